What follows belongs to an exercise in optimizing a design on an open flow for small area; a production flow would make more cautious choices.
Only simulation tests tie the RTL to the original design; equivalence was not proved.
The runs stand in the order in which they began. Some may have run side by side, so a run need not build on the results above it, and the first need not be the original design.
Not every run is shown, and edits may drop behaviour that the tests do not exercise.
Power and IR drop assume default switching activity. The clock port is modelled as an ideal driver; clocking choices that lean on that would not hold on a real chip.

[config.mk]
export PLATFORM = sky130hd
export DESIGN_NAME = uvc_app
export DESIGN_NICKNAME = uvc_app
export VERILOG_FILES = /design/flow/design.v
export SDC_FILE = /design/flow/constraint.sdc
export NUM_CORES = 4
export LEC_CHECK = 0
export CAP_MARGIN = 20
export CORE_MARGIN = 2
export CORE_UTILIZATION = 40
export SLEW_MARGIN = 20
[constraint.sdc]
create_clock -name core_clock -period 12.5 [get_ports {clk}]
set_input_delay 2.5000 -clock core_clock [delete_from_list [all_inputs] [get_ports {clk}]]
set_output_delay 2.5000 -clock core_clock [all_outputs]
set_load 0.01 [all_outputs]
[design.v]
module frame
(
    input              CLK_I     ,        
    input              RST_I     ,        
    input              FIFO_AFULL_I,     
    input              FIFO_EMPTY_I,     
    input              SOF_I     ,       
    output [7:0]       DATA_O    ,       
    output             DVAL_O            
);
localparam HERADER_LEN = 12;
localparam WIDTH  = 480 ; 
localparam HEIGHT = 320; 
localparam PAYLOAD_SIZE = ((3) * (1024));
localparam FRAME_SIZE = WIDTH * HEIGHT * 2;
reg sof_d0;
reg sof_d1;
wire sof_rise;
always @(posedge CLK_I or posedge RST_I) begin
    if (RST_I) begin
        sof_d0 <= 1'b0;
        sof_d1 <= 1'b0;
    end
    else begin
        sof_d0 <= SOF_I;
        sof_d1 <= sof_d0;
    end
end
assign sof_rise = (sof_d0)&(~sof_d1);
reg [10:0] sofCounts;
reg [10:0] sofCounts_reg;
reg [3:0] sof_1ms;
always @(posedge CLK_I or posedge RST_I) begin
    if (RST_I) begin
        sofCounts <= 11'd0;
        sof_1ms <= 4'd0;
    end
    else begin
        if (sof_rise) begin
            if (sof_1ms >= 4'd7) begin
                sof_1ms <= 4'd0;
            end
            else begin
                sof_1ms <= sof_1ms + 4'd1;
            end
        end
        if ((sof_rise)&&(sof_1ms == 3'd7)) begin
            sofCounts <= sofCounts + 'd1;
        end
    end
end
reg [31:0] pts;
reg [31:0] pts_reg;
always @(posedge CLK_I or posedge RST_I) begin
    if (RST_I) begin
        pts <= 32'd0;
    end
    else begin
        pts <= pts + 32'd1;
    end
end
reg [7:0] frame;
reg [15:0] byte_cnt;
reg [11:0] color_cnt;
reg [31:0] expectPixels;
reg frame_valid;
reg [7:0] dout;
reg       dval;
reg [15:0] sof_cnt;
assign DATA_O = dout;
assign DVAL_O = dval;
reg [7:0] moving_pixel;
always @(posedge CLK_I or posedge RST_I) begin
    if (RST_I) begin
        frame_valid <= 1'b0;
        dout <= 8'd0;
        dval <= 1'd0;
        byte_cnt <= 16'd0;
        color_cnt <= 12'd0;
        expectPixels <= 32'd0;
        frame <= 8'h0C;
        pts_reg <= 32'd0;
        sofCounts_reg <= 11'd0;
        moving_pixel <= 8'd0;
    end
    else begin
        if (frame_valid) begin
            if(FIFO_AFULL_I == 1'b0) begin
                dval <= 1'b1;
                if (byte_cnt >= PAYLOAD_SIZE - 1'b1) begin
                    byte_cnt <= 16'd0;
                end
                else begin
                    byte_cnt <= byte_cnt + 16'd1;
                end
                case (byte_cnt)
                    16'd0 : dout <= HERADER_LEN;
                    16'd1 : 
                        if (expectPixels >= FRAME_SIZE - PAYLOAD_SIZE - 12 - 1'b1) begin
                            dout <= frame|8'h02;
                        end
                        else begin
                            dout <= frame;
                        end
                    16'd2 : dout <= pts_reg[7:0];      
                    16'd3 : dout <= pts_reg[15:8];     
                    16'd4 : dout <= pts_reg[23:16];    
                    16'd5 : dout <= pts_reg[31:24];    
                    16'd6 : dout <= pts_reg[7:0];      
                    16'd7 : dout <= pts_reg[15:8];     
                    16'd8 : dout <= pts_reg[23:16];    
                    16'd9 : dout <= pts_reg[31:24];    
                    16'd10 : dout <= sofCounts[7:0];             
                    16'd11 : dout <= {5'd0,sofCounts[10:8]};     
                    default : begin
                        if (color_cnt >= 12'd480 - 1) begin
                            color_cnt <= 12'd0;
                        end
                        else begin
                            color_cnt <= color_cnt + 4'd1;
                        end
                        if (expectPixels >= FRAME_SIZE - 1'b1) begin
                            frame_valid <= 1'b0;
                            expectPixels <= 32'd0;
                            frame <= {frame[7:1],frame[0]^1'b1};
                        end
                        else begin
                            expectPixels <= expectPixels + 1'b1;
                        end
                        if (color_cnt < 12'd80 - moving_pixel) begin  
                            case (byte_cnt[1:0])
                                2'd0 : dout <= 8'h20;
                                2'd1 : dout <= 8'h60;
                                2'd2 : dout <= 8'h20;
                                2'd3 : dout <= 8'hDC;
                            endcase
                        end
                        else if (color_cnt < 12'd160 - moving_pixel) begin  
                            case (byte_cnt[1:0])
                                2'd0 : dout <= 8'h00; 
                                2'd1 : dout <= 8'h00; 
                                2'd2 : dout <= 8'h00; 
                                2'd3 : dout <= 8'h00; 
                            endcase
                        end
                        else if (color_cnt < 12'd240 - moving_pixel) begin  
                            case (byte_cnt[1:0])
                                2'd0 : dout <= 8'h10; 
                                2'd1 : dout <= 8'hD0; 
                                2'd2 : dout <= 8'h10; 
                                2'd3 : dout <= 8'h70; 
                            endcase
                        end
                        else if (color_cnt < 12'd320 - moving_pixel) begin  
                            case (byte_cnt[1:0])
                                2'd0 : dout <= 8'h20; 
                                2'd1 : dout <= 8'h60; 
                                2'd2 : dout <= 8'h20; 
                                2'd3 : dout <= 8'hDC; 
                            endcase
                        end
                        else if (color_cnt < 12'd400 - moving_pixel) begin  
                            case (byte_cnt[1:0])
                                2'd0 : dout <= 8'h00; 
                                2'd1 : dout <= 8'h00; 
                                2'd2 : dout <= 8'h00; 
                                2'd3 : dout <= 8'h00; 
                            endcase
                        end
                        else if (color_cnt < 12'd480 - moving_pixel) begin  
                            case (byte_cnt[1:0])
                                2'd0 : dout <= 8'h10; 
                                2'd1 : dout <= 8'hD0; 
                                2'd2 : dout <= 8'h10; 
                                2'd3 : dout <= 8'h70; 
                            endcase
                        end
                        else begin
                            case (byte_cnt[1:0])
                                2'd0 : dout <= 8'h20;
                                2'd1 : dout <= 8'h60;
                                2'd2 : dout <= 8'h20;
                                2'd3 : dout <= 8'hDC;
                            endcase
                        end
                    end
                endcase
            end
            else begin
                dval <= 1'b0;
            end
        end
        else if ((sof_cnt == 16'd0)&&(sof_rise)) begin
            if (FIFO_EMPTY_I) begin
                if (color_cnt >= 480) begin
                    color_cnt <= 12'd4;
                end
                else if (color_cnt >= 476) begin
                    color_cnt <= 12'd0;
                end
                else begin
                    color_cnt <= color_cnt + 12'd4;
                end
                frame_valid <= 1'b1;
                pts_reg <= pts;
                sofCounts_reg <= sofCounts;
            end
            byte_cnt <= 16'd0;
            expectPixels <= 32'd0;
            dout <= 8'd0;
            dval <= 1'd0;
        end
        else begin
            byte_cnt <= 16'd0;
            expectPixels <= 32'd0;
            dout <= 8'd0;
            dval <= 1'd0;
        end
    end
end
always @(posedge CLK_I or posedge RST_I) begin
    if (RST_I) begin
        sof_cnt <= 16'd0;
    end
    else begin
        if (sof_rise) begin
            if (sof_cnt >= 103) begin
                sof_cnt <= 16'd0;
            end
            else begin
                sof_cnt <= sof_cnt + 16'd1;
            end
        end
    end
end
endmodule
module usb_desc #(
        parameter VENDORID = 16'h0403, 
        parameter PRODUCTID = 16'h6010, 
        parameter VERSIONBCD = 16'h0100, 
        parameter VENDORSTR = "Gowinsemi",
        parameter VENDORSTR_LEN = 9, 
        parameter PRODUCTSTR = "Gowin USB Video",
        parameter PRODUCTSTR_LEN = 15, 
        parameter SERIALSTR = "Blank string",
        parameter SERIALSTR_LEN = 0,
        parameter HSSUPPORT = 0,
        parameter SELFPOWERED = 0
)
(
        input        CLK                  ,
        input        RESET                ,
        input  [9:0] i_descrom_raddr        ,
        output [7:0] o_descrom_rdat         ,
        output [9:0] o_desc_dev_addr        ,
        output [7:0] o_desc_dev_len         ,
        output [9:0] o_desc_qual_addr       ,
        output [7:0] o_desc_qual_len        ,
        output [9:0] o_desc_fscfg_addr      ,
        output [7:0] o_desc_fscfg_len       ,
        output [9:0] o_desc_hscfg_addr      ,
        output [7:0] o_desc_hscfg_len       ,
        output [9:0] o_desc_oscfg_addr      ,
        output [9:0] o_desc_strlang_addr    ,
        output [9:0] o_desc_strvendor_addr  ,
        output [7:0] o_desc_strvendor_len   ,
        output [9:0] o_desc_strproduct_addr ,
        output [7:0] o_desc_strproduct_len  ,
        output [9:0] o_desc_strserial_addr  ,
        output [7:0] o_desc_strserial_len   ,
        output       o_descrom_have_strings
);
    localparam  DESC_DEV_ADDR         = 0;
    localparam  DESC_DEV_LEN          = 18;
    localparam  DESC_QUAL_ADDR        = 20;
    localparam  DESC_QUAL_LEN         = 10;
    localparam  DESC_FSCFG_ADDR       = 32;
    localparam  DESC_FSCFG_LEN        = 174;
    localparam  DESC_HSCFG_ADDR       = DESC_FSCFG_ADDR;
    localparam  DESC_HSCFG_LEN        = DESC_FSCFG_LEN;
    localparam  DESC_OSCFG_ADDR       = DESC_HSCFG_ADDR + DESC_HSCFG_LEN;
    localparam  DESC_OSCFG_LEN        = 13;
    localparam  DESC_STRLANG_ADDR     = DESC_OSCFG_ADDR + DESC_OSCFG_LEN;
    localparam  DESC_STRVENDOR_ADDR   = DESC_STRLANG_ADDR + 4;
    localparam  DESC_STRVENDOR_LEN    = 2 + 2*VENDORSTR_LEN;
    localparam  DESC_STRPRODUCT_ADDR  = DESC_STRVENDOR_ADDR + DESC_STRVENDOR_LEN;
    localparam  DESC_STRPRODUCT_LEN   = 2 + 2*PRODUCTSTR_LEN;
    localparam  DESC_STRSERIAL_ADDR   = DESC_STRPRODUCT_ADDR + DESC_STRPRODUCT_LEN;
    localparam  DESC_STRSERIAL_LEN    = 2 + 2*SERIALSTR_LEN;
    localparam  DESC_END_ADDR         = DESC_STRSERIAL_ADDR + DESC_STRSERIAL_LEN;
    assign  o_desc_dev_addr        = DESC_DEV_ADDR        ;
    assign  o_desc_dev_len         = DESC_DEV_LEN         ;
    assign  o_desc_qual_addr       = DESC_QUAL_ADDR       ;
    assign  o_desc_qual_len        = DESC_QUAL_LEN        ;
    assign  o_desc_fscfg_addr      = DESC_FSCFG_ADDR      ;
    assign  o_desc_fscfg_len       = DESC_FSCFG_LEN       ;
    assign  o_desc_hscfg_addr      = DESC_HSCFG_ADDR      ;
    assign  o_desc_hscfg_len       = DESC_HSCFG_LEN       ;
    assign  o_desc_oscfg_addr      = DESC_OSCFG_ADDR      ;
    assign  o_desc_strlang_addr    = DESC_STRLANG_ADDR    ;
    assign  o_desc_strvendor_addr  = DESC_STRVENDOR_ADDR  ;
    assign  o_desc_strvendor_len   = DESC_STRVENDOR_LEN   ;
    assign  o_desc_strproduct_addr = DESC_STRPRODUCT_ADDR ;
    assign  o_desc_strproduct_len  = DESC_STRPRODUCT_LEN  ;
    assign  o_desc_strserial_addr  = DESC_STRSERIAL_ADDR  ;
    assign  o_desc_strserial_len   = DESC_STRSERIAL_LEN   ;
    localparam descrom_have_strings = (VENDORSTR_LEN > 0 || PRODUCTSTR_LEN > 0 || SERIALSTR_LEN > 0);
    localparam descrom_len = (HSSUPPORT || descrom_have_strings)?((descrom_have_strings)? DESC_END_ADDR : DESC_OSCFG_ADDR + DESC_OSCFG_LEN) : DESC_FSCFG_ADDR + DESC_FSCFG_LEN;
    assign o_descrom_have_strings = descrom_have_strings;
    localparam [31:0] C_ADDITIONAL_PACKET = (2);
    localparam [31:0] C_FRAME_INTERVAL = (10000000/78);
    localparam [31:0] C_HEIGHT = 320;
    localparam [31:0] C_MAX_BIT_RATE = ((480 * 320 * 16 / 8) * 78 * 8);
    localparam [31:0] C_MAX_FRAME_SIZE = (480 * 320 * 16 / 8);
    localparam [31:0] C_MIN_BIT_RATE = ((480 * 320 * 16 / 8) * 1 * 8);
    localparam [31:0] C_PACKET_SIZE = (1024);
    localparam [31:0] C_WIDTH = 480;
    reg [7:0] descrom [0 : descrom_len-1];
    integer i;
    integer z;
    always @(posedge CLK or posedge RESET)
      if(RESET) begin
        descrom[0]  <= 8'h12; 
        descrom[1]  <= 8'h01  ; 
        descrom[2]  <= (HSSUPPORT)? 8'h00 :8'h10; 
        descrom[3]  <= (HSSUPPORT)? 8'h02 :8'h01;
        descrom[4]  <= 8'hEF; 
        descrom[5]  <= 8'h02; 
        descrom[6]  <= 8'h01; 
        descrom[7]  <= 8'h40; 
        descrom[8]  <= VENDORID[7 : 0]; 
        descrom[9]  <= VENDORID[15 :8];
        descrom[10] <= PRODUCTID[7 :0]; 
        descrom[11] <= PRODUCTID[15 :8];
        descrom[12] <= VERSIONBCD[7 : 0]; 
        descrom[13] <= VERSIONBCD[15 : 8];
        descrom[14] <= (VENDORSTR_LEN > 0)?  8'h01: 8'h00; 
        descrom[15] <= (PRODUCTSTR_LEN > 0)? 8'h02: 8'h00; 
        descrom[16] <= (SERIALSTR_LEN > 0)?  8'h03: 8'h00; 
        descrom[17] <= 8'h01;                   
        descrom[18] <= 8'h00;
        descrom[19] <= 8'h00;
        descrom[DESC_QUAL_ADDR + 0] <= 8'h0a; 
        descrom[DESC_QUAL_ADDR + 1] <= 8'h06; 
        descrom[DESC_QUAL_ADDR + 2] <= 8'h00;
        descrom[DESC_QUAL_ADDR + 3] <= 8'h02; 
        descrom[DESC_QUAL_ADDR + 4] <= 8'h01; 
        descrom[DESC_QUAL_ADDR + 5] <= 8'h00; 
        descrom[DESC_QUAL_ADDR + 6] <= 8'h00; 
        descrom[DESC_QUAL_ADDR + 7] <= 8'h40; 
        descrom[DESC_QUAL_ADDR + 8] <= 8'h00; 
        descrom[DESC_QUAL_ADDR + 9] <= 8'h00; 
        descrom[DESC_QUAL_ADDR + 10] <= 8'h00;
        descrom[DESC_QUAL_ADDR + 11] <= 8'h00;
        descrom[DESC_FSCFG_ADDR + 0] <= 8'h09; 
        descrom[DESC_FSCFG_ADDR + 1] <= 8'h02  ; 
        descrom[DESC_FSCFG_ADDR + 2] <= DESC_FSCFG_LEN[7:0]; 
        descrom[DESC_FSCFG_ADDR + 3] <= DESC_FSCFG_LEN[15:8]; 
        descrom[DESC_FSCFG_ADDR + 4] <= 8'h02; 
        descrom[DESC_FSCFG_ADDR + 5] <= 8'h01; 
        descrom[DESC_FSCFG_ADDR + 6] <= 8'h00; 
        descrom[DESC_FSCFG_ADDR + 7] <= (SELFPOWERED)? 8'hc0 : 8'h80;  
        descrom[DESC_FSCFG_ADDR + 8] <= 8'hFA; 
        descrom[DESC_FSCFG_ADDR + 9 + 0]  <= 8'h08; 
        descrom[DESC_FSCFG_ADDR + 9 + 1] <= 8'h0B  ; 
        descrom[DESC_FSCFG_ADDR + 9 + 2] <= 8'h00; 
        descrom[DESC_FSCFG_ADDR + 9 + 3] <= 8'h02; 
        descrom[DESC_FSCFG_ADDR + 9 + 4] <= 8'h0E; 
        descrom[DESC_FSCFG_ADDR + 9 + 5] <= 8'h03; 
        descrom[DESC_FSCFG_ADDR + 9 + 6] <= 8'h00; 
        descrom[DESC_FSCFG_ADDR + 9 + 7] <= 8'h02; 
        descrom[DESC_FSCFG_ADDR + 17 + 0] <= 8'h09; 
        descrom[DESC_FSCFG_ADDR + 17 + 1] <= 8'h04  ; 
        descrom[DESC_FSCFG_ADDR + 17 + 2] <= 8'h00; 
        descrom[DESC_FSCFG_ADDR + 17 + 3] <= 8'h00; 
        descrom[DESC_FSCFG_ADDR + 17 + 4] <= 8'h01; 
        descrom[DESC_FSCFG_ADDR + 17 + 5] <= 8'h0E; 
        descrom[DESC_FSCFG_ADDR + 17 + 6] <= 8'h01; 
        descrom[DESC_FSCFG_ADDR + 17 + 7] <= 8'h00; 
        descrom[DESC_FSCFG_ADDR + 17 + 8] <= 8'h02; 
        descrom[DESC_FSCFG_ADDR + 26 + 0] <= 8'h0D; 
        descrom[DESC_FSCFG_ADDR + 26 + 1] <= 8'h24; 
        descrom[DESC_FSCFG_ADDR + 26 + 2] <= 8'h01; 
        descrom[DESC_FSCFG_ADDR + 26 + 3] <= 8'h10; 
        descrom[DESC_FSCFG_ADDR + 26 + 4] <= 8'h01; 
        descrom[DESC_FSCFG_ADDR + 26 + 5] <= 8'h28; 
        descrom[DESC_FSCFG_ADDR + 26 + 6] <= 8'h00; 
        descrom[DESC_FSCFG_ADDR + 26 + 7] <=  8'h00; 
        descrom[DESC_FSCFG_ADDR + 26 + 8] <=  8'h87; 
        descrom[DESC_FSCFG_ADDR + 26 + 9] <=  8'h93; 
        descrom[DESC_FSCFG_ADDR + 26 + 10] <= 8'h03; 
        descrom[DESC_FSCFG_ADDR + 26 + 11] <= 8'h01; 
        descrom[DESC_FSCFG_ADDR + 26 + 12] <= 8'h01; 
        descrom[DESC_FSCFG_ADDR + 39 + 0] <= 8'h12; 
        descrom[DESC_FSCFG_ADDR + 39 + 1] <= 8'h24; 
        descrom[DESC_FSCFG_ADDR + 39 + 2] <= 8'h02; 
        descrom[DESC_FSCFG_ADDR + 39 + 3] <= 8'h01; 
        descrom[DESC_FSCFG_ADDR + 39 + 4] <= 8'h01; 
        descrom[DESC_FSCFG_ADDR + 39 + 5] <= 8'h02; 
        descrom[DESC_FSCFG_ADDR + 39 + 6] <= 8'h00; 
        descrom[DESC_FSCFG_ADDR + 39 + 7] <= 8'h00; 
        descrom[DESC_FSCFG_ADDR + 39 + 8] <= 8'h00; 
        descrom[DESC_FSCFG_ADDR + 39 + 9] <= 8'h00; 
        descrom[DESC_FSCFG_ADDR + 39 + 10] <= 8'h00; 
        descrom[DESC_FSCFG_ADDR + 39 + 11] <= 8'h00; 
        descrom[DESC_FSCFG_ADDR + 39 + 12] <= 8'h00; 
        descrom[DESC_FSCFG_ADDR + 39 + 13] <= 8'h00; 
        descrom[DESC_FSCFG_ADDR + 39 + 14] <= 8'h03; 
        descrom[DESC_FSCFG_ADDR + 39 + 15] <= 8'h00; 
        descrom[DESC_FSCFG_ADDR + 39 + 16] <= 8'h00; 
        descrom[DESC_FSCFG_ADDR + 39 + 17] <= 8'h00; 
        descrom[DESC_FSCFG_ADDR + 57 + 0] <= 8'h09; 
        descrom[DESC_FSCFG_ADDR + 57 + 1] <= 8'h24; 
        descrom[DESC_FSCFG_ADDR + 57 + 2] <= 8'h03; 
        descrom[DESC_FSCFG_ADDR + 57 + 3] <= 8'h02; 
        descrom[DESC_FSCFG_ADDR + 57 + 4] <= 8'h01; 
        descrom[DESC_FSCFG_ADDR + 57 + 5] <= 8'h01; 
        descrom[DESC_FSCFG_ADDR + 57 + 6] <= 8'h00; 
        descrom[DESC_FSCFG_ADDR + 57 + 7] <= 8'h01; 
        descrom[DESC_FSCFG_ADDR + 57 + 8] <= 8'h00; 
        descrom[DESC_FSCFG_ADDR + 66 + 0] <= 8'h07; 
        descrom[DESC_FSCFG_ADDR + 66 + 1] <= 8'h05  ; 
        descrom[DESC_FSCFG_ADDR + 66 + 2] <= (8'h01   | 8'h80); 
        descrom[DESC_FSCFG_ADDR + 66 + 3] <= 8'h03; 
        descrom[DESC_FSCFG_ADDR + 66 + 4] <= 8'h40; 
        descrom[DESC_FSCFG_ADDR + 66 + 5] <= 8'h00; 
        descrom[DESC_FSCFG_ADDR + 66 + 6] <= 8'h09; 
        descrom[DESC_FSCFG_ADDR + 73 + 0] <= 8'h05; 
        descrom[DESC_FSCFG_ADDR + 73 + 1] <= 8'h25; 
        descrom[DESC_FSCFG_ADDR + 73 + 2] <= 8'h03; 
        descrom[DESC_FSCFG_ADDR + 73 + 3] <= 8'h40; 
        descrom[DESC_FSCFG_ADDR + 73 + 4] <= 8'h00; 
        descrom[DESC_FSCFG_ADDR + 78 + 0] <= 8'h09; 
        descrom[DESC_FSCFG_ADDR + 78 + 1] <= 8'h04  ; 
        descrom[DESC_FSCFG_ADDR + 78 + 2] <= 8'h01; 
        descrom[DESC_FSCFG_ADDR + 78 + 3] <= 8'h00; 
        descrom[DESC_FSCFG_ADDR + 78 + 4] <= 8'h00; 
        descrom[DESC_FSCFG_ADDR + 78 + 5] <= 8'h0E; 
        descrom[DESC_FSCFG_ADDR + 78 + 6] <= 8'h02; 
        descrom[DESC_FSCFG_ADDR + 78 + 7] <= 8'h00; 
        descrom[DESC_FSCFG_ADDR + 78 + 8] <= 8'h00; 
        descrom[DESC_FSCFG_ADDR + 87 + 0] <= 8'h0E; 
        descrom[DESC_FSCFG_ADDR + 87 + 1] <= 8'h24; 
        descrom[DESC_FSCFG_ADDR + 87 + 2] <= 8'h01; 
        descrom[DESC_FSCFG_ADDR + 87 + 3] <= 8'h01; 
        descrom[DESC_FSCFG_ADDR + 87 + 4] <= 8'h47; 
        descrom[DESC_FSCFG_ADDR + 87 + 5] <= 8'h00; 
        descrom[DESC_FSCFG_ADDR + 87 + 6] <= (8'h02   | 8'h80); 
        descrom[DESC_FSCFG_ADDR + 87 + 7] <= 8'h00; 
        descrom[DESC_FSCFG_ADDR + 87 + 8] <= 8'h02; 
        descrom[DESC_FSCFG_ADDR + 87 + 9] <= 8'h01; 
        descrom[DESC_FSCFG_ADDR + 87 + 10] <= 8'h00; 
        descrom[DESC_FSCFG_ADDR + 87 + 11] <= 8'h00; 
        descrom[DESC_FSCFG_ADDR + 87 + 12] <= 8'h01; 
        descrom[DESC_FSCFG_ADDR + 87 + 13] <= 8'h00; 
        descrom[DESC_FSCFG_ADDR + 101 + 0] <= 8'h1B; 
        descrom[DESC_FSCFG_ADDR + 101 + 1] <= 8'h24; 
        descrom[DESC_FSCFG_ADDR + 101 + 2] <= 8'h04; 
        descrom[DESC_FSCFG_ADDR + 101 + 3] <= 8'h01; 
        descrom[DESC_FSCFG_ADDR + 101 + 4] <= 8'h01; 
        descrom[DESC_FSCFG_ADDR + 101 + 5 ] <= 8'h59; 
        descrom[DESC_FSCFG_ADDR + 101 + 6 ] <= 8'h55; 
        descrom[DESC_FSCFG_ADDR + 101 + 7 ] <= 8'h59; 
        descrom[DESC_FSCFG_ADDR + 101 + 8 ] <= 8'h32; 
        descrom[DESC_FSCFG_ADDR + 101 + 9 ] <= 8'h00; 
        descrom[DESC_FSCFG_ADDR + 101 + 10] <= 8'h00; 
        descrom[DESC_FSCFG_ADDR + 101 + 11] <= 8'h10; 
        descrom[DESC_FSCFG_ADDR + 101 + 12] <= 8'h00; 
        descrom[DESC_FSCFG_ADDR + 101 + 13] <= 8'h80; 
        descrom[DESC_FSCFG_ADDR + 101 + 14] <= 8'h00; 
        descrom[DESC_FSCFG_ADDR + 101 + 15] <= 8'h00; 
        descrom[DESC_FSCFG_ADDR + 101 + 16] <= 8'hAA; 
        descrom[DESC_FSCFG_ADDR + 101 + 17] <= 8'h00; 
        descrom[DESC_FSCFG_ADDR + 101 + 18] <= 8'h38; 
        descrom[DESC_FSCFG_ADDR + 101 + 19] <= 8'h9B; 
        descrom[DESC_FSCFG_ADDR + 101 + 20] <= 8'h71; 
        descrom[DESC_FSCFG_ADDR + 101 + 21] <= 16; 
        descrom[DESC_FSCFG_ADDR + 101 + 22] <= 8'h01; 
        descrom[DESC_FSCFG_ADDR + 101 + 23] <= 8'h00; 
        descrom[DESC_FSCFG_ADDR + 101 + 24] <= 8'h00; 
        descrom[DESC_FSCFG_ADDR + 101 + 25] <= 8'h00; 
        descrom[DESC_FSCFG_ADDR + 101 + 26] <= 8'h00; 
        descrom[DESC_FSCFG_ADDR + 128 + 0 ] <= 8'h1E; 
        descrom[DESC_FSCFG_ADDR + 128 + 1 ] <= 8'h24; 
        descrom[DESC_FSCFG_ADDR + 128 + 2 ] <= 8'h05; 
        descrom[DESC_FSCFG_ADDR + 128 + 3 ] <= 8'h01; 
        descrom[DESC_FSCFG_ADDR + 128 + 4 ] <= 8'h01; 
        descrom[DESC_FSCFG_ADDR + 128 + 5 ] <= C_WIDTH[7:0]; 
        descrom[DESC_FSCFG_ADDR + 128 + 6 ] <= C_WIDTH[15:8]; 
        descrom[DESC_FSCFG_ADDR + 128 + 7 ] <= C_HEIGHT[7:0]; 
        descrom[DESC_FSCFG_ADDR + 128 + 8 ] <= C_HEIGHT[15:8]; 
        descrom[DESC_FSCFG_ADDR + 128 + 9 ] <= C_MIN_BIT_RATE[7:0]; 
        descrom[DESC_FSCFG_ADDR + 128 + 10] <= C_MIN_BIT_RATE[15:8]; 
        descrom[DESC_FSCFG_ADDR + 128 + 11] <= C_MIN_BIT_RATE[23:16]; 
        descrom[DESC_FSCFG_ADDR + 128 + 12] <= C_MIN_BIT_RATE[31:24]; 
        descrom[DESC_FSCFG_ADDR + 128 + 13] <= C_MAX_BIT_RATE[7:0]; 
        descrom[DESC_FSCFG_ADDR + 128 + 14] <= C_MAX_BIT_RATE[15:8]; 
        descrom[DESC_FSCFG_ADDR + 128 + 15] <= C_MAX_BIT_RATE[23:16]; 
        descrom[DESC_FSCFG_ADDR + 128 + 16] <= C_MAX_BIT_RATE[31:24]; 
        descrom[DESC_FSCFG_ADDR + 128 + 17] <= C_MAX_FRAME_SIZE[7:0]; 
        descrom[DESC_FSCFG_ADDR + 128 + 18] <= C_MAX_FRAME_SIZE[15:8]; 
        descrom[DESC_FSCFG_ADDR + 128 + 19] <= C_MAX_FRAME_SIZE[23:16]; 
        descrom[DESC_FSCFG_ADDR + 128 + 20] <= C_MAX_FRAME_SIZE[31:24]; 
        descrom[DESC_FSCFG_ADDR + 128 + 21] <= C_FRAME_INTERVAL[7:0]; 
        descrom[DESC_FSCFG_ADDR + 128 + 22] <= C_FRAME_INTERVAL[15:8]; 
        descrom[DESC_FSCFG_ADDR + 128 + 23] <= C_FRAME_INTERVAL[23:16]; 
        descrom[DESC_FSCFG_ADDR + 128 + 24] <= C_FRAME_INTERVAL[31:24]; 
        descrom[DESC_FSCFG_ADDR + 128 + 25] <= 8'h01; 
        descrom[DESC_FSCFG_ADDR + 128 + 26] <= C_FRAME_INTERVAL[7:0]; 
        descrom[DESC_FSCFG_ADDR + 128 + 27] <= C_FRAME_INTERVAL[15:8]; 
        descrom[DESC_FSCFG_ADDR + 128 + 28] <= C_FRAME_INTERVAL[23:16]; 
        descrom[DESC_FSCFG_ADDR + 128 + 29] <= C_FRAME_INTERVAL[31:24]; 
        descrom[DESC_FSCFG_ADDR + 158 + 0] <= 8'h09; 
        descrom[DESC_FSCFG_ADDR + 158 + 1] <= 8'h04  ; 
        descrom[DESC_FSCFG_ADDR + 158 + 2] <= 8'h01; 
        descrom[DESC_FSCFG_ADDR + 158 + 3] <= 8'h01; 
        descrom[DESC_FSCFG_ADDR + 158 + 4] <= 8'h01; 
        descrom[DESC_FSCFG_ADDR + 158 + 5] <= 8'h0E; 
        descrom[DESC_FSCFG_ADDR + 158 + 6] <= 8'h02; 
        descrom[DESC_FSCFG_ADDR + 158 + 7] <= 8'h00; 
        descrom[DESC_FSCFG_ADDR + 158 + 8] <= 8'h00; 
        descrom[DESC_FSCFG_ADDR + 167 + 0] <= 8'h07; 
        descrom[DESC_FSCFG_ADDR + 167 + 1] <= 8'h05  ; 
        descrom[DESC_FSCFG_ADDR + 167 + 2] <= (8'h02   | 8'h80); 
        descrom[DESC_FSCFG_ADDR + 167 + 3] <= 8'h05; 
        descrom[DESC_FSCFG_ADDR + 167 + 4] <= C_PACKET_SIZE[7:0]; 
        descrom[DESC_FSCFG_ADDR + 167 + 5] <= {3'd0,C_ADDITIONAL_PACKET[1:0],C_PACKET_SIZE[10:8]}; 
        descrom[DESC_FSCFG_ADDR + 167 + 6] <= 8'h01; 
        descrom[DESC_OSCFG_ADDR + 0]  <= 8'h07;
        descrom[DESC_OSCFG_ADDR + 1]  <= 8'h00; 
        descrom[DESC_OSCFG_ADDR + 2]  <= 8'h00;
        descrom[DESC_OSCFG_ADDR + 3]  <= 8'h00; 
        descrom[DESC_OSCFG_ADDR + 4]  <= 8'h00; 
        descrom[DESC_OSCFG_ADDR + 5]  <= 8'h00; 
        descrom[DESC_OSCFG_ADDR + 6]  <= 8'h00; 
        descrom[DESC_OSCFG_ADDR + 7]  <= 8'h00; 
        descrom[DESC_OSCFG_ADDR + 8]  <= 8'h00; 
        descrom[DESC_OSCFG_ADDR + 9]  <= 8'h00; 
        descrom[DESC_OSCFG_ADDR + 10] <= 8'h00;
        descrom[DESC_OSCFG_ADDR + 11] <= 8'h00; 
        descrom[DESC_OSCFG_ADDR + 12] <= 8'h00; 
        if(descrom_len > DESC_STRLANG_ADDR)begin
            descrom[DESC_STRLANG_ADDR + 0] <= 8'h04;                 
            descrom[DESC_STRLANG_ADDR + 1] <= 8'h03;                 
            descrom[DESC_STRLANG_ADDR + 2] <= 8'h09;
            descrom[DESC_STRLANG_ADDR + 3] <= 8'h04;          
            descrom[DESC_STRVENDOR_ADDR + 0] <= 2 + 2*VENDORSTR_LEN;
            descrom[DESC_STRVENDOR_ADDR + 1] <= 8'h03;
            for(i = 0; i < VENDORSTR_LEN; i = i + 1) begin
                for(z = 0; z < 8; z = z + 1) begin
                    descrom[DESC_STRVENDOR_ADDR+ 2*i + 2][z] <= VENDORSTR[(VENDORSTR_LEN - 1 -i)*8+z];
                end
                descrom[DESC_STRVENDOR_ADDR+ 2*i + 3] <= 8'h00;
            end
            descrom[DESC_STRPRODUCT_ADDR + 0] <= 2 + 2*PRODUCTSTR_LEN;
            descrom[DESC_STRPRODUCT_ADDR + 1] <= 8'h03;
            for(i = 0; i < PRODUCTSTR_LEN; i = i + 1) begin
                for(z = 0; z < 8; z = z + 1) begin
                    descrom[DESC_STRPRODUCT_ADDR + 2*i + 2][z] <= PRODUCTSTR[(PRODUCTSTR_LEN - 1 - i)*8+z];
                end
                descrom[DESC_STRPRODUCT_ADDR + 2*i + 3] <= 8'h00;
            end
            descrom[DESC_STRSERIAL_ADDR + 0] <= 2 + 2*SERIALSTR_LEN;
            descrom[DESC_STRSERIAL_ADDR + 1] <= 8'h03;
            for(i = 0; i < SERIALSTR_LEN; i = i + 1) begin
                for(z = 0; z < 8; z = z + 1) begin
                    descrom[DESC_STRSERIAL_ADDR + 2*i + 2][z] <= SERIALSTR[(SERIALSTR_LEN - 1 - i)*8+z];
                end
                descrom[DESC_STRSERIAL_ADDR + 2*i + 3] <= 8'h00;
            end
        end
      end
    assign o_descrom_rdat = descrom[i_descrom_raddr];
endmodule
module uvc_app(
    input         clk,
    input         rst,               
    input         usb_sof_i,
    input         usb_txact_i,
    input         usb_txpop_i,
    input  [7:0]  usb_rxdat_i,
    input         usb_rxval_i,
    input         usb_rxact_i,
    input         usb_setup_i,
    input  [3:0]  usb_endpt_i,
    input  [7:0]  inf_alter_i,
    input  [7:0]  inf_sel_i,
    input         inf_set_i,
    input  [9:0]  descrom_raddr_i,
    input         phy_txvalid_i,
    input  [7:0]  fifo_rdat_i,
    input  [11:0] fifo_wnum_i,
    input         fifo_aempty_i,
    input         fifo_afull_i,
    input         fifo_empty_i,
    output [7:0]  usb_txdat_o,
    output        usb_txval_o,
    output [11:0] usb_txdat_len_o,
    output        usb_txcork_o,
    output [3:0]  usb_txiso_pid_o,
    output [7:0]  inf_alter_o,
    output [7:0]  descrom_rdat_o,
    output [9:0]  desc_dev_addr_o,
    output [7:0]  desc_dev_len_o,
    output [9:0]  desc_qual_addr_o,
    output [7:0]  desc_qual_len_o,
    output [9:0]  desc_fscfg_addr_o,
    output [7:0]  desc_fscfg_len_o,
    output [9:0]  desc_hscfg_addr_o,
    output [7:0]  desc_hscfg_len_o,
    output [9:0]  desc_oscfg_addr_o,
    output [9:0]  desc_strlang_addr_o,
    output [9:0]  desc_strvendor_addr_o,
    output [7:0]  desc_strvendor_len_o,
    output [9:0]  desc_strproduct_addr_o,
    output [7:0]  desc_strproduct_len_o,
    output [9:0]  desc_strserial_addr_o,
    output [7:0]  desc_strserial_len_o,
    output        desc_have_strings_o,
    output [7:0]  fifo_wdat_o,
    output        fifo_wren_o,
    output        fifo_rden_o,
    output        LED,
    output [5:0]  GPIO
);
wire        PHY_CLKOUT = clk;
wire        RESET_IN   = rst;
wire        PHY_TXVALID = phy_txvalid_i;
wire [7:0]  usb_txdat;
wire        usb_txval;
reg  [11:0] txdat_len;
reg         usb_txcork;
wire        usb_txpop    = usb_txpop_i;
wire        usb_txact    = usb_txact_i;
wire [7:0]  usb_rxdat    = usb_rxdat_i;
wire        usb_rxact    = usb_rxact_i;
wire        usb_rxval    = usb_rxval_i;
wire [3:0]  endpt_sel    = usb_endpt_i;
wire        setup_active = usb_setup_i;
wire        usb_sof      = usb_sof_i;
wire [7:0]  fifo_rdat    = fifo_rdat_i;
wire [11:0] fifo_wnum    = fifo_wnum_i;
wire        fifo_afull   = fifo_afull_i;
wire        fifo_aempty  = fifo_aempty_i;
wire        fifo_empty   = fifo_empty_i;
wire [7:0]  frame_data;
wire        frame_dval;
reg  [7:0]  endpt0_dat;
reg         endpt0_send;
reg  [3:0]  iso_pid_data;
reg  [7:0]  interface0_alter;
reg  [7:0]  interface1_alter;
wire [7:0]  interface_alter_i;
wire [7:0]  interface_alter_o = inf_alter_i;
wire [7:0]  interface_sel     = inf_sel_i;
wire        interface_update  = inf_set_i;
assign usb_txdat_o     = usb_txdat;
assign usb_txval_o     = usb_txval;
assign usb_txdat_len_o = txdat_len;
assign usb_txcork_o    = usb_txcork;
assign usb_txiso_pid_o = iso_pid_data;
assign inf_alter_o     = interface_alter_i;
assign fifo_wdat_o     = frame_data;
assign fifo_wren_o     = frame_dval;
assign fifo_rden_o     = usb_txact&usb_txpop&(endpt_sel==4'd2);
reg [31:0] led_cnt;
assign LED = (led_cnt >= 10000);
always@(posedge PHY_CLKOUT, posedge RESET_IN) begin
    if (RESET_IN) begin
        led_cnt <= 31'd0;
    end
    else if (led_cnt >= 16'd60000000) begin
        led_cnt <= 31'd0;
    end
    else begin
        led_cnt <= led_cnt + 1'd1;
    end
end
reg [7:0] dect;
always@(posedge PHY_CLKOUT, posedge RESET_IN) begin
    if (RESET_IN) begin
         dect <= 'd0;
    end
    else begin
        if (PHY_TXVALID) begin
            dect <= 'd0;
        end
        else begin
            dect <= dect + 1'd1;
        end
    end
end
assign usb_txdat = (endpt_sel == 4'd0) ? endpt0_dat[7:0] : fifo_rdat[7:0];
assign usb_txval = (endpt_sel == 4'd0) ? endpt0_send : 1'b0;
frame u_frame
(
     .CLK_I       (PHY_CLKOUT)
    ,.RST_I       (RESET_IN  )
    ,.FIFO_AFULL_I(fifo_afull)
    ,.FIFO_EMPTY_I(fifo_empty)
    ,.SOF_I       (usb_sof   )
    ,.DATA_O      (frame_data)
    ,.DVAL_O      (frame_dval)
);
reg txact_d0;
reg txact_d1;
wire txact_rise;
wire txact_fall;
assign txact_rise = txact_d0&(~txact_d1);
assign txact_fall = txact_d1&(~txact_d0);
always@(posedge PHY_CLKOUT, posedge RESET_IN) begin
    if (RESET_IN) begin
        txact_d0 <= 1'b0;
        txact_d1 <= 1'b0;
    end
    else begin
        txact_d0 <= usb_txact;
        txact_d1 <= txact_d0;
    end
end
reg sof_d0;
reg sof_d1;
wire sof_rise;
assign sof_rise = sof_d0&(~sof_d1);
always@(posedge PHY_CLKOUT, posedge RESET_IN) begin
    if (RESET_IN) begin
        sof_d0 <= 1'b0;
        sof_d1 <= 1'b0;
    end
    else begin
        sof_d0 <= usb_sof;
        sof_d1 <= sof_d0;
    end
end
reg [15:0] sof_dly_cnt;
wire tx_dual_flag;
assign GPIO[0] = dect>=150;
assign GPIO[1] = usb_txact&usb_txpop&(endpt_sel==4'd2);
assign GPIO[2] = frame_dval;
assign GPIO[3] = usb_txact;
assign GPIO[4] = tx_dual_flag;
assign GPIO[5] = (sof_dly_cnt>=8000);
always@(posedge PHY_CLKOUT, posedge RESET_IN) begin
    if (RESET_IN) begin
        sof_dly_cnt <= 16'd0;
    end
    else begin
        if (sof_rise) begin
            sof_dly_cnt <= 16'd0;
        end
        else  begin
            sof_dly_cnt <= sof_dly_cnt + 16'd1;
        end
    end
end
reg [15:0] tx_width_cnt;
always@(posedge PHY_CLKOUT, posedge RESET_IN) begin
    if (RESET_IN) begin
        tx_width_cnt <= 16'd0;
    end
    else begin
        if (txact_fall&&(endpt_sel==4'd2)) begin
            tx_width_cnt <= 16'd0;
        end
        else if (usb_txact&&(endpt_sel==4'd2)) begin
            tx_width_cnt <= 16'd0;
        end
        else begin
            if (iso_pid_data == 4'b1011) begin
                tx_width_cnt <= tx_width_cnt + 16'd1;
            end
        end
    end
end
assign tx_dual_flag = (tx_width_cnt>350)&fifo_afull;
always@(posedge PHY_CLKOUT, posedge RESET_IN) begin
    if (RESET_IN) begin
        txdat_len <= 12'd34;
        usb_txcork <= 1'b0;
    end
    else if (usb_txact) begin
        if (endpt_sel == 0) begin
            txdat_len <= 12'd0;  
        end
        else begin
            txdat_len <= txdat_len;
        end
    end
    else begin
        if (endpt_sel == 0) begin
            txdat_len <= 12'd34;  
            usb_txcork <= 1'b0;
        end
        else if (endpt_sel == 4'd2) begin
            if (fifo_afull) begin
                txdat_len <= 12'd1024;
                usb_txcork <= 1'b0;
            end
            else begin
                if (frame_dval) begin
                    usb_txcork <= 1'b1;
                    txdat_len <= 12'd0;
                end
                else if (fifo_empty) begin
                    usb_txcork <= 1'b1;
                    txdat_len <= 12'd0;
                end
                else if (fifo_aempty) begin
                    usb_txcork <= 1'b0;
                    txdat_len <= fifo_wnum;
                end
                else begin
                    usb_txcork <= 1'b0;
                    txdat_len <= 12'd1024; 
                end
            end
        end
        else begin
            txdat_len <= 12'd0;
            usb_txcork <= 1'b1;
        end
    end
end
always @(posedge PHY_CLKOUT) begin
    if(RESET_IN) begin
        iso_pid_data <= 4'b0111; 
    end
    else begin
        if (usb_sof) begin
            if (fifo_afull) begin
                iso_pid_data <= 4'b0111; 
            end
            else if (fifo_aempty) begin
                iso_pid_data <= 4'b0011; 
            end
            else begin
                iso_pid_data <= 4'b1011; 
            end
        end
        else if (txact_fall&&(endpt_sel==4'd2)) begin
            iso_pid_data <= (iso_pid_data == 4'b0111) ? 4'b1011 : ((iso_pid_data == 4'b1011) ? 4'b0011 : iso_pid_data); 
        end
    end
end
assign interface_alter_i = (interface_sel == 0) ?  interface0_alter :
                           (interface_sel == 1) ?  interface1_alter : 8'd0;
always@(posedge PHY_CLKOUT, posedge RESET_IN   ) begin
    if (RESET_IN) begin
        interface0_alter <= 'd0;
        interface1_alter <= 'd0;
    end
    else begin
        if (interface_update) begin
            if (interface_sel == 0) begin
                interface0_alter <= interface_alter_o;
            end
            else if (interface_sel == 1) begin
                interface1_alter <= interface_alter_o;
            end
        end
    end
end
usb_desc
#(
         .VENDORID    (16'h33AA)
        ,.PRODUCTID   (16'h0200)
        ,.VERSIONBCD  (16'h0200)
        ,.HSSUPPORT   (1)
        ,.SELFPOWERED (0)
)
u_usb_desc (
         .CLK                    (PHY_CLKOUT            )
        ,.RESET                  (RESET_IN              )
        ,.i_descrom_raddr        (descrom_raddr_i       )
        ,.o_descrom_rdat         (descrom_rdat_o        )
        ,.o_desc_dev_addr        (desc_dev_addr_o       )
        ,.o_desc_dev_len         (desc_dev_len_o        )
        ,.o_desc_qual_addr       (desc_qual_addr_o      )
        ,.o_desc_qual_len        (desc_qual_len_o       )
        ,.o_desc_fscfg_addr      (desc_fscfg_addr_o     )
        ,.o_desc_fscfg_len       (desc_fscfg_len_o      )
        ,.o_desc_hscfg_addr      (desc_hscfg_addr_o     )
        ,.o_desc_hscfg_len       (desc_hscfg_len_o      )
        ,.o_desc_oscfg_addr      (desc_oscfg_addr_o     )
        ,.o_desc_strlang_addr    (desc_strlang_addr_o   )
        ,.o_desc_strvendor_addr  (desc_strvendor_addr_o )
        ,.o_desc_strvendor_len   (desc_strvendor_len_o  )
        ,.o_desc_strproduct_addr (desc_strproduct_addr_o)
        ,.o_desc_strproduct_len  (desc_strproduct_len_o )
        ,.o_desc_strserial_addr  (desc_strserial_addr_o )
        ,.o_desc_strserial_len   (desc_strserial_len_o  )
        ,.o_descrom_have_strings (desc_have_strings_o   )
);
reg  [15:0] bmHint                  ;
reg  [ 7:0] bFormatIndex            ;
reg  [ 7:0] bFrameIndex             ;
reg  [31:0] dwFrameInterval         ;
reg  [15:0] wKeyFrameRate           ;
reg  [15:0] wPFrameRate             ;
reg  [15:0] wCompQuality            ;
reg  [15:0] wCompWindowSize         ;
reg  [15:0] wDelay                  ;
reg  [31:0] dwMaxVideoFrameSize     ;
reg  [31:0] dwMaxPayloadTransferSize;
reg  [31:0] dwClockFrequency        ;
reg  [ 7:0] bmFramingInfo           ;
reg  [ 7:0] bPreferedVersion        ;
reg  [ 7:0] bMinVersion             ;
reg  [ 7:0] bMaxVersion             ;
reg  [ 7:0] bmRequestType;
reg  [ 7:0] bRequest     ;
reg  [15:0] wValue       ;
reg  [15:0] wIndex       ;
reg  [15:0] wLength      ;
reg  [ 7:0] sub_stage    ;
reg  [ 7:0] stage        ;
always @(posedge PHY_CLKOUT,posedge RESET_IN) begin
    if (RESET_IN) begin
        stage <= 8'd0;
        sub_stage <= 8'd0;
        endpt0_send <= 1'd0;
        endpt0_dat  <= 8'd0;
        bmRequestType <= 8'd0;
        bRequest      <= 8'd0;
        wValue        <= 16'd0;
        wIndex        <= 16'd0;
        wLength       <= 16'd0;
        bmHint                   <= 0;
        bFormatIndex             <= 8'h01;
        bFrameIndex              <= 8'h01;
        dwFrameInterval          <= 333333; 
        wKeyFrameRate            <= 0;
        wPFrameRate              <= 0;
        wCompQuality             <= 0;
        wCompWindowSize          <= 0;
        wDelay                   <= 0;
        dwMaxVideoFrameSize      <= (480 * 320 * 16 / 8);
        dwMaxPayloadTransferSize <= 32'd1024; 
        dwClockFrequency         <= 60000000;
        bmFramingInfo            <= 0;
        bPreferedVersion         <= 0;
        bMinVersion              <= 0;
        bMaxVersion              <= 0;
    end
    else begin
        if (setup_active) begin
            if (usb_rxval) begin
                case (stage)
                    8'd0 : begin
                        bmRequestType <= usb_rxdat;
                        stage <= stage + 8'd1;
                        sub_stage <= 8'd0;
                        endpt0_send <= 1'd0;
                    end
                    8'd1 : begin
                        bRequest <= usb_rxdat;
                        stage <= stage + 8'd1;
                    end
                    8'd2 : begin
                        wValue[7:0] <= usb_rxdat;
                        stage <= stage + 8'd1;
                    end
                    8'd3 : begin
                        wValue[15:8] <= usb_rxdat;
                        stage <= stage + 8'd1;
                    end
                    8'd4 : begin
                        stage <= stage + 8'd1;
                        wIndex[7:0] <= usb_rxdat;
                    end
                    8'd5 : begin
                        stage <= stage + 8'd1;
                        wIndex[15:8] <= usb_rxdat;
                    end
                    8'd6 : begin
                        if ((bRequest == 8'h81)||(bRequest == 8'h87)) begin
                            if (wIndex[7:0] == 8'h01) begin  
                                if (wValue[15:8] == 8'h01) begin
                                    endpt0_send <= 1'd1;
                                end
                            end
                        end
                        wLength[7:0] <= usb_rxdat;
                        stage <= stage + 8'd1;
                    end
                    8'd7 : begin
                        wLength[15:8] <= usb_rxdat;
                        stage <= stage + 8'd1;
                        sub_stage <= 8'd0;
                    end
                    8'd8 : begin
                        ;
                    end
                endcase
            end
        end
        else if (bRequest == 8'h01) begin
            stage <= 8'd0;
            if (wIndex[7:0] == 8'h01) begin
                if (wValue[15:8] == 8'h01) begin
                    if ((usb_rxact)&&(endpt_sel == 4'd0)) begin
                        if (usb_rxval) begin
                            sub_stage <= sub_stage + 8'd1;
                            case (sub_stage)
                                8'd0 :
                                    bmHint[7:0] <= usb_rxdat;
                                8'd1 :
                                    bmHint[15:8] <= usb_rxdat;
                                8'd2 :
                                    bFormatIndex[7:0] <= usb_rxdat;
                                8'd3 :
                                    bFrameIndex[7:0] <= usb_rxdat;
                                8'd4 :
                                    dwFrameInterval[7:0]  <= usb_rxdat;
                                8'd5 :
                                    dwFrameInterval[15:8] <= usb_rxdat;
                                8'd6 :
                                    dwFrameInterval[23:16] <= usb_rxdat;
                                8'd7 :
                                    dwFrameInterval[31:24] <= usb_rxdat;
                                8'd8 :
                                    wKeyFrameRate[7:0] <= usb_rxdat;
                                8'd9 :
                                    wKeyFrameRate[15:8] <= usb_rxdat;
                                8'd10 :
                                    wPFrameRate[7:0] <= usb_rxdat;
                                8'd11 :
                                    wPFrameRate[15:8]<= usb_rxdat;
                                8'd12 :
                                    wCompQuality[7:0] <= usb_rxdat;
                                8'd13 :
                                    wCompQuality[15:8] <= usb_rxdat;
                                8'd14 :
                                    wCompWindowSize[7:0] <= usb_rxdat;
                                8'd15 :
                                    wCompWindowSize[15:8] <= usb_rxdat;
                                8'd16 :
                                    wDelay[7:0] <= usb_rxdat;
                                8'd17 :
                                    wDelay[15:8] <= usb_rxdat;
                                8'd18 :
                                    dwMaxVideoFrameSize[7:0]  <= usb_rxdat;
                                8'd19 :
                                    dwMaxVideoFrameSize[15:8] <= usb_rxdat;
                                8'd20 :
                                    dwMaxVideoFrameSize[23:16] <= usb_rxdat;
                                8'd21 :
                                    dwMaxVideoFrameSize[31:24] <= usb_rxdat;
                                8'd22 :
                                    ; 
                                8'd23 :
                                    ; 
                                8'd24 :
                                    ; 
                                8'd25 :
                                    ; 
                                8'd26 :
                                    dwClockFrequency[7:0]  <= usb_rxdat;
                                8'd27 :
                                    dwClockFrequency[15:8] <= usb_rxdat;
                                8'd28 :
                                    dwClockFrequency[23:16] <= usb_rxdat;
                                8'd29 :
                                    dwClockFrequency[31:24] <= usb_rxdat;
                                8'd30 :
                                    bmFramingInfo[7:0] <= usb_rxdat;
                                8'd31 :
                                    bPreferedVersion[7:0] <= usb_rxdat;
                                8'd32 :
                                    bMinVersion[7:0] <= usb_rxdat;
                                8'd33 :
                                    bMaxVersion[7:0] <= usb_rxdat;
                                default : ;
                            endcase
                        end
                    end
                    else begin
                        sub_stage <= 8'd0;
                    end
                end
            end
        end
        else if ((bRequest == 8'h81)||(bRequest == 8'h87)) begin
            stage <= 8'd0;
            if (wIndex[7:0] == 8'h01) begin
                if (wValue[15:8] == 8'h01) begin
                    if ((usb_txact)&&(endpt_sel == 4'd0)) begin
                        if (endpt0_send == 1'b1) begin
                            if (usb_txpop) begin
                                sub_stage <= sub_stage + 8'd1;
                                if (sub_stage == 12'd33) begin
                                    endpt0_send <= 1'd0;
                                end
                                case (sub_stage)
                                    8'd0 :
                                        endpt0_dat <= bmHint[15:8];
                                    8'd1 :
                                        endpt0_dat <= bFormatIndex[7:0];
                                    8'd2 :
                                        endpt0_dat <= bFrameIndex[7:0];
                                    8'd3 :
                                        endpt0_dat <= dwFrameInterval[7:0];
                                    8'd4 :
                                        endpt0_dat <= dwFrameInterval[15:8];
                                    8'd5 :
                                        endpt0_dat <= dwFrameInterval[23:16];
                                    8'd6 :
                                        endpt0_dat <= dwFrameInterval[31:24];
                                    8'd7 :
                                        endpt0_dat <= wKeyFrameRate[7:0];
                                    8'd8 :
                                        endpt0_dat <= wKeyFrameRate[15:8];
                                    8'd9 :
                                        endpt0_dat <= wPFrameRate[7:0];
                                    8'd10 :
                                        endpt0_dat <= wPFrameRate[15:8];
                                    8'd11 :
                                        endpt0_dat <= wCompQuality[7:0];
                                    8'd12 :
                                        endpt0_dat <= wCompQuality[15:8];
                                    8'd13 :
                                        endpt0_dat <= wCompWindowSize[7:0];
                                    8'd14 :
                                        endpt0_dat <= wCompWindowSize[15:8];
                                    8'd15 :
                                        endpt0_dat <= wDelay[7:0];
                                    8'd16 :
                                        endpt0_dat <= wDelay[15:8];
                                    8'd17 :
                                        endpt0_dat <= dwMaxVideoFrameSize[7:0];
                                    8'd18 :
                                        endpt0_dat <= dwMaxVideoFrameSize[15:8];
                                    8'd19 :
                                        endpt0_dat <= dwMaxVideoFrameSize[23:16];
                                    8'd20 :
                                        endpt0_dat <= dwMaxVideoFrameSize[31:24];
                                    8'd21 :
                                        endpt0_dat <= dwMaxPayloadTransferSize[7:0];
                                    8'd22 :
                                        endpt0_dat <= dwMaxPayloadTransferSize[15:8];
                                    8'd23 :
                                        endpt0_dat <= dwMaxPayloadTransferSize[23:16];
                                    8'd24 :
                                        endpt0_dat <= dwMaxPayloadTransferSize[31:24];
                                    8'd25 :
                                        endpt0_dat <= dwClockFrequency[7:0];
                                    8'd26 :
                                        endpt0_dat <= dwClockFrequency[15:8];
                                    8'd27 :
                                        endpt0_dat <= dwClockFrequency[23:16];
                                    8'd28 :
                                        endpt0_dat <= dwClockFrequency[31:24];
                                    8'd29 :
                                        endpt0_dat <= bmFramingInfo[7:0];
                                    8'd30 :
                                        endpt0_dat <= bPreferedVersion[7:0];
                                    8'd31 :
                                        endpt0_dat <= bMinVersion[7:0];
                                    8'd32 :
                                        endpt0_dat <=  bMaxVersion[7:0];
                                    default : ;
                                endcase
                            end
                            else if (sub_stage == 8'd0) begin
                                endpt0_dat <= bmHint[7:0];
                            end
                        end
                    end
                    else begin
                        sub_stage <= 8'd0;
                    end
                end
            end
        end
        else begin
             stage <= 8'd0;
             sub_stage <= 8'd0;
        end
    end
end
endmodule
[run.sh]
#!/bin/bash
# synth_recipe.tcl (not shown) runs the flow's synth.tcl, then flattens the netlist and writes it again
# the make line also repeats each setting of config.mk as NAME=value (left out here)
make -C /OpenROAD-flow-scripts/flow DESIGN_CONFIG=/design/flow/config.mk WORK_HOME=/design/flow/orfs CLKGATE_MAP_FILE= SYNTH_SCRIPT=/design/flow/synth_recipe.tcl finish
==> flow_metrics.env, run 1 <==
export IMPL_initial_core_util=0.404
export IMPL_gp_congestion=0.942
export IMPL_ff2ff_path_depth=9
export IMPL_grt_util_met1=0.311
export IMPL_grt_pass1_wl_um=139000
export IMPL_setup_viol_count_final=0
export IMPL_portBuffers=126
export IMPL_grt_pass1_vias=23679
export IMPL_r2r_start="sub_stage[2]$_DFFE_PP0P_"
export IMPL_cts_tree="done"
export IMPL_detailed_place_hpwl_um=61100
export IMPL_synth_cell_types=99
export IMPL_syn_inst=2936
export IMPL_synth_seq_cells=562
export IMPL_slew_headroom=0.230
export IMPL_status="finished clean"
export IMPL_placed_cell_area_um2=31800
export IMPL_drt_iter0_drc=2196
export IMPL_ys_flop_type="dfrtp_1"
export IMPL_h_tree_depth=3
export IMPL_syn_area_um2=30200
export IMPL_rsz0062_at_grt="false"
export IMPL_slew_viol_final=0
export IMPL_fillCellCount=6911
export IMPL_core_area_um2=74600
export IMPL_max_slew_worst_pin_slew_ps=1150
export IMPL_end_kind="output port"
export IMPL_clock_latency_ps=610
export IMPL_final_cell_mix="534 x dfrtp_1, 329 x mux2_2, 239 x nor2_1"
export IMPL_post_cts_buffers=0
export IMPL_grt_use_met3=0.0366
export IMPL_avgSynthCellArea_um2=10.3
export IMPL_arrival_ps=7050
export IMPL_fin_crit_sh=0.764
export IMPL_cts_resized=0
export IMPL_ir_drop_uv=87.7
export IMPL_clk_pin_slew_ps=60
export IMPL_wl_um=89900
export IMPL_pin_count=277
export IMPL_crit_end="descrom_rdat_o[2]"
export IMPL_cts_root_buf="clkbuf_16"
export IMPL_final_area_um2=34000
export IMPL_reg2reg_slack_ps=8410
export IMPL_hold_path_class="reg -> reg"
export IMPL_cts_hold_buf=0
export IMPL_synth_edf_count=0
export IMPL_syn_to_final_growth_pct=12.7
export IMPL_clock_sinks=562
export IMPL_rows=100
export IMPL_wl_per_cell_um=22.3
export IMPL_crit_path_start="descrom_raddr_i[3]"
export IMPL_fmax_mhz=105
export IMPL_top_usage_layer="met2"
export IMPL_yosysSeqAreaShare=0.467
export IMPL_grt_ovfl_total=0
export IMPL_r2r_end="endpt0_dat[3]$_DFFE_PP0P_"
export IMPL_die_h_um=279
export IMPL_drive_above_1_share=0.181
export IMPL_grt_use_total=0.229
export IMPL_crit_type="in -> out"
export IMPL_detail_route_antenna_nets=0
export IMPL_hold_viol=0
export IMPL_viasPerCell=5.86
export IMPL_required_ps=10000
export IMPL_largest_reg_flops=64
export IMPL_grt_antenna_before_repair=2
export IMPL_firstDrtPassIters=6
export IMPL_route_vias_total=23651
export IMPL_numCtsBuffers=66
export IMPL_crit_fanout=19
export IMPL_p_per_area_nw_per_um2=131
export IMPL_fin_nets=3121
export IMPL_period_minus_slack_ps=9550
export IMPL_final_common_cell="dfrtp_1"
export IMPL_drc=0
export IMPL_synthArstFlopShare=0.996
export IMPL_fin_tns_setup_ps=0
export IMPL_die_area_um2=77600
export IMPL_grt_max_degree=164
export IMPL_ctsLongestPathBuffers=3
export IMPL_maxCapViolations=0
export IMPL_antennaDiodeCount=0
export IMPL_fin_skew_ps=32.0
export IMPL_use_met2=0.364
export IMPL_cp_start_kind="input port"
export IMPL_p_leak_nw=15.1
export IMPL_yosysWarningCount=5
export IMPL_die_x_um=279
[logic make-up (layout without fill, tap and decap cells)]
family	Yosys count	count (layout)	synth area share
compound gates	541	541	0.122
xor+xnor	95	95	0.0276
fa+ha+maj	31	31	0.0129
buf+inv	370	340	0.0693
flops	562	562	0.467
mux	359	359	0.133
other cells	2	165	0.000249
simple gates	976	976	0.168
[final cells by class]
type / instances / area, um2 / area share
flip-flops and latches: 562 / 14100 / 0.415
multi-input cells: 2167 / 14600 / 0.431
clock buffers: 104 / 1990 / 0.0584
clock inverters: 14 / 213 / 0.00626
well taps: 969 / 1210 / 0.0357
inverters: 43 / 165 / 0.00486
repair buffers: 179 / 1680 / 0.0493
[report_power, final]
| group | total (mW) | leakage (nW) | switching [mW] | internal [mW] |
|---|---|---|---|---|
| Clock | 1.94 | 1.07 | 0.776 | 1.16 |
| Combinational | 0.520 | 6.42 | 0.323 | 0.197 |
| Sequential | 2.00 | 7.59 | 0.0958 | 1.91 |
| Total | 4.46 | 15.1 | 1.19 | 3.27 |
[synth_stat cells (all sizes together), types with 10 or more instances]
master	n	area [um2]
dfrtp	534	13400
mux2	329	3700
nor2	241	910
nand2	197	757
buf	193	1420
clkbuf	134	513
o21ai	118	591
nand3	116	591
a21oi	92	460
nor3	75	450
and3	56	350
a22oi	55	418
xnor2	51	447
nand4	50	313
xor2	44	385
inv	42	158
nor2b	40	250
and2	37	236
nor4	37	231
a31oi	36	231
o22ai	32	200
ha	31	388
mux2i	30	300
a22o	27	236
o31ai	27	203
dfstp	26	683
nand2b	26	165
or3	19	119
a32oi	15	131
a221oi	13	114
a211oi	10	75.1
a222oi	10	100
nor4b	10	87.6
o211ai	10	75.1
[critical path, cell delays in order]
cell	delay, ps
clkdlybuf4s50_1	1080
nor2_1	300
buf_4	260
nand2_1	320
nor4_1	120
a31oi_2	350
nand2_1	150
or4_1	550
or4_1	420
or4b_1	490
clkdlybuf4s50_1	500
[worst min-delay path by stage]
| stage | slack, ps | start | to | cells after the start |
|---|---|---|---|---|
| CTS | 380 | txact_d0$_DFF_PP0_ | txact_d1$_DFF_PP0_ | 0 |
| floorplan | 350 | txact_d0$_DFF_PP0_ | txact_d1$_DFF_PP0_ | 0 |
| detailed placement | 360 | txact_d0$_DFF_PP0_ | txact_d1$_DFF_PP0_ | 0 |
| global route | 390 | txact_d0$_DFF_PP0_ | txact_d1$_DFF_PP0_ | 0 |
| finish | 380 | txact_d0$_DFF_PP0_ | txact_d1$_DFF_PP0_ | 0 |
| global placement | 350 | txact_d0$_DFF_PP0_ | txact_d1$_DFF_PP0_ | 0 |
[per-layer routing]
layer / wire, um / up-vias / part of all wire
met2: 41500 / 972 / 0.46
met4: 3480 / 2 / 0.039
met1: 38600 / 11907 / 0.43
met5: 16 / - / 0.00018
met3: 6330 / 242 / 0.070
li1: - / 10528 / -
[through the flow]
stage / total power [mW] / hold slack, ps / instances / util / worst slack (ps)
floorplan: 2.40 / 345 / 3099 / - / 2400
global placement: 2.53 / 352 / 3920 / 0.426 / 2920
detailed placement: 2.55 / 361 / 3920 / 0.426 / 3020
CTS: 4.51 / 381 / 4038 / 0.456 / 3010
global route: 4.66 / 393 / 4038 / 0.456 / 2850
finish: 4.46 / 375 / 4038 / 0.456 / 2950
==> inputs of run 2 (changes only) <==
==> design.v (replaced) <==
module frame
(
    input             CLK_I,
    input             RST_I,
    input             FIFO_AFULL_I,
    input             FIFO_EMPTY_I,
    input             SOF_RISE_I,
    output reg [7:0]  DATA_O,
    output reg        DVAL_O
);
reg [13:0] sofc;
always @(posedge CLK_I or posedge RST_I) begin
    if (RST_I)
        sofc <= 14'd0;
    else if (SOF_RISE_I)
        sofc <= sofc + 14'd1;
end
reg [6:0] sof_cnt;
wire sof_cnt_wrap = sof_cnt[6] & sof_cnt[5] & sof_cnt[2] & sof_cnt[1] & sof_cnt[0];  
always @(posedge CLK_I or posedge RST_I) begin
    if (RST_I)
        sof_cnt <= 7'd0;
    else if (SOF_RISE_I)
        sof_cnt <= sof_cnt_wrap ? 7'd0 : sof_cnt + 7'd1;
end
reg [31:0] pts;
always @(posedge CLK_I or posedge RST_I) begin
    if (RST_I)
        pts <= 32'd0;
    else
        pts <= pts + 32'd1;
end
reg        fv;
reg [11:0] byte_cnt;
reg [6:0]  pay_cnt;
reg [7:0]  pos;
reg        fid;
reg [31:0] pts_reg;
wire start    = ~fv & SOF_RISE_I & (sof_cnt == 7'd0) & FIFO_EMPTY_I;
wire wr       = fv & ~FIFO_AFULL_I;
wire hdr      = (byte_cnt[11:4] == 8'd0) & ~(byte_cnt[3] & byte_cnt[2]);
wire pay_end  = byte_cnt[11] & (&byte_cnt[9:0]);                       
wire last_pay = pay_cnt[6] & pay_cnt[5] & pay_cnt[2];                   
wire frm_end  = last_pay & byte_cnt[10] & byte_cnt[7] & byte_cnt[5] &
                byte_cnt[4] & byte_cnt[3] & byte_cnt[1] & byte_cnt[0];  
wire pix      = wr & ~hdr;
always @(posedge CLK_I) begin
    if (start)
        pts_reg <= pts;
end
always @(posedge CLK_I or posedge RST_I) begin
    if (RST_I) begin
        fv       <= 1'b0;
        byte_cnt <= 12'd0;
        pay_cnt  <= 7'd0;
        fid      <= 1'b0;
    end
    else begin
        if (fv) begin
            if (wr) begin
                byte_cnt <= pay_end ? 12'd0 : byte_cnt + 12'd1;
                if (pay_end)
                    pay_cnt <= pay_cnt + 7'd1;
                if (frm_end) begin
                    fv  <= 1'b0;
                    fid <= ~fid;
                end
            end
        end
        else begin
            byte_cnt <= 12'd0;
            pay_cnt  <= 7'd0;
            if (start)
                fv <= 1'b1;
        end
    end
end
always @(posedge CLK_I or posedge RST_I) begin
    if (RST_I)
        pos <= 8'd0;
    else if (start)
        pos <= (pos >= 8'd236) ? pos - 8'd236 : pos + 8'd4;
    else if (pix)
        pos <= (pos == 8'd239) ? 8'd0 : pos + 8'd1;
end
reg [7:0] pixel;
always @(*) begin
    if (pos < 8'd80) begin           
        case (byte_cnt[1:0])
            2'd0: pixel = 8'h20;
            2'd1: pixel = 8'h60;
            2'd2: pixel = 8'h20;
            default: pixel = 8'hDC;
        endcase
    end
    else if (pos < 8'd160)           
        pixel = 8'h00;
    else begin                       
        case (byte_cnt[1:0])
            2'd0: pixel = 8'h10;
            2'd1: pixel = 8'hD0;
            2'd2: pixel = 8'h10;
            default: pixel = 8'h70;
        endcase
    end
end
reg [7:0] hbyte;
always @(*) begin
    case (byte_cnt[3:0])
        4'd0:  hbyte = 8'd12;
        4'd1:  hbyte = {6'b000011, last_pay, fid};
        4'd2:  hbyte = pts_reg[7:0];
        4'd3:  hbyte = pts_reg[15:8];
        4'd4:  hbyte = pts_reg[23:16];
        4'd5:  hbyte = pts_reg[31:24];
        4'd6:  hbyte = pts_reg[7:0];
        4'd7:  hbyte = pts_reg[15:8];
        4'd8:  hbyte = pts_reg[23:16];
        4'd9:  hbyte = pts_reg[31:24];
        4'd10: hbyte = sofc[10:3];
        default: hbyte = {5'd0, sofc[13:11]};
    endcase
end
always @(posedge CLK_I or posedge RST_I) begin
    if (RST_I) begin
        DATA_O <= 8'd0;
        DVAL_O <= 1'b0;
    end
    else begin
        DVAL_O <= wr;
        if (~fv)
            DATA_O <= 8'd0;
        else if (wr)
            DATA_O <= hdr ? hbyte : pixel;
    end
end
endmodule
module usb_desc (
    input      [9:0] i_descrom_raddr,
    output reg [7:0] o_descrom_rdat
);
always @(*) begin
    case (i_descrom_raddr[8:0])
        9'd0: o_descrom_rdat = 8'h12;
        9'd1: o_descrom_rdat = 8'h01;
        9'd2: o_descrom_rdat = 8'h00;
        9'd3: o_descrom_rdat = 8'h02;
        9'd4: o_descrom_rdat = 8'hef;
        9'd5: o_descrom_rdat = 8'h02;
        9'd6: o_descrom_rdat = 8'h01;
        9'd7: o_descrom_rdat = 8'h40;
        9'd8: o_descrom_rdat = 8'haa;
        9'd9: o_descrom_rdat = 8'h33;
        9'd10: o_descrom_rdat = 8'h00;
        9'd11: o_descrom_rdat = 8'h02;
        9'd12: o_descrom_rdat = 8'h00;
        9'd13: o_descrom_rdat = 8'h02;
        9'd14: o_descrom_rdat = 8'h01;
        9'd15: o_descrom_rdat = 8'h02;
        9'd16: o_descrom_rdat = 8'h00;
        9'd17: o_descrom_rdat = 8'h01;
        9'd18: o_descrom_rdat = 8'h00;
        9'd19: o_descrom_rdat = 8'h00;
        9'd20: o_descrom_rdat = 8'h0a;
        9'd21: o_descrom_rdat = 8'h06;
        9'd22: o_descrom_rdat = 8'h00;
        9'd23: o_descrom_rdat = 8'h02;
        9'd24: o_descrom_rdat = 8'h01;
        9'd25: o_descrom_rdat = 8'h00;
        9'd26: o_descrom_rdat = 8'h00;
        9'd27: o_descrom_rdat = 8'h40;
        9'd28: o_descrom_rdat = 8'h00;
        9'd29: o_descrom_rdat = 8'h00;
        9'd30: o_descrom_rdat = 8'h00;
        9'd31: o_descrom_rdat = 8'h00;
        9'd32: o_descrom_rdat = 8'h09;
        9'd33: o_descrom_rdat = 8'h02;
        9'd34: o_descrom_rdat = 8'hae;
        9'd35: o_descrom_rdat = 8'h00;
        9'd36: o_descrom_rdat = 8'h02;
        9'd37: o_descrom_rdat = 8'h01;
        9'd38: o_descrom_rdat = 8'h00;
        9'd39: o_descrom_rdat = 8'h80;
        9'd40: o_descrom_rdat = 8'hfa;
        9'd41: o_descrom_rdat = 8'h08;
        9'd42: o_descrom_rdat = 8'h0b;
        9'd43: o_descrom_rdat = 8'h00;
        9'd44: o_descrom_rdat = 8'h02;
        9'd45: o_descrom_rdat = 8'h0e;
        9'd46: o_descrom_rdat = 8'h03;
        9'd47: o_descrom_rdat = 8'h00;
        9'd48: o_descrom_rdat = 8'h02;
        9'd49: o_descrom_rdat = 8'h09;
        9'd50: o_descrom_rdat = 8'h04;
        9'd51: o_descrom_rdat = 8'h00;
        9'd52: o_descrom_rdat = 8'h00;
        9'd53: o_descrom_rdat = 8'h01;
        9'd54: o_descrom_rdat = 8'h0e;
        9'd55: o_descrom_rdat = 8'h01;
        9'd56: o_descrom_rdat = 8'h00;
        9'd57: o_descrom_rdat = 8'h02;
        9'd58: o_descrom_rdat = 8'h0d;
        9'd59: o_descrom_rdat = 8'h24;
        9'd60: o_descrom_rdat = 8'h01;
        9'd61: o_descrom_rdat = 8'h10;
        9'd62: o_descrom_rdat = 8'h01;
        9'd63: o_descrom_rdat = 8'h28;
        9'd64: o_descrom_rdat = 8'h00;
        9'd65: o_descrom_rdat = 8'h00;
        9'd66: o_descrom_rdat = 8'h87;
        9'd67: o_descrom_rdat = 8'h93;
        9'd68: o_descrom_rdat = 8'h03;
        9'd69: o_descrom_rdat = 8'h01;
        9'd70: o_descrom_rdat = 8'h01;
        9'd71: o_descrom_rdat = 8'h12;
        9'd72: o_descrom_rdat = 8'h24;
        9'd73: o_descrom_rdat = 8'h02;
        9'd74: o_descrom_rdat = 8'h01;
        9'd75: o_descrom_rdat = 8'h01;
        9'd76: o_descrom_rdat = 8'h02;
        9'd77: o_descrom_rdat = 8'h00;
        9'd78: o_descrom_rdat = 8'h00;
        9'd79: o_descrom_rdat = 8'h00;
        9'd80: o_descrom_rdat = 8'h00;
        9'd81: o_descrom_rdat = 8'h00;
        9'd82: o_descrom_rdat = 8'h00;
        9'd83: o_descrom_rdat = 8'h00;
        9'd84: o_descrom_rdat = 8'h00;
        9'd85: o_descrom_rdat = 8'h03;
        9'd86: o_descrom_rdat = 8'h00;
        9'd87: o_descrom_rdat = 8'h00;
        9'd88: o_descrom_rdat = 8'h00;
        9'd89: o_descrom_rdat = 8'h09;
        9'd90: o_descrom_rdat = 8'h24;
        9'd91: o_descrom_rdat = 8'h03;
        9'd92: o_descrom_rdat = 8'h02;
        9'd93: o_descrom_rdat = 8'h01;
        9'd94: o_descrom_rdat = 8'h01;
        9'd95: o_descrom_rdat = 8'h00;
        9'd96: o_descrom_rdat = 8'h01;
        9'd97: o_descrom_rdat = 8'h00;
        9'd98: o_descrom_rdat = 8'h07;
        9'd99: o_descrom_rdat = 8'h05;
        9'd100: o_descrom_rdat = 8'h81;
        9'd101: o_descrom_rdat = 8'h03;
        9'd102: o_descrom_rdat = 8'h40;
        9'd103: o_descrom_rdat = 8'h00;
        9'd104: o_descrom_rdat = 8'h09;
        9'd105: o_descrom_rdat = 8'h05;
        9'd106: o_descrom_rdat = 8'h25;
        9'd107: o_descrom_rdat = 8'h03;
        9'd108: o_descrom_rdat = 8'h40;
        9'd109: o_descrom_rdat = 8'h00;
        9'd110: o_descrom_rdat = 8'h09;
        9'd111: o_descrom_rdat = 8'h04;
        9'd112: o_descrom_rdat = 8'h01;
        9'd113: o_descrom_rdat = 8'h00;
        9'd114: o_descrom_rdat = 8'h00;
        9'd115: o_descrom_rdat = 8'h0e;
        9'd116: o_descrom_rdat = 8'h02;
        9'd117: o_descrom_rdat = 8'h00;
        9'd118: o_descrom_rdat = 8'h00;
        9'd119: o_descrom_rdat = 8'h0e;
        9'd120: o_descrom_rdat = 8'h24;
        9'd121: o_descrom_rdat = 8'h01;
        9'd122: o_descrom_rdat = 8'h01;
        9'd123: o_descrom_rdat = 8'h47;
        9'd124: o_descrom_rdat = 8'h00;
        9'd125: o_descrom_rdat = 8'h82;
        9'd126: o_descrom_rdat = 8'h00;
        9'd127: o_descrom_rdat = 8'h02;
        9'd128: o_descrom_rdat = 8'h01;
        9'd129: o_descrom_rdat = 8'h00;
        9'd130: o_descrom_rdat = 8'h00;
        9'd131: o_descrom_rdat = 8'h01;
        9'd132: o_descrom_rdat = 8'h00;
        9'd133: o_descrom_rdat = 8'h1b;
        9'd134: o_descrom_rdat = 8'h24;
        9'd135: o_descrom_rdat = 8'h04;
        9'd136: o_descrom_rdat = 8'h01;
        9'd137: o_descrom_rdat = 8'h01;
        9'd138: o_descrom_rdat = 8'h59;
        9'd139: o_descrom_rdat = 8'h55;
        9'd140: o_descrom_rdat = 8'h59;
        9'd141: o_descrom_rdat = 8'h32;
        9'd142: o_descrom_rdat = 8'h00;
        9'd143: o_descrom_rdat = 8'h00;
        9'd144: o_descrom_rdat = 8'h10;
        9'd145: o_descrom_rdat = 8'h00;
        9'd146: o_descrom_rdat = 8'h80;
        9'd147: o_descrom_rdat = 8'h00;
        9'd148: o_descrom_rdat = 8'h00;
        9'd149: o_descrom_rdat = 8'haa;
        9'd150: o_descrom_rdat = 8'h00;
        9'd151: o_descrom_rdat = 8'h38;
        9'd152: o_descrom_rdat = 8'h9b;
        9'd153: o_descrom_rdat = 8'h71;
        9'd154: o_descrom_rdat = 8'h10;
        9'd155: o_descrom_rdat = 8'h01;
        9'd156: o_descrom_rdat = 8'h00;
        9'd157: o_descrom_rdat = 8'h00;
        9'd158: o_descrom_rdat = 8'h00;
        9'd159: o_descrom_rdat = 8'h00;
        9'd160: o_descrom_rdat = 8'h1e;
        9'd161: o_descrom_rdat = 8'h24;
        9'd162: o_descrom_rdat = 8'h05;
        9'd163: o_descrom_rdat = 8'h01;
        9'd164: o_descrom_rdat = 8'h01;
        9'd165: o_descrom_rdat = 8'he0;
        9'd166: o_descrom_rdat = 8'h01;
        9'd167: o_descrom_rdat = 8'h40;
        9'd168: o_descrom_rdat = 8'h01;
        9'd169: o_descrom_rdat = 8'h00;
        9'd170: o_descrom_rdat = 8'h80;
        9'd171: o_descrom_rdat = 8'h25;
        9'd172: o_descrom_rdat = 8'h00;
        9'd173: o_descrom_rdat = 8'h00;
        9'd174: o_descrom_rdat = 8'h00;
        9'd175: o_descrom_rdat = 8'h6d;
        9'd176: o_descrom_rdat = 8'h0b;
        9'd177: o_descrom_rdat = 8'h00;
        9'd178: o_descrom_rdat = 8'hb0;
        9'd179: o_descrom_rdat = 8'h04;
        9'd180: o_descrom_rdat = 8'h00;
        9'd181: o_descrom_rdat = 8'hcd;
        9'd182: o_descrom_rdat = 8'hf4;
        9'd183: o_descrom_rdat = 8'h01;
        9'd184: o_descrom_rdat = 8'h00;
        9'd185: o_descrom_rdat = 8'h01;
        9'd186: o_descrom_rdat = 8'hcd;
        9'd187: o_descrom_rdat = 8'hf4;
        9'd188: o_descrom_rdat = 8'h01;
        9'd189: o_descrom_rdat = 8'h00;
        9'd190: o_descrom_rdat = 8'h09;
        9'd191: o_descrom_rdat = 8'h04;
        9'd192: o_descrom_rdat = 8'h01;
        9'd193: o_descrom_rdat = 8'h01;
        9'd194: o_descrom_rdat = 8'h01;
        9'd195: o_descrom_rdat = 8'h0e;
        9'd196: o_descrom_rdat = 8'h02;
        9'd197: o_descrom_rdat = 8'h00;
        9'd198: o_descrom_rdat = 8'h00;
        9'd199: o_descrom_rdat = 8'h07;
        9'd200: o_descrom_rdat = 8'h05;
        9'd201: o_descrom_rdat = 8'h82;
        9'd202: o_descrom_rdat = 8'h05;
        9'd203: o_descrom_rdat = 8'h00;
        9'd204: o_descrom_rdat = 8'h14;
        9'd205: o_descrom_rdat = 8'h01;
        9'd206: o_descrom_rdat = 8'h07;
        9'd207: o_descrom_rdat = 8'h00;
        9'd208: o_descrom_rdat = 8'h00;
        9'd209: o_descrom_rdat = 8'h00;
        9'd210: o_descrom_rdat = 8'h00;
        9'd211: o_descrom_rdat = 8'h00;
        9'd212: o_descrom_rdat = 8'h00;
        9'd213: o_descrom_rdat = 8'h00;
        9'd214: o_descrom_rdat = 8'h00;
        9'd215: o_descrom_rdat = 8'h00;
        9'd216: o_descrom_rdat = 8'h00;
        9'd217: o_descrom_rdat = 8'h00;
        9'd218: o_descrom_rdat = 8'h00;
        9'd219: o_descrom_rdat = 8'h04;
        9'd220: o_descrom_rdat = 8'h03;
        9'd221: o_descrom_rdat = 8'h09;
        9'd222: o_descrom_rdat = 8'h04;
        9'd223: o_descrom_rdat = 8'h14;
        9'd224: o_descrom_rdat = 8'h03;
        9'd225: o_descrom_rdat = 8'h47;
        9'd226: o_descrom_rdat = 8'h00;
        9'd227: o_descrom_rdat = 8'h6f;
        9'd228: o_descrom_rdat = 8'h00;
        9'd229: o_descrom_rdat = 8'h77;
        9'd230: o_descrom_rdat = 8'h00;
        9'd231: o_descrom_rdat = 8'h69;
        9'd232: o_descrom_rdat = 8'h00;
        9'd233: o_descrom_rdat = 8'h6e;
        9'd234: o_descrom_rdat = 8'h00;
        9'd235: o_descrom_rdat = 8'h73;
        9'd236: o_descrom_rdat = 8'h00;
        9'd237: o_descrom_rdat = 8'h65;
        9'd238: o_descrom_rdat = 8'h00;
        9'd239: o_descrom_rdat = 8'h6d;
        9'd240: o_descrom_rdat = 8'h00;
        9'd241: o_descrom_rdat = 8'h69;
        9'd242: o_descrom_rdat = 8'h00;
        9'd243: o_descrom_rdat = 8'h20;
        9'd244: o_descrom_rdat = 8'h03;
        9'd245: o_descrom_rdat = 8'h47;
        9'd246: o_descrom_rdat = 8'h00;
        9'd247: o_descrom_rdat = 8'h6f;
        9'd248: o_descrom_rdat = 8'h00;
        9'd249: o_descrom_rdat = 8'h77;
        9'd250: o_descrom_rdat = 8'h00;
        9'd251: o_descrom_rdat = 8'h69;
        9'd252: o_descrom_rdat = 8'h00;
        9'd253: o_descrom_rdat = 8'h6e;
        9'd254: o_descrom_rdat = 8'h00;
        9'd255: o_descrom_rdat = 8'h20;
        9'd256: o_descrom_rdat = 8'h00;
        9'd257: o_descrom_rdat = 8'h55;
        9'd258: o_descrom_rdat = 8'h00;
        9'd259: o_descrom_rdat = 8'h53;
        9'd260: o_descrom_rdat = 8'h00;
        9'd261: o_descrom_rdat = 8'h42;
        9'd262: o_descrom_rdat = 8'h00;
        9'd263: o_descrom_rdat = 8'h20;
        9'd264: o_descrom_rdat = 8'h00;
        9'd265: o_descrom_rdat = 8'h56;
        9'd266: o_descrom_rdat = 8'h00;
        9'd267: o_descrom_rdat = 8'h69;
        9'd268: o_descrom_rdat = 8'h00;
        9'd269: o_descrom_rdat = 8'h64;
        9'd270: o_descrom_rdat = 8'h00;
        9'd271: o_descrom_rdat = 8'h65;
        9'd272: o_descrom_rdat = 8'h00;
        9'd273: o_descrom_rdat = 8'h6f;
        9'd274: o_descrom_rdat = 8'h00;
        9'd275: o_descrom_rdat = 8'h02;
        9'd276: o_descrom_rdat = 8'h03;
        default: o_descrom_rdat = 8'h00;
    endcase
end
endmodule
module uvc_app(
    input         clk,
    input         rst,               
    input         usb_sof_i,
    input         usb_txact_i,
    input         usb_txpop_i,
    input  [7:0]  usb_rxdat_i,
    input         usb_rxval_i,
    input         usb_rxact_i,
    input         usb_setup_i,
    input  [3:0]  usb_endpt_i,
    input  [7:0]  inf_alter_i,
    input  [7:0]  inf_sel_i,
    input         inf_set_i,
    input  [9:0]  descrom_raddr_i,
    input         phy_txvalid_i,
    input  [7:0]  fifo_rdat_i,
    input  [11:0] fifo_wnum_i,
    input         fifo_aempty_i,
    input         fifo_afull_i,
    input         fifo_empty_i,
    output [7:0]  usb_txdat_o,
    output        usb_txval_o,
    output [11:0] usb_txdat_len_o,
    output        usb_txcork_o,
    output [3:0]  usb_txiso_pid_o,
    output [7:0]  inf_alter_o,
    output [7:0]  descrom_rdat_o,
    output [9:0]  desc_dev_addr_o,
    output [7:0]  desc_dev_len_o,
    output [9:0]  desc_qual_addr_o,
    output [7:0]  desc_qual_len_o,
    output [9:0]  desc_fscfg_addr_o,
    output [7:0]  desc_fscfg_len_o,
    output [9:0]  desc_hscfg_addr_o,
    output [7:0]  desc_hscfg_len_o,
    output [9:0]  desc_oscfg_addr_o,
    output [9:0]  desc_strlang_addr_o,
    output [9:0]  desc_strvendor_addr_o,
    output [7:0]  desc_strvendor_len_o,
    output [9:0]  desc_strproduct_addr_o,
    output [7:0]  desc_strproduct_len_o,
    output [9:0]  desc_strserial_addr_o,
    output [7:0]  desc_strserial_len_o,
    output        desc_have_strings_o,
    output [7:0]  fifo_wdat_o,
    output        fifo_wren_o,
    output        fifo_rden_o,
    output        LED,
    output [5:0]  GPIO
);
reg txact_d0, txact_d1;
reg sof_d0, sof_d1;
always @(posedge clk, posedge rst) begin
    if (rst) begin
        txact_d0 <= 1'b0;
        txact_d1 <= 1'b0;
        sof_d0   <= 1'b0;
        sof_d1   <= 1'b0;
    end
    else begin
        txact_d0 <= usb_txact_i;
        txact_d1 <= txact_d0;
        sof_d0   <= usb_sof_i;
        sof_d1   <= sof_d0;
    end
end
wire txact_fall = txact_d1 & ~txact_d0;
wire sof_rise   = sof_d0 & ~sof_d1;
wire ep0 = (usb_endpt_i == 4'd0);
wire ep2 = (usb_endpt_i == 4'd2);
reg [15:0] led_cnt;
assign LED = (led_cnt >= 16'd10000);
always @(posedge clk, posedge rst) begin
    if (rst)
        led_cnt <= 16'd0;
    else if (led_cnt[15] & led_cnt[10] & led_cnt[9] & led_cnt[8])  
        led_cnt <= 16'd0;
    else
        led_cnt <= led_cnt + 16'd1;
end
reg [7:0] dect;
always @(posedge clk, posedge rst) begin
    if (rst)
        dect <= 8'd0;
    else if (phy_txvalid_i)
        dect <= 8'd0;
    else
        dect <= dect + 8'd1;
end
reg [15:0] sof_dly_cnt;
always @(posedge clk, posedge rst) begin
    if (rst)
        sof_dly_cnt <= 16'd0;
    else if (sof_rise)
        sof_dly_cnt <= 16'd0;
    else
        sof_dly_cnt <= sof_dly_cnt + 16'd1;
end
reg [1:0] pid_hi;
always @(posedge clk) begin
    if (rst)
        pid_hi <= 2'b01;
    else if (usb_sof_i)
        pid_hi <= fifo_afull_i ? 2'b01 : fifo_aempty_i ? 2'b00 : 2'b10;
    else if (txact_fall & ep2)
        pid_hi <= {pid_hi[0], 1'b0};
end
assign usb_txiso_pid_o = {pid_hi, 2'b11};
reg [15:0] tx_width_cnt;
always @(posedge clk, posedge rst) begin
    if (rst)
        tx_width_cnt <= 16'd0;
    else if ((txact_fall | usb_txact_i) & ep2)
        tx_width_cnt <= 16'd0;
    else if (pid_hi[1])
        tx_width_cnt <= tx_width_cnt + 16'd1;
end
wire frame_dval;
assign GPIO[0] = (dect >= 8'd150);
assign GPIO[1] = fifo_rden_o;
assign GPIO[2] = frame_dval;
assign GPIO[3] = usb_txact_i;
assign GPIO[4] = (tx_width_cnt > 16'd350) & fifo_afull_i;
assign GPIO[5] = (sof_dly_cnt >= 16'd8000);
assign fifo_rden_o = usb_txact_i & usb_txpop_i & ep2;
assign fifo_wren_o = frame_dval;
frame u_frame (
    .CLK_I       (clk),
    .RST_I       (rst),
    .FIFO_AFULL_I(fifo_afull_i),
    .FIFO_EMPTY_I(fifo_empty_i),
    .SOF_RISE_I  (sof_rise),
    .DATA_O      (fifo_wdat_o),
    .DVAL_O      (frame_dval)
);
reg [11:0] txdat_len;
reg        usb_txcork;
assign usb_txdat_len_o = txdat_len;
assign usb_txcork_o    = usb_txcork;
always @(posedge clk, posedge rst) begin
    if (rst) begin
        txdat_len  <= 12'd34;
        usb_txcork <= 1'b0;
    end
    else if (usb_txact_i) begin
        if (ep0)
            txdat_len <= 12'd0;
    end
    else if (ep0) begin
        txdat_len  <= 12'd34;
        usb_txcork <= 1'b0;
    end
    else if (ep2) begin
        if (fifo_afull_i) begin
            txdat_len  <= 12'd1024;
            usb_txcork <= 1'b0;
        end
        else if (frame_dval | fifo_empty_i) begin
            txdat_len  <= 12'd0;
            usb_txcork <= 1'b1;
        end
        else if (fifo_aempty_i) begin
            txdat_len  <= fifo_wnum_i;
            usb_txcork <= 1'b0;
        end
        else begin
            txdat_len  <= 12'd1024;
            usb_txcork <= 1'b0;
        end
    end
    else begin
        txdat_len  <= 12'd0;
        usb_txcork <= 1'b1;
    end
end
reg [7:0] interface0_alter;
reg [7:0] interface1_alter;
wire inf0 = (inf_sel_i == 8'd0);
wire inf1 = (inf_sel_i == 8'd1);
assign inf_alter_o = inf0 ? interface0_alter : inf1 ? interface1_alter : 8'd0;
always @(posedge clk, posedge rst) begin
    if (rst) begin
        interface0_alter <= 8'd0;
        interface1_alter <= 8'd0;
    end
    else if (inf_set_i) begin
        if (inf0)
            interface0_alter <= inf_alter_i;
        else if (inf1)
            interface1_alter <= inf_alter_i;
    end
end
usb_desc u_usb_desc (
    .i_descrom_raddr (descrom_raddr_i),
    .o_descrom_rdat  (descrom_rdat_o)
);
assign desc_dev_addr_o        = 10'd0;
assign desc_dev_len_o         = 8'd18;
assign desc_qual_addr_o       = 10'd20;
assign desc_qual_len_o        = 8'd10;
assign desc_fscfg_addr_o      = 10'd32;
assign desc_fscfg_len_o       = 8'd174;
assign desc_hscfg_addr_o      = 10'd32;
assign desc_hscfg_len_o       = 8'd174;
assign desc_oscfg_addr_o      = 10'd206;
assign desc_strlang_addr_o    = 10'd219;
assign desc_strvendor_addr_o  = 10'd223;
assign desc_strvendor_len_o   = 8'd20;
assign desc_strproduct_addr_o = 10'd243;
assign desc_strproduct_len_o  = 8'd32;
assign desc_strserial_addr_o  = 10'd275;
assign desc_strserial_len_o   = 8'd2;
assign desc_have_strings_o    = 1'b1;
reg        rq_set, rq_get, v_ok, i_ok;
reg [3:0]  stage;
reg [7:0]  sub_stage;
reg        endpt0_send;
reg [7:0]  endpt0_dat;
wire       match = v_ok & i_ok;
assign usb_txdat_o = ep0 ? endpt0_dat : fifo_rdat_i;
assign usb_txval_o = ep0 & endpt0_send;
localparam [271:0] PROBE_RST = 272'h0000000003938700000004000004b000000000000000000000000005161501010000;
wire [271:0] probe;
wire probe_we = ~usb_setup_i & rq_set & match & usb_rxact_i & ep0 & usb_rxval_i;
genvar k;
generate
    for (k = 0; k < 34; k = k + 1) begin : g_probe
        if (k >= 22 && k <= 25) begin : g_const
            assign probe[8*k +: 8] = PROBE_RST[8*k +: 8];
        end
        else begin : g_reg
            reg [7:0] r;
            always @(posedge clk, posedge rst) begin
                if (rst)
                    r <= PROBE_RST[8*k +: 8];
                else if (probe_we && sub_stage == k)
                    r <= usb_rxdat_i;
            end
            assign probe[8*k +: 8] = r;
        end
    end
endgenerate
reg [7:0] probe_next;
integer j;
always @(*) begin
    probe_next = endpt0_dat;
    for (j = 0; j < 33; j = j + 1)
        if (sub_stage == j)
            probe_next = probe[8*(j+1) +: 8];
end
always @(posedge clk, posedge rst) begin
    if (rst) begin
        stage       <= 4'd0;
        sub_stage   <= 8'd0;
        endpt0_send <= 1'b0;
        endpt0_dat  <= 8'd0;
        rq_set      <= 1'b0;
        rq_get      <= 1'b0;
        v_ok        <= 1'b0;
        i_ok        <= 1'b0;
    end
    else if (usb_setup_i) begin
        if (usb_rxval_i) begin
            if (stage != 4'd8)
                stage <= stage + 4'd1;
            case (stage)
                4'd0: begin
                    sub_stage   <= 8'd0;
                    endpt0_send <= 1'b0;
                end
                4'd1: begin
                    rq_set <= (usb_rxdat_i == 8'h01);
                    rq_get <= (usb_rxdat_i == 8'h81) | (usb_rxdat_i == 8'h87);
                end
                4'd3: v_ok <= (usb_rxdat_i == 8'h01);
                4'd4: i_ok <= (usb_rxdat_i == 8'h01);
                4'd6: if (rq_get & match) endpt0_send <= 1'b1;
                4'd7: sub_stage <= 8'd0;
                default: ;
            endcase
        end
    end
    else begin
        stage <= 4'd0;
        if (rq_set) begin
            if (match) begin
                if (usb_rxact_i & ep0) begin
                    if (usb_rxval_i)
                        sub_stage <= sub_stage + 8'd1;
                end
                else
                    sub_stage <= 8'd0;
            end
        end
        else if (rq_get) begin
            if (match) begin
                if (usb_txact_i & ep0) begin
                    if (endpt0_send) begin
                        if (usb_txpop_i) begin
                            sub_stage <= sub_stage + 8'd1;
                            if (sub_stage == 8'd33)
                                endpt0_send <= 1'b0;
                            endpt0_dat <= probe_next;
                        end
                        else if (sub_stage == 8'd0)
                            endpt0_dat <= probe[7:0];
                    end
                end
                else
                    sub_stage <= 8'd0;
            end
        end
        else
            sub_stage <= 8'd0;
    end
end
endmodule
--- a/config.mk
+++ b/config.mk
@@ -5,6 +5,7 @@
 export SDC_FILE = /design/flow/constraint.sdc
 export NUM_CORES = 4
 export LEC_CHECK = 0
+export ABC_AREA = 1
 export CAP_MARGIN = 20
 export CORE_MARGIN = 2
 export CORE_UTILIZATION = 40
==> run 2 against run 1 <==
Still clean on timing, DRC and antenna. Global-route usage fell by 2.6 points. Via count is 8.3% lower. Maximum frequency up 8.3%. First-iteration DRC count is 26% lower. Clock skew is essentially flat. Cell count increased by 8.0%. Cell area is 13% lower. Die area decreased by 13%. Flip-flop and latch count is 83 lower. Largest cell class is now flip-flops and latches. Largest power group unchanged. Highest routed layer unchanged.
==> flow_metrics.env, run 2 <==
export IMPL_grt_antenna_before_repair=3
export IMPL_core_area_um2=64600
export IMPL_synth_most_common_cell="nand2_1"
export IMPL_slew_viol_final=0
export IMPL_crit_fanout=9
export IMPL_yosysTopAreaCell="dfrtp_1"
export IMPL_antennaDiodeCount=0
export IMPL_rsz0062_at_grt="false"
export IMPL_grt_use_total=0.203
export IMPL_portBuffers=126
export IMPL_final_cells=4363
export IMPL_required_ps=10000
export IMPL_cts_resized=0
export IMPL_synth_area_leaders="dfrtp_1 40%, nand2_1 12%, o21ai_0 7.6%, inv_1 5.1%, buf_4 4.4%"
export IMPL_die_x_um=260
export IMPL_route_vias_total=21696
export IMPL_initial_core_util=0.406
export IMPL_firstDrtPassIters=8
export IMPL_r2r_start="sub_stage[5]$_DFFE_PP0P_"
export IMPL_dpl_cell_count=4261
export IMPL_clock_latency_ps=610
export IMPL_syn_area_um2=26200
export IMPL_detail_route_antenna_nets=0
export IMPL_slew_headroom=0.258
export IMPL_period_minus_slack_ps=8820
export IMPL_setup_ws_ps=3680
export IMPL_viasPerCell=4.97
export IMPL_pin_count=277
export IMPL_fin_tns_setup_ps=0
export IMPL_synth_mux_area_frac=0.00115
export IMPL_wl_per_cell_um=15.7
export IMPL_hold_viol=0
export IMPL_maxCapViolations=0
export IMPL_clk_pin_slew_ps=60
export IMPL_synth_top_area_frac=0.400
export IMPL_largest_reg_flops=240
export IMPL_die_h_um=260
export IMPL_grt_pass1_wl_um=112000
export IMPL_ir_drop_uv=106
export IMPL_detailed_place_hpwl_um=47400
export IMPL_crit_type="in -> out"
export IMPL_ff2ff_path_depth=37
export IMPL_final_cell_mix="843 x nand2_1, 419 x dfrtp_1, 399 x o21ai_0"
export IMPL_grt_max_degree=76
export IMPL_p_per_area_nw_per_um2=129
export IMPL_status="finished clean"
export IMPL_post_cts_buffers=0
export IMPL_synthXorXnorAreaFrac=0.0201
export IMPL_cts_root_buf="clkbuf_16"
export IMPL_setup_viol_count_final=0
export IMPL_yosysWarningCount=3
export IMPL_cts_hold_buf=0
export IMPL_worstHoldStart="sof_d0$_DFF_PP0_"
export IMPL_die_area_um2=67600
export IMPL_fin_crit_sh=0.706
export IMPL_grt_pass1_vias=20886
export IMPL_r2r_end="endpt0_dat[6]$_DFFE_PP0P_"
export IMPL_fin_skew_ps=32.2
export IMPL_cp_start_kind="input port"
export IMPL_synth_common_cells="843 x nand2_1, 419 x dfrtp_1, 399 x o21ai_0, 354 x inv_1, 303 x nor2_1"
export IMPL_synthArstFlopShare=0.929
export IMPL_synthAdderAreaFrac=0.0186
export IMPL_synth_top_family_by_area="simple AND/OR/NAND/NOR gates"
export IMPL_synth_compound_area_frac=0.147
export IMPL_fillCellCount=6556
export IMPL_ctsLongestPathBuffers=3
export IMPL_drt_iter0_drc=1615
export IMPL_p_leak_nw=13.8
export IMPL_hold_path_class="reg -> reg"
export IMPL_yosysSeqAreaShare=0.464
export IMPL_fin_nets=3573
export IMPL_rows=93
export IMPL_end_kind="output port"
export IMPL_syn_to_final_growth_pct=13.0
export IMPL_final_common_cell="nand2_1"
export IMPL_yosys_area_share_simple=0.232
export IMPL_synth_seq_cells=479
export IMPL_numCtsBuffers=54
export IMPL_ys_flop_type="dfrtp_1"
export IMPL_place_ws_ps=3830
export IMPL_reg2reg_slack_ps=8720
export IMPL_hold_path_end="sof_d1$_DFF_PP0_"
export IMPL_wl_um=68700
export IMPL_avgSynthCellArea_um2=7.78
export IMPL_clock_sinks=479
export IMPL_synth_cell_types=70
export IMPL_max_slew_worst_pin_slew_ps=1110
export IMPL_drive_above_1_share=0.0639
export IMPL_drc=0
export IMPL_gp_congestion=0.946
export IMPL_syn_inst=3366
export IMPL_arrival_ps=6320
export IMPL_fmax_mhz=113
export IMPL_cts_tree="done"
export IMPL_synth_edf_count=32
export IMPL_hold_depth=0
export IMPL_h_tree_depth=2
export IMPL_grt_ovfl_total=0
-- run 2: critical path, cell delays in order --
cell and delay, ps:
clkdlybuf4s50_1 620, inv_1 300, ha_1 360, inv_1 100
nor2_1 590, inv_1 300, nand3_1 160, nand2_1 70
o311ai_0 80, o21ai_0 140, o21ai_0 390, a32o_1 180
clkdlybuf4s50_1 540
-- run 2: how the worst max path moves through the flow --
stage,to,cells after the start,slack [ps],start
6_report,descrom_rdat_o[0],13,3680,descrom_raddr_i[1]
5_1_grt,descrom_rdat_o[3],18,3580,descrom_raddr_i[3]
4_1_cts,descrom_rdat_o[3],18,3850,descrom_raddr_i[3]
3_5_place_dp,descrom_rdat_o[0],13,3830,descrom_raddr_i[1]
3_3_place_gp,descrom_rdat_o[0],13,3720,descrom_raddr_i[1]
2_1_floorplan,pid_hi[0]$_SDFFE_PP1P_,2,2860,rst
-- run 2: layer usage --
| metal | track usage | share of wire | vias to the layer above |
|---|---|---|---|
| li1 | - | - | 10865 |
| met1 | 0.291 | 0.47 | 10182 |
| met3 | 0.0267 | 0.050 | 123 |
| met5 | 0 | 0.00060 | - |
| met4 | 0.0603 | 0.025 | 6 |
| met2 | 0.318 | 0.45 | 520 |
-- run 2: cells by family after synthesis --
group                      Yosys count
and+or+nand+nor                   1449
AOI/OAI and AO/OA                  690
buffers and inverters              644
DFF                                479
xor gates and xnor gates            60
adders and majority gates           39
muxes                                3
other                                2
-- run 2: stage by stage --
step | hold WS (ps) | total power [mW] | utilization | cell area (um2)
final | 352 | 3.82 | 0.459 | 29600
after global routing | 374 | 4.00 | 0.459 | 29600
after CTS | 356 | 3.87 | 0.458 | 29600
after detailed placement | 365 | 2.20 | 0.429 | 27700
after global placement | 359 | 2.20 | 0.429 | 27700
after floorplan | 354 | 2.06 | - | 26800
-- run 2: final cells by class --
| type | count | area (um2) | share of cell area |
|---|---|---|---|
| repair buffers | 160 | 1530 | 0.0518 |
| multi-input cells | 2390 | 11600 | 0.390 |
| flip-flops and latches | 479 | 12200 | 0.411 |
| well taps | 855 | 1070 | 0.0361 |
| clock inverters | 16 | 213 | 0.00718 |
| clock buffers | 85 | 1650 | 0.0556 |
| inverters | 378 | 1420 | 0.0480 |
-- run 2: power by group --
| group | switching, mW | leakage (nW) | internal [mW] | total (mW) |
|---|---|---|---|---|
| Clock | 0.660 | 0.919 | 0.988 | 1.65 |
| Combinational | 0.322 | 6.55 | 0.166 | 0.488 |
| Sequential | 0.0578 | 6.36 | 1.63 | 1.69 |
==> inputs of run 3 (changes only) <==
--- a/config.mk
+++ b/config.mk
@@ -9,4 +9,7 @@
 export CAP_MARGIN = 20
 export CORE_MARGIN = 2
 export CORE_UTILIZATION = 40
+export CTS_BUF_LIST = sky130_fd_sc_hd__clkbuf_16
+export CTS_CLUSTER_DIAMETER = 100
+export CTS_CLUSTER_SIZE = 32
 export SLEW_MARGIN = 20
==> run 3 against run 2 <==
Still clean. Register-to-register slack worse by 70 ps. Count of clock-buffer cells in the layout is 59 lower. Core utilization is 1.5 points lower. Global-route usage is 0.39 points lower. Die area stayed put. Cell count is 1.3% lower. Wire length is 1.6% lower. Via count is 1.2% lower. Clock skew is 11 ps higher. Power is 16% lower. Critical path type unchanged. Largest cell class unchanged.
==> flow_metrics.env, run 3 <==
export IMPL_post_cts_buffers=0
export IMPL_path_cells="clkdlybuf4s50_1 > inv_1 > ha_1 > inv_1 > nor2_1 > inv_1 > nand3_1 > nand2_1 > o311ai_0 > o21ai_0 > o21ai_0 > a32o_1 > clkdlybuf4s50_1"
export IMPL_grt_antenna_before_repair=3
export IMPL_route_vias_total=21438
export IMPL_drt_iter0_drc=1805
export IMPL_core_area_um2=64600
export IMPL_arrival_ps=6340
export IMPL_cp_slowest_cell="clkdlybuf4s50_1"
export IMPL_use_met2=0.318
export IMPL_hold_viol=0
export IMPL_die_x_um=260
export IMPL_rows=93
export IMPL_cts_tree="done"
export IMPL_fin_crit_sh=0.707
export IMPL_synth_most_common_cell="nand2_1"
export IMPL_drc=0
export IMPL_detailed_place_hpwl_um=47400
export IMPL_synth_common_cells="843 x nand2_1, 419 x dfrtp_1, 399 x o21ai_0, 354 x inv_1, 303 x nor2_1"
export IMPL_crit_family="buffers and inverters"
export IMPL_syn_inst=3366
export IMPL_viasPerCell=4.98
export IMPL_cp_buffers_inverters=5
export IMPL_cts_root_buf="clkbuf_16"
export IMPL_grt_pass1_vias=20450
export IMPL_setup_ws_ps=3660
export IMPL_clock_latency_ps=610
export IMPL_cts_hold_buf=0
export IMPL_numCtsBuffers=24
export IMPL_clock_sinks=479
export IMPL_place_ws_ps=3830
export IMPL_end_kind="output port"
export IMPL_wl_um=67600
export IMPL_yosysWarningCount=3
export IMPL_synth_top_area_frac=0.400
export IMPL_grt_max_degree=76
export IMPL_placed_cell_area_um2=27700
export IMPL_ir_drop_uv=75.2
export IMPL_rsz0062_at_grt="false"
export IMPL_fin_nets=3543
export IMPL_final_area_um2=28700
export IMPL_initial_core_util=0.406
export IMPL_synthArstFlopShare=0.929
export IMPL_avgSynthCellArea_um2=7.78
export IMPL_status="finished clean"
export IMPL_synth_area_leaders="dfrtp_1 40%, nand2_1 12%, o21ai_0 7.6%, inv_1 5.1%, buf_4 4.4%"
export IMPL_grt_use_total=0.199
export IMPL_yosysTopAreaCell="dfrtp_1"
export IMPL_die_area_um2=67600
export IMPL_p_per_area_nw_per_um2=111
export IMPL_setup_viol_count_final=0
export IMPL_detail_route_antenna_nets=0
export IMPL_grt_ovfl_total=0
export IMPL_worstHoldStart="txact_d0$_DFF_PP0_"
export IMPL_final_cell_mix="843 x nand2_1, 419 x dfrtp_1, 399 x o21ai_0"
export IMPL_grt_pass1_wl_um=110000
export IMPL_required_ps=10000
export IMPL_die_h_um=260
export IMPL_ctsLongestPathBuffers=3
export IMPL_synth_seq_cells=479
export IMPL_crit_fanout=9
export IMPL_fin_skew_ps=42.8
export IMPL_period_minus_slack_ps=8840
export IMPL_crit_type="in -> out"
export IMPL_hold_path_class="reg -> reg"
export IMPL_syn_area_um2=26200
export IMPL_grt_util_met1=0.290
export IMPL_post_route_util=0.444
export IMPL_r2r_end="endpt0_dat[4]$_DFFE_PP0P_"
export IMPL_h_tree_depth=1
export IMPL_p_leak_nw=13.3
export IMPL_fmax_mhz=113
export IMPL_crit_end="descrom_rdat_o[0]"
export IMPL_r2r_start="sub_stage[0]$_DFFE_PP0P_"
export IMPL_drive_above_1_share=0.0516
export IMPL_cp_depth=13
export IMPL_ff2ff_path_depth=15
export IMPL_cts_resized=0
export IMPL_portBuffers=126
export IMPL_fin_tns_setup_ps=0
export IMPL_power_mw=3.19
export IMPL_pin_count=277
export IMPL_synth_cell_types=70
export IMPL_yosysSeqAreaShare=0.464
export IMPL_antennaDiodeCount=0
export IMPL_maxCapViolations=0
export IMPL_slew_headroom=0.256
export IMPL_cp_start_kind="input port"
export IMPL_crit_path_start="descrom_raddr_i[1]"
export IMPL_crit_top_cell="inv_1"
export IMPL_wl_per_cell_um=15.7
export IMPL_largest_reg_flops=240
export IMPL_firstDrtPassIters=6
export IMPL_clk_pin_slew_ps=110
export IMPL_slew_viol_final=0
export IMPL_final_common_cell="nand2_1"
export IMPL_synth_edf_count=32
export IMPL_grt_use_met3=0.0215
export IMPL_max_slew_worst_pin_slew_ps=1110
export IMPL_ys_flop_type="dfrtp_1"
export IMPL_top_usage_layer="met2"
export IMPL_gp_congestion=0.946
export IMPL_critPathMaxStageDelay_ps=620
export IMPL_reg2reg_slack_ps=8650
export IMPL_syn_to_final_growth_pct=9.42
[run 3: metrics by stage]
| stage | instances | hold slack (ps) |
|---|---|---|
| floorplan | 3513 | 354 |
| global placement | 4260 | 359 |
| detailed placement | 4261 | 365 |
| CTS | 4305 | 392 |
| global route | 4306 | 409 |
| finish | 4306 | 389 |
[run 3: logic make-up (layout without fill, tap and decap cells)]
group	count (synthesis)	in the layout	share of synthesized area
compound gates	690	690	0.147
xor+xnor	60	60	0.0201
fa+ha+maj	39	39	0.0186
buf+inv	644	582	0.116
flops	479	479	0.464
mux	3	3	0.00115
other cells	2	149	0.000287
simple gates	1449	1449	0.232
[run 3: layer usage]
| metal | wire, um | share of wire |
|---|---|---|
| met3 | 3450 | 0.051 |
| met5 | 37 | 0.00055 |
| met4 | 1350 | 0.020 |
| met1 | 32200 | 0.48 |
| met2 | 30600 | 0.45 |
[run 3: how the worst min path moves through the flow]
stage                                     to  slack, ps  depth (start not counted)
after floorplan             sof_d1$_DFF_PP0_        350                          0
after CTS                 txact_d1$_DFF_PP0_        390                          0
after global placement      sof_d1$_DFF_PP0_        360                          0
after global routing      txact_d1$_DFF_PP0_        410                          0
after detailed placement  txact_d1$_DFF_PP0_        360                          0
final                     txact_d1$_DFF_PP0_        390                          0
[run 3: worst reg2reg max path: cells and delay by family (launching register included)]
kind | cells | cell delay, ps
flops | 1 | 430
buf+inv | 4 | 630
fa+ha+maj | 1 | 170
simple gates | 9 | 2410
compound gates | 1 | 150
[run 3: final cells by class]
class,count,area [um2]
clock buffer,26,651
clock inverter,18,263
fill,6648,35900
inverter,378,1420
multi-input combinational,2390,11600
sequential,479,12200
tap,855,1070
timing repair buffer,160,1530
[run 3: where the power goes]
part	leakage, nW	internal [mW]	switching, mW
clock network	0.446	0.437	0.586
registers	6.36	1.62	0.0579
logic	6.55	0.166	0.322
total	13.3	2.23	0.966
==> inputs of run 4 (changes only) <==
--- a/design.v
+++ b/design.v
@@ -636,17 +636,50 @@
 assign desc_strserial_addr_o  = 10'd275;
 assign desc_strserial_len_o   = 8'd2;
 assign desc_have_strings_o    = 1'b1;
+wire       endpt0_send;
+wire [7:0] endpt0_dat;
+uvc_probe u_probe (
+    .clk         (clk),
+    .rst         (rst),
+    .setup_i     (usb_setup_i),
+    .rxdat_i     (usb_rxdat_i),
+    .rxval_i     (usb_rxval_i),
+    .rxact_i     (usb_rxact_i),
+    .txact_i     (usb_txact_i),
+    .txpop_i     (usb_txpop_i),
+    .ep0_i       (ep0),
+    .send_o      (endpt0_send),
+    .dat_o       (endpt0_dat)
+);
+assign usb_txdat_o = ep0 ? endpt0_dat : fifo_rdat_i;
+assign usb_txval_o = ep0 & endpt0_send;
+endmodule
+module uvc_probe (
+    input            clk,
+    input            rst,
+    input            setup_i,
+    input      [7:0] rxdat_i,
+    input            rxval_i,
+    input            rxact_i,
+    input            txact_i,
+    input            txpop_i,
+    input            ep0_i,
+    output           send_o,
+    output     [7:0] dat_o
+);
 reg        rq_set, rq_get, v_ok, i_ok;
 reg [3:0]  stage;
 reg [7:0]  sub_stage;
 reg        endpt0_send;
+assign send_o = endpt0_send;
 reg [7:0]  endpt0_dat;
+assign dat_o = endpt0_dat;
 wire       match = v_ok & i_ok;
-assign usb_txdat_o = ep0 ? endpt0_dat : fifo_rdat_i;
-assign usb_txval_o = ep0 & endpt0_send;
 localparam [271:0] PROBE_RST = 272'h0000000003938700000004000004b000000000000000000000000005161501010000;
 wire [271:0] probe;
-wire probe_we = ~usb_setup_i & rq_set & match & usb_rxact_i & ep0 & usb_rxval_i;
+wire probe_we = ~setup_i & rq_set & match & rxact_i & ep0_i & rxval_i;
+wire [7:0] rxd_z = rxdat_i & {8{~rst}};
+wire [7:0] rxd_o = rxdat_i | {8{rst}};
 genvar k;
 generate
     for (k = 0; k < 34; k = k + 1) begin : g_probe
@@ -655,24 +688,29 @@
         end
         else begin : g_reg
             reg [7:0] r;
-            always @(posedge clk, posedge rst) begin
-                if (rst)
-                    r <= PROBE_RST[8*k +: 8];
-                else if (probe_we && sub_stage == k)
-                    r <= usb_rxdat_i;
+            wire en = rst | (probe_we & dec[k]);
+            always @(posedge clk) begin
+                if (en)
+                    r <= (rxd_z & ~PROBE_RST[8*k +: 8]) | (rxd_o & PROBE_RST[8*k +: 8]);
             end
             assign probe[8*k +: 8] = r;
         end
     end
 endgenerate
+wire [33:0] dec;
+generate
+    for (k = 0; k < 34; k = k + 1) begin : g_dec
+        assign dec[k] = (sub_stage == k);
+    end
+endgenerate
 reg [7:0] probe_next;
 integer j;
 always @(*) begin
-    probe_next = endpt0_dat;
+    probe_next = 8'd0;
     for (j = 0; j < 33; j = j + 1)
-        if (sub_stage == j)
-            probe_next = probe[8*(j+1) +: 8];
+        probe_next = probe_next | ({8{dec[j]}} & probe[8*(j+1) +: 8]);
 end
+wire rd_ok = |dec[32:0];
 always @(posedge clk, posedge rst) begin
     if (rst) begin
         stage       <= 4'd0;
@@ -684,8 +722,8 @@
         v_ok        <= 1'b0;
         i_ok        <= 1'b0;
     end
-    else if (usb_setup_i) begin
-        if (usb_rxval_i) begin
+    else if (setup_i) begin
+        if (rxval_i) begin
             if (stage != 4'd8)
                 stage <= stage + 4'd1;
             case (stage)
@@ -694,11 +732,11 @@
                     endpt0_send <= 1'b0;
                 end
                 4'd1: begin
-                    rq_set <= (usb_rxdat_i == 8'h01);
-                    rq_get <= (usb_rxdat_i == 8'h81) | (usb_rxdat_i == 8'h87);
+                    rq_set <= (rxdat_i == 8'h01);
+                    rq_get <= (rxdat_i == 8'h81) | (rxdat_i == 8'h87);
                 end
-                4'd3: v_ok <= (usb_rxdat_i == 8'h01);
-                4'd4: i_ok <= (usb_rxdat_i == 8'h01);
+                4'd3: v_ok <= (rxdat_i == 8'h01);
+                4'd4: i_ok <= (rxdat_i == 8'h01);
                 4'd6: if (rq_get & match) endpt0_send <= 1'b1;
                 4'd7: sub_stage <= 8'd0;
                 default: ;
@@ -709,8 +747,8 @@
         stage <= 4'd0;
         if (rq_set) begin
             if (match) begin
-                if (usb_rxact_i & ep0) begin
-                    if (usb_rxval_i)
+                if (rxact_i & ep0_i) begin
+                    if (rxval_i)
                         sub_stage <= sub_stage + 8'd1;
                 end
                 else
@@ -719,15 +757,16 @@
         end
         else if (rq_get) begin
             if (match) begin
-                if (usb_txact_i & ep0) begin
+                if (txact_i & ep0_i) begin
                     if (endpt0_send) begin
-                        if (usb_txpop_i) begin
+                        if (txpop_i) begin
                             sub_stage <= sub_stage + 8'd1;
-                            if (sub_stage == 8'd33)
+                            if (dec[33])
                                 endpt0_send <= 1'b0;
-                            endpt0_dat <= probe_next;
+                            if (rd_ok)
+                                endpt0_dat <= probe_next;
                         end
-                        else if (sub_stage == 8'd0)
+                        else if (dec[0])
                             endpt0_dat <= probe[7:0];
                     end
                 end
==> flow/run.sh (new file) <==
#!/bin/bash
# Standard ORFS layout (standard.sh, standard synthesis unchanged) with
# two changes: ports are buffered with buf_1 instead of the resizer's default
# pick, and the clock tree uses clkbuf_16 leaf clusters without dummy loads.
# make's output goes to flow_make.log; ORFS keeps each step's log under orfs/logs.
set -euo pipefail
bash standard.sh \
  "BUFFER_PORTS_ARGS=-buffer_cell sky130_fd_sc_hd__buf_1" \
  "CTS_ARGS=-sink_clustering_enable -repair_clock_nets -dont_use_dummy_load -buf_list sky130_fd_sc_hd__clkbuf_16 -sink_clustering_size 32 -sink_clustering_max_diameter 100" \
  finish > flow_make.log 2>&1
==> standard.sh (new file) <==
#!/bin/bash
# synth_recipe.tcl (not shown) runs the flow's synth.tcl, then flattens the netlist and writes it again
# the make line also repeats each setting of config.mk as NAME=value (left out here)
make -C /OpenROAD-flow-scripts/flow DESIGN_CONFIG=/design/flow/config.mk WORK_HOME=/design/flow/orfs CLKGATE_MAP_FILE= SYNTH_SCRIPT=/design/flow/synth_recipe.tcl "${@:-finish}"
--- a/config.mk
+++ b/config.mk
@@ -9,7 +9,4 @@
 export CAP_MARGIN = 20
 export CORE_MARGIN = 2
 export CORE_UTILIZATION = 40
-export CTS_BUF_LIST = sky130_fd_sc_hd__clkbuf_16
-export CTS_CLUSTER_DIAMETER = 100
-export CTS_CLUSTER_SIZE = 32
 export SLEW_MARGIN = 20
removed: run.sh
==> run 4 against run 3 <==
Still clean. Die area fell by 4.9%. Core utilization fell by 1.6 points. Power fell by 1.8%. Flip-flop and latch count did not move. Hold slack improved by 2.0 ps. Largest cell class unchanged.
==> flow_metrics.env, run 4 <==
export IMPL_rsz0062_at_grt="false"
export IMPL_r2r_start="u_probe.sub_stage[1]$_DFFE_PP0P_"
export IMPL_drive_above_1_share=0.0486
export IMPL_drc=0
export IMPL_detailed_place_hpwl_um=48700
export IMPL_die_x_um=253
export IMPL_grt_antenna_before_repair=0
export IMPL_period_minus_slack_ps=7840
export IMPL_cts_resized=0
export IMPL_viasPerCell=5.17
export IMPL_initial_core_util=0.404
export IMPL_fmax_mhz=127
export IMPL_status="finished clean"
export IMPL_largest_reg_flops=240
export IMPL_final_cell_mix="732 x nand2_1, 286 x nor2_1, 272 x edfxtp_1"
export IMPL_die_h_um=253
export IMPL_p_per_area_nw_per_um2=119
export IMPL_clock_latency_ps=560
export IMPL_crit_fanout=34
export IMPL_placed_cell_area_um2=25800
export IMPL_cts_root_buf="clkbuf_16"
export IMPL_cts_hold_buf=0
export IMPL_maxCapViolations=0
export IMPL_reg2reg_slack_ps=9560
export IMPL_ctsLongestPathBuffers=3
export IMPL_dpl_cell_count=3735
export IMPL_synth_seq_cells=479
export IMPL_ys_flop_type="edfxtp_1"
export IMPL_rows=91
export IMPL_fin_hold_ws_ps=391
export IMPL_syn_to_final_growth_pct=5.87
export IMPL_fin_nets=3033
export IMPL_antennaDiodeCount=0
export IMPL_hold_path_end="txact_d1$_DFF_PP0_"
export IMPL_crit_type="in -> out"
export IMPL_syn_inst=2806
export IMPL_h_tree_depth=1
export IMPL_gp_congestion=0.913
export IMPL_wl_per_cell_um=18.3
export IMPL_grt_use_total=0.209
export IMPL_max_slew_worst_pin_slew_ps=1140
export IMPL_fin_skew_ps=49.6
export IMPL_clock_sinks=479
export IMPL_hold_path_class="reg -> reg"
export IMPL_synthArstFlopShare=0.428
export IMPL_final_area_um2=26300
export IMPL_wl_um=68800
export IMPL_pin_count=277
export IMPL_setup_viol_count_final=0
export IMPL_grt_pass1_wl_um=104000
export IMPL_syn_area_um2=24900
export IMPL_drt_iter0_drc=1852
export IMPL_r2r_end="u_probe.g_probe[9].g_reg.r[3]$_DFFE_PP_"
export IMPL_route_vias_total=19424
export IMPL_grt_max_degree=113
export IMPL_hold_viol=0
export IMPL_cp_start_kind="input port"
export IMPL_fin_tns_setup_ps=0
export IMPL_yosysWarningCount=4
export IMPL_slew_viol_final=0
export IMPL_fin_crit_sh=0.628
export IMPL_numCtsBuffers=20
export IMPL_avgSynthCellArea_um2=8.87
export IMPL_synth_area_leaders="edfxtp_1 33%, dfrtp_1 20%, nand2_1 11%, buf_4 4.9%, nand3_1 4.8%"
export IMPL_clk_pin_slew_ps=110
export IMPL_ff2ff_path_depth=6
export IMPL_grt_pass1_vias=18193
export IMPL_portBuffers=126
export IMPL_yosysTopAreaCell="edfxtp_1"
export IMPL_final_cells=3758
export IMPL_arrival_ps=5340
export IMPL_die_area_um2=64200
export IMPL_synth_most_common_cell="nand2_1"
export IMPL_p_leak_nw=11.6
export IMPL_detail_route_antenna_nets=0
export IMPL_yosysSeqAreaShare=0.536
export IMPL_grt_ovfl_total=0
export IMPL_end_kind="output port"
export IMPL_firstDrtPassIters=8
export IMPL_core_area_um2=61600
export IMPL_synth_edf_count=272
export IMPL_hold_depth=0
export IMPL_post_cts_buffers=0
export IMPL_final_common_cell="nand2_1"
export IMPL_synth_common_cells="732 x nand2_1, 293 x nor2_1, 272 x edfxtp_1, 251 x inv_1, 237 x nand3_1"
export IMPL_cts_tree="done"
export IMPL_ir_drop_uv=88.0
export IMPL_worstHoldStart="txact_d0$_DFF_PP0_"
export IMPL_synth_top_area_frac=0.328
export IMPL_required_ps=10000
export IMPL_synth_cell_types=67
export IMPL_slew_headroom=0.233
run 4: changes by cell type after synthesis, moves of 71 or more:
| cell | change |
|---|---|
| o21ai_0 | -261 |
| inv_1 | -103 |
| clkbuf_1 | -71 |
| dfrtp_1 | -216 |
| nand2_1 | -111 |
| edfxtp_1 | +240 |
| nand3_1 | +117 |
run 4: cell families (layout without fill, tap and decap cells):
group | Yosys count | count (layout) | share of synthesized area
adder cells (fa/ha/maj) | 39 | 39 | 0.0196
buffers and inverters | 479 | 447 | 0.0986
XOR/XNOR | 66 | 66 | 0.0232
AO/OA/AOI/OAI | 310 | 310 | 0.0731
AND/OR/NAND/NOR | 1431 | 1431 | 0.249
flip-flops | 479 | 479 | 0.536
other | 2 | 149 | 0.000302
run 4: through the flow:
| step | worst slack, ps | util | power, mW |
|---|---|---|---|
| 4_1_cts | 4750 | 0.427 | 3.16 |
| 3_3_place_gp | 4670 | 0.419 | 2.39 |
| 6_report | 4660 | 0.428 | 3.14 |
| 5_1_grt | 4430 | 0.428 | 3.30 |
| 2_1_floorplan | 908 | - | 2.28 |
| 3_5_place_dp | 4740 | 0.419 | 2.41 |
run 4: routing by layer:
metal / GRT usage / share of wire / up-vias
met2: 0.332 / 0.45 / 842
met4: 0.0529 / 0.022 / 0
met3: 0.0203 / 0.077 / 78
met1: 0.307 / 0.45 / 9284
li1: - / - / 9220
met5: 0 / 0 / -
run 4: power breakdown:
group	internal (mW)	total [mW]	switching, mW
combinational	0.144	0.487	0.343
sequential	1.81	1.89	0.0817
clock	0.290	0.761	0.471
total	2.24	3.14	0.896
run 4: cell type report:
| class | count | area [um2] |
|---|---|---|
| inverters | 266 | 1010 |
| well taps | 837 | 1050 |
| flip-flops and latches | 479 | 13300 |
| repair buffers | 161 | 738 |
| multi-input cells | 1995 | 9710 |
| clock buffers | 20 | 500 |
| fillers | 5986 | 35300 |
run 4: worst max-delay path by stage:
| stage | startpoint | endpoint | slack, ps | depth (start not counted) |
|---|---|---|---|---|
| after floorplan | rst | u_probe.g_probe[1].g_reg.r[0]$_DFFE_PP_ | 910 | 5 |
| after global placement | descrom_raddr_i[3] | descrom_rdat_o[5] | 4670 | 10 |
| after detailed placement | descrom_raddr_i[3] | descrom_rdat_o[5] | 4740 | 10 |
| after CTS | descrom_raddr_i[3] | descrom_rdat_o[5] | 4750 | 10 |
| after global routing | descrom_raddr_i[3] | descrom_rdat_o[3] | 4430 | 11 |
| final | descrom_raddr_i[3] | descrom_rdat_o[3] | 4660 | 11 |
run 4: worst max-delay path, stage by stage:
cell	delay [ps]
clkbuf_2	580
inv_1	600
nor2_2	570
nand2_1	170
inv_1	100
o21ai_0	70
and2_1	180
a31oi_1	250
nand2_1	100
nand2_1	70
buf_1	160
==> inputs of run 5 (changes only) <==
==> run.sh (new file) <==
#!/bin/bash
# synth_recipe.tcl (not shown) runs the flow's synth.tcl, then flattens the netlist and writes it again
# the make line also repeats each setting of config.mk as NAME=value (left out here)
make -C /OpenROAD-flow-scripts/flow DESIGN_CONFIG=/design/flow/config.mk WORK_HOME=/design/flow/orfs CLKGATE_MAP_FILE= SYNTH_SCRIPT=/design/flow/synth_recipe.tcl finish
--- a/config.mk
+++ b/config.mk
@@ -9,4 +9,7 @@
 export CAP_MARGIN = 20
 export CORE_MARGIN = 2
 export CORE_UTILIZATION = 40
+export CTS_BUF_LIST = sky130_fd_sc_hd__clkbuf_16
+export CTS_CLUSTER_DIAMETER = 100
+export CTS_CLUSTER_SIZE = 32
 export SLEW_MARGIN = 20
removed: flow/run.sh
removed: standard.sh
==> run 5 against run 4 <==
Sequential power about the same. Critical endpoint is now descrom_rdat_o[5]. Setup slack got worse by 730 ps. Hold slack gained 4.2 ps. Non-clock buffer count is 3 lower. Wire length is 0.40% lower. Sequential share of layout area shrank 1.8 points. Still clean on timing, DRC and antenna. Register-to-register slack worse by 140 ps. Clock power rose by 12%. Critical path depth did not move.
==> flow_metrics.env, run 5 <==
export IMPL_clock_sinks=479
export IMPL_power_mw=3.27
export IMPL_portBuffers=126
export IMPL_cts_resized=0
export IMPL_numCtsBuffers=21
export IMPL_synth_edf_count=272
export IMPL_fin_tns_setup_ps=0
export IMPL_slew_viol_final=0
export IMPL_wl_met1_um=31300
export IMPL_die_x_um=253
export IMPL_syn_to_final_growth_pct=9.71
export IMPL_syn_area_um2=24900
export IMPL_post_cts_buffers=0
export IMPL_fin_skew_ps=34.9
export IMPL_ys_flop_type="edfxtp_1"
export IMPL_drt_iter0_drc=2075
export IMPL_h_tree_depth=1
export IMPL_r2r_start="u_probe.sub_stage[7]$_DFFE_PP0P_"
export IMPL_final_cell_mix="732 x nand2_1, 286 x nor2_1, 272 x edfxtp_1"
export IMPL_slew_headroom=0.215
export IMPL_drc=0
export IMPL_final_common_cell="nand2_1"
export IMPL_switchingPower_mw=0.947
export IMPL_initial_core_util=0.404
export IMPL_pwr_share_seq=0.579
export IMPL_synth_area_leaders="edfxtp_1 33%, dfrtp_1 20%, nand2_1 11%, buf_4 4.9%, nand3_1 4.8%"
export IMPL_status="finished clean"
export IMPL_fin_nets=3031
export IMPL_die_area_um2=64200
export IMPL_cts_tree="done"
export IMPL_cp_start_kind="input port"
export IMPL_crit_family="buffers and inverters"
export IMPL_period_minus_slack_ps=8570
export IMPL_grt_max_degree=100
export IMPL_netSwitchingFraction=0.290
export IMPL_required_ps=10000
export IMPL_hold_viol=0
export IMPL_fmax_mhz=117
export IMPL_cp_buffers_inverters=4
export IMPL_max_slew_worst_pin_slew_ps=1170
export IMPL_pwr_share_clk=0.261
export IMPL_wl_met2_um=30900
export IMPL_pin_count=277
export IMPL_synth_top_area_frac=0.328
export IMPL_p_per_area_nw_per_um2=120
export IMPL_gp_congestion=0.931
export IMPL_die_h_um=253
export IMPL_grt_use_total=0.211
export IMPL_path_cells="clkdlybuf4s50_1 > inv_1 > nand2_1 > nor2_1 > inv_1 > nand3_1 > nand3_1 > o2111ai_1 > nand2_1 > o21ai_0 > clkdlybuf4s50_1"
export IMPL_cts_hold_buf=0
export IMPL_route_vias_total=19320
export IMPL_critPathMaxStageDelay_ps=860
export IMPL_detailed_place_hpwl_um=48500
export IMPL_firstDrtPassIters=5
export IMPL_core_area_um2=61600
export IMPL_wl_per_cell_um=18.2
export IMPL_clk_pin_slew_ps=120
export IMPL_cp_slowest_cell="clkdlybuf4s50_1"
export IMPL_avgSynthCellArea_um2=8.87
export IMPL_viasPerCell=5.12
export IMPL_synthArstFlopShare=0.428
export IMPL_drive_above_1_share=0.0494
export IMPL_ir_drop_uv=97.7
export IMPL_clock_latency_ps=560
export IMPL_fin_crit_sh=0.686
export IMPL_crit_type="in -> out"
export IMPL_yosysTopAreaCell="edfxtp_1"
export IMPL_ctsLongestPathBuffers=3
export IMPL_synth_cell_types=67
export IMPL_p_int_mw=2.32
export IMPL_rsz0062_at_grt="false"
export IMPL_top_layer="met4"
export IMPL_maxCapViolations=0
export IMPL_yosysWarningCount=4
export IMPL_synth_seq_cells=479
export IMPL_cts_root_buf="clkbuf_16"
export IMPL_setup_viol_count_final=0
export IMPL_detail_route_antenna_nets=0
export IMPL_crit_path_start="descrom_raddr_i[2]"
export IMPL_wl_met3_um=4930
export IMPL_wl_um=68500
export IMPL_grt_antenna_before_repair=1
export IMPL_largest_reg_flops=240
export IMPL_arrival_ps=6070
export IMPL_power_frac_comb=0.160
export IMPL_grt_ovfl_total=0
export IMPL_grt_pass1_wl_um=106000
export IMPL_syn_inst=2806
export IMPL_yosysSeqAreaShare=0.536
export IMPL_grt_pass1_vias=17961
export IMPL_hold_path_class="reg -> reg"
export IMPL_synth_common_cells="732 x nand2_1, 293 x nor2_1, 272 x edfxtp_1, 251 x inv_1, 237 x nand3_1"
export IMPL_worstHoldStart="sof_d0$_DFF_PP0_"
export IMPL_crit_fanout=22
export IMPL_rows=91
export IMPL_p_leak_nw=12.0
export IMPL_synth_most_common_cell="nand2_1"
export IMPL_end_kind="output port"
## run 5: layout make-up
type	count	area [um2]
flip-flops and latches	479	13300
clock inverters	16	155
inverters	266	1010
clock buffers	21	526
repair buffers	158	1500
well taps	837	1050
diodes	1	2.50
fillers	5945	34300
multi-input cells	1995	9720
## run 5: power groups by stage
stage / registers, mW / clock network (mW) / logic (mW)
global route: 1.91 / 0.928 / 0.592
global placement: 1.92 / 0 / 0.508
floorplan: 1.91 / 0 / 0.367
CTS: 1.89 / 0.879 / 0.522
detailed placement: 1.92 / 0 / 0.519
finish: 1.89 / 0.851 / 0.523
## run 5: worst paths after layout
kind / slack (ps) / cells past startpoint / end
max reg2reg: 9420 / 5 / u_probe.g_probe[15].g_reg.r[6]$_DFFE_PP_
min: 390 / 0 / sof_d1$_DFF_PP0_
max in group asynchronous: 8100 / 3 / u_probe.stage[2]$_DFFE_PP0P_
max: 3930 / 11 / descrom_rdat_o[5]
min reg2reg: 390 / 0 / sof_d1$_DFF_PP0_
min in group asynchronous: 2920 / 2 / u_frame.pts[6]$_DFF_PP0_
## run 5: layer usage
layer  vias to the layer above  track usage
met5                         -            0
met4                         0       0.0499
met3                        69       0.0207
met2                       768        0.328
met1                      9247        0.316
li1                       9236            -
## run 5: metrics by stage
| stage | setup slack, ps | cells | utilization | cell area (um2) | hold WS [ps] |
|---|---|---|---|---|---|
| after CTS | 4010 | 3771 | 0.443 | 27300 | 399 |
| after floorplan | 908 | 2953 | - | 25400 | 354 |
| after global placement | 3970 | 3734 | 0.431 | 26600 | 361 |
| after global routing | 3800 | 3773 | 0.443 | 27300 | 410 |
| after detailed placement | 3990 | 3734 | 0.432 | 26600 | 366 |
| final | 3930 | 3773 | 0.443 | 27300 | 395 |
## run 5: cell families after synthesis
family / count (synthesis) / synth area share
adders and majority gates: 39 / 0.0196
buffers and inverters: 479 / 0.0986
other: 2 / 0.000302
AOI/OAI and AO/OA: 310 / 0.0731
xor gates and xnor gates: 66 / 0.0232
DFF: 479 / 0.536
and+or+nand+nor: 1431 / 0.249
==> inputs of run 6 (changes only) <==
--- a/design.v
+++ b/design.v
@@ -50,29 +50,27 @@
 end
 always @(posedge CLK_I or posedge RST_I) begin
     if (RST_I) begin
-        fv       <= 1'b0;
+        fv  <= 1'b0;
+        fid <= 1'b0;
+    end
+    else if (fv) begin
+        if (wr & frm_end) begin
+            fv  <= 1'b0;
+            fid <= ~fid;
+        end
+    end
+    else if (start)
+        fv <= 1'b1;
+end
+always @(posedge CLK_I) begin
+    if (~fv) begin
         byte_cnt <= 12'd0;
         pay_cnt  <= 7'd0;
-        fid      <= 1'b0;
     end
-    else begin
-        if (fv) begin
-            if (wr) begin
-                byte_cnt <= pay_end ? 12'd0 : byte_cnt + 12'd1;
-                if (pay_end)
-                    pay_cnt <= pay_cnt + 7'd1;
-                if (frm_end) begin
-                    fv  <= 1'b0;
-                    fid <= ~fid;
-                end
-            end
-        end
-        else begin
-            byte_cnt <= 12'd0;
-            pay_cnt  <= 7'd0;
-            if (start)
-                fv <= 1'b1;
-        end
+    else if (wr) begin
+        byte_cnt <= pay_end ? 12'd0 : byte_cnt + 12'd1;
+        if (pay_end)
+            pay_cnt <= pay_cnt + 7'd1;
     end
 end
 always @(posedge CLK_I or posedge RST_I) begin
@@ -136,291 +134,501 @@
 end
 endmodule
 module usb_desc (
-    input      [9:0] i_descrom_raddr,
-    output reg [7:0] o_descrom_rdat
+    input  [9:0] i_descrom_raddr,
+    output [7:0] o_descrom_rdat
 );
-always @(*) begin
-    case (i_descrom_raddr[8:0])
-        9'd0: o_descrom_rdat = 8'h12;
-        9'd1: o_descrom_rdat = 8'h01;
-        9'd2: o_descrom_rdat = 8'h00;
-        9'd3: o_descrom_rdat = 8'h02;
-        9'd4: o_descrom_rdat = 8'hef;
-        9'd5: o_descrom_rdat = 8'h02;
-        9'd6: o_descrom_rdat = 8'h01;
-        9'd7: o_descrom_rdat = 8'h40;
-        9'd8: o_descrom_rdat = 8'haa;
-        9'd9: o_descrom_rdat = 8'h33;
-        9'd10: o_descrom_rdat = 8'h00;
-        9'd11: o_descrom_rdat = 8'h02;
-        9'd12: o_descrom_rdat = 8'h00;
-        9'd13: o_descrom_rdat = 8'h02;
-        9'd14: o_descrom_rdat = 8'h01;
-        9'd15: o_descrom_rdat = 8'h02;
-        9'd16: o_descrom_rdat = 8'h00;
-        9'd17: o_descrom_rdat = 8'h01;
-        9'd18: o_descrom_rdat = 8'h00;
-        9'd19: o_descrom_rdat = 8'h00;
-        9'd20: o_descrom_rdat = 8'h0a;
-        9'd21: o_descrom_rdat = 8'h06;
-        9'd22: o_descrom_rdat = 8'h00;
-        9'd23: o_descrom_rdat = 8'h02;
-        9'd24: o_descrom_rdat = 8'h01;
-        9'd25: o_descrom_rdat = 8'h00;
-        9'd26: o_descrom_rdat = 8'h00;
-        9'd27: o_descrom_rdat = 8'h40;
-        9'd28: o_descrom_rdat = 8'h00;
-        9'd29: o_descrom_rdat = 8'h00;
-        9'd30: o_descrom_rdat = 8'h00;
-        9'd31: o_descrom_rdat = 8'h00;
-        9'd32: o_descrom_rdat = 8'h09;
-        9'd33: o_descrom_rdat = 8'h02;
-        9'd34: o_descrom_rdat = 8'hae;
-        9'd35: o_descrom_rdat = 8'h00;
-        9'd36: o_descrom_rdat = 8'h02;
-        9'd37: o_descrom_rdat = 8'h01;
-        9'd38: o_descrom_rdat = 8'h00;
-        9'd39: o_descrom_rdat = 8'h80;
-        9'd40: o_descrom_rdat = 8'hfa;
-        9'd41: o_descrom_rdat = 8'h08;
-        9'd42: o_descrom_rdat = 8'h0b;
-        9'd43: o_descrom_rdat = 8'h00;
-        9'd44: o_descrom_rdat = 8'h02;
-        9'd45: o_descrom_rdat = 8'h0e;
-        9'd46: o_descrom_rdat = 8'h03;
-        9'd47: o_descrom_rdat = 8'h00;
-        9'd48: o_descrom_rdat = 8'h02;
-        9'd49: o_descrom_rdat = 8'h09;
-        9'd50: o_descrom_rdat = 8'h04;
-        9'd51: o_descrom_rdat = 8'h00;
-        9'd52: o_descrom_rdat = 8'h00;
-        9'd53: o_descrom_rdat = 8'h01;
-        9'd54: o_descrom_rdat = 8'h0e;
-        9'd55: o_descrom_rdat = 8'h01;
-        9'd56: o_descrom_rdat = 8'h00;
-        9'd57: o_descrom_rdat = 8'h02;
-        9'd58: o_descrom_rdat = 8'h0d;
-        9'd59: o_descrom_rdat = 8'h24;
-        9'd60: o_descrom_rdat = 8'h01;
-        9'd61: o_descrom_rdat = 8'h10;
-        9'd62: o_descrom_rdat = 8'h01;
-        9'd63: o_descrom_rdat = 8'h28;
-        9'd64: o_descrom_rdat = 8'h00;
-        9'd65: o_descrom_rdat = 8'h00;
-        9'd66: o_descrom_rdat = 8'h87;
-        9'd67: o_descrom_rdat = 8'h93;
-        9'd68: o_descrom_rdat = 8'h03;
-        9'd69: o_descrom_rdat = 8'h01;
-        9'd70: o_descrom_rdat = 8'h01;
-        9'd71: o_descrom_rdat = 8'h12;
-        9'd72: o_descrom_rdat = 8'h24;
-        9'd73: o_descrom_rdat = 8'h02;
-        9'd74: o_descrom_rdat = 8'h01;
-        9'd75: o_descrom_rdat = 8'h01;
-        9'd76: o_descrom_rdat = 8'h02;
-        9'd77: o_descrom_rdat = 8'h00;
-        9'd78: o_descrom_rdat = 8'h00;
-        9'd79: o_descrom_rdat = 8'h00;
-        9'd80: o_descrom_rdat = 8'h00;
-        9'd81: o_descrom_rdat = 8'h00;
-        9'd82: o_descrom_rdat = 8'h00;
-        9'd83: o_descrom_rdat = 8'h00;
-        9'd84: o_descrom_rdat = 8'h00;
-        9'd85: o_descrom_rdat = 8'h03;
-        9'd86: o_descrom_rdat = 8'h00;
-        9'd87: o_descrom_rdat = 8'h00;
-        9'd88: o_descrom_rdat = 8'h00;
-        9'd89: o_descrom_rdat = 8'h09;
-        9'd90: o_descrom_rdat = 8'h24;
-        9'd91: o_descrom_rdat = 8'h03;
-        9'd92: o_descrom_rdat = 8'h02;
-        9'd93: o_descrom_rdat = 8'h01;
-        9'd94: o_descrom_rdat = 8'h01;
-        9'd95: o_descrom_rdat = 8'h00;
-        9'd96: o_descrom_rdat = 8'h01;
-        9'd97: o_descrom_rdat = 8'h00;
-        9'd98: o_descrom_rdat = 8'h07;
-        9'd99: o_descrom_rdat = 8'h05;
-        9'd100: o_descrom_rdat = 8'h81;
-        9'd101: o_descrom_rdat = 8'h03;
-        9'd102: o_descrom_rdat = 8'h40;
-        9'd103: o_descrom_rdat = 8'h00;
-        9'd104: o_descrom_rdat = 8'h09;
-        9'd105: o_descrom_rdat = 8'h05;
-        9'd106: o_descrom_rdat = 8'h25;
-        9'd107: o_descrom_rdat = 8'h03;
-        9'd108: o_descrom_rdat = 8'h40;
-        9'd109: o_descrom_rdat = 8'h00;
-        9'd110: o_descrom_rdat = 8'h09;
-        9'd111: o_descrom_rdat = 8'h04;
-        9'd112: o_descrom_rdat = 8'h01;
-        9'd113: o_descrom_rdat = 8'h00;
-        9'd114: o_descrom_rdat = 8'h00;
-        9'd115: o_descrom_rdat = 8'h0e;
-        9'd116: o_descrom_rdat = 8'h02;
-        9'd117: o_descrom_rdat = 8'h00;
-        9'd118: o_descrom_rdat = 8'h00;
-        9'd119: o_descrom_rdat = 8'h0e;
-        9'd120: o_descrom_rdat = 8'h24;
-        9'd121: o_descrom_rdat = 8'h01;
-        9'd122: o_descrom_rdat = 8'h01;
-        9'd123: o_descrom_rdat = 8'h47;
-        9'd124: o_descrom_rdat = 8'h00;
-        9'd125: o_descrom_rdat = 8'h82;
-        9'd126: o_descrom_rdat = 8'h00;
-        9'd127: o_descrom_rdat = 8'h02;
-        9'd128: o_descrom_rdat = 8'h01;
-        9'd129: o_descrom_rdat = 8'h00;
-        9'd130: o_descrom_rdat = 8'h00;
-        9'd131: o_descrom_rdat = 8'h01;
-        9'd132: o_descrom_rdat = 8'h00;
-        9'd133: o_descrom_rdat = 8'h1b;
-        9'd134: o_descrom_rdat = 8'h24;
-        9'd135: o_descrom_rdat = 8'h04;
-        9'd136: o_descrom_rdat = 8'h01;
-        9'd137: o_descrom_rdat = 8'h01;
-        9'd138: o_descrom_rdat = 8'h59;
-        9'd139: o_descrom_rdat = 8'h55;
-        9'd140: o_descrom_rdat = 8'h59;
-        9'd141: o_descrom_rdat = 8'h32;
-        9'd142: o_descrom_rdat = 8'h00;
-        9'd143: o_descrom_rdat = 8'h00;
-        9'd144: o_descrom_rdat = 8'h10;
-        9'd145: o_descrom_rdat = 8'h00;
-        9'd146: o_descrom_rdat = 8'h80;
-        9'd147: o_descrom_rdat = 8'h00;
-        9'd148: o_descrom_rdat = 8'h00;
-        9'd149: o_descrom_rdat = 8'haa;
-        9'd150: o_descrom_rdat = 8'h00;
-        9'd151: o_descrom_rdat = 8'h38;
-        9'd152: o_descrom_rdat = 8'h9b;
-        9'd153: o_descrom_rdat = 8'h71;
-        9'd154: o_descrom_rdat = 8'h10;
-        9'd155: o_descrom_rdat = 8'h01;
-        9'd156: o_descrom_rdat = 8'h00;
-        9'd157: o_descrom_rdat = 8'h00;
-        9'd158: o_descrom_rdat = 8'h00;
-        9'd159: o_descrom_rdat = 8'h00;
-        9'd160: o_descrom_rdat = 8'h1e;
-        9'd161: o_descrom_rdat = 8'h24;
-        9'd162: o_descrom_rdat = 8'h05;
-        9'd163: o_descrom_rdat = 8'h01;
-        9'd164: o_descrom_rdat = 8'h01;
-        9'd165: o_descrom_rdat = 8'he0;
-        9'd166: o_descrom_rdat = 8'h01;
-        9'd167: o_descrom_rdat = 8'h40;
-        9'd168: o_descrom_rdat = 8'h01;
-        9'd169: o_descrom_rdat = 8'h00;
-        9'd170: o_descrom_rdat = 8'h80;
-        9'd171: o_descrom_rdat = 8'h25;
-        9'd172: o_descrom_rdat = 8'h00;
-        9'd173: o_descrom_rdat = 8'h00;
-        9'd174: o_descrom_rdat = 8'h00;
-        9'd175: o_descrom_rdat = 8'h6d;
-        9'd176: o_descrom_rdat = 8'h0b;
-        9'd177: o_descrom_rdat = 8'h00;
-        9'd178: o_descrom_rdat = 8'hb0;
-        9'd179: o_descrom_rdat = 8'h04;
-        9'd180: o_descrom_rdat = 8'h00;
-        9'd181: o_descrom_rdat = 8'hcd;
-        9'd182: o_descrom_rdat = 8'hf4;
-        9'd183: o_descrom_rdat = 8'h01;
-        9'd184: o_descrom_rdat = 8'h00;
-        9'd185: o_descrom_rdat = 8'h01;
-        9'd186: o_descrom_rdat = 8'hcd;
-        9'd187: o_descrom_rdat = 8'hf4;
-        9'd188: o_descrom_rdat = 8'h01;
-        9'd189: o_descrom_rdat = 8'h00;
-        9'd190: o_descrom_rdat = 8'h09;
-        9'd191: o_descrom_rdat = 8'h04;
-        9'd192: o_descrom_rdat = 8'h01;
-        9'd193: o_descrom_rdat = 8'h01;
-        9'd194: o_descrom_rdat = 8'h01;
-        9'd195: o_descrom_rdat = 8'h0e;
-        9'd196: o_descrom_rdat = 8'h02;
-        9'd197: o_descrom_rdat = 8'h00;
-        9'd198: o_descrom_rdat = 8'h00;
-        9'd199: o_descrom_rdat = 8'h07;
-        9'd200: o_descrom_rdat = 8'h05;
-        9'd201: o_descrom_rdat = 8'h82;
-        9'd202: o_descrom_rdat = 8'h05;
-        9'd203: o_descrom_rdat = 8'h00;
-        9'd204: o_descrom_rdat = 8'h14;
-        9'd205: o_descrom_rdat = 8'h01;
-        9'd206: o_descrom_rdat = 8'h07;
-        9'd207: o_descrom_rdat = 8'h00;
-        9'd208: o_descrom_rdat = 8'h00;
-        9'd209: o_descrom_rdat = 8'h00;
-        9'd210: o_descrom_rdat = 8'h00;
-        9'd211: o_descrom_rdat = 8'h00;
-        9'd212: o_descrom_rdat = 8'h00;
-        9'd213: o_descrom_rdat = 8'h00;
-        9'd214: o_descrom_rdat = 8'h00;
-        9'd215: o_descrom_rdat = 8'h00;
-        9'd216: o_descrom_rdat = 8'h00;
-        9'd217: o_descrom_rdat = 8'h00;
-        9'd218: o_descrom_rdat = 8'h00;
-        9'd219: o_descrom_rdat = 8'h04;
-        9'd220: o_descrom_rdat = 8'h03;
-        9'd221: o_descrom_rdat = 8'h09;
-        9'd222: o_descrom_rdat = 8'h04;
-        9'd223: o_descrom_rdat = 8'h14;
-        9'd224: o_descrom_rdat = 8'h03;
-        9'd225: o_descrom_rdat = 8'h47;
-        9'd226: o_descrom_rdat = 8'h00;
-        9'd227: o_descrom_rdat = 8'h6f;
-        9'd228: o_descrom_rdat = 8'h00;
-        9'd229: o_descrom_rdat = 8'h77;
-        9'd230: o_descrom_rdat = 8'h00;
-        9'd231: o_descrom_rdat = 8'h69;
-        9'd232: o_descrom_rdat = 8'h00;
-        9'd233: o_descrom_rdat = 8'h6e;
-        9'd234: o_descrom_rdat = 8'h00;
-        9'd235: o_descrom_rdat = 8'h73;
-        9'd236: o_descrom_rdat = 8'h00;
-        9'd237: o_descrom_rdat = 8'h65;
-        9'd238: o_descrom_rdat = 8'h00;
-        9'd239: o_descrom_rdat = 8'h6d;
-        9'd240: o_descrom_rdat = 8'h00;
-        9'd241: o_descrom_rdat = 8'h69;
-        9'd242: o_descrom_rdat = 8'h00;
-        9'd243: o_descrom_rdat = 8'h20;
-        9'd244: o_descrom_rdat = 8'h03;
-        9'd245: o_descrom_rdat = 8'h47;
-        9'd246: o_descrom_rdat = 8'h00;
-        9'd247: o_descrom_rdat = 8'h6f;
-        9'd248: o_descrom_rdat = 8'h00;
-        9'd249: o_descrom_rdat = 8'h77;
-        9'd250: o_descrom_rdat = 8'h00;
-        9'd251: o_descrom_rdat = 8'h69;
-        9'd252: o_descrom_rdat = 8'h00;
-        9'd253: o_descrom_rdat = 8'h6e;
-        9'd254: o_descrom_rdat = 8'h00;
-        9'd255: o_descrom_rdat = 8'h20;
-        9'd256: o_descrom_rdat = 8'h00;
-        9'd257: o_descrom_rdat = 8'h55;
-        9'd258: o_descrom_rdat = 8'h00;
-        9'd259: o_descrom_rdat = 8'h53;
-        9'd260: o_descrom_rdat = 8'h00;
-        9'd261: o_descrom_rdat = 8'h42;
-        9'd262: o_descrom_rdat = 8'h00;
-        9'd263: o_descrom_rdat = 8'h20;
-        9'd264: o_descrom_rdat = 8'h00;
-        9'd265: o_descrom_rdat = 8'h56;
-        9'd266: o_descrom_rdat = 8'h00;
-        9'd267: o_descrom_rdat = 8'h69;
-        9'd268: o_descrom_rdat = 8'h00;
-        9'd269: o_descrom_rdat = 8'h64;
-        9'd270: o_descrom_rdat = 8'h00;
-        9'd271: o_descrom_rdat = 8'h65;
-        9'd272: o_descrom_rdat = 8'h00;
-        9'd273: o_descrom_rdat = 8'h6f;
-        9'd274: o_descrom_rdat = 8'h00;
-        9'd275: o_descrom_rdat = 8'h02;
-        9'd276: o_descrom_rdat = 8'h03;
-        default: o_descrom_rdat = 8'h00;
-    endcase
-end
+  wire x0 = i_descrom_raddr[8];
+  wire x1 = i_descrom_raddr[7];
+  wire x2 = i_descrom_raddr[6];
+  wire x3 = i_descrom_raddr[5];
+  wire x4 = i_descrom_raddr[4];
+  wire x5 = i_descrom_raddr[3];
+  wire x6 = i_descrom_raddr[2];
+  wire x7 = i_descrom_raddr[1];
+  wire x8 = i_descrom_raddr[0];
+  wire z0, z1, z2, z3, z4, z5, z6, z7;
+  assign o_descrom_rdat = {z0, z1, z2, z3, z4, z5, z6, z7};
+  wire new_n18, new_n19, new_n20, new_n21, new_n22, new_n23, new_n24,
+    new_n25, new_n26, new_n27, new_n28, new_n29, new_n30, new_n31, new_n32,
+    new_n33, new_n34, new_n35, new_n36, new_n37, new_n38, new_n39, new_n40,
+    new_n41, new_n42, new_n43, new_n44, new_n45, new_n46, new_n47, new_n48,
+    new_n49, new_n50, new_n51, new_n52, new_n53, new_n54, new_n55, new_n56,
+    new_n57, new_n58, new_n59, new_n60, new_n61, new_n62, new_n63, new_n64,
+    new_n65, new_n66, new_n67, new_n68, new_n69, new_n70, new_n71, new_n72,
+    new_n73, new_n74, new_n75, new_n76, new_n77, new_n78, new_n79, new_n80,
+    new_n81, new_n82, new_n83, new_n84, new_n85, new_n86, new_n87, new_n88,
+    new_n89, new_n90, new_n91, new_n92, new_n93, new_n94, new_n95, new_n96,
+    new_n97, new_n98, new_n99, new_n100, new_n101, new_n102, new_n103,
+    new_n104, new_n105, new_n106, new_n107, new_n108, new_n109, new_n110,
+    new_n111, new_n112, new_n113, new_n114, new_n115, new_n116, new_n117,
+    new_n118, new_n119, new_n120, new_n121, new_n122, new_n123, new_n124,
+    new_n125, new_n126, new_n127, new_n128, new_n130, new_n131, new_n132,
+    new_n133, new_n134, new_n135, new_n136, new_n137, new_n138, new_n139,
+    new_n140, new_n141, new_n142, new_n143, new_n144, new_n145, new_n146,
+    new_n147, new_n148, new_n149, new_n150, new_n151, new_n152, new_n153,
+    new_n154, new_n155, new_n156, new_n157, new_n158, new_n159, new_n160,
+    new_n161, new_n162, new_n163, new_n164, new_n165, new_n166, new_n167,
+    new_n168, new_n169, new_n170, new_n171, new_n172, new_n173, new_n174,
+    new_n175, new_n176, new_n177, new_n178, new_n179, new_n180, new_n181,
+    new_n182, new_n183, new_n184, new_n185, new_n186, new_n187, new_n188,
+    new_n189, new_n190, new_n191, new_n192, new_n193, new_n194, new_n195,
+    new_n196, new_n197, new_n198, new_n199, new_n200, new_n202, new_n203,
+    new_n204, new_n205, new_n206, new_n207, new_n208, new_n209, new_n210,
+    new_n211, new_n212, new_n213, new_n214, new_n215, new_n216, new_n217,
+    new_n218, new_n219, new_n220, new_n221, new_n222, new_n223, new_n224,
+    new_n225, new_n226, new_n227, new_n228, new_n229, new_n230, new_n231,
+    new_n232, new_n233, new_n234, new_n235, new_n236, new_n237, new_n238,
+    new_n240, new_n241, new_n242, new_n243, new_n244, new_n245, new_n246,
+    new_n247, new_n248, new_n249, new_n250, new_n251, new_n252, new_n253,
+    new_n254, new_n255, new_n256, new_n257, new_n258, new_n259, new_n260,
+    new_n261, new_n262, new_n263, new_n264, new_n265, new_n266, new_n267,
+    new_n269, new_n270, new_n271, new_n272, new_n273, new_n274, new_n275,
+    new_n276, new_n277, new_n278, new_n279, new_n280, new_n281, new_n282,
+    new_n283, new_n284, new_n285, new_n286, new_n287, new_n288, new_n289,
+    new_n290, new_n291, new_n292, new_n293, new_n294, new_n295, new_n296,
+    new_n297, new_n298, new_n299, new_n301, new_n302, new_n303, new_n304,
+    new_n305, new_n306, new_n307, new_n308, new_n309, new_n310, new_n311,
+    new_n312, new_n313, new_n314, new_n315, new_n316, new_n317, new_n318,
+    new_n319, new_n320, new_n321, new_n323, new_n324, new_n325, new_n326,
+    new_n327, new_n328, new_n329, new_n330, new_n331, new_n332, new_n333,
+    new_n334, new_n335, new_n336, new_n337, new_n338, new_n339, new_n340,
+    new_n341, new_n342, new_n343, new_n344, new_n345, new_n346, new_n347,
+    new_n348, new_n349, new_n350, new_n351, new_n352, new_n353, new_n354,
+    new_n355, new_n356, new_n357, new_n358, new_n359, new_n360, new_n361,
+    new_n362, new_n363, new_n364, new_n365, new_n366, new_n367, new_n368,
+    new_n369, new_n370, new_n371, new_n372, new_n373, new_n374, new_n375,
+    new_n376, new_n377, new_n379, new_n380, new_n381, new_n382, new_n383,
+    new_n384, new_n385, new_n386, new_n387, new_n388, new_n389, new_n390,
+    new_n391, new_n392, new_n393, new_n394, new_n395, new_n396, new_n397,
+    new_n398, new_n399, new_n400, new_n401, new_n402, new_n403, new_n404,
+    new_n405, new_n406, new_n407, new_n408, new_n409, new_n410, new_n411,
+    new_n412, new_n413, new_n414, new_n415, new_n416, new_n417, new_n418,
+    new_n419, new_n420, new_n421, new_n422, new_n423, new_n424, new_n425,
+    new_n426, new_n427, new_n428, new_n429, new_n430, new_n431, new_n432,
+    new_n433, new_n434, new_n435, new_n436, new_n437, new_n438, new_n439;
+  assign new_n18 = ~x3 & ~x6;
+  assign new_n19 = ~x6 & x7;
+  assign new_n20 = ~x4 & ~x7;
+  assign new_n21 = x4 & x7;
+  assign new_n22 = ~new_n20 & ~new_n21;
+  assign new_n23 = x5 & ~new_n22;
+  assign new_n24 = ~new_n19 & new_n23;
+  assign new_n25 = new_n18 & new_n24;
+  assign new_n26 = ~x5 & ~x6;
+  assign new_n27 = x4 & new_n26;
+  assign new_n28 = x1 & x3;
+  assign new_n29 = ~new_n27 & new_n28;
+  assign new_n30 = x5 & x6;
+  assign new_n31 = x4 & ~new_n30;
+  assign new_n32 = ~new_n26 & ~new_n31;
+  assign new_n33 = ~x5 & ~new_n32;
+  assign new_n34 = x7 & ~new_n33;
+  assign new_n35 = new_n29 & ~new_n34;
+  assign new_n36 = ~x4 & ~x5;
+  assign new_n37 = x4 & x5;
+  assign new_n38 = ~new_n36 & ~new_n37;
+  assign new_n39 = x1 & ~x3;
+  assign new_n40 = x7 & new_n39;
+  assign new_n41 = ~new_n38 & new_n40;
+  assign new_n42 = ~x1 & x3;
+  assign new_n43 = x7 & new_n42;
+  assign new_n44 = ~new_n32 & new_n43;
+  assign new_n45 = ~new_n41 & ~new_n44;
+  assign new_n46 = ~new_n35 & new_n45;
+  assign new_n47 = ~x1 & ~x3;
+  assign new_n48 = ~x5 & ~x7;
+  assign new_n49 = x6 & new_n48;
+  assign new_n50 = new_n47 & new_n49;
+  assign new_n51 = x6 & ~x7;
+  assign new_n52 = ~new_n19 & ~new_n51;
+  assign new_n53 = x5 & new_n39;
+  assign new_n54 = ~new_n52 & new_n53;
+  assign new_n55 = ~x1 & x5;
+  assign new_n56 = ~x6 & ~x7;
+  assign new_n57 = x3 & new_n56;
+  assign new_n58 = new_n55 & new_n57;
+  assign new_n59 = ~new_n54 & ~new_n58;
+  assign new_n60 = ~new_n50 & new_n59;
+  assign new_n61 = ~x2 & ~new_n60;
+  assign new_n62 = new_n46 & ~new_n61;
+  assign new_n63 = ~x1 & ~x4;
+  assign new_n64 = x6 & x7;
+  assign new_n65 = ~new_n63 & ~new_n64;
+  assign new_n66 = ~x4 & ~new_n65;
+  assign new_n67 = ~new_n62 & new_n66;
+  assign new_n68 = x1 & new_n21;
+  assign new_n69 = x5 & x7;
+  assign new_n70 = ~x3 & ~x5;
+  assign new_n71 = ~new_n69 & ~new_n70;
+  assign new_n72 = new_n68 & new_n71;
+  assign new_n73 = ~x2 & ~new_n72;
+  assign new_n74 = ~new_n67 & new_n73;
+  assign new_n75 = ~new_n25 & new_n74;
+  assign new_n76 = ~x1 & ~x8;
+  assign new_n77 = ~x2 & new_n76;
+  assign new_n78 = ~new_n75 & new_n77;
+  assign new_n79 = new_n18 & ~new_n55;
+  assign new_n80 = x8 & new_n20;
+  assign new_n81 = ~new_n63 & ~new_n80;
+  assign new_n82 = ~new_n48 & ~new_n69;
+  assign new_n83 = ~new_n81 & new_n82;
+  assign new_n84 = x2 & new_n83;
+  assign new_n85 = ~x7 & ~x8;
+  assign new_n86 = ~x2 & x5;
+  assign new_n87 = new_n85 & new_n86;
+  assign new_n88 = ~new_n38 & new_n87;
+  assign new_n89 = ~new_n84 & ~new_n88;
+  assign new_n90 = new_n79 & ~new_n89;
+  assign new_n91 = x1 & ~x2;
+  assign new_n92 = x8 & new_n49;
+  assign new_n93 = ~x6 & ~x8;
+  assign new_n94 = ~new_n31 & ~new_n93;
+  assign new_n95 = x6 & x8;
+  assign new_n96 = new_n82 & new_n95;
+  assign new_n97 = x7 & ~new_n26;
+  assign new_n98 = ~new_n96 & new_n97;
+  assign new_n99 = ~new_n94 & new_n98;
+  assign new_n100 = ~new_n92 & ~new_n99;
+  assign new_n101 = new_n91 & ~new_n100;
+  assign new_n102 = ~x4 & ~x6;
+  assign new_n103 = x4 & x6;
+  assign new_n104 = ~new_n102 & ~new_n103;
+  assign new_n105 = new_n48 & ~new_n104;
+  assign new_n106 = new_n101 & new_n105;
+  assign new_n107 = ~new_n90 & ~new_n106;
+  assign new_n108 = ~new_n78 & new_n107;
+  assign new_n109 = x4 & x8;
+  assign new_n110 = new_n91 & ~new_n109;
+  assign new_n111 = new_n21 & new_n26;
+  assign new_n112 = new_n110 & new_n111;
+  assign new_n113 = ~x5 & x6;
+  assign new_n114 = ~x2 & x8;
+  assign new_n115 = new_n113 & new_n114;
+  assign new_n116 = new_n83 & new_n115;
+  assign new_n117 = ~x2 & ~new_n56;
+  assign new_n118 = ~x1 & ~new_n117;
+  assign new_n119 = ~x4 & ~x8;
+  assign new_n120 = ~new_n109 & ~new_n119;
+  assign new_n121 = ~new_n38 & new_n51;
+  assign new_n122 = ~new_n120 & new_n121;
+  assign new_n123 = new_n118 & new_n122;
+  assign new_n124 = ~new_n116 & ~new_n123;
+  assign new_n125 = ~new_n101 & new_n124;
+  assign new_n126 = x3 & ~new_n125;
+  assign new_n127 = ~new_n112 & ~new_n126;
+  assign new_n128 = new_n108 & new_n127;
+  assign z0 = ~x0 & ~new_n128;
+  assign new_n130 = new_n61 & new_n119;
+  assign new_n131 = ~new_n26 & ~new_n30;
+  assign new_n132 = new_n44 & new_n131;
+  assign new_n133 = x5 & new_n21;
+  assign new_n134 = ~x7 & new_n26;
+  assign new_n135 = ~new_n133 & ~new_n134;
+  assign new_n136 = new_n28 & ~new_n135;
+  assign new_n137 = ~new_n50 & ~new_n136;
+  assign new_n138 = ~new_n132 & new_n137;
+  assign new_n139 = ~x8 & ~new_n138;
+  assign new_n140 = new_n108 & ~new_n139;
+  assign new_n141 = ~x4 & new_n140;
+  assign new_n142 = new_n47 & ~new_n141;
+  assign new_n143 = ~new_n47 & new_n141;
+  assign new_n144 = ~x5 & ~new_n95;
+  assign new_n145 = ~new_n93 & new_n144;
+  assign new_n146 = x3 & x4;
+  assign new_n147 = ~x2 & new_n56;
+  assign new_n148 = ~new_n146 & new_n147;
+  assign new_n149 = ~new_n145 & new_n148;
+  assign new_n150 = ~new_n143 & new_n149;
+  assign new_n151 = ~new_n142 & new_n150;
+  assign new_n152 = ~x2 & ~new_n64;
+  assign new_n153 = x3 & ~new_n152;
+  assign new_n154 = x7 & new_n18;
+  assign new_n155 = new_n86 & new_n154;
+  assign new_n156 = ~new_n153 & ~new_n155;
+  assign new_n157 = ~new_n151 & new_n156;
+  assign new_n158 = x6 & ~new_n89;
+  assign new_n159 = ~x8 & ~new_n158;
+  assign new_n160 = ~new_n91 & new_n131;
+  assign new_n161 = new_n21 & ~new_n160;
+  assign new_n162 = ~x1 & x8;
+  assign new_n163 = ~new_n133 & new_n162;
+  assign new_n164 = ~new_n161 & ~new_n163;
+  assign new_n165 = ~new_n159 & new_n164;
+  assign new_n166 = ~new_n157 & new_n165;
+  assign new_n167 = ~x4 & x7;
+  assign new_n168 = x3 & ~new_n167;
+  assign new_n169 = new_n101 & new_n168;
+  assign new_n170 = ~x3 & new_n116;
+  assign new_n171 = ~new_n169 & ~new_n170;
+  assign new_n172 = ~new_n166 & new_n171;
+  assign new_n173 = ~new_n130 & new_n172;
+  assign new_n174 = ~x0 & ~new_n173;
+  assign new_n175 = x2 & x8;
+  assign new_n176 = ~new_n166 & ~new_n175;
+  assign new_n177 = ~new_n62 & ~new_n105;
+  assign new_n178 = x8 & ~new_n177;
+  assign new_n179 = new_n176 & ~new_n178;
+  assign new_n180 = x3 & x5;
+  assign new_n181 = ~x1 & ~new_n20;
+  assign new_n182 = ~x2 & ~new_n181;
+  assign new_n183 = ~x2 & x6;
+  assign new_n184 = ~x4 & ~new_n183;
+  assign new_n185 = new_n52 & new_n184;
+  assign new_n186 = ~new_n182 & ~new_n185;
+  assign new_n187 = new_n180 & ~new_n186;
+  assign new_n188 = new_n62 & ~new_n187;
+  assign new_n189 = ~new_n179 & ~new_n188;
+  assign new_n190 = ~x1 & ~x2;
+  assign new_n191 = new_n37 & new_n190;
+  assign new_n192 = ~x8 & ~new_n43;
+  assign new_n193 = ~new_n191 & ~new_n192;
+  assign new_n194 = ~x2 & new_n47;
+  assign new_n195 = ~new_n119 & new_n194;
+  assign new_n196 = x0 & ~new_n21;
+  assign new_n197 = new_n195 & new_n196;
+  assign new_n198 = new_n193 & new_n197;
+  assign new_n199 = new_n172 & new_n198;
+  assign new_n200 = ~new_n189 & new_n199;
+  assign z1 = new_n174 | new_n200;
+  assign new_n202 = ~new_n102 & ~new_n113;
+  assign new_n203 = ~new_n97 & ~new_n202;
+  assign new_n204 = new_n198 & ~new_n203;
+  assign new_n205 = ~new_n82 & ~new_n103;
+  assign new_n206 = new_n29 & new_n205;
+  assign new_n207 = new_n37 & new_n43;
+  assign new_n208 = ~new_n36 & new_n39;
+  assign new_n209 = ~new_n20 & ~new_n113;
+  assign new_n210 = new_n208 & ~new_n209;
+  assign new_n211 = ~new_n207 & ~new_n210;
+  assign new_n212 = ~new_n206 & new_n211;
+  assign new_n213 = x8 & new_n212;
+  assign new_n214 = ~new_n151 & new_n213;
+  assign new_n215 = ~x8 & new_n75;
+  assign new_n216 = new_n43 & new_n102;
+  assign new_n217 = new_n18 & ~new_n167;
+  assign new_n218 = ~new_n39 & ~new_n217;
+  assign new_n219 = x1 & ~x6;
+  assign new_n220 = x7 & ~new_n219;
+  assign new_n221 = x4 & ~new_n220;
+  assign new_n222 = ~new_n218 & ~new_n221;
+  assign new_n223 = new_n57 & new_n181;
+  assign new_n224 = ~new_n222 & ~new_n223;
+  assign new_n225 = x5 & ~new_n224;
+  assign new_n226 = ~new_n216 & ~new_n225;
+  assign new_n227 = new_n131 & ~new_n226;
+  assign new_n228 = x2 & ~new_n227;
+  assign new_n229 = x1 & new_n227;
+  assign new_n230 = ~new_n228 & ~new_n229;
+  assign new_n231 = ~new_n215 & new_n230;
+  assign new_n232 = ~new_n214 & new_n231;
+  assign new_n233 = x3 & x8;
+  assign new_n234 = x1 & x2;
+  assign new_n235 = new_n233 & new_n234;
+  assign new_n236 = ~new_n105 & new_n235;
+  assign new_n237 = ~new_n232 & ~new_n236;
+  assign new_n238 = ~x0 & ~new_n237;
+  assign z2 = new_n204 | new_n238;
+  assign new_n240 = new_n189 & ~new_n226;
+  assign new_n241 = ~new_n232 & ~new_n240;
+  assign new_n242 = new_n68 & ~new_n241;
+  assign new_n243 = x7 & new_n36;
+  assign new_n244 = new_n47 & new_n243;
+  assign new_n245 = x1 & new_n180;
+  assign new_n246 = ~new_n206 & ~new_n245;
+  assign new_n247 = ~new_n23 & new_n131;
+  assign new_n248 = ~new_n246 & new_n247;
+  assign new_n249 = ~new_n244 & ~new_n248;
+  assign new_n250 = new_n175 & ~new_n249;
+  assign new_n251 = new_n39 & new_n183;
+  assign new_n252 = new_n80 & new_n251;
+  assign new_n253 = ~new_n250 & ~new_n252;
+  assign new_n254 = ~new_n242 & new_n253;
+  assign new_n255 = new_n110 & new_n154;
+  assign new_n256 = ~x2 & new_n42;
+  assign new_n257 = new_n109 & new_n256;
+  assign new_n258 = new_n39 & new_n119;
+  assign new_n259 = ~new_n257 & ~new_n258;
+  assign new_n260 = new_n51 & ~new_n259;
+  assign new_n261 = ~new_n255 & ~new_n260;
+  assign new_n262 = x5 & ~new_n261;
+  assign new_n263 = ~new_n151 & ~new_n262;
+  assign new_n264 = new_n254 & new_n263;
+  assign new_n265 = ~x0 & ~new_n264;
+  assign new_n266 = ~x6 & new_n198;
+  assign new_n267 = ~z2 & new_n266;
+  assign z3 = new_n265 | new_n267;
+  assign new_n269 = x3 & x6;
+  assign new_n270 = ~new_n18 & ~new_n269;
+  assign new_n271 = new_n167 & ~new_n270;
+  assign new_n272 = ~x7 & new_n27;
+  assign new_n273 = ~new_n271 & ~new_n272;
+  assign new_n274 = z2 & ~new_n273;
+  assign new_n275 = x4 & new_n71;
+  assign new_n276 = ~new_n208 & ~new_n275;
+  assign new_n277 = new_n219 & ~new_n276;
+  assign new_n278 = ~new_n219 & ~new_n275;
+  assign new_n279 = ~new_n21 & ~new_n82;
+  assign new_n280 = ~new_n18 & new_n55;
+  assign new_n281 = x8 & ~new_n280;
+  assign new_n282 = ~new_n279 & new_n281;
+  assign new_n283 = ~new_n278 & new_n282;
+  assign new_n284 = ~new_n277 & new_n283;
+  assign new_n285 = new_n76 & new_n187;
+  assign new_n286 = x2 & ~new_n285;
+  assign new_n287 = ~new_n284 & new_n286;
+  assign new_n288 = new_n70 & ~new_n254;
+  assign new_n289 = x8 & ~new_n272;
+  assign new_n290 = ~new_n24 & new_n289;
+  assign new_n291 = ~x8 & ~new_n102;
+  assign new_n292 = new_n42 & ~new_n291;
+  assign new_n293 = ~new_n290 & new_n292;
+  assign new_n294 = ~x2 & ~new_n293;
+  assign new_n295 = new_n140 & new_n294;
+  assign new_n296 = ~new_n288 & new_n295;
+  assign new_n297 = ~new_n287 & ~new_n296;
+  assign new_n298 = ~new_n130 & ~new_n297;
+  assign new_n299 = ~x0 & ~new_n298;
+  assign z4 = new_n274 | new_n299;
+  assign new_n301 = ~new_n39 & ~new_n219;
+  assign new_n302 = ~x2 & new_n301;
+  assign new_n303 = ~new_n90 & ~new_n302;
+  assign new_n304 = new_n226 & new_n303;
+  assign new_n305 = ~new_n74 & new_n304;
+  assign new_n306 = ~new_n119 & new_n212;
+  assign new_n307 = ~new_n138 & ~new_n306;
+  assign new_n308 = ~x3 & ~x8;
+  assign new_n309 = ~new_n48 & ~new_n308;
+  assign new_n310 = ~x8 & new_n309;
+  assign new_n311 = new_n33 & new_n310;
+  assign new_n312 = ~x2 & ~new_n311;
+  assign new_n313 = ~new_n307 & new_n312;
+  assign new_n314 = ~new_n305 & ~new_n313;
+  assign new_n315 = new_n176 & new_n314;
+  assign new_n316 = new_n305 & new_n313;
+  assign new_n317 = ~new_n315 & ~new_n316;
+  assign new_n318 = ~new_n189 & new_n317;
+  assign new_n319 = ~x0 & ~new_n318;
+  assign new_n320 = ~new_n19 & ~new_n113;
+  assign new_n321 = new_n198 & new_n320;
+  assign z5 = new_n319 | new_n321;
+  assign new_n323 = new_n75 & ~new_n145;
+  assign new_n324 = new_n195 & ~new_n323;
+  assign new_n325 = x0 & ~new_n324;
+  assign new_n326 = x4 & ~new_n301;
+  assign new_n327 = ~x4 & new_n301;
+  assign new_n328 = ~new_n326 & ~new_n327;
+  assign new_n329 = new_n189 & new_n328;
+  assign new_n330 = x3 & ~new_n120;
+  assign new_n331 = ~x3 & ~new_n119;
+  assign new_n332 = ~x5 & ~new_n331;
+  assign new_n333 = ~new_n330 & new_n332;
+  assign new_n334 = new_n37 & new_n308;
+  assign new_n335 = x5 & x8;
+  assign new_n336 = new_n47 & ~new_n335;
+  assign new_n337 = ~new_n120 & new_n336;
+  assign new_n338 = ~new_n334 & ~new_n337;
+  assign new_n339 = ~new_n333 & new_n338;
+  assign new_n340 = new_n51 & ~new_n339;
+  assign new_n341 = ~new_n26 & ~new_n53;
+  assign new_n342 = new_n119 & new_n220;
+  assign new_n343 = ~new_n341 & new_n342;
+  assign new_n344 = ~new_n340 & ~new_n343;
+  assign new_n345 = ~new_n329 & new_n344;
+  assign new_n346 = ~new_n75 & ~new_n345;
+  assign new_n347 = x2 & x4;
+  assign new_n348 = ~new_n180 & ~new_n233;
+  assign new_n349 = ~new_n347 & new_n348;
+  assign new_n350 = ~new_n140 & new_n349;
+  assign new_n351 = x7 & x8;
+  assign new_n352 = ~new_n85 & ~new_n351;
+  assign new_n353 = new_n270 & new_n352;
+  assign new_n354 = ~new_n270 & ~new_n352;
+  assign new_n355 = ~new_n38 & ~new_n354;
+  assign new_n356 = ~new_n353 & new_n355;
+  assign new_n357 = ~x3 & new_n113;
+  assign new_n358 = ~x0 & x4;
+  assign new_n359 = ~new_n57 & new_n358;
+  assign new_n360 = ~new_n357 & new_n359;
+  assign new_n361 = ~new_n51 & new_n233;
+  assign new_n362 = ~new_n308 & ~new_n361;
+  assign new_n363 = ~x7 & ~new_n38;
+  assign new_n364 = ~new_n362 & ~new_n363;
+  assign new_n365 = new_n190 & ~new_n364;
+  assign new_n366 = ~new_n360 & new_n365;
+  assign new_n367 = ~new_n356 & new_n366;
+  assign new_n368 = new_n18 & ~new_n22;
+  assign new_n369 = x3 & ~new_n104;
+  assign new_n370 = ~new_n20 & new_n369;
+  assign new_n371 = ~new_n368 & ~new_n370;
+  assign new_n372 = new_n55 & new_n175;
+  assign new_n373 = ~new_n371 & new_n372;
+  assign new_n374 = ~new_n367 & ~new_n373;
+  assign new_n375 = new_n253 & new_n374;
+  assign new_n376 = ~new_n350 & new_n375;
+  assign new_n377 = ~new_n346 & new_n376;
+  assign z6 = ~new_n325 & ~new_n377;
+  assign new_n379 = ~new_n69 & ~new_n145;
+  assign new_n380 = new_n197 & ~new_n379;
+  assign new_n381 = ~x8 & ~new_n71;
+  assign new_n382 = new_n117 & new_n381;
+  assign new_n383 = new_n79 & new_n86;
+  assign new_n384 = ~new_n46 & new_n335;
+  assign new_n385 = ~x1 & ~new_n49;
+  assign new_n386 = ~new_n114 & ~new_n385;
+  assign new_n387 = ~new_n180 & ~new_n357;
+  assign new_n388 = ~new_n351 & ~new_n387;
+  assign new_n389 = ~new_n19 & ~new_n245;
+  assign new_n390 = ~new_n388 & new_n389;
+  assign new_n391 = ~new_n386 & new_n390;
+  assign new_n392 = ~x6 & ~new_n309;
+  assign new_n393 = ~new_n233 & new_n234;
+  assign new_n394 = ~new_n96 & new_n393;
+  assign new_n395 = ~new_n392 & new_n394;
+  assign new_n396 = new_n51 & new_n180;
+  assign new_n397 = ~x4 & ~new_n190;
+  assign new_n398 = ~new_n396 & new_n397;
+  assign new_n399 = ~new_n395 & new_n398;
+  assign new_n400 = ~new_n391 & new_n399;
+  assign new_n401 = ~new_n384 & new_n400;
+  assign new_n402 = ~new_n151 & new_n401;
+  assign new_n403 = ~new_n383 & ~new_n402;
+  assign new_n404 = ~new_n382 & ~new_n403;
+  assign new_n405 = ~new_n183 & new_n226;
+  assign new_n406 = ~new_n63 & ~new_n184;
+  assign new_n407 = new_n381 & ~new_n406;
+  assign new_n408 = ~new_n405 & new_n407;
+  assign new_n409 = new_n193 & ~new_n369;
+  assign new_n410 = ~new_n117 & new_n180;
+  assign new_n411 = ~new_n118 & ~new_n410;
+  assign new_n412 = ~new_n26 & new_n65;
+  assign new_n413 = x2 & ~new_n412;
+  assign new_n414 = ~new_n411 & ~new_n413;
+  assign new_n415 = new_n409 & new_n414;
+  assign new_n416 = new_n147 & new_n181;
+  assign new_n417 = x3 & ~new_n416;
+  assign new_n418 = ~new_n64 & ~new_n86;
+  assign new_n419 = new_n118 & ~new_n418;
+  assign new_n420 = x5 & new_n51;
+  assign new_n421 = new_n234 & new_n420;
+  assign new_n422 = ~new_n419 & ~new_n421;
+  assign new_n423 = ~new_n417 & new_n422;
+  assign new_n424 = ~x8 & ~new_n113;
+  assign new_n425 = ~new_n115 & ~new_n234;
+  assign new_n426 = ~new_n424 & new_n425;
+  assign new_n427 = ~new_n111 & ~new_n410;
+  assign new_n428 = ~x1 & new_n48;
+  assign new_n429 = ~x4 & ~new_n428;
+  assign new_n430 = ~x8 & ~new_n51;
+  assign new_n431 = new_n234 & new_n430;
+  assign new_n432 = ~new_n429 & ~new_n431;
+  assign new_n433 = new_n427 & new_n432;
+  assign new_n434 = ~new_n426 & new_n433;
+  assign new_n435 = ~new_n423 & new_n434;
+  assign new_n436 = ~new_n415 & ~new_n435;
+  assign new_n437 = ~new_n408 & new_n436;
+  assign new_n438 = ~new_n404 & new_n437;
+  assign new_n439 = ~x0 & ~new_n438;
+  assign z7 = new_n380 | new_n439;
 endmodule
 module uvc_app(
     input         clk,
==> flow/run.sh (new file) <==
#!/bin/bash
# Standard ORFS layout (standard.sh, standard synthesis unchanged) with
# two changes: ports are buffered with buf_1 instead of the resizer's default
# pick, and the clock tree uses clkbuf_16 leaf clusters without dummy loads.
# make's output goes to flow_make.log; ORFS keeps each step's log under orfs/logs.
set -euo pipefail
bash standard.sh \
  "BUFFER_PORTS_ARGS=-buffer_cell sky130_fd_sc_hd__buf_1" \
  "CTS_ARGS=-sink_clustering_enable -repair_clock_nets -dont_use_dummy_load -buf_list sky130_fd_sc_hd__clkbuf_16 -sink_clustering_size 32 -sink_clustering_max_diameter 100" \
  finish > flow_make.log 2>&1
==> standard.sh (new file) <==
#!/bin/bash
# synth_recipe.tcl (not shown) runs the flow's synth.tcl, then flattens the netlist and writes it again
# the make line also repeats each setting of config.mk as NAME=value (left out here)
make -C /OpenROAD-flow-scripts/flow DESIGN_CONFIG=/design/flow/config.mk WORK_HOME=/design/flow/orfs CLKGATE_MAP_FILE= SYNTH_SCRIPT=/design/flow/synth_recipe.tcl "${@:-finish}"
--- a/config.mk
+++ b/config.mk
@@ -9,7 +9,4 @@
 export CAP_MARGIN = 20
 export CORE_MARGIN = 2
 export CORE_UTILIZATION = 40
-export CTS_BUF_LIST = sky130_fd_sc_hd__clkbuf_16
-export CTS_CLUSTER_DIAMETER = 100
-export CTS_CLUSTER_SIZE = 32
 export SLEW_MARGIN = 20
removed: run.sh
==> run 6 against run 5 <==
Via count down 10%. Power decreased by 5.2%. Non-clock buffer count rose by 12. Maximum frequency rose by 0.20%. Combinational power decreased by 15%. Synthesized area shrank 4.9%. Critical path type unchanged. Largest power group unchanged.
==> flow_metrics.env, run 6 <==
export IMPL_status="finished clean"
export IMPL_fin_nets=2679
export IMPL_path_cells="buf_1 > inv_2 > ha_1 > nand2_1 > inv_1 > nand2_1 > nand3_1 > nand2_1 > nand3_2 > nand2_2 > nand3_2 > a21oi_2 > nand4_1 > nand3_1 > nand2_1 > o211ai_1 > o31ai_1 > nand2_1 > o221ai_1 > o22ai_1 > buf_1"
export IMPL_pin_count=277
export IMPL_cp_slowest_cell="buf_1"
export IMPL_crit_fanout=14
export IMPL_reg2reg_slack_ps=8930
export IMPL_crit_top_cell="nand2_1"
export IMPL_hold_path_class="reg -> reg"
export IMPL_die_x_um=247
export IMPL_setup_viol_count_final=0
export IMPL_synth_common_cells="372 x nand2_1, 284 x inv_1, 272 x edfxtp_1, 214 x nor2_1, 184 x dfrtp_1"
export IMPL_required_ps=10000
export IMPL_fin_tns_setup_ps=0
export IMPL_numCtsBuffers=21
export IMPL_synthAdderAreaFrac=0.0264
export IMPL_power_mw=3.10
export IMPL_yosysSeqAreaShare=0.560
export IMPL_h_tree_depth=1
export IMPL_cp_buffers_inverters=4
export IMPL_slew_headroom=0.271
export IMPL_cts_hold_buf=0
export IMPL_dpl_cell_count=3308
export IMPL_fmax_mhz=117
export IMPL_p_per_area_nw_per_um2=123
export IMPL_synth_top_family_by_area="simple AND/OR/NAND/NOR gates"
export IMPL_clk_pin_slew_ps=70
export IMPL_grt_use_total=0.190
export IMPL_wl_um=59500
export IMPL_fin_skew_ps=40.1
export IMPL_gp_congestion=0.891
export IMPL_syn_inst=2419
export IMPL_wl_per_cell_um=17.9
export IMPL_synth_top_area_frac=0.345
export IMPL_drive_above_1_share=0.0556
export IMPL_setup_ws_ps=3940
export IMPL_syn_area_um2=23700
export IMPL_cts_root_buf="clkbuf_16"
export IMPL_cp_start_kind="input port"
export IMPL_die_area_um2=61100
export IMPL_detailed_place_hpwl_um=42800
export IMPL_avgSynthCellArea_um2=9.78
export IMPL_synth_compound_area_frac=0.113
export IMPL_synth_edf_count=272
export IMPL_drc=0
export IMPL_yosys_area_share_simple=0.172
export IMPL_p_leak_nw=10.3
export IMPL_syn_to_final_growth_pct=6.37
export IMPL_route_vias_total=17382
export IMPL_rsz0062_at_grt="false"
export IMPL_clock_sinks=479
export IMPL_grt_antenna_before_repair=1
export IMPL_max_slew_worst_pin_slew_ps=1070
export IMPL_portBuffers=126
export IMPL_largest_reg_flops=240
export IMPL_core_area_um2=58800
export IMPL_cts_tree="done"
export IMPL_ctsLongestPathBuffers=3
export IMPL_yosysWarningCount=3
export IMPL_critPathMaxStageDelay_ps=570
export IMPL_grt_ovfl_total=0
export IMPL_synth_cell_types=64
export IMPL_firstDrtPassIters=7
export IMPL_synthArstFlopShare=0.388
export IMPL_die_h_um=247
export IMPL_synth_most_common_cell="nand2_1"
export IMPL_slew_viol_final=0
export IMPL_final_cells=3330
export IMPL_synth_area_leaders="edfxtp_1 35%, dfrtp_1 19%, nand2_1 5.9%, buf_4 5.3%, inv_1 4.5%"
export IMPL_synth_seq_cells=479
export IMPL_drt_iter0_drc=1637
export IMPL_final_common_cell="nand2_1"
export IMPL_place_ws_ps=4050
export IMPL_rows=89
export IMPL_initial_core_util=0.402
export IMPL_detail_route_antenna_nets=0
export IMPL_yosysTopAreaCell="edfxtp_1"
export IMPL_hold_viol=0
export IMPL_synthXorXnorAreaFrac=0.0204
export IMPL_maxCapViolations=0
export IMPL_post_cts_buffers=0
export IMPL_grt_pass1_wl_um=91300
export IMPL_viasPerCell=5.22
export IMPL_ir_drop_uv=84.9
export IMPL_clock_latency_ps=580
export IMPL_ys_flop_type="edfxtp_1"
export IMPL_fin_crit_sh=0.685
export IMPL_arrival_ps=6060
export IMPL_synth_mux_area_frac=0
export IMPL_grt_pass1_vias=16486
export IMPL_grt_max_degree=96
export IMPL_final_cell_mix="371 x nand2_1, 283 x inv_1, 272 x edfxtp_1"
export IMPL_period_minus_slack_ps=8560
export IMPL_end_kind="output port"
export IMPL_crit_family="simple AND/OR/NAND/NOR gates"
export IMPL_cts_resized=0
export IMPL_crit_type="in -> out"
==> run 6: cell count changes in the layout (fill, tap and decap cells not counted), sizes merged, moves of 19 or more <==
cell           change
a221oi            +28
o21ai             +21
dfxtp             +19
buf              +138
nor2              -95
clkdlybuf4s50    -126
nand2            -358
nand3            -108
dfrtp             -19
nor4              +20
inv               +31
==> run 6: where the power goes <==
group	total [mW]	internal [mW]	switching, mW
clock	0.765	0.303	0.462
combinational	0.445	0.138	0.307
sequential	1.89	1.80	0.0831
==> run 6: cell type report <==
class | count | area, um2
tap | 773 | 967
sequential | 479 | 13200
inverter | 310 | 1170
clock buffer | 21 | 526
timing repair buffer | 170 | 803
fill | 5657 | 33600
multi-input combinational | 1576 | 8450
antenna | 1 | 2.50
==> run 6: cells by family (layout without fill, tap and decap cells) <==
group | after synthesis | in the layout
compound gates | 421 | 421
xor+xnor | 55 | 55
fa+ha+maj | 50 | 50
buf+inv | 511 | 501
flops | 479 | 479
other cells | 2 | 150
simple gates | 901 | 901
==> run 6: worst register-to-register path: cells and delay by family, from the launching register on <==
kind                       cells  cell delay (ps)
AOI/OAI and AO/OA              4             1610
adders and majority gates      1              200
buffers and inverters          3              400
DFF                            1              440
and+or+nand+nor                5              810
==> run 6: routing by layer <==
| layer | vias to the layer above | GRT usage | routed length [um] |
|---|---|---|---|
| met5 | - | 0 | 0 |
| met4 | 0 | 0.0569 | 1590 |
| met1 | 8454 | 0.260 | 26500 |
| li1 | 8277 | - | - |
| met3 | 99 | 0.0246 | 3490 |
| met2 | 552 | 0.316 | 28000 |
==> run 6: path summary, 6_finish.rpt <==
| check | cells past startpoint | endpoint | from |
|---|---|---|---|
| worst max-delay path | 21 | descrom_rdat_o[4] | descrom_raddr_i[1] |
| worst min-delay path | 0 | txact_d1$_DFF_PP0_ | txact_d0$_DFF_PP0_ |
| worst max register to register | 13 | u_probe.endpt0_dat[7]$_DFFE_PP0P_ | u_probe.sub_stage[0]$_DFFE_PP0P_ |
| worst min register to register | 0 | txact_d1$_DFF_PP0_ | txact_d0$_DFF_PP0_ |
| max in group asynchronous | 4 | u_frame.sofc[12]$_DFFE_PP0P_ | rst |
| min in group asynchronous | 2 | u_probe.rq_get$_DFFE_PP0P_ | rst |
==> run 6: stage by stage <==
step                       util  hold WS (ps)  instance area, um2
final                     0.428           380               25200
after global routing      0.428           405               25200
after CTS                 0.428           382               25200
after detailed placement  0.419           364               24600
after global placement    0.419           358               24600
after floorplan               -           354               24200
==> inputs of run 7 (changes only) <==
--- a/flow/run.sh
+++ b/flow/run.sh
@@ -6,5 +6,5 @@
 set -euo pipefail
 bash standard.sh \
   "BUFFER_PORTS_ARGS=-buffer_cell sky130_fd_sc_hd__buf_1" \
-  "CTS_ARGS=-sink_clustering_enable -repair_clock_nets -dont_use_dummy_load -buf_list sky130_fd_sc_hd__clkbuf_16 -sink_clustering_size 32 -sink_clustering_max_diameter 100" \
+  "CTS_ARGS=-sink_clustering_enable -repair_clock_nets -dont_use_dummy_load -buf_list sky130_fd_sc_hd__clkbuf_16 -sink_clustering_size 45 -sink_clustering_max_diameter 60" \
   finish > flow_make.log 2>&1
--- a/config.mk
+++ b/config.mk
@@ -8,5 +8,5 @@
 export ABC_AREA = 1
 export CAP_MARGIN = 20
 export CORE_MARGIN = 2
-export CORE_UTILIZATION = 40
+export CORE_UTILIZATION = 65
 export SLEW_MARGIN = 20
==> run 7 against run 6 <==
Clock skew up 32 ps. Cell area down 0.34%. Clock power up 28%. Sequential share of layout area up 0.18 points. Synthesized cell count unchanged. Hold slack better by 6.7 ps. Register-to-register slack worse by 30 ps. Maximum frequency down 0.86%. Count of clock-buffer cells in the layout up 13. Core utilization up 27 points. Non-clock buffer count down 2. Largest cell class unchanged.
==> flow_metrics.env, run 7 <==
export IMPL_status="finished clean"
export IMPL_hold_path_class="reg -> reg"
export IMPL_viasPerCell=5.89
export IMPL_post_route_util=0.702
export IMPL_crit_top_cell="nand2_1"
export IMPL_detailed_place_hpwl_um=40000
export IMPL_synthArstFlopShare=0.388
export IMPL_grt_use_total=0.300
export IMPL_p_per_area_nw_per_um2=132
export IMPL_clock_latency_ps=560
export IMPL_p_leak_nw=10.5
export IMPL_gp_congestion=0.955
export IMPL_fin_skew_ps=71.8
export IMPL_ir_drop_uv=138
export IMPL_drc=0
export IMPL_grt_ovfl_total=0
export IMPL_required_ps=10000
export IMPL_ys_flop_type="edfxtp_1"
export IMPL_drive_above_1_share=0.0580
export IMPL_slew_headroom=0.178
export IMPL_cts_hold_buf=0
export IMPL_synth_edf_count=272
export IMPL_synth_common_cells="372 x nand2_1, 284 x inv_1, 272 x edfxtp_1, 214 x nor2_1, 184 x dfrtp_1"
export IMPL_crit_family="simple AND/OR/NAND/NOR gates"
export IMPL_syn_inst=2419
export IMPL_hold_viol=0
export IMPL_crit_type="in -> out"
export IMPL_post_cts_buffers=0
export IMPL_pin_count=277
export IMPL_final_common_cell="nand2_1"
export IMPL_initial_core_util=0.662
export IMPL_synth_seq_cells=479
export IMPL_power_mw=3.31
export IMPL_cts_resized=0
export IMPL_critPathMaxStageDelay_ps=600
export IMPL_h_tree_depth=2
export IMPL_clock_sinks=479
export IMPL_die_h_um=195
export IMPL_wl_um=56900
export IMPL_dpl_cell_count=2993
export IMPL_grt_pass1_vias=16944
export IMPL_detail_route_antenna_nets=0
export IMPL_numCtsBuffers=34
export IMPL_fin_crit_sh=0.690
export IMPL_die_x_um=195
export IMPL_route_vias_total=17833
export IMPL_grt_pass1_wl_um=90100
export IMPL_rows=69
export IMPL_rsz0062_at_grt="false"
export IMPL_fmax_mhz=116
export IMPL_synth_most_common_cell="nand2_1"
export IMPL_cp_buffers_inverters=4
export IMPL_period_minus_slack_ps=8630
export IMPL_portBuffers=126
export IMPL_crit_fanout=14
export IMPL_fin_nets=2690
export IMPL_cp_start_kind="input port"
export IMPL_avgSynthCellArea_um2=9.78
export IMPL_ctsLongestPathBuffers=3
export IMPL_end_kind="output port"
export IMPL_yosysTopAreaCell="edfxtp_1"
export IMPL_drt_iter0_drc=1738
export IMPL_fin_tns_setup_ps=0
export IMPL_syn_area_um2=23700
export IMPL_maxCapViolations=0
export IMPL_grt_max_degree=89
export IMPL_grt_antenna_before_repair=0
export IMPL_firstDrtPassIters=6
export IMPL_fin_hold_ws_ps=386
export IMPL_synth_area_leaders="edfxtp_1 35%, dfrtp_1 19%, nand2_1 5.9%, buf_4 5.3%, inv_1 4.5%"
export IMPL_core_area_um2=35700
export IMPL_clk_pin_slew_ps=90
export IMPL_arrival_ps=6130
export IMPL_yosysWarningCount=3
export IMPL_yosysSeqAreaShare=0.560
export IMPL_syn_to_final_growth_pct=6.00
export IMPL_setup_viol_count_final=0
export IMPL_die_area_um2=37900
export IMPL_final_cell_mix="372 x nand2_1, 283 x inv_1, 272 x edfxtp_1"
export IMPL_largest_reg_flops=240
export IMPL_cp_slowest_cell="buf_1"
export IMPL_wl_per_cell_um=18.8
export IMPL_cts_root_buf="clkbuf_16"
export IMPL_synth_top_area_frac=0.345
export IMPL_antennaDiodeCount=0
export IMPL_cts_tree="done"
export IMPL_synth_cell_types=64
export IMPL_slew_viol_final=0
export IMPL_max_slew_worst_pin_slew_ps=1200
export IMPL_final_cells=3028
run 7: report_power, final:
part           internal, mW  switching, mW
Clock                 0.482          0.494
Sequential             1.80         0.0840
Combinational         0.138          0.305
run 7: cells by family after synthesis:
logic type / Yosys count / share of synthesized area
buf+inv: 511 / 0.108
xor+xnor: 55 / 0.0204
fa+ha+maj: 50 / 0.0264
flops: 479 / 0.560
other cells: 2 / 0.000317
compound gates: 421 / 0.113
simple gates: 901 / 0.172
run 7: worst paths after layout:
check                      slack, ps                              from                           endpoint  cells after the start
min in group asynchronous       2420                               rst   u_probe.sub_stage[2]$_DFFE_PP0P_                      2
max                             3870                descrom_raddr_i[1]                  descrom_rdat_o[3]                     28
min                              390                txact_d0$_DFF_PP0_                 txact_d1$_DFF_PP0_                      0
max reg2reg                     8900  u_probe.sub_stage[6]$_DFFE_PP0P_  u_probe.endpt0_dat[5]$_DFFE_PP0P_                     13
max in group asynchronous       8710                               rst          sof_dly_cnt[13]$_DFF_PP0_                      3
min reg2reg                      390                txact_d0$_DFF_PP0_                 txact_d1$_DFF_PP0_                      0
run 7: layer usage:
layer / part of all wire / vias to the layer above / global-route usage
met5: 0 / - / 0
li1: - / 8302 / -
met4: 0.040 / 0 / 0.126
met1: 0.41 / 8534 / 0.407
met2: 0.48 / 851 / 0.492
met3: 0.074 / 146 / 0.0401
run 7: layout make-up:
class	instances	area (um2)
tap	461	577
multi-input combinational	1576	8440
inverter	310	1170
fill	2680	10700
timing repair buffer	168	796
sequential	479	13200
clock buffer	34	851
run 7: worst reg2reg max path, delay by kind of cell (launching register included):
kind / cells / cell delay [ps]
simple gates: 8 / 2150
compound gates: 2 / 290
buf+inv: 3 / 720
flops: 1 / 410
run 7: per-stage QoR:
| stage | cell area (um2) | setup slack (ps) |
|---|---|---|
| after global routing | 25100 | 3580 |
| after detailed placement | 24200 | 4030 |
| after global placement | 24200 | 3980 |
| after floorplan | 24200 | 1620 |
| final | 25100 | 3870 |
| after CTS | 25100 | 4010 |
==> inputs of run 8 (changes only) <==
--- a/design.v
+++ b/design.v
@@ -9,31 +9,38 @@
     output reg        DVAL_O
 );
 reg [13:0] sofc;
+wire [13:0] sofc_inc;
+rinc #(14) u_sofc_inc (.q(sofc), .cin(SOF_RISE_I), .s(sofc_inc));
 always @(posedge CLK_I or posedge RST_I) begin
     if (RST_I)
         sofc <= 14'd0;
-    else if (SOF_RISE_I)
-        sofc <= sofc + 14'd1;
+    else
+        sofc <= sofc_inc;
 end
 reg [6:0] sof_cnt;
 wire sof_cnt_wrap = sof_cnt[6] & sof_cnt[5] & sof_cnt[2] & sof_cnt[1] & sof_cnt[0];  
+wire [6:0] sof_cnt_inc;
+rinc #(7) u_sof_cnt_inc (.q(sof_cnt), .cin(SOF_RISE_I), .s(sof_cnt_inc));
+wire sof_cnt_clr = SOF_RISE_I & sof_cnt_wrap;
 always @(posedge CLK_I or posedge RST_I) begin
     if (RST_I)
         sof_cnt <= 7'd0;
-    else if (SOF_RISE_I)
-        sof_cnt <= sof_cnt_wrap ? 7'd0 : sof_cnt + 7'd1;
+    else
+        sof_cnt <= sof_cnt_inc & ~{sof_cnt_clr, sof_cnt_clr, 1'b0, sof_cnt_clr, sof_cnt_clr, sof_cnt_clr, sof_cnt_clr};
 end
 reg [31:0] pts;
+wire [31:0] pts_inc;
+rinc #(32) u_pts_inc (.q(pts), .cin(1'b1), .s(pts_inc));
 always @(posedge CLK_I or posedge RST_I) begin
     if (RST_I)
         pts <= 32'd0;
     else
-        pts <= pts + 32'd1;
+        pts <= pts_inc;
 end
 reg        fv;
 reg [11:0] byte_cnt;
 reg [6:0]  pay_cnt;
-reg [7:0]  pos;
+reg [5:0]  pos;
 reg        fid;
 reg [31:0] pts_reg;
 wire start    = ~fv & SOF_RISE_I & (sof_cnt == 7'd0) & FIFO_EMPTY_I;
@@ -62,28 +69,27 @@
     else if (start)
         fv <= 1'b1;
 end
+wire [11:0] byte_cnt_inc;
+wire [6:0]  pay_cnt_inc;
+rinc #(12) u_byte_cnt_inc (.q(byte_cnt), .cin(wr), .s(byte_cnt_inc));
+rinc #(7)  u_pay_cnt_inc  (.q(pay_cnt), .cin(wr & pay_end), .s(pay_cnt_inc));
 always @(posedge CLK_I) begin
-    if (~fv) begin
-        byte_cnt <= 12'd0;
-        pay_cnt  <= 7'd0;
-    end
-    else if (wr) begin
-        byte_cnt <= pay_end ? 12'd0 : byte_cnt + 12'd1;
-        if (pay_end)
-            pay_cnt <= pay_cnt + 7'd1;
-    end
+    byte_cnt <= byte_cnt_inc & {12{fv & ~(wr & pay_end)}};
+    pay_cnt  <= pay_cnt_inc & {7{fv}};
 end
+wire pos_ci = start | (pix & byte_cnt[1] & byte_cnt[0]);
+wire [5:0] pos_inc;
+rinc #(6) u_pos_inc (.q(pos), .cin(pos_ci), .s(pos_inc));
+wire pos_wrap = pos_ci & pos[5] & pos[4] & pos[3] & pos[1] & pos[0];  
 always @(posedge CLK_I or posedge RST_I) begin
     if (RST_I)
-        pos <= 8'd0;
-    else if (start)
-        pos <= (pos >= 8'd236) ? pos - 8'd236 : pos + 8'd4;
-    else if (pix)
-        pos <= (pos == 8'd239) ? 8'd0 : pos + 8'd1;
+        pos <= 6'd0;
+    else
+        pos <= pos_inc & {6{~pos_wrap}};
 end
 reg [7:0] pixel;
 always @(*) begin
-    if (pos < 8'd80) begin           
+    if (pos < 6'd20) begin           
         case (byte_cnt[1:0])
             2'd0: pixel = 8'h20;
             2'd1: pixel = 8'h60;
@@ -91,7 +97,7 @@
             default: pixel = 8'hDC;
         endcase
     end
-    else if (pos < 8'd160)           
+    else if (pos < 6'd40)            
         pixel = 8'h00;
     else begin                       
         case (byte_cnt[1:0])
@@ -133,6 +139,38 @@
     end
 end
 endmodule
+module rinc #(parameter W = 8) (
+    input  [W-1:0] q,
+    input          cin,
+    output [W-1:0] s
+);
+wire [W:0] c;
+assign c[0] = cin;
+genvar i;
+generate
+    for (i = 0; i < W; i = i + 1) begin : g
+        assign s[i]   = q[i] ^ c[i];
+        assign c[i+1] = q[i] & c[i];
+    end
+endgenerate
+endmodule
+module cge #(parameter W = 8, parameter [W-1:0] C = 0) (
+    input  [W-1:0] x,
+    output         ge
+);
+wire [W:0] g;
+assign g[0] = 1'b1;
+genvar i;
+generate
+    for (i = 0; i < W; i = i + 1) begin : g_bit
+        if (C[i])
+            assign g[i+1] = x[i] & g[i];
+        else
+            assign g[i+1] = x[i] | g[i];
+    end
+endgenerate
+assign ge = g[W];
+endmodule
 module usb_desc (
     input  [9:0] i_descrom_raddr,
     output [7:0] o_descrom_rdat
@@ -702,32 +740,33 @@
 wire ep0 = (usb_endpt_i == 4'd0);
 wire ep2 = (usb_endpt_i == 4'd2);
 reg [15:0] led_cnt;
-assign LED = (led_cnt >= 16'd10000);
+wire [15:0] led_inc;
+rinc #(16) u_led_inc (.q(led_cnt), .cin(1'b1), .s(led_inc));
+cge #(16, 16'd10000) u_led_ge (.x(led_cnt), .ge(LED));
+wire led_wrap = led_cnt[15] & led_cnt[10] & led_cnt[9] & led_cnt[8];
 always @(posedge clk, posedge rst) begin
     if (rst)
         led_cnt <= 16'd0;
-    else if (led_cnt[15] & led_cnt[10] & led_cnt[9] & led_cnt[8])  
-        led_cnt <= 16'd0;
     else
-        led_cnt <= led_cnt + 16'd1;
+        led_cnt <= led_inc & ~{led_wrap, 4'd0, {3{led_wrap}}, 7'd0, led_wrap};
 end
 reg [7:0] dect;
+wire [7:0] dect_inc;
+rinc #(8) u_dect_inc (.q(dect), .cin(1'b1), .s(dect_inc));
 always @(posedge clk, posedge rst) begin
     if (rst)
         dect <= 8'd0;
-    else if (phy_txvalid_i)
-        dect <= 8'd0;
     else
-        dect <= dect + 8'd1;
+        dect <= dect_inc & {8{~phy_txvalid_i}};
 end
 reg [15:0] sof_dly_cnt;
+wire [15:0] sof_dly_inc;
+rinc #(16) u_sof_dly_inc (.q(sof_dly_cnt), .cin(1'b1), .s(sof_dly_inc));
 always @(posedge clk, posedge rst) begin
     if (rst)
         sof_dly_cnt <= 16'd0;
-    else if (sof_rise)
-        sof_dly_cnt <= 16'd0;
     else
-        sof_dly_cnt <= sof_dly_cnt + 16'd1;
+        sof_dly_cnt <= sof_dly_inc & {16{~sof_rise}};
 end
 reg [1:0] pid_hi;
 always @(posedge clk) begin
@@ -740,21 +779,23 @@
 end
 assign usb_txiso_pid_o = {pid_hi, 2'b11};
 reg [15:0] tx_width_cnt;
+wire [15:0] tx_width_inc;
+rinc #(16) u_tx_width_inc (.q(tx_width_cnt), .cin(pid_hi[1]), .s(tx_width_inc));
 always @(posedge clk, posedge rst) begin
     if (rst)
         tx_width_cnt <= 16'd0;
-    else if ((txact_fall | usb_txact_i) & ep2)
-        tx_width_cnt <= 16'd0;
-    else if (pid_hi[1])
-        tx_width_cnt <= tx_width_cnt + 16'd1;
+    else
+        tx_width_cnt <= tx_width_inc & {16{~((txact_fall | usb_txact_i) & ep2)}};
 end
 wire frame_dval;
-assign GPIO[0] = (dect >= 8'd150);
+cge #(8, 8'd150) u_dect_ge (.x(dect), .ge(GPIO[0]));
 assign GPIO[1] = fifo_rden_o;
 assign GPIO[2] = frame_dval;
 assign GPIO[3] = usb_txact_i;
-assign GPIO[4] = (tx_width_cnt > 16'd350) & fifo_afull_i;
-assign GPIO[5] = (sof_dly_cnt >= 16'd8000);
+wire tx_width_gt;
+cge #(16, 16'd351) u_tx_width_ge (.x(tx_width_cnt), .ge(tx_width_gt));
+assign GPIO[4] = tx_width_gt & fifo_afull_i;
+cge #(16, 16'd8000) u_sof_dly_ge (.x(sof_dly_cnt), .ge(GPIO[5]));
 assign fifo_rden_o = usb_txact_i & usb_txpop_i & ep2;
 assign fifo_wren_o = frame_dval;
 frame u_frame (
@@ -886,8 +927,15 @@
 localparam [271:0] PROBE_RST = 272'h0000000003938700000004000004b000000000000000000000000005161501010000;
 wire [271:0] probe;
 wire probe_we = ~setup_i & rq_set & match & rxact_i & ep0_i & rxval_i;
-wire [7:0] rxd_z = rxdat_i & {8{~rst}};
-wire [7:0] rxd_o = rxdat_i | {8{rst}};
+reg rst_seen;
+always @(posedge clk, posedge rst) begin
+    if (rst)
+        rst_seen <= 1'b1;
+    else
+        rst_seen <= 1'b0;
+end
+wire [7:0] rxd_z = rxdat_i & {8{~rst_seen}};
+wire [7:0] rxd_o = rxdat_i | {8{rst_seen}};
 genvar k;
 generate
     for (k = 0; k < 34; k = k + 1) begin : g_probe
@@ -896,7 +944,7 @@
         end
         else begin : g_reg
             reg [7:0] r;
-            wire en = rst | (probe_we & dec[k]);
+            wire en = rst_seen | (probe_we & dec[k]);
             always @(posedge clk) begin
                 if (en)
                     r <= (rxd_z & ~PROBE_RST[8*k +: 8]) | (rxd_o & PROBE_RST[8*k +: 8]);
@@ -919,10 +967,22 @@
         probe_next = probe_next | ({8{dec[j]}} & probe[8*(j+1) +: 8]);
 end
 wire rd_ok = |dec[32:0];
+wire sub_clr = setup_i ? (rxval_i & ((stage == 4'd0) | (stage == 4'd7))) :
+               rq_set  ? (match & ~(rxact_i & ep0_i)) :
+               rq_get  ? (match & ~(txact_i & ep0_i)) : 1'b1;
+wire sub_inc = ~setup_i & match & ep0_i &
+               ((rq_set & rxact_i & rxval_i) | (rq_get & txact_i & endpt0_send & txpop_i));
+wire [7:0] sub_nxt;
+rinc #(8) u_sub_inc (.q(sub_stage), .cin(sub_inc), .s(sub_nxt));
+always @(posedge clk, posedge rst) begin
+    if (rst)
+        sub_stage <= 8'd0;
+    else
+        sub_stage <= sub_nxt & {8{~sub_clr}};
+end
 always @(posedge clk, posedge rst) begin
     if (rst) begin
         stage       <= 4'd0;
-        sub_stage   <= 8'd0;
         endpt0_send <= 1'b0;
         endpt0_dat  <= 8'd0;
         rq_set      <= 1'b0;
@@ -935,10 +995,7 @@
             if (stage != 4'd8)
                 stage <= stage + 4'd1;
             case (stage)
-                4'd0: begin
-                    sub_stage   <= 8'd0;
-                    endpt0_send <= 1'b0;
-                end
+                4'd0: endpt0_send <= 1'b0;
                 4'd1: begin
                     rq_set <= (rxdat_i == 8'h01);
                     rq_get <= (rxdat_i == 8'h81) | (rxdat_i == 8'h87);
@@ -946,29 +1003,17 @@
                 4'd3: v_ok <= (rxdat_i == 8'h01);
                 4'd4: i_ok <= (rxdat_i == 8'h01);
                 4'd6: if (rq_get & match) endpt0_send <= 1'b1;
-                4'd7: sub_stage <= 8'd0;
                 default: ;
             endcase
         end
     end
     else begin
         stage <= 4'd0;
-        if (rq_set) begin
-            if (match) begin
-                if (rxact_i & ep0_i) begin
-                    if (rxval_i)
-                        sub_stage <= sub_stage + 8'd1;
-                end
-                else
-                    sub_stage <= 8'd0;
-            end
-        end
-        else if (rq_get) begin
+        if (rq_get) begin
             if (match) begin
                 if (txact_i & ep0_i) begin
                     if (endpt0_send) begin
                         if (txpop_i) begin
-                            sub_stage <= sub_stage + 8'd1;
                             if (dec[33])
                                 endpt0_send <= 1'b0;
                             if (rd_ok)
@@ -978,12 +1023,8 @@
                             endpt0_dat <= probe[7:0];
                     end
                 end
-                else
-                    sub_stage <= 8'd0;
             end
         end
-        else
-            sub_stage <= 8'd0;
     end
 end
 endmodule
==> flow/run.sh (replaced) <==
#!/bin/bash
# Standard ORFS layout (standard.sh, standard synthesis unchanged) with
# three changes:
#  - ports are buffered with buf_1 instead of the resizer's default pick;
#  - the clock tree uses clkbuf_16 leaf clusters without dummy loads;
#  - after placement, each tie-low conb_1 is folded into the nearest tie-high
#    conb_1 (one cell drives both a 1 and a 0 through its HI and LO pins).
# Each step's output goes to its own log here; ORFS keeps per-step logs under orfs/logs.
set -euo pipefail
KNOBS=(
  "BUFFER_PORTS_ARGS=-buffer_cell sky130_fd_sc_hd__buf_1"
  "CTS_ARGS=-sink_clustering_enable -repair_clock_nets -dont_use_dummy_load -buf_list sky130_fd_sc_hd__clkbuf_16 -sink_clustering_size 24 -sink_clustering_max_diameter 100"
)
bash standard.sh "${KNOBS[@]}" place > flow_place.log 2>&1
R=orfs/results/${FLOW_PLATFORM}/uvc_app/base
TIE_IN=$R/3_place.odb TIE_OUT=$R/3_place.odb openroad -no_init -exit flow/merge_ties.tcl > merge_ties.log 2>&1
bash standard.sh "${KNOBS[@]}" finish > flow_finish.log 2>&1
==> flow/merge_ties.tcl (new file) <==
# Let one conb_1 tie cell drive a tie-high and a tie-low load: pair each
# tie-high cell with the nearest tie-low cell, move the low load onto the
# high cell's LO pin and delete the emptied cell.
set db_file $::env(TIE_IN)
set out_file $::env(TIE_OUT)
read_db $db_file
set block [ord::get_db_block]
set his {}
set los {}
foreach inst [$block getInsts] {
  if {[[$inst getMaster] getName] ne "sky130_fd_sc_hd__conb_1"} { continue }
  set hi [$inst findITerm HI]
  set lo [$inst findITerm LO]
  set hn [$hi getNet]
  set ln [$lo getNet]
  if {$hn ne "NULL" && $ln eq "NULL"} { lappend his $inst }
  if {$ln ne "NULL" && $hn eq "NULL"} { lappend los $inst }
}
puts "tie-high cells [llength $his], tie-low cells [llength $los]"
set merged 0
foreach h $his {
  if {[llength $los] == 0} { break }
  set hx [lindex [$h getLocation] 0]
  set hy [lindex [$h getLocation] 1]
  set best -1
  set bestd 0
  set i 0
  foreach l $los {
    set d [expr {abs([lindex [$l getLocation] 0] - $hx) + abs([lindex [$l getLocation] 1] - $hy)}]
    if {$best < 0 || $d < $bestd} { set best $i; set bestd $d }
    incr i
  }
  set l [lindex $los $best]
  set los [lreplace $los $best $best]
  set net [[$l findITerm LO] getNet]
  [$l findITerm LO] disconnect
  [$h findITerm LO] connect $net
  odb::dbInst_destroy $l
  incr merged
}
puts "merged $merged tie-low cells into tie-high cells"
write_db $out_file
==> run 8 against run 7 <==
Setup slack improved by 180 ps. Core utilization decreased by 2.0 points. Critical path depth is 3 lower. Sequential share of layout area up 3.6 points. Highest routed layer unchanged. Largest cell class unchanged. Hold slack worse by 12 ps. Cell area decreased by 6.5%. Register-to-register slack got worse by 3200 ps. Critical endpoint is now descrom_rdat_o[1]. Maximum frequency rose by 2.1%. Still clean on timing, DRC and antenna.
==> flow_metrics.env, run 8 <==
export IMPL_status="finished clean"
export IMPL_initial_core_util=0.655
export IMPL_cts_tree="done"
export IMPL_top_usage_layer="met2"
export IMPL_crit_type="in -> out"
export IMPL_maxCapViolations=0
export IMPL_grt_util_met1=0.401
export IMPL_cp_buffers_inverters=5
export IMPL_grt_max_degree=121
export IMPL_synthArstFlopShare=0.387
export IMPL_grt_use_total=0.303
export IMPL_viasPerCell=5.96
export IMPL_hold_viol=0
export IMPL_end_kind="output port"
export IMPL_cts_root_buf="clkbuf_16"
export IMPL_synth_top_family_by_area="simple AND/OR/NAND/NOR gates"
export IMPL_rsz0062_at_grt="false"
export IMPL_cp_slowest_cell="buf_1"
export IMPL_setup_viol_count_final=0
export IMPL_synth_area_leaders="edfxtp_1 36%, dfrtp_1 20%, ha_1 8.4%, buf_4 5.5%, nand2_1 4.6%"
export IMPL_ctsLongestPathBuffers=3
export IMPL_crit_family="simple AND/OR/NAND/NOR gates"
export IMPL_grt_use_met3=0.0410
export IMPL_ir_drop_uv=155
export IMPL_die_area_um2=36200
export IMPL_wl_per_cell_um=21.2
export IMPL_post_cts_buffers=0
export IMPL_gp_congestion=0.960
export IMPL_place_ws_ps=4150
export IMPL_synth_seq_cells=478
export IMPL_h_tree_depth=1
export IMPL_grt_pass1_wl_um=83400
export IMPL_arrival_ps=5950
export IMPL_max_slew_worst_pin_slew_ps=1220
export IMPL_synthAdderAreaFrac=0.0844
export IMPL_fin_tns_setup_ps=0
export IMPL_period_minus_slack_ps=8450
export IMPL_portBuffers=126
export IMPL_syn_inst=2026
export IMPL_synth_mux_area_frac=0.000444
export IMPL_r2r_end="u_frame.pts[31]$_DFF_PP0_"
export IMPL_crit_end="descrom_rdat_o[1]"
export IMPL_synth_most_common_cell="nand2_1"
export IMPL_clock_sinks=478
export IMPL_slew_headroom=0.184
export IMPL_drive_above_1_share=0.0536
export IMPL_grt_antenna_before_repair=0
export IMPL_fin_skew_ps=58.1
export IMPL_grt_ovfl_total=0
export IMPL_syn_to_final_growth_pct=4.10
export IMPL_die_x_um=190
export IMPL_rows=68
export IMPL_cp_start_kind="input port"
export IMPL_clock_latency_ps=560
export IMPL_required_ps=10000
export IMPL_avgSynthCellArea_um2=11.1
export IMPL_ys_flop_type="edfxtp_1"
export IMPL_synth_cell_types=68
export IMPL_cp_depth=25
export IMPL_grt_pass1_vias=14806
export IMPL_crit_top_cell="nand2_1"
export IMPL_synth_top_area_frac=0.363
export IMPL_fmax_mhz=118
export IMPL_p_leak_nw=10.6
export IMPL_cts_resized=0
export IMPL_core_area_um2=34400
export IMPL_final_cells=2562
export IMPL_wl_um=54300
export IMPL_p_per_area_nw_per_um2=126
export IMPL_use_met2=0.516
export IMPL_drt_iter0_drc=1714
export IMPL_fin_nets=2385
export IMPL_die_h_um=190
export IMPL_synthXorXnorAreaFrac=0.00506
export IMPL_largest_reg_flops=240
export IMPL_yosysSeqAreaShare=0.587
export IMPL_synth_common_cells="273 x nand2_1, 272 x edfxtp_1, 232 x inv_1, 187 x nor2_1, 182 x dfrtp_1"
export IMPL_final_common_cell="nand2_1"
export IMPL_yosysTopAreaCell="edfxtp_1"
export IMPL_final_cell_mix="273 x nand2_1, 272 x edfxtp_1, 230 x inv_1"
export IMPL_synth_compound_area_frac=0.0982
export IMPL_setup_ws_ps=4050
export IMPL_crit_path_start="descrom_raddr_i[2]"
export IMPL_pin_count=277
export IMPL_clk_pin_slew_ps=100
export IMPL_route_vias_total=15282
export IMPL_yosys_area_share_simple=0.122
export IMPL_critPathMaxStageDelay_ps=430
export IMPL_cts_hold_buf=0
export IMPL_reg2reg_slack_ps=5750
export IMPL_yosysWarningCount=3
export IMPL_fin_crit_sh=0.676
export IMPL_detailed_place_hpwl_um=38600
export IMPL_dpl_cell_count=2590
export IMPL_crit_fanout=11
export IMPL_r2r_start="u_frame.pts[0]$_DFF_PP0_"
export IMPL_ff2ff_path_depth=31
export IMPL_numCtsBuffers=24
export IMPL_syn_area_um2=22500
export IMPL_firstDrtPassIters=7
export IMPL_detail_route_antenna_nets=0
export IMPL_hold_path_class="reg -> reg"
export IMPL_synth_edf_count=272
export IMPL_antennaDiodeCount=0
export IMPL_drc=0
export IMPL_slew_viol_final=0
export IMPL_post_route_util=0.682
==> run 8: cell families (layout without fill, tap and decap cells) <==
group | Yosys count | in the layout
xor+xnor | 13 | 13
buf+inv | 437 | 423
compound gates | 317 | 317
other cells | 2 | 97
simple gates | 626 | 626
mux | 1 | 1
fa+ha+maj | 152 | 152
flops | 478 | 478
==> run 8: area by class of cell <==
type	instances	area, um2
Multi-Input combinational cell	1206	7420
Inverter	243	930
Fill cell	2627	10900
Sequential cell	478	13200
Timing Repair Buffer	156	706
Clock buffer	24	601
Tap cell	455	569
==> run 8: metal layers <==
metal | vias to the layer above | routed length [um]
met5 | - | 0
met4 | 0 | 2220
met3 | 135 | 4750
met2 | 762 | 26300
met1 | 7378 | 21100
li1 | 7007 | -
==> run 8: power breakdown <==
| group | internal (mW) | switching [mW] |
|---|---|---|
| clock network | 0.343 | 0.453 |
| registers | 1.77 | 0.0521 |
| logic | 0.0939 | 0.228 |
==> run 8: how the worst min path moves through the flow <==
stage                                  start  cells past startpoint  slack, ps                 end
after floorplan           txact_d0$_DFF_PP0_                      0        350  txact_d1$_DFF_PP0_
after global routing      txact_d0$_DFF_PP0_                      0        410  txact_d1$_DFF_PP0_
after detailed placement  txact_d0$_DFF_PP0_                      0        350  txact_d1$_DFF_PP0_
final                     txact_d0$_DFF_PP0_                      0        370  txact_d1$_DFF_PP0_
after global placement    txact_d0$_DFF_PP0_                      0        350  txact_d1$_DFF_PP0_
after CTS                 txact_d0$_DFF_PP0_                      0        380  txact_d1$_DFF_PP0_
==> run 8: stage by stage <==
step	hold WS, ps	power [mW]	cell area, um2
after detailed placement	355	2.18	23000
after CTS	375	2.96	23400
after global placement	352	2.16	23000
final	374	2.94	23400
after floorplan	345	2.10	23100
after global routing	405	3.06	23400
==> inputs of run 9 (changes only) <==
--- a/flow/run.sh
+++ b/flow/run.sh
@@ -9,7 +9,7 @@
 set -euo pipefail
 KNOBS=(
   "BUFFER_PORTS_ARGS=-buffer_cell sky130_fd_sc_hd__buf_1"
-  "CTS_ARGS=-sink_clustering_enable -repair_clock_nets -dont_use_dummy_load -buf_list sky130_fd_sc_hd__clkbuf_16 -sink_clustering_size 24 -sink_clustering_max_diameter 100"
+  "CTS_ARGS=-sink_clustering_enable -repair_clock_nets -dont_use_dummy_load -buf_list sky130_fd_sc_hd__clkbuf_16 -sink_clustering_size 32 -sink_clustering_max_diameter 100"
 )
 bash standard.sh "${KNOBS[@]}" place > flow_place.log 2>&1
 R=orfs/results/${FLOW_PLATFORM}/uvc_app/base
==> run 9 against run 8 <==
Combinational power about the same. Core utilization is 0.36 points lower. Maximum frequency about the same. Wire length is 0.29% lower. Sequential share of layout area is 0.30 points higher. Sequential power is essentially flat. Die area unchanged. Power decreased by 2.7%. Setup slack worse by 3.2 ps. Still clean on timing, DRC and antenna. Cell area is 0.52% lower. Count of clock-buffer cells in the layout decreased by 5. Non-clock buffer count is 1 higher.
==> flow_metrics.env, run 9 <==
export IMPL_clock_latency_ps=560
export IMPL_hold_path_class="reg -> reg"
export IMPL_numCtsBuffers=19
export IMPL_rsz0062_at_grt="false"
export IMPL_power_mw=2.86
export IMPL_syn_inst=2026
export IMPL_status="finished clean"
export IMPL_grt_pass1_wl_um=83200
export IMPL_cts_resized=0
export IMPL_ctsLongestPathBuffers=3
export IMPL_maxCapViolations=0
export IMPL_reg2reg_slack_ps=5720
export IMPL_ys_flop_type="edfxtp_1"
export IMPL_grt_pass1_vias=14756
export IMPL_die_h_um=190
export IMPL_crit_fanout=11
export IMPL_crit_type="in -> out"
export IMPL_drive_above_1_share=0.0514
export IMPL_detail_route_antenna_nets=0
export IMPL_period_minus_slack_ps=8450
export IMPL_gp_congestion=0.960
export IMPL_required_ps=10000
export IMPL_grt_use_total=0.301
export IMPL_cts_root_buf="clkbuf_16"
export IMPL_grt_ovfl_total=0
export IMPL_synth_most_common_cell="nand2_1"
export IMPL_grt_max_degree=121
export IMPL_die_area_um2=36200
export IMPL_rows=68
export IMPL_cts_hold_buf=0
export IMPL_yosysWarningCount=3
export IMPL_netSwitchingFraction=0.252
export IMPL_largest_reg_flops=240
export IMPL_slew_viol_final=0
export IMPL_synth_seq_cells=478
export IMPL_initial_core_util=0.655
export IMPL_detailed_place_hpwl_um=38600
export IMPL_firstDrtPassIters=6
export IMPL_ir_drop_uv=125
export IMPL_synth_cell_types=68
export IMPL_cts_tree="done"
export IMPL_placed_cell_area_um2=23000
export IMPL_final_cell_mix="273 x nand2_1, 272 x edfxtp_1, 230 x inv_1"
export IMPL_clk_pin_slew_ps=90
export IMPL_route_vias_total=15247
export IMPL_wl_um=54200
export IMPL_fin_nets=2381
export IMPL_synth_area_leaders="edfxtp_1 36%, dfrtp_1 20%, ha_1 8.4%, buf_4 5.5%, nand2_1 4.6%"
export IMPL_syn_area_um2=22500
export IMPL_setup_viol_count_final=0
export IMPL_arrival_ps=5950
export IMPL_p_per_area_nw_per_um2=123
export IMPL_switchingPower_mw=0.721
export IMPL_pwr_share_seq=0.637
export IMPL_end_kind="output port"
export IMPL_syn_to_final_growth_pct=3.56
export IMPL_core_area_um2=34400
export IMPL_p_int_mw=2.14
export IMPL_drt_iter0_drc=1576
export IMPL_wl_per_cell_um=21.2
export IMPL_post_cts_buffers=0
export IMPL_fin_crit_sh=0.676
export IMPL_synth_top_area_frac=0.363
export IMPL_die_x_um=190
export IMPL_clock_sinks=478
export IMPL_p_leak_nw=10.5
export IMPL_synth_edf_count=272
export IMPL_fin_skew_ps=75.9
export IMPL_pwr_share_clk=0.250
export IMPL_fin_tns_setup_ps=0
export IMPL_synthArstFlopShare=0.387
export IMPL_cp_start_kind="input port"
export IMPL_max_slew_worst_pin_slew_ps=1200
export IMPL_pin_count=277
export IMPL_slew_headroom=0.195
export IMPL_grt_antenna_before_repair=0
export IMPL_yosysSeqAreaShare=0.587
export IMPL_portBuffers=126
export IMPL_final_area_um2=23300
export IMPL_h_tree_depth=1
export IMPL_fmax_mhz=118
export IMPL_final_common_cell="nand2_1"
export IMPL_avgSynthCellArea_um2=11.1
export IMPL_power_frac_comb=0.112
export IMPL_viasPerCell=5.96
export IMPL_synth_common_cells="273 x nand2_1, 272 x edfxtp_1, 232 x inv_1, 187 x nor2_1, 182 x dfrtp_1"
export IMPL_yosysTopAreaCell="edfxtp_1"
export IMPL_drc=0
export IMPL_hold_viol=0
-- run 9: cell types whose count changed in the layout (fill, tap and decap cells not counted) --
cell and change:
o21ai_1 +1, buf_8 -1, clkbuf_16 -5, diode_2 +1, buf_4 +1, o21ai_2 -1
buf_6 +1
-- run 9: cell type report --
| class | instances | area, um2 |
|---|---|---|
| Clock buffer | 19 | 475 |
| Antenna cell | 1 | 2.50 |
| Tap cell | 455 | 569 |
| Sequential cell | 478 | 13200 |
| Multi-Input combinational cell | 1206 | 7410 |
| Inverter | 243 | 930 |
| Fill cell | 2643 | 11100 |
| Timing Repair Buffer | 157 | 709 |
-- run 9: worst max-delay path: stages --
cell	delay (ps)
buf_1	440
inv_1	400
ha_1	380
inv_2	150
nand2_4	80
nand2_1	80
nand2_1	60
nand2_1	100
nand3_2	140
nand2_4	120
nand3_4	90
nand2_1	90
nand4_1	70
nand2_1	110
nand3_2	120
nand2_2	90
nand2_2	70
nand3_2	80
nand2_1	50
inv_1	90
nand2_1	70
nand3_1	80
nand2_1	60
a41oi_1	230
buf_1	190
-- run 9: cells by family (layout without fill, tap and decap cells) --
group                      Yosys count  in the layout  synth area share
and+or+nand+nor                    626            626             0.122
DFF                                478            478             0.587
buffers and inverters              437            419             0.102
AOI/OAI and AO/OA                  317            317            0.0982
adders and majority gates          152            152            0.0844
xor gates and xnor gates            13             13           0.00506
other                                2             98          0.000333
muxes                                1              1          0.000444
-- run 9: path summary, 6_finish.rpt --
kind                                                     end                      from  depth (start not counted)
worst min register to register            txact_d1$_DFF_PP0_        txact_d0$_DFF_PP0_                          0
min in group asynchronous          u_frame.pts[14]$_DFF_PP0_                       rst                          2
worst max-delay path                       descrom_rdat_o[1]        descrom_raddr_i[2]                         25
worst min-delay path                      txact_d1$_DFF_PP0_        txact_d0$_DFF_PP0_                          0
max in group asynchronous       u_probe.stage[2]$_DFFE_PP0P_                       rst                          3
worst max register to register     u_frame.pts[31]$_DFF_PP0_  u_frame.pts[0]$_DFF_PP0_                         31
-- run 9: per-layer routing --
layer | global-route usage | wire [um] | up-vias
met3 | 0.0424 | 4670 | 119
met2 | 0.517 | 26500 | 734
met4 | 0.103 | 1930 | 0
met1 | 0.397 | 21100 | 7411
li1 | - | - | 6983
met5 | 0 | 0 | -
-- run 9: stage by stage --
step	setup slack, ps	hold slack, ps	std cells	util
after floorplan	4940	345	2174	-
final	4050	374	2559	0.679
after global placement	4060	352	2590	0.669
after global routing	3800	405	2558	0.678
after CTS	4140	375	2556	0.678
after detailed placement	4150	355	2590	0.670
-- run 9: power by group through the flow --
stage          sequential [mW]  clock [mW]  combinational, mW
3_5_place_dp              1.86           0              0.317
6_report                  1.83       0.717              0.321
4_1_cts                   1.83       0.727              0.319
2_1_floorplan             1.84           0              0.256
5_1_grt                   1.84       0.778              0.363
3_3_place_gp              1.85           0              0.307
==> inputs of run 10 (changes only) <==
--- a/design.v
+++ b/design.v
@@ -953,18 +953,35 @@
         end
     end
 endgenerate
+wire [7:0] dlo;
+wire [4:0] dhi;
+genvar m;
+generate
+    for (m = 0; m < 8; m = m + 1) begin : g_dlo
+        assign dlo[m] = (sub_stage[2:0] == m);
+    end
+    for (m = 0; m < 5; m = m + 1) begin : g_dhi
+        assign dhi[m] = (sub_stage[7:3] == m);
+    end
+endgenerate
 wire [33:0] dec;
 generate
     for (k = 0; k < 34; k = k + 1) begin : g_dec
-        assign dec[k] = (sub_stage == k);
+        assign dec[k] = dhi[k / 8] & dlo[k % 8];
     end
 endgenerate
+reg [7:0] grp [0:4];
 reg [7:0] probe_next;
-integer j;
+integer j, g;
 always @(*) begin
+    for (g = 0; g < 5; g = g + 1) begin
+        grp[g] = 8'd0;
+        for (j = 8 * g; j < 8 * g + 8 && j < 33; j = j + 1)
+            grp[g] = grp[g] | ({8{dlo[j % 8]}} & probe[8*(j+1) +: 8]);
+    end
     probe_next = 8'd0;
-    for (j = 0; j < 33; j = j + 1)
-        probe_next = probe_next | ({8{dec[j]}} & probe[8*(j+1) +: 8]);
+    for (g = 0; g < 5; g = g + 1)
+        probe_next = probe_next | ({8{dhi[g]}} & grp[g]);
 end
 wire rd_ok = |dec[32:0];
 wire sub_clr = setup_i ? (rxval_i & ((stage == 4'd0) | (stage == 4'd7))) :
--- a/flow/run.sh
+++ b/flow/run.sh
@@ -9,7 +9,7 @@
 set -euo pipefail
 KNOBS=(
   "BUFFER_PORTS_ARGS=-buffer_cell sky130_fd_sc_hd__buf_1"
-  "CTS_ARGS=-sink_clustering_enable -repair_clock_nets -dont_use_dummy_load -buf_list sky130_fd_sc_hd__clkbuf_16 -sink_clustering_size 32 -sink_clustering_max_diameter 100"
+  "CTS_ARGS=-sink_clustering_enable -repair_clock_nets -dont_use_dummy_load -buf_list sky130_fd_sc_hd__clkbuf_16 -sink_clustering_size 28 -sink_clustering_max_diameter 100"
 )
 bash standard.sh "${KNOBS[@]}" place > flow_place.log 2>&1
 R=orfs/results/${FLOW_PLATFORM}/uvc_app/base
--- a/config.mk
+++ b/config.mk
@@ -9,4 +9,5 @@
 export CAP_MARGIN = 20
 export CORE_MARGIN = 2
 export CORE_UTILIZATION = 65
+export GPL_TIMING_DRIVEN = 0
 export SLEW_MARGIN = 20
==> run 10 against run 9 <==
Hold slack improved by 16 ps. Cell area is 5.4% higher. Synthesized area down 0.25%. Cell count is 7.3% higher. Via count rose by 6.2%. Setup slack got worse by 210 ps. Power grew 2.5%.
==> flow_metrics.env, run 10 <==
export IMPL_final_cells=2747
export IMPL_detailed_place_hpwl_um=42700
export IMPL_synth_cell_types=65
export IMPL_yosysTopAreaCell="edfxtp_1"
export IMPL_final_cell_mix="329 x nand2_1, 272 x edfxtp_1, 197 x inv_1"
export IMPL_die_area_um2=36100
export IMPL_numCtsBuffers=21
export IMPL_synthArstFlopShare=0.387
export IMPL_clock_sinks=478
export IMPL_avgSynthCellArea_um2=11.0
export IMPL_end_kind="output port"
export IMPL_synth_edf_count=272
export IMPL_viasPerCell=5.89
export IMPL_die_h_um=190
export IMPL_crit_type="in -> out"
export IMPL_fmax_mhz=115
export IMPL_portBuffers=123
export IMPL_firstDrtPassIters=6
export IMPL_ir_drop_uv=136
export IMPL_detail_route_antenna_nets=0
export IMPL_maxCapViolations=0
export IMPL_fin_skew_ps=60.4
export IMPL_synth_top_area_frac=0.364
export IMPL_cts_tree="done"
export IMPL_clock_latency_ps=550
export IMPL_reg2reg_slack_ps=5760
export IMPL_yosysSeqAreaShare=0.589
export IMPL_initial_core_util=0.655
export IMPL_setup_viol_count_final=0
export IMPL_crit_top_cell="nand2_1"
export IMPL_die_x_um=190
export IMPL_drc=0
export IMPL_p_per_area_nw_per_um2=119
export IMPL_grt_pass1_vias=15606
export IMPL_hold_viol=0
export IMPL_grt_use_total=0.325
export IMPL_cp_slowest_cell="buf_1"
export IMPL_post_cts_buffers=0
export IMPL_synth_seq_cells=478
export IMPL_crit_path_start="descrom_raddr_i[1]"
export IMPL_fin_tns_setup_ps=0
export IMPL_syn_inst=2040
export IMPL_hold_path_class="reg -> reg"
export IMPL_rows=68
export IMPL_crit_fanout=13
export IMPL_r2r_start="u_frame.pts[1]$_DFF_PP0_"
export IMPL_status="finished clean"
export IMPL_required_ps=10000
export IMPL_synth_common_cells="329 x nand2_1, 272 x edfxtp_1, 199 x inv_1, 182 x dfrtp_1, 165 x buf_4"
export IMPL_post_route_util=0.717
export IMPL_route_vias_total=16192
export IMPL_rsz0062_at_grt="false"
export IMPL_fin_crit_sh=0.693
export IMPL_synth_area_leaders="edfxtp_1 36%, dfrtp_1 20%, ha_1 8.5%, buf_4 5.5%, nand2_1 5.5%"
export IMPL_slew_headroom=0.237
export IMPL_wl_per_cell_um=21.3
export IMPL_grt_antenna_before_repair=6
export IMPL_synth_most_common_cell="nand2_1"
export IMPL_gp_congestion=0.991
export IMPL_largest_reg_flops=240
export IMPL_crit_end="descrom_rdat_o[3]"
export IMPL_ctsLongestPathBuffers=3
export IMPL_ys_flop_type="edfxtp_1"
export IMPL_yosysWarningCount=4
export IMPL_fin_nets=2565
export IMPL_grt_pass1_wl_um=88800
export IMPL_cts_resized=0
export IMPL_clk_pin_slew_ps=110
export IMPL_r2r_end="u_frame.pts[31]$_DFF_PP0_"
export IMPL_syn_area_um2=22500
export IMPL_drt_iter0_drc=1964
export IMPL_cts_hold_buf=0
export IMPL_dpl_cell_count=2774
export IMPL_h_tree_depth=1
export IMPL_critPathMaxStageDelay_ps=600
export IMPL_grt_max_degree=93
export IMPL_arrival_ps=6160
export IMPL_ff2ff_path_depth=31
export IMPL_wl_um=58400
export IMPL_core_area_um2=34300
export IMPL_drive_above_1_share=0.112
export IMPL_period_minus_slack_ps=8660
export IMPL_grt_ovfl_total=0
export IMPL_final_common_cell="nand2_1"
export IMPL_slew_viol_final=0
export IMPL_cp_start_kind="input port"
export IMPL_pin_count=277
export IMPL_max_slew_worst_pin_slew_ps=1140
export IMPL_p_leak_nw=11.1
export IMPL_syn_to_final_growth_pct=9.45
export IMPL_power_mw=2.94
export IMPL_cts_root_buf="clkbuf_16"
[run 10: cell type report]
| class | instances | area (um2) |
|---|---|---|
| diodes | 5 | 12.5 |
| plain buffers | 211 | 1430 |
| clock buffers | 21 | 526 |
| fillers | 2425 | 9700 |
| inverters | 211 | 807 |
| multi-input cells | 1235 | 7440 |
| flip-flops and latches | 478 | 13200 |
| well taps | 455 | 569 |
| repair buffers | 131 | 582 |
[run 10: cell families (layout without fill, tap and decap cells)]
group	after synthesis	count (layout)	share of synthesized area
simple gates	645	645	0.123
flops	478	478	0.589
buf+inv	422	574	0.0994
compound gates	327	327	0.0982
fa+ha+maj	152	152	0.0847
xor+xnor	14	14	0.00546
other cells	2	102	0.000334
[run 10: report_power, final]
group | internal, mW | leakage [nW] | switching, mW
logic | 0.127 | 5.43 | 0.239
clock network | 0.303 | 0.259 | 0.452
registers | 1.77 | 5.41 | 0.0441
[run 10: worst min path at each step]
| stage | startpoint | end | slack (ps) | depth (start not counted) |
|---|---|---|---|---|
| floorplan | txact_d0$_DFF_PP0_ | txact_d1$_DFF_PP0_ | 350 | 0 |
| global placement | txact_d0$_DFF_PP0_ | txact_d1$_DFF_PP0_ | 350 | 0 |
| detailed placement | txact_d0$_DFF_PP0_ | txact_d1$_DFF_PP0_ | 360 | 0 |
| CTS | txact_d0$_DFF_PP0_ | txact_d1$_DFF_PP0_ | 380 | 0 |
| global route | txact_d0$_DFF_PP0_ | txact_d1$_DFF_PP0_ | 400 | 0 |
| finish | sof_d0$_DFF_PP0_ | sof_d1$_DFF_PP0_ | 390 | 0 |
[run 10: critical path: cells and delay by family]
family	cells	cell delay, ps
adders and majority gates	1	370
buffers and inverters	5	1240
and+or+nand+nor	24	2060
[run 10: layer usage]
layer,wire length [um],share of wire,track usage,vias up
li1,-,-,-,7387
met1,22000,0.38,0.427,7669
met2,28000,0.48,0.541,967
met3,5750,0.098,0.0509,167
met4,2720,0.047,0.139,2
met5,11,0.00019,0,-
[run 10: per-stage QoR]
step           instance area, um2  setup WS (ps)  hold WS [ps]
2_1_floorplan               23000           4940           345
3_3_place_gp                24100           3060           354
3_5_place_dp                24200           3950           362
4_1_cts                     24600           3960           384
5_1_grt                     24600           3560           404
6_report                    24600           3840           389
==> inputs of run 11 (changes only) <==
--- a/config.mk
+++ b/config.mk
@@ -9,5 +9,4 @@
 export CAP_MARGIN = 20
 export CORE_MARGIN = 2
 export CORE_UTILIZATION = 65
-export GPL_TIMING_DRIVEN = 0
 export SLEW_MARGIN = 20
==> run 11 against run 10 <==
Sequential power barely moved. Still clean. Register-to-register slack got worse by 50 ps. Setup slack better by 380 ps. Via count down 5.2%. Combinational power shrank 13%. Critical path type unchanged. Critical path depth fell by 2. Flip-flop and latch count unchanged. Cell area decreased by 4.8%. Cell count down 6.0%. Sequential share of layout area up 2.7 points. Power is 1.6% lower.
==> flow_metrics.env, run 11 <==
export IMPL_syn_inst=2040
export IMPL_grt_ovfl_total=0
export IMPL_synth_most_common_cell="nand2_1"
export IMPL_slew_viol_final=0
export IMPL_synth_common_cells="329 x nand2_1, 272 x edfxtp_1, 199 x inv_1, 182 x dfrtp_1, 165 x buf_4"
export IMPL_grt_pass1_vias=14730
export IMPL_grt_max_degree=112
export IMPL_synth_area_leaders="edfxtp_1 36%, dfrtp_1 20%, ha_1 8.5%, buf_4 5.5%, nand2_1 5.5%"
export IMPL_clock_latency_ps=540
export IMPL_final_area_um2=23400
export IMPL_hold_path_class="reg -> reg"
export IMPL_grt_pass1_wl_um=83600
export IMPL_ys_flop_type="edfxtp_1"
export IMPL_required_ps=10000
export IMPL_post_cts_buffers=0
export IMPL_fin_crit_sh=0.663
export IMPL_viasPerCell=5.95
export IMPL_rsz0062_at_grt="false"
export IMPL_firstDrtPassIters=6
export IMPL_cp_start_kind="input port"
export IMPL_slew_headroom=0.247
export IMPL_gp_congestion=0.928
export IMPL_wl_um=55100
export IMPL_cts_root_buf="clkbuf_16"
export IMPL_fin_nets=2400
export IMPL_placed_cell_area_um2=23000
export IMPL_portBuffers=126
export IMPL_p_leak_nw=10.4
export IMPL_status="finished clean"
export IMPL_syn_area_um2=22500
export IMPL_syn_to_final_growth_pct=4.19
export IMPL_period_minus_slack_ps=8280
export IMPL_setup_viol_count_final=0
export IMPL_fin_skew_ps=65.2
export IMPL_detailed_place_hpwl_um=38500
export IMPL_synth_edf_count=272
export IMPL_detail_route_antenna_nets=0
export IMPL_power_mw=2.89
export IMPL_wl_per_cell_um=21.3
export IMPL_die_x_um=190
export IMPL_clk_pin_slew_ps=110
export IMPL_dpl_cell_count=2608
export IMPL_cts_resized=0
export IMPL_fin_tns_setup_ps=0
export IMPL_numCtsBuffers=21
export IMPL_yosysWarningCount=4
export IMPL_clock_sinks=478
export IMPL_hold_viol=0
export IMPL_drive_above_1_share=0.0561
export IMPL_drc=0
export IMPL_final_cells=2581
export IMPL_die_h_um=190
export IMPL_end_kind="output port"
export IMPL_fillCellCount=2545
export IMPL_grt_use_total=0.305
export IMPL_synth_seq_cells=478
export IMPL_h_tree_depth=1
export IMPL_synth_top_area_frac=0.364
export IMPL_yosysSeqAreaShare=0.589
export IMPL_drt_iter0_drc=1568
export IMPL_synthArstFlopShare=0.387
export IMPL_pin_count=277
export IMPL_synth_cell_types=65
export IMPL_ff2ff_path_depth=31
export IMPL_grt_util_met1=0.406
export IMPL_ctsLongestPathBuffers=3
export IMPL_initial_core_util=0.655
export IMPL_core_area_um2=34300
export IMPL_crit_type="in -> out"
export IMPL_place_ws_ps=4270
export IMPL_fmax_mhz=121
export IMPL_route_vias_total=15355
export IMPL_max_slew_worst_pin_slew_ps=1120
export IMPL_use_met2=0.508
export IMPL_p_per_area_nw_per_um2=123
export IMPL_arrival_ps=5780
export IMPL_largest_reg_flops=240
export IMPL_yosysTopAreaCell="edfxtp_1"
export IMPL_grt_antenna_before_repair=7
export IMPL_final_common_cell="nand2_1"
export IMPL_avgSynthCellArea_um2=11.0
export IMPL_maxCapViolations=0
export IMPL_ir_drop_uv=150
export IMPL_crit_fanout=11
export IMPL_rows=68
export IMPL_grt_use_met3=0.0445
export IMPL_cts_tree="done"
export IMPL_hold_depth=0
export IMPL_cts_hold_buf=0
export IMPL_die_area_um2=36100
export IMPL_final_cell_mix="329 x nand2_1, 272 x edfxtp_1, 197 x inv_1"
export IMPL_top_usage_layer="met2"
export IMPL_setup_ws_ps=4220
-- run 11: cell counts after synthesis --
Identical to the previous run, type by type.
-- run 11: final timing paths --
kind / start / to / slack [ps]
worst min-delay path: sof_d0$_DFF_PP0_ / sof_d1$_DFF_PP0_ / 400
min in group asynchronous: rst / dect[7]$_DFF_PP0_ / 2130
worst max register to register: u_frame.pts[0]$_DFF_PP0_ / u_frame.pts[31]$_DFF_PP0_ / 5710
worst max-delay path: descrom_raddr_i[2] / descrom_rdat_o[3] / 4220
max in group asynchronous: rst / u_frame.pts[13]$_DFF_PP0_ / 9200
worst min register to register: sof_d0$_DFF_PP0_ / sof_d1$_DFF_PP0_ / 400
-- run 11: cells by family after synthesis --
kind of cell,after synthesis,share of synthesized area
AO/OA/AOI/OAI,327,0.0982
XOR/XNOR,14,0.00546
adder cells (fa/ha/maj),152,0.0847
buffers and inverters,422,0.0994
flip-flops,478,0.589
other,2,0.000334
AND/OR/NAND/NOR,645,0.123
-- run 11: critical path: stages --
cell,delay [ps]
buf_1,470
inv_2,260
ha_1,390
inv_2,140
nand2_2,100
nand2_1,90
nand2_1,50
nand2_1,100
nand3_2,130
nand2_2,130
nand3_4,110
a21oi_4,180
nand4_2,90
nand3_2,100
nand2_1,70
nand2_2,90
nand3_2,80
nand3_1,80
nand2_1,60
nand2_1,70
nand2_1,70
nand2_1,70
nand2_1,40
nand2_1,60
nand2_1,60
nand2_1,50
nand2_1,50
buf_1,120
-- run 11: layer usage --
layer  vias up  routed length [um]
li1       7037                   -
met3       128                4300
met2       698               26800
met1      7492               22000
met5         -                   0
met4         0                1970
-- run 11: per-stage QoR --
step	hold WS [ps]	utilization
after detailed placement	367	0.672
after floorplan	345	-
final	397	0.683
after global routing	401	0.683
after global placement	353	0.672
after CTS	393	0.681
-- run 11: final cells by class --
type / count / area (um2) / share of cell area
inverter: 211 / 807 / 0.0345
antenna: 4 / 10.0 / 0.000428
sequential: 478 / 13200 / 0.565
timing repair buffer: 177 / 880 / 0.0376
multi-input combinational: 1235 / 7390 / 0.316
tap: 455 / 569 / 0.0243
clock buffer: 21 / 526 / 0.0225
-- run 11: power breakdown --
group          switching (mW)  internal [mW]
clock                   0.448          0.303
sequential             0.0491           1.77
combinational           0.224         0.0946
total                   0.721           2.17
==> inputs of run 12 (changes only) <==
--- a/config.mk
+++ b/config.mk
@@ -8,5 +8,5 @@
 export ABC_AREA = 1
 export CAP_MARGIN = 20
 export CORE_MARGIN = 2
-export CORE_UTILIZATION = 65
+export CORE_UTILIZATION = 80
 export SLEW_MARGIN = 20
==> run 12 against run 11 <==
Setup slack worse by 79 ps. Core utilization is 16 points higher. Register-to-register slack worse by 500 ps. Hold slack worse by 4.1 ps. Cell count is 3.1% lower. Critical path type unchanged. Largest power group unchanged.
==> flow_metrics.env, run 12 <==
export IMPL_ys_flop_type="edfxtp_1"
export IMPL_yosysTopAreaCell="edfxtp_1"
export IMPL_crit_top_cell="nand2_1"
export IMPL_fmax_mhz=120
export IMPL_syn_area_um2=22500
export IMPL_firstDrtPassIters=9
export IMPL_wl_um=64400
export IMPL_cts_root_buf="clkbuf_16"
export IMPL_viasPerCell=6.85
export IMPL_hold_viol=0
export IMPL_cts_hold_buf=0
export IMPL_gp_congestion=1.01
export IMPL_grt_pass1_wl_um=95600
export IMPL_crit_family="simple AND/OR/NAND/NOR gates"
export IMPL_final_common_cell="nand2_1"
export IMPL_power_mw=2.94
export IMPL_critPathMaxStageDelay_ps=480
export IMPL_fin_nets=2400
export IMPL_pin_count=277
export IMPL_maxCapViolations=0
export IMPL_max_slew_worst_pin_slew_ps=1030
export IMPL_syn_to_final_growth_pct=3.73
export IMPL_required_ps=10000
export IMPL_yosysSeqAreaShare=0.589
export IMPL_detailed_place_hpwl_um=41000
export IMPL_fin_crit_sh=0.669
export IMPL_portBuffers=126
export IMPL_synth_most_common_cell="nand2_1"
export IMPL_rows=61
export IMPL_ctsLongestPathBuffers=3
export IMPL_yosysWarningCount=4
export IMPL_status="finished clean"
export IMPL_h_tree_depth=1
export IMPL_crit_fanout=11
export IMPL_grt_use_total=0.436
export IMPL_clock_latency_ps=540
export IMPL_synth_seq_cells=478
export IMPL_initial_core_util=0.811
export IMPL_clock_sinks=478
export IMPL_avgSynthCellArea_um2=11.0
export IMPL_end_kind="output port"
export IMPL_drt_iter0_drc=3013
export IMPL_die_h_um=172
export IMPL_wl_per_cell_um=25.7
export IMPL_grt_antenna_before_repair=2
export IMPL_fin_tns_setup_ps=0
export IMPL_die_area_um2=29400
export IMPL_period_minus_slack_ps=8360
export IMPL_synth_cell_types=65
export IMPL_hold_path_class="reg -> reg"
export IMPL_synth_area_leaders="edfxtp_1 36%, dfrtp_1 20%, ha_1 8.5%, buf_4 5.5%, nand2_1 5.5%"
export IMPL_core_area_um2=27700
export IMPL_p_per_area_nw_per_um2=126
export IMPL_largest_reg_flops=240
export IMPL_grt_ovfl_total=0
export IMPL_syn_inst=2040
export IMPL_synth_top_area_frac=0.364
export IMPL_cp_start_kind="input port"
export IMPL_drive_above_1_share=0.0570
export IMPL_drc=0
export IMPL_final_cell_mix="329 x nand2_1, 272 x edfxtp_1, 197 x inv_1"
export IMPL_cts_resized=0
export IMPL_fin_skew_ps=72.1
export IMPL_synthArstFlopShare=0.387
export IMPL_setup_viol_count_final=0
export IMPL_numCtsBuffers=21
export IMPL_synth_common_cells="329 x nand2_1, 272 x edfxtp_1, 199 x inv_1, 182 x dfrtp_1, 165 x buf_4"
export IMPL_cts_tree="done"
export IMPL_ir_drop_uv=164
export IMPL_slew_viol_final=0
export IMPL_detail_route_antenna_nets=0
export IMPL_die_x_um=172
export IMPL_arrival_ps=5860
export IMPL_post_cts_buffers=0
export IMPL_clk_pin_slew_ps=110
export IMPL_slew_headroom=0.298
export IMPL_rsz0062_at_grt="false"
export IMPL_crit_type="in -> out"
export IMPL_p_leak_nw=10.4
export IMPL_cp_slowest_cell="buf_1"
export IMPL_cp_buffers_inverters=4
export IMPL_route_vias_total=17130
export IMPL_synth_edf_count=272
export IMPL_grt_max_degree=120
export IMPL_grt_pass1_vias=16750
-- run 12: cell counts after synthesis --
Identical to the previous run, type by type.
-- run 12: worst paths after layout --
| kind | depth (start not counted) | startpoint | slack (ps) | end |
|---|---|---|---|---|
| setup reg to reg | 31 | u_frame.pts[1]$_DFF_PP0_ | 5210 | u_frame.pts[31]$_DFF_PP0_ |
| hold reg to reg | 0 | sof_d0$_DFF_PP0_ | 390 | sof_d1$_DFF_PP0_ |
| max in group asynchronous | 3 | rst | 9040 | interface0_alter[2]$_DFFE_PP0P_ |
| setup / recovery | 29 | descrom_raddr_i[2] | 4140 | descrom_rdat_o[3] |
| min in group asynchronous | 2 | rst | 2110 | u_frame.DVAL_O$_DFF_PP0_ |
| hold / removal | 0 | sof_d0$_DFF_PP0_ | 390 | sof_d1$_DFF_PP0_ |
-- run 12: layout make-up --
cell class | instances | area [um2]
Multi-Input combinational cell | 1235 | 7400
Sequential cell | 478 | 13200
Tap cell | 378 | 473
Clock buffer | 21 | 526
Antenna cell | 2 | 5.00
Fill cell | 1286 | 4400
Inverter | 211 | 807
Timing Repair Buffer | 177 | 866
-- run 12: worst register-to-register path: cells and delay by family, from the launching register on --
kind | cells | cell delay (ps)
flip-flops | 1 | 430
adder cells (fa/ha/maj) | 30 | 6570
XOR/XNOR | 1 | 160
-- run 12: through the flow --
step / util / instance area (um2) / setup WS (ps) / hold slack (ps) / std cells
2_1_floorplan: - / 23000 / 4940 / 345 / 2188
3_3_place_gp: 0.827 / 22900 / 4310 / 353 / 2527
3_5_place_dp: 0.829 / 23000 / 4330 / 364 / 2532
4_1_cts: 0.841 / 23300 / 4320 / 389 / 2500
5_1_grt: 0.841 / 23300 / 3880 / 406 / 2501
6_report: 0.841 / 23300 / 4140 / 393 / 2502
-- run 12: cell families (layout without fill, tap and decap cells) --
kind of cell | after synthesis | after routing | share of synthesized area
simple gates | 645 | 645 | 0.123
flops | 478 | 478 | 0.589
buf+inv | 422 | 409 | 0.0994
compound gates | 327 | 327 | 0.0982
fa+ha+maj | 152 | 152 | 0.0847
xor+xnor | 14 | 14 | 0.00546
other cells | 2 | 99 | 0.000334
-- run 12: layer usage --
metal	vias up	routed length, um	global-route usage
met5	-	13	0
met1	7918	20700	0.531
met4	2	4550	0.244
met2	1751	30600	0.719
li1	7032	-	-
met3	427	8520	0.105
-- run 12: power breakdown --
part	total [mW]	internal [mW]	switching, mW
logic	0.343	0.0966	0.247
clock network	0.768	0.303	0.465
registers	1.83	1.77	0.0600
==> inputs of run 13 (changes only) <==
--- a/flow/run.sh
+++ b/flow/run.sh
@@ -3,8 +3,8 @@
 # three changes:
 #  - ports are buffered with buf_1 instead of the resizer's default pick;
 #  - the clock tree uses clkbuf_16 leaf clusters without dummy loads;
-#  - after placement, each tie-low conb_1 is folded into the nearest tie-high
-#    conb_1 (one cell drives both a 1 and a 0 through its HI and LO pins).
+#  - after placement, the constant outputs on each side of the die are all
+#    driven by one conb_1 tie cell (HI and LO pins) instead of one per port.
 # Each step's output goes to its own log here; ORFS keeps per-step logs under orfs/logs.
 set -euo pipefail
 KNOBS=(
==> flow/merge_ties.tcl (replaced) <==
# Constant outputs: after placement, let one conb_1 tie cell per die side
# drive all the constant ports on that side, through its HI and LO pins,
# instead of one tie cell per port. A tie cell has no timing arcs and its
# pins allow 1.9 pF, far above the few port loads each net gets here.
set db_file $::env(TIE_IN)
set out_file $::env(TIE_OUT)
read_db $db_file
set block [ord::get_db_block]
set die [$block getDieArea]
set dx0 [$die xMin]; set dy0 [$die yMin]; set dx1 [$die xMax]; set dy1 [$die yMax]
proc side_of {inst} {
  global dx0 dy0 dx1 dy1
  set x [lindex [$inst getLocation] 0]
  set y [lindex [$inst getLocation] 1]
  set d [list [expr {$x - $dx0}] [expr {$dx1 - $x}] [expr {$y - $dy0}] [expr {$dy1 - $y}]]
  set best 0
  for {set i 1} {$i < 4} {incr i} {
    if {[lindex $d $i] < [lindex $d $best]} { set best $i }
  }
  return $best
}
set ties {}
foreach inst [$block getInsts] {
  if {[[$inst getMaster] getName] eq "sky130_fd_sc_hd__conb_1"} { lappend ties $inst }
}
puts "tie cells before: [llength $ties]"
# keeper per side, and the keeper's HI / LO nets (created on demand)
array set keeper {}
set removed 0
foreach inst $ties {
  set s [side_of $inst]
  if {![info exists keeper($s)]} { set keeper($s) $inst; continue }
  set k $keeper($s)
  foreach pin {HI LO} {
    set it [$inst findITerm $pin]
    set net [$it getNet]
    if {$net eq "NULL"} { continue }
    set kit [$k findITerm $pin]
    set knet [$kit getNet]
    if {$knet eq "NULL"} {
      $it disconnect
      $kit connect $net
      continue
    }
    # move every other pin of net onto the keeper's net
    foreach bt [$net getBTerms] { $bt disconnect; $bt connect $knet }
    foreach oit [$net getITerms] {
      if {$oit eq $it} { continue }
      $oit disconnect; $oit connect $knet
    }
    $it disconnect
    odb::dbNet_destroy $net
  }
  odb::dbInst_destroy $inst
  incr removed
}
puts "tie cells removed: $removed"
write_db $out_file
--- a/config.mk
+++ b/config.mk
@@ -8,5 +8,5 @@
 export ABC_AREA = 1
 export CAP_MARGIN = 20
 export CORE_MARGIN = 2
-export CORE_UTILIZATION = 80
+export CORE_UTILIZATION = 65
 export SLEW_MARGIN = 20
==> run 13 against run 12 <==
Maximum frequency rose by 0.84%. First-iteration DRC count is 48% lower. Largest cell class unchanged. Clock skew shrank 8.0 ps. Critical path depth down 1. Via count decreased by 12%. Power fell by 1.9%. Combinational power decreased by 7.3%. Cell count shrank 0.56%. Largest power group unchanged. Non-clock buffer count did not move. Count of clock-buffer cells in the layout unchanged.
==> flow_metrics.env, run 13 <==
export IMPL_avgSynthCellArea_um2=11.0
export IMPL_cts_resized=0
export IMPL_core_area_um2=34300
export IMPL_die_h_um=190
export IMPL_h_tree_depth=1
export IMPL_placed_cell_area_um2=23000
export IMPL_grt_pass1_wl_um=83900
export IMPL_required_ps=10000
export IMPL_cts_tree="done"
export IMPL_gp_congestion=0.928
export IMPL_fin_tns_setup_ps=0
export IMPL_syn_to_final_growth_pct=2.64
export IMPL_wl_per_cell_um=22.1
export IMPL_synth_top_area_frac=0.364
export IMPL_yosysWarningCount=4
export IMPL_route_vias_total=15102
export IMPL_fmax_mhz=121
export IMPL_clock_sinks=478
export IMPL_synth_area_leaders="edfxtp_1 36%, dfrtp_1 20%, ha_1 8.5%, buf_4 5.5%, nand2_1 5.5%"
export IMPL_detailed_place_hpwl_um=38500
export IMPL_ff2ff_path_depth=31
export IMPL_slew_headroom=0.213
export IMPL_r2r_start="u_frame.pts[0]$_DFF_PP0_"
export IMPL_synth_cell_types=65
export IMPL_cts_hold_buf=0
export IMPL_pin_count=277
export IMPL_synth_most_common_cell="nand2_1"
export IMPL_die_x_um=190
export IMPL_syn_area_um2=22500
export IMPL_grt_ovfl_total=0
export IMPL_firstDrtPassIters=6
export IMPL_yosysTopAreaCell="edfxtp_1"
export IMPL_clk_pin_slew_ps=110
export IMPL_period_minus_slack_ps=8290
export IMPL_power_mw=2.89
export IMPL_synth_seq_cells=478
export IMPL_drive_above_1_share=0.0586
export IMPL_final_area_um2=23100
export IMPL_viasPerCell=6.07
export IMPL_cp_start_kind="input port"
export IMPL_top_usage_layer="met2"
export IMPL_fin_hold_ws_ps=396
export IMPL_maxCapViolations=0
export IMPL_final_common_cell="nand2_1"
export IMPL_grt_max_degree=112
export IMPL_use_met2=0.505
export IMPL_drc=0
export IMPL_final_cell_mix="329 x nand2_1, 272 x edfxtp_1, 197 x inv_1"
export IMPL_end_kind="output port"
export IMPL_max_slew_worst_pin_slew_ps=1170
export IMPL_synthArstFlopShare=0.387
export IMPL_crit_end="descrom_rdat_o[3]"
export IMPL_cts_root_buf="clkbuf_16"
export IMPL_reg2reg_slack_ps=5710
export IMPL_synth_common_cells="329 x nand2_1, 272 x edfxtp_1, 199 x inv_1, 182 x dfrtp_1, 165 x buf_4"
export IMPL_ir_drop_uv=151
export IMPL_fin_nets=2258
export IMPL_fillCellCount=2554
export IMPL_drt_iter0_drc=1554
export IMPL_yosysSeqAreaShare=0.589
export IMPL_hold_path_class="reg -> reg"
export IMPL_crit_fanout=11
export IMPL_initial_core_util=0.655
export IMPL_grt_antenna_before_repair=7
export IMPL_crit_path_start="descrom_raddr_i[2]"
export IMPL_crit_type="in -> out"
export IMPL_grt_use_met3=0.0456
export IMPL_fin_crit_sh=0.663
export IMPL_syn_inst=2040
export IMPL_largest_reg_flops=240
export IMPL_arrival_ps=5790
export IMPL_p_leak_nw=10.1
export IMPL_rsz0062_at_grt="false"
export IMPL_slew_viol_final=0
export IMPL_synth_edf_count=272
export IMPL_wl_um=54900
export IMPL_rows=68
export IMPL_portBuffers=126
export IMPL_die_area_um2=36100
export IMPL_clock_latency_ps=540
export IMPL_grt_use_total=0.306
export IMPL_grt_util_met1=0.411
export IMPL_post_cts_buffers=0
export IMPL_r2r_end="u_frame.pts[31]$_DFF_PP0_"
export IMPL_fin_skew_ps=64.1
export IMPL_setup_viol_count_final=0
export IMPL_ys_flop_type="edfxtp_1"
export IMPL_status="finished clean"
export IMPL_grt_pass1_vias=14697
export IMPL_ctsLongestPathBuffers=3
export IMPL_detail_route_antenna_nets=0
export IMPL_hold_viol=0
export IMPL_p_per_area_nw_per_um2=125
export IMPL_numCtsBuffers=21
run 13: changes by cell type in the layout (fill, tap and decap cells not counted), moves of 2 or more:
cell,delta
buf_2,-2
buf_4,+3
conb_1,-93
diode_2,+2
run 13: power breakdown:
part / internal, mW / total, mW / switching [mW]
Sequential: 1.77 / 1.82 / 0.0490
Combinational: 0.0947 / 0.318 / 0.223
Clock: 0.303 / 0.751 / 0.448
Total: 2.17 / 2.89 / 0.720
run 13: cells by family after synthesis:
| family | synth area share |
|---|---|
| compound gates | 0.0982 |
| xor+xnor | 0.00546 |
| fa+ha+maj | 0.0847 |
| buf+inv | 0.0994 |
| flops | 0.589 |
| other cells | 0.000334 |
| simple gates | 0.123 |
run 13: worst min path at each step:
stage                             startpoint                  to  slack (ps)  cells after the start
after floorplan           txact_d0$_DFF_PP0_  txact_d1$_DFF_PP0_         350                      0
final                       sof_d0$_DFF_PP0_    sof_d1$_DFF_PP0_         400                      0
after global routing        sof_d0$_DFF_PP0_    sof_d1$_DFF_PP0_         400                      0
after global placement    txact_d0$_DFF_PP0_  txact_d1$_DFF_PP0_         350                      0
after detailed placement    sof_d0$_DFF_PP0_    sof_d1$_DFF_PP0_         370                      0
after CTS                   sof_d0$_DFF_PP0_    sof_d1$_DFF_PP0_         390                      0
run 13: critical path, cell delays in order:
cell,delay [ps]
buf_1,480
inv_2,260
ha_1,390
inv_2,130
nand2_2,90
nand2_1,80
nand2_1,50
nand2_1,100
nand3_2,130
nand2_2,140
nand3_4,110
a21oi_4,180
nand4_2,100
nand3_2,100
nand2_1,70
nand2_2,90
nand3_2,70
nand3_1,80
nand2_1,60
nand2_1,70
nand2_1,70
nand2_1,70
nand2_1,40
nand2_1,60
nand2_1,50
nand2_1,50
nand2_1,50
buf_1,120
run 13: routing by layer:
metal  part of all wire  up-vias
met1               0.40     7370
met4              0.034        0
met2               0.49      728
li1                   -     6893
met3              0.082      111
met5                  0        -
run 13: layout make-up:
| cell class | count | area [um2] | area share |
|---|---|---|---|
| Sequential cell | 478 | 13200 | 0.573 |
| Multi-Input combinational cell | 1142 | 7050 | 0.306 |
| Timing Repair Buffer | 177 | 880 | 0.0381 |
| Clock buffer | 21 | 526 | 0.0228 |
| Antenna cell | 4 | 10.0 | 0.000434 |
| Inverter | 211 | 807 | 0.0350 |
| Tap cell | 455 | 569 | 0.0247 |
run 13: per-stage QoR:
step	util	setup slack, ps	instances
after floorplan	-	4940	2188
after global placement	0.672	4230	2607
after detailed placement	0.672	4270	2608
after CTS	0.671	4270	2483
after global routing	0.672	3870	2488
final	0.672	4210	2488
==> inputs of run 14 (changes only) <==
--- a/flow/run.sh
+++ b/flow/run.sh
@@ -3,8 +3,8 @@
 # three changes:
 #  - ports are buffered with buf_1 instead of the resizer's default pick;
 #  - the clock tree uses clkbuf_16 leaf clusters without dummy loads;
-#  - after placement, the constant outputs on each side of the die are all
-#    driven by one conb_1 tie cell (HI and LO pins) instead of one per port.
+#  - after placement, up to eight neighbouring constant outputs on a side of
+#    the die share one conb_1 tie cell (HI and LO pins) instead of one per port.
 # Each step's output goes to its own log here; ORFS keeps per-step logs under orfs/logs.
 set -euo pipefail
 KNOBS=(
--- a/flow/merge_ties.tcl
+++ b/flow/merge_ties.tcl
@@ -1,6 +1,6 @@
-# Constant outputs: after placement, let one conb_1 tie cell per die side
-# drive all the constant ports on that side, through its HI and LO pins,
-# instead of one tie cell per port. A tie cell has no timing arcs and its
+# Constant outputs: after placement, let one conb_1 tie cell drive up to
+# eight neighbouring constant ports on the same side of the die, through its
+# HI and LO pins, instead of one tie cell per port. A tie cell has no timing arcs and its
 # pins allow 1.9 pF, far above the few port loads each net gets here.
 set db_file $::env(TIE_IN)
 set out_file $::env(TIE_OUT)
@@ -21,15 +21,29 @@
 }
 set ties {}
 foreach inst [$block getInsts] {
-  if {[[$inst getMaster] getName] eq "sky130_fd_sc_hd__conb_1"} { lappend ties $inst }
+  if {[[$inst getMaster] getName] eq "sky130_fd_sc_hd__conb_1"} {
+    set loc [$inst getLocation]
+    lappend ties [list [side_of $inst] [expr {[lindex $loc 0] + [lindex $loc 1]}] $inst]
+  }
 }
+# walk each side in order along it
+set ties [lsort -integer -index 1 $ties]
+set ties [lsort -integer -index 0 $ties]
+set group_max 8
 puts "tie cells before: [llength $ties]"
 # keeper per side, and the keeper's HI / LO nets (created on demand)
 array set keeper {}
+array set count {}
 set removed 0
-foreach inst $ties {
-  set s [side_of $inst]
-  if {![info exists keeper($s)]} { set keeper($s) $inst; continue }
+foreach t $ties {
+  set s [lindex $t 0]
+  set inst [lindex $t 2]
+  if {![info exists keeper($s)] || $count($s) >= $group_max} {
+    set keeper($s) $inst
+    set count($s) 1
+    continue
+  }
+  incr count($s)
   set k $keeper($s)
   foreach pin {HI LO} {
     set it [$inst findITerm $pin]
==> run 14 against run 13 <==
Count of clock-buffer cells in the layout unchanged. Global-route usage is 0.078 points lower. Die area is the same. Critical endpoint unchanged.
==> flow_metrics.env, run 14 <==
export IMPL_die_h_um=190
export IMPL_ir_drop_uv=148
export IMPL_drive_above_1_share=0.0582
export IMPL_hold_path_class="reg -> reg"
export IMPL_clk_pin_slew_ps=110
export IMPL_power_mw=2.89
export IMPL_synth_area_leaders="edfxtp_1 36%, dfrtp_1 20%, ha_1 8.5%, buf_4 5.5%, nand2_1 5.5%"
export IMPL_yosysTopAreaCell="edfxtp_1"
export IMPL_fmax_mhz=121
export IMPL_ff2ff_path_depth=31
export IMPL_grt_pass1_wl_um=83700
export IMPL_cts_resized=0
export IMPL_avgSynthCellArea_um2=11.0
export IMPL_cp_depth=28
export IMPL_cts_root_buf="clkbuf_16"
export IMPL_setup_viol_count_final=0
export IMPL_r2r_start="u_frame.pts[0]$_DFF_PP0_"
export IMPL_crit_end="descrom_rdat_o[3]"
export IMPL_crit_family="simple AND/OR/NAND/NOR gates"
export IMPL_ys_flop_type="edfxtp_1"
export IMPL_synth_top_area_frac=0.364
export IMPL_p_leak_nw=10.1
export IMPL_post_cts_buffers=0
export IMPL_grt_use_total=0.305
export IMPL_syn_area_um2=22500
export IMPL_fin_hold_ws_ps=396
export IMPL_pin_count=277
export IMPL_h_tree_depth=1
export IMPL_dpl_cell_count=2608
export IMPL_crit_fanout=11
export IMPL_die_x_um=190
export IMPL_cp_buffers_inverters=4
export IMPL_clock_sinks=478
export IMPL_p_per_area_nw_per_um2=125
export IMPL_reg2reg_slack_ps=5700
export IMPL_syn_inst=2040
export IMPL_cts_hold_buf=0
export IMPL_final_cell_mix="329 x nand2_1, 272 x edfxtp_1, 197 x inv_1"
export IMPL_largest_reg_flops=240
export IMPL_synth_most_common_cell="nand2_1"
export IMPL_clock_latency_ps=540
export IMPL_route_vias_total=15157
export IMPL_crit_type="in -> out"
export IMPL_arrival_ps=5770
export IMPL_crit_top_cell="nand2_1"
export IMPL_crit_path_start="descrom_raddr_i[2]"
export IMPL_max_slew_worst_pin_slew_ps=1190
export IMPL_end_kind="output port"
export IMPL_status="finished clean"
export IMPL_grt_max_degree=112
export IMPL_final_common_cell="nand2_1"
export IMPL_grt_antenna_before_repair=6
export IMPL_synth_edf_count=272
export IMPL_core_area_um2=34300
export IMPL_critPathMaxStageDelay_ps=470
export IMPL_fin_crit_sh=0.662
export IMPL_synthArstFlopShare=0.387
export IMPL_gp_congestion=0.928
export IMPL_ctsLongestPathBuffers=3
export IMPL_syn_to_final_growth_pct=2.91
export IMPL_synth_common_cells="329 x nand2_1, 272 x edfxtp_1, 199 x inv_1, 182 x dfrtp_1, 165 x buf_4"
export IMPL_grt_pass1_vias=14737
export IMPL_synth_cell_types=65
export IMPL_maxCapViolations=0
export IMPL_slew_viol_final=0
export IMPL_grt_ovfl_total=0
export IMPL_drt_iter0_drc=1526
export IMPL_wl_um=54600
export IMPL_fin_nets=2291
export IMPL_fin_skew_ps=64.4
export IMPL_portBuffers=126
export IMPL_r2r_end="u_frame.pts[31]$_DFF_PP0_"
export IMPL_synth_seq_cells=478
export IMPL_hold_viol=0
export IMPL_drc=0
export IMPL_cp_start_kind="input port"
export IMPL_detail_route_antenna_nets=0
export IMPL_yosysWarningCount=4
export IMPL_numCtsBuffers=21
export IMPL_firstDrtPassIters=6
export IMPL_slew_headroom=0.203
export IMPL_period_minus_slack_ps=8270
export IMPL_wl_per_cell_um=21.8
export IMPL_yosysSeqAreaShare=0.589
export IMPL_cp_slowest_cell="buf_1"
export IMPL_initial_core_util=0.655
export IMPL_required_ps=10000
export IMPL_rsz0062_at_grt="false"
export IMPL_rows=68
export IMPL_fin_tns_setup_ps=0
export IMPL_viasPerCell=6.05
export IMPL_cts_tree="done"
export IMPL_detailed_place_hpwl_um=38500
export IMPL_final_cells=2504
export IMPL_die_area_um2=36100
==> run 14: cell count changes in the layout (fill, tap and decap cells not counted), sizes merged <==
cell   previous run  this run
diode             4         3
conb              4        21
==> run 14: cell type report <==
class,count,area (um2)
sequential,478,13200
fill,2554,11200
multi-input combinational,1159,7110
timing repair buffer,177,880
inverter,211,807
tap,455,569
clock buffer,21,526
antenna,3,7.51
==> run 14: per-layer routing <==
metal,part of all wire,wire length [um],vias to the layer above,global-route usage
met3,0.080,4360,117,0.0446
met1,0.40,21900,7402,0.409
met5,0,0,-,0
li1,-,-,6928,-
met2,0.48,26500,710,0.506
met4,0.035,1890,0,0.119
==> run 14: per-stage QoR <==
stage / cell area (um2) / setup WS, ps / util
floorplan: 23000 / 4940 / -
global placement: 23000 / 4230 / 0.672
detailed placement: 23000 / 4270 / 0.672
CTS: 23100 / 4270 / 0.673
global route: 23100 / 3860 / 0.674
finish: 23100 / 4230 / 0.674
==> run 14: cells by family (layout without fill, tap and decap cells) <==
family / after synthesis / after routing / synth area share
buffers and inverters: 422 / 409 / 0.0994
flip-flops: 478 / 478 / 0.589
AO/OA/AOI/OAI: 327 / 327 / 0.0982
other: 2 / 24 / 0.000334
AND/OR/NAND/NOR: 645 / 645 / 0.123
XOR/XNOR: 14 / 14 / 0.00546
adder cells (fa/ha/maj): 152 / 152 / 0.0847
==> run 14: worst register-to-register path: cells and delay by family, from the launching register on <==
kind,cells,cell delay (ps)
xor+xnor,1,160
fa+ha+maj,30,6150
flops,1,410
==> run 14: power breakdown <==
group	internal, mW	switching (mW)	total (mW)	leakage [nW]
combinational	0.0946	0.223	0.317	4.47
clock	0.303	0.448	0.751	0.259
sequential	1.77	0.0492	1.82	5.41
==> run 14: worst min-delay path by stage <==
stage                             startpoint                 end  depth (start not counted)
after floorplan           txact_d0$_DFF_PP0_  txact_d1$_DFF_PP0_                          0
after global placement    txact_d0$_DFF_PP0_  txact_d1$_DFF_PP0_                          0
after detailed placement    sof_d0$_DFF_PP0_    sof_d1$_DFF_PP0_                          0
after CTS                   sof_d0$_DFF_PP0_    sof_d1$_DFF_PP0_                          0
after global routing        sof_d0$_DFF_PP0_    sof_d1$_DFF_PP0_                          0
final                       sof_d0$_DFF_PP0_    sof_d1$_DFF_PP0_                          0

## static timing again, ports no longer ideal
Ports are ideal in the flow. The routed layouts listed here were re-timed in OpenROAD. Step 1 (the two cells are an assumption about what drives the block):
set clk [get_ports {clk}]
set_driving_cell -lib_cell sky130_fd_sc_hd__clkbuf_16 $clk
set_driving_cell -lib_cell sky130_fd_sc_hd__buf_2 [delete_from_list [all_inputs] $clk]
Step 2 adds t to the input delays and takes it off the output delays; t is the mean of the earliest and latest rising clock arrival at the registers after step 1. Input paths then give back, and output paths get back, about the clock's delay inside the block. Slacks: no drivers / after step 1 / after step 2; pairs: no drivers / after step 1.
run	t (ns)	setup slack, ns	worst register clock-pin slew, ns	cell pins on the clock port's net
run 1	0.665	2.948 / 2.916 / 2.916	0.06 / 0.06	1
run 2	0.655	3.676 / 3.644 / 3.644	0.06 / 0.06	1
run 3	0.649	3.663 / 3.632 / 3.632	0.12 / 0.12	1
run 4	0.605	4.655 / 4.632 / 4.632	0.12 / 0.12	1
run 5	0.609	3.926 / 3.901 / 3.901	0.12 / 0.12	1
run 6	0.615	3.943 / 3.915 / 3.915	0.12 / 0.12	1
run 7	0.571	3.870 / 3.835 / 3.835	0.09 / 0.09	1
run 8	0.592	4.051 / 4.026 / 4.026	0.10 / 0.10	1
run 9	0.575	4.047 / 4.023 / 4.023	0.12 / 0.12	1
run 10	0.580	3.839 / 3.799 / 3.799	0.11 / 0.11	1
run 11	0.569	4.215 / 4.191 / 4.191	0.11 / 0.11	1
run 12	0.573	4.137 / 4.113 / 4.113	0.11 / 0.11	1
run 13	0.572	4.207 / 4.183 / 4.183	0.11 / 0.11	1
run 14	0.569	4.231 / 4.207 / 4.207	0.11 / 0.11	1
After both steps setup and hold are still met in every run listed. The setup slack of run 10, which loses most, moves by -0.040 ns with the drivers and by -0.040 ns with both steps.
